Context: an optimization exercise on an open-source flow, tuned for small area and a short achievable clock period. The choices shown serve that exercise and are no tape-out recipe. Where RTL was checked, it was by simulation tests only, not by an equivalence proof against the original. Runs are listed by start time; runs that overlapped did not see each other's results, and the first one shown may already differ from the original design. The series may have gaps, and a smaller design here may also do less where the tests do not look. No functional check of the RTL was part of runs 2 to 7, 10 and 11. Power is estimated from default activity; no workload was simulated.

--- design/flow/design.v ---
`timescale 1ns / 1ps
module MUX_2x1 #(parameter W = 32) (
    input [W-1:0] in1,
    input [W-1:0] w1,
    input s,
    output [W-1:0] out
    );
	 assign out=s?w1:in1;
endmodule
`timescale 1ns / 1ps
module PC(
	 input clk,
	 input rst,
    input [7:0] in,
    output reg [7:0] out
    );
	always @(posedge clk)       
		begin
		if(rst)
			out<=0;
		else
			out<=in;          
		end
endmodule
`timescale 1ns / 1ps
module PC_incrementor(
    input [7:0] in,
    output [7:0] out
    );
	assign out=in+8'b00000001;   
endmodule
`timescale 1ns / 1ps
module IF_ID(
		input rst,
		input clock,
		input [31:0] In,
		input [7:0] NPCI,
		output reg [31:0] Out,
		output reg [7:0] NPCO
    );
	always @(posedge clock)      
			begin
			if(rst)
				begin
					NPCO<=0;
					Out<=0;
				end
			else
				begin
					NPCO<=NPCI;
					Out<=In;
				end				
			end
endmodule
`timescale 1ns / 1ps
module InstrFetch(
	input clock,
	input rst,
	input select,
	input [7:0] EN,
	output [7:0] imem_addr,
	input [31:0] imem_data,
	output [31:0] instruction,
	output [7:0] NPC
    );
	wire [7:0] npc,pc,npc_mux;
	MUX_2x1 #(8) M(npc,EN,select,npc_mux);
	PC P1(clock,rst,npc_mux,pc); 
	assign imem_addr = pc;           
	IF_ID if_id(rst,clock,imem_data,npc,instruction,NPC);
	PC_incrementor I(pc,npc);
endmodule
`timescale 1ns / 1ps
module InstDecode( 
    input [31:0] inst,
    output reg [2:0] opcode,
    output reg [4:0] rsA,
    output reg [4:0] rtA,
    output reg [4:0] shamt,
    output reg [3:0] func,
    output reg [21:0] immt,
    output reg [24:0] lbl,
   output reg MemWrite
    );
always @(*)
  begin
  opcode=inst[31:29];     
  if(opcode==3'b100)      
    begin
    rsA<=inst[28:24];
    rtA<=5'b0;
    shamt<=5'b0;
    func<=4'b0;
    immt<=22'b0;
    lbl<=25'b0;
    end
  else if(opcode==3'b011)  
    begin
    rsA<=5'b0;
    rtA<=5'b0;
    shamt<=5'b0;
    func<=inst[3:0];
    immt<=22'b0;
    lbl<=inst[28:4];
    end
  else if(opcode==3'b010) 
    begin
    rsA<=inst[28:24];
    rtA<=inst[23:19];
    shamt<=5'b0;
    func<={3'b0,inst[0]};
    immt<={5'b0,inst[18:1]};
    lbl<=25'b0;
    end
  else if(opcode==3'b001)     
    begin
    rsA<=inst[28:24];
    rtA<=5'b0;
    shamt<=5'b0;
    func<={2'b0,inst[1:0]};
    immt<=inst[23:2];
    lbl<=25'b0;
    end
  else if(opcode==3'b000)  
    begin
    rsA<=inst[28:24];
    rtA<=inst[23:19];
    shamt<=inst[18:14];
    func<=inst[13:10];
    immt<=22'b0;
    lbl<=25'b0;
    end
  else              
    begin
    rsA<=5'b0;
    rtA<=5'b0;
    shamt<=5'b0;
    func<=4'b0;
    immt<=22'b0;
    lbl<=25'b0;
    end
  end
always @(*)            
  begin
    if(opcode==3'd2 & func==4'd1)
      begin
      MemWrite<=1;
      end
    else
      MemWrite<=0;
  end
endmodule
`timescale 1ns / 1ps
module regBank(
  input rst,
  input clock,
  input RgW,       
  input [4:0] wrA,     
  input [31:0] wrD,       
  input [4:0] rdA,       
  output reg [31:0] rdDA,
  input [4:0] rdB,
  output reg [31:0] rdDB,
  output [31:0] rout
  );
  reg [31:0] r[31:0];
  assign rout=r[7];
  always @(*) 
    begin
      if(rdB<32)begin
          rdDB=r[rdB];           
        end 
      else begin
          rdDB=32'h0;        
        end
      if(rdA<32) begin
          rdDA=r[rdA];           
        end
      else begin
          rdDA=32'h0;
        end
    end
  always @(posedge clock)             
    begin
    if (RgW) begin
        r[wrA]=wrD;
        end
    end
endmodule
`timescale 1ns / 1ps
module writeAddress(
    input [2:0] opcode,
    input [3:0] fcode,
    input [4:0] rsA,
    input [4:0] rtA,
    input [31:0] ALUOut,
    input [31:0] ra,
    input [31:0] MemOut,
    output reg [4:0] wrA,
    output reg RegWrite,
    output reg [31:0] wrD
    );
always @(*)
  begin
    if(opcode==3'd3)     		 
		begin	
      if(fcode==4'd9)         
        begin
        RegWrite<=1;
        wrA<=5'b11111;
        wrD<=ra;
        end
      else
        begin               
          RegWrite<=0;
          wrA<=0;
          wrD<=0;
        end
      end
	 else if (opcode==3'd2)
		begin
        if(fcode==4'd0)
          begin
          RegWrite<=1;
          wrA<=rtA;
          wrD<=MemOut;       
          end
        else 
          begin
            RegWrite<=0;     
            wrA<=0;
            wrD<=0;
          end
      end
    else if(opcode==3'b000)   
      begin
		wrD<=ALUOut;      
      wrA<=rsA;
		RegWrite<=1;
      end
    else if(opcode==3'b001)     
      begin
		wrD<=ALUOut;      
      wrA<=rsA;
      RegWrite<=1;	
		end
    else 
    begin
      RegWrite<=0;         
      wrA<=0;
      wrD<=0;
    end
  end
endmodule
`timescale 1ns / 1ps
module assignInputs(
		input [31:0] rs,
		input [31:0] rt,
		input [4:0] shamt,
		input [21:0] immt,
		input [2:0] opcode,
		input [3:0] fcode,
		output reg [31:0] inp1,
		output reg [31:0] inp2
    );
always @(*)
	begin
		if(opcode==3'b1) 
			begin				
				inp1<=rs;
				if(immt[21]!=1'b1)
					inp2<={10'b0,immt};
				else inp2<={10'b1111111111,immt};
			end
		else if(opcode==3'd0)     
			begin      
				if(fcode==4'd0)		 
					begin
					inp1<=rs;
					inp2<=rt;
					end
				else if(fcode==4'd1)
					begin
					inp1<=rs;
					inp2<=rt;
					end
				else if(fcode==4'd2)
					begin
					inp2<=rt;
					inp1<=rs;
					end
				else if(fcode==4'd3)
					begin
					inp2<=rt;
					inp1<=rs;
					end
				else if(fcode==4'd4)
					begin
					inp2<=rt;
					inp1<=rs;
					end
				else if(fcode==4'd5)
					begin
					inp1<=rs;
					inp2<=rt;
					end
				else if(fcode==4'd6)
					begin
					inp2<=rt;
					inp1<=rs;
					end
				else if(fcode==4'd7)
					begin
					inp1<=rs;
					inp2<=rt;
					end
				else if(fcode==4'd8)
					begin
					inp1<=rs;
					inp2<=rt;
					end
				else if(fcode==4'd9)
					begin
					inp2<=rt;
					inp1<=rs;
					end
				else if(fcode==4'd10)
					begin
					inp1<=rs;
					inp2<=rt;
					end
				else if(fcode==4'd11)
					begin
					inp2<=rt;
					inp1<=rs;
					end		
				else    
					begin
					inp1<=rs;
					inp2<={27'b0,shamt};
					end
			end
		else                  
			begin
				inp1<=0;
				inp2<=0;
			end
	end
endmodule
`timescale 1ns / 1ps
module hybrid_adder(
    input [31:0] a,
    input [31:0] b,
    output [31:0] sum,
    output cout
    );
	 wire cin = 0;  
	 wire [7:0] c;			 
	 four_bit_CLA_adder Adder1(a[3:0], b[3:0], cin, sum[3:0], c[0]); 
	 four_bit_CLA_adder Adder2(a[7:4], b[7:4], c[0], sum[7:4], c[1]); 
	 four_bit_CLA_adder Adder3(a[11:8], b[11:8], c[1], sum[11:8], c[2]);
	 four_bit_CLA_adder Adder4(a[15:12], b[15:12], c[2], sum[15:12], c[3]);
	 four_bit_CLA_adder Adder5(a[19:16], b[19:16], c[3], sum[19:16], c[4]);
	 four_bit_CLA_adder Adder6(a[23:20], b[23:20], c[4], sum[23:20], c[5]);
	 four_bit_CLA_adder Adder7(a[27:24], b[27:24], c[5], sum[27:24], c[6]);
	 four_bit_CLA_adder Adder8(a[31:28], b[31:28], c[6], sum[31:28], cout);
endmodule
module four_bit_CLA_adder(input [3:0]a, input [3:0]b, input cin, output [3:0]sum, output cout);
	 wire [3:0]G,P,C; 	 
	 assign G = a&b; 		 
	 assign P = a^b;		 
	 assign C[0] = cin; 	 
	 assign C[1]=G[0] + (P[0]&C[0]);
	 assign C[2]=G[1] + (P[1]&G[0]) + (P[1]&P[0]&cin);
	 assign C[3]=G[2] + (P[2]&G[1]) + (P[2]&P[1]&G[0]) +  (P[2]&P[1]&P[0]&cin);
	 assign cout=G[3]+ (P[3]&G[2]) + (P[3]&P[2]&G[1]) +  (P[3]&P[2]&P[1]&G[0]) + (P[3]&P[2]&P[1]&P[0]&cin);	 
	 assign sum = P^C;
endmodule
`timescale 1ns / 1ps
module twos_complement(
    input [31:0] inp1,
    output [31:0] out
    );
	 wire c;
	 wire [31:0] one = 32'b00000000000000000000000000000001;
	 hybrid_adder HA1(~inp1,one,out,c);
endmodule
`timescale 1ns / 1ps
module twos_complement_64(
    input [63:0] inp1,
    output [63:0] out
    );
	 wire c;
	 wire [63:0] one = 64'b1;
	 assign out = ~inp1 + one;
endmodule
`timescale 1ns / 1ps
module Barrel_Shifter(
   input [31:0] in,
	input [4:0] shamt,
	input dir,
	output [31:0] out
	);
	 wire [31:0] w1;
	 wire [31:0] w2;
	 wire [31:0] w3;
	 wire [31:0] w4;
	 wire [31:0] w5;
	 wire [31:0] out1;
	 wire [31:0] out2;
	 wire [31:0] out3;
	 wire [31:0] out4;
	 assign w1=dir?{in[15:0],16'b0}:{16'b0,in[31:16]};
	 MUX_2x1 M1(in,w1,shamt[4],out1);
	 assign w2=dir?{out1[23:0],8'b0}:{8'b0,out1[31:8]};
	 MUX_2x1 M2(out1,w2,shamt[3],out2);
	 assign w3=dir?{out2[27:0],4'b0}:{4'b0,out2[31:4]};
	 MUX_2x1 M3(out2,w3,shamt[2],out3);
	 assign w4=dir?{out3[29:0],2'b0}:{2'b0,out3[31:2]};
	 MUX_2x1 M4(out3,w4,shamt[1],out4);
	 assign w5=dir?{out4[30:0],1'b0}:{1'b0,out4[31:1]};
	 MUX_2x1 M5(out4,w5,shamt[0],out);
endmodule
`timescale 1ns / 1ps
module Arithmetic_Barrel_Right_Shifter(
   input [31:0] in,
	input [4:0] shamt,
	output [31:0] out
	);
	 wire [31:0] w1;
	 wire [31:0] w2;
	 wire [31:0] w3;
	 wire [31:0] w4;
	 wire [31:0] w5;
	 wire [31:0] out1;
	 wire [31:0] out2;
	 wire [31:0] out3;
	 wire [31:0] out4;
	 assign w1=in[31]?{16'b1111111111111111,in[31:16]}:{16'b0,in[31:16]};
	 MUX_2x1 M1(in,w1,shamt[4],out1);
	 assign w2=out1[31]?{8'b11111111,out1[31:8]}:{8'b0,out1[31:8]};
	 MUX_2x1 M2(out1,w2,shamt[3],out2);
	 assign w3=out2[31]?{4'b1111,out2[31:4]}:{4'b0,out2[31:4]};
	 MUX_2x1 M3(out2,w3,shamt[2],out3);
	 assign w4=out3[31]?{2'b11,out3[31:2]}:{2'b0,out3[31:2]};
	 MUX_2x1 M4(out3,w4,shamt[1],out4);
	 assign w5=out4[31]?{1'b1,out4[31:1]}:{1'b0,out4[31:1]};
	 MUX_2x1 M5(out4,w5,shamt[0],out);
endmodule
`timescale 1ns / 1ps
module Combinational_32x32_Multiplier(
   input [31:0] inp1,
	input [31:0] inp2,
	output [63:0] result
		 );
	parameter size = 32;      
	wire [(2*size*size)-1:0] p;         
	genvar i;        
	assign p[(2*size)-1 : 0] = inp1[0] ? inp2 : 0;   
	generate          
	for (i = 1; i < size; i = i+1)      
		begin        
			assign p[(size*(4+(2*(i-1))))-1 : (size*2)*i] = (inp1[i]? inp2<<i :0)+ p[(size*(4+(2*(i-2))))-1:(size*2)*(i-1)];      
		end
	endgenerate
	assign result=p[(2*size*size)-1:(2*size)*(size-1)];      
endmodule
`timescale 1ns / 1ps
module ALU(
    input [31:0] inp1,
    input [31:0] inp2,
   input [2:0] opcode,
    input [3:0] fcode,
    output reg [31:0] out,
   output reg [31:0] ext_out,
   output reg cFlag,
   output reg zFlag,
   output reg sFlag,
   output reg oFlag
    );
reg c31, c32;
reg [31:0] mag1, mag2;
wire w_c31;
wire [31:0] in1;
wire [31:0] in2;
wire [31:0] w_sum_out;
wire [31:0] sr,sl,as;   
wire [63:0] p, p_comp, p_unsigned;  
wire [31:0] inp1_comp, inp2_comp;
twos_complement C1 (inp1,inp1_comp);
twos_complement C2 (inp2,inp2_comp);
assign in1 = mag1;
assign in2 = mag2;
hybrid_adder HA(inp1,inp2,w_sum_out,w_c31);
Barrel_Shifter BSR(inp1,inp2[4:0],1'b0,sr);
Barrel_Shifter BSL(inp1,inp2[4:0],1'b1,sl);
Arithmetic_Barrel_Right_Shifter ABRS(inp1, inp2[4:0], as);
Combinational_32x32_Multiplier Mult_32x32(in1, in2, p);
Combinational_32x32_Multiplier Mult_32x32_unsigned(inp1, inp2, p_unsigned);
twos_complement_64 C3(p, p_comp);
always @(*)
  begin
    mag1 = (inp1[31]) ? inp1_comp : inp1;
    mag2 = (inp2[31]) ? inp2_comp : inp2;
    out = 0;             
    ext_out = 0;
    cFlag = 1'b0;
    zFlag = 1'b0;
    sFlag = 1'b0;
    oFlag = 1'b0;
    case(opcode)  
       3'b001:
        begin
          case(fcode)             
            4'b0000:  begin        
              out = w_sum_out;
              cFlag=w_c31;
              ext_out = 0;
              oFlag=cFlag^out[31]^inp1[31]^inp2[31];
              zFlag=(out==0)?1'b1:1'b0;
              sFlag=out[31];
            end
            4'b0001:  begin
              out=inp2_comp;       
              oFlag=1'b0;
              cFlag=1'b0;
              zFlag=(out==0)?1'b1:1'b0;
              sFlag=out[31];
            end
          endcase
        end
      3'b000: begin              
          case(fcode)
            4'b1010: begin  
              {ext_out, out} = p_unsigned;
              oFlag=1'b0;
              cFlag=1'b0;
              zFlag=({ext_out,out}==0)?1'b1:1'b0;
              sFlag=0;
            end
            4'b1011: begin  
              zFlag=(p==0)?1'b1:1'b0;
              sFlag=(zFlag==1)?1'b0:(inp1[31]^inp2[31]);
              {ext_out, out}=(sFlag)? p_comp : p;
              oFlag=1'b0;
              cFlag=1'b0;
            end
            4'b1001:  begin  
              out=as;
              ext_out = 0;
              oFlag=1'b0;
              cFlag=1'b0;
              zFlag=(out==0)?1'b1:1'b0;
              sFlag=out[31];
            end
            4'b1000:  begin  
              out=as;
              ext_out = 0;
              oFlag=1'b0;
              cFlag=1'b0;
              zFlag=(out==0)?1'b1:1'b0;
              sFlag=out[31];
            end
            4'b0111:  begin  
              out=sr;
              ext_out = 0;
              oFlag=1'b0;
              cFlag=1'b0;
              zFlag=(out==0)?1'b1:1'b0;
              sFlag=out[31];
            end
            4'b0101:  begin  
              out=sr;
              ext_out = 0;
              oFlag=1'b0;
              cFlag=1'b0;
              zFlag=(out==0)?1'b1:1'b0;
              sFlag=out[31];
            end
            4'b0110:  begin  
              out=sl;
              ext_out = 0;
              oFlag=1'b0;
              cFlag=1'b0;
              zFlag=(out==0)?1'b1:1'b0;
              sFlag=out[31];
            end  
            4'b0100:  begin  
              out=sl;
              ext_out = 0;
              oFlag=1'b0;
              cFlag=1'b0;
              zFlag=(out==0)?1'b1:1'b0;
              sFlag=out[31];
            end
            4'b0011:  begin  
              out = w_sum_out;
              cFlag=w_c31;
              ext_out = 0;
              oFlag=cFlag^out[31]^inp1[31]^inp2[31];
              zFlag=(out==0)?1'b1:1'b0;
              sFlag=out[31];
            end
            4'b0010:  begin  
              out=inp2_comp;
              ext_out = 0;
              oFlag=1'b0;
              cFlag=1'b0;
              zFlag=(out==0)?1'b1:1'b0;
              sFlag=out[31];
            end
            4'b0001:  begin  
              out=inp1&inp2;
              ext_out = 0;
              oFlag=1'b0;
              cFlag=1'b0;
              zFlag=(out==0)?1'b1:1'b0;
              sFlag=out[31];
            end
            4'b0000: begin    
              out=inp1^inp2;
              ext_out = 0;
              oFlag=1'b0;
              cFlag=1'b0;
              zFlag=(out==0)?1'b1:1'b0;
              sFlag=out[31];
            end
          endcase
        end
      default:  
        begin               
          out=0;
        end
    endcase
  end
endmodule
`timescale 1ns / 1ps
module branch(
    input [2:0] opcode,
    input [3:0] fcode,
   input [24:0] lbl,
    input cFlag,
    input zFlag,
    input oFlag,
    input sFlag,
   input [7:0] PC,
    output reg [7:0] eN,
   output reg PCSrc,
   output reg [31:0] ra
    );
always @(*)
  begin
  ra<=0;     
      if(opcode==3'b011)      
        begin
        PCSrc<=1;
        eN<=lbl[7:0];
        end
      else if(opcode==3'b100)
        begin
        if(fcode==4'b0)
          begin        
            eN<=lbl[7:0];
            PCSrc<=1;
          end
        else if(fcode==4'b0001)
          begin        
            if(zFlag==1) 
              begin
                eN<=lbl[7:0];
                PCSrc<=1;
              end
            else 
              begin
                PCSrc<=0;
                eN<=0;
              end
          end
        else if(fcode==4'd2)
          begin    
            if(zFlag==0) 
              begin
                eN<=lbl[7:0];
                PCSrc<=1;
              end
            else 
              begin
                PCSrc<=0;
                eN<=0;
              end
          end
        else if(fcode==4'd3)
          begin    
            if(cFlag==1) 
              begin
                eN<=lbl[7:0];
                PCSrc<=1;
              end
            else 
              begin
                PCSrc<=0;
                eN<=0;
              end
          end
        else if(fcode==4'd4)
          begin    
            if(cFlag==0) 
              begin
                eN<=lbl[7:0];
                PCSrc<=1;
              end
            else 
              begin
                PCSrc<=0;
                eN<=0;
              end
          end
        else if(fcode==4'd5)
          begin    
            if(sFlag==1) 
              begin
                eN<=lbl[7:0];
                PCSrc<=1;
              end
            else 
              begin
                PCSrc<=0;
                eN<=0;
              end
          end
        else if(fcode==4'd6)
          begin  
            if(sFlag==0) 
              begin
                eN<=lbl[7:0];
                PCSrc<=1;
              end
            else 
              begin
                PCSrc<=0;
                eN<=0;
              end
          end
        else if(fcode==4'd7)
          begin  
            if(oFlag==1) 
              begin
                eN<=lbl[7:0];
                PCSrc<=1;
              end
            else 
              begin
                PCSrc<=0;
                eN<=0;
              end
          end
        else if(fcode==4'd8)
          begin  
            if(oFlag==0) 
              begin
                eN<=lbl[7:0];
                PCSrc<=1;
              end
            else 
              begin
                PCSrc<=0;
                eN<=0;
              end
          end
        else if(fcode==4'd9)
          begin    
            eN<=lbl[7:0];
            PCSrc<=1;
            ra<=PC;    
          end
        else if(fcode==4'd10)
            begin  
            eN<=ra[7:0];
            PCSrc<=1;
          end
        else    
          begin  
            PCSrc<=0;
            eN<=0;
          end
      end
      else
        begin
          eN<=0;
          PCSrc<=0;
        end
    end
endmodule
`timescale 1ns / 1ps
module KGP_RISC(
        input clock,
        input rst,
        output [7:0] imem_addr,
        input [31:0] imem_data,
        output [7:0] dmem_addr,
        output [31:0] dmem_wdata,
        output dmem_we,
        input [31:0] dmem_rdata,
        output [15:0] r
    );
wire [31:0] rout;
assign r = rout[15:0];
wire PCSrcIn,PCSrc;         
wire [7:0] eNI,eN;   
wire [7:0] npc,pc,npc_mux;   
wire [2:0] opcode;
wire [4:0] rsA,rtA,shamt,wrAddr;
wire [7:0] if_id_NPC;
wire [31:0] if_id_instr; 
wire [3:0] fcode;
wire [21:0] immt;
wire [24:0] lbl;
wire RegWrite;
wire [31:0] rsData,rtData,wrData;
wire [31:0] dout,ra;
wire MemWrite;
wire cFlag,oFlag,zFlag,sFlag;
wire [31:0] ALUOut,ALUExtOut,inp1,inp2;
wire [31:0] MemOut;
wire [31:0] MemAddrFull;
wire [7:0] MemAddr;
wire [31:0] rout2;
InstrFetch IF(clock,rst,PCSrc,eN,imem_addr,imem_data,if_id_instr,if_id_NPC);
InstDecode I_D(
     .inst(if_id_instr),
     .opcode(opcode),
     .rsA(rsA),
     .rtA(rtA),
     .shamt(shamt),
     .func(fcode),
     .immt(immt),
     .lbl(lbl),
     .MemWrite(MemWrite)
     );
writeAddress wa (
    .opcode(opcode), 
    .fcode(fcode), 
    .rsA(rsA),
     .rtA(rtA),
    .ALUOut(ALUOut), 
    .ra(ra), 
     .MemOut(MemOut),
    .wrA(wrAddr), 
    .RegWrite(RegWrite), 
    .wrD(wrData)
    );
assign rout = rout2;
regBank RB(
     .rst(rst),
    .clock(clock), 
    .RgW(RegWrite), 
    .wrA(wrAddr), 
    .wrD(wrData), 
    .rdA(rsA), 
    .rdDA(rsData), 
    .rdB(rtA), 
    .rdDB(rtData),
     .rout(rout2)
    );
assign MemAddrFull=rsData+immt;   
assign MemAddr=MemAddrFull[7:0];
assignInputs a_i (
    .rs(rsData), 
    .rt(rtData), 
    .shamt(shamt), 
    .immt(immt), 
    .opcode(opcode), 
    .fcode(fcode), 
    .inp1(inp1), 
    .inp2(inp2)
    ); 
ALU alu(
    .inp1(inp1), 
    .inp2(inp2), 
    .opcode(opcode), 
    .fcode(fcode), 
    .out(ALUOut),
     .ext_out(ALUExtOut),
    .cFlag(cFlag), 
    .zFlag(zFlag), 
    .sFlag(sFlag), 
    .oFlag(oFlag)
    );
branch b (
    .opcode(opcode), 
    .fcode(fcode), 
    .lbl(lbl), 
    .cFlag(cFlag), 
    .zFlag(zFlag), 
    .oFlag(oFlag), 
    .sFlag(sFlag), 
    .PC(if_id_NPC), 
    .eN(eN), 
    .PCSrc(PCSrc), 
    .ra(ra)
    );
assign dmem_addr = MemAddr;
assign dmem_wdata = rtData;
assign dmem_we = MemWrite;
assign MemOut = dmem_rdata;
endmodule
--- design/flow/run.sh ---
#!/bin/bash
# synth_recipe.tcl (not shown) runs the flow's synth.tcl, then flattens the netlist and writes it again
# the make line also repeats each setting of config.mk as NAME=value (left out here)
make -C /OpenROAD-flow-scripts/flow DESIGN_CONFIG=/design/flow/config.mk WORK_HOME=/design/flow/orfs CLKGATE_MAP_FILE= SYNTH_SCRIPT=/design/flow/synth_recipe.tcl finish
--- design/flow/config.mk ---
export PLATFORM = sky130hd
export DESIGN_NAME = KGP_RISC
export DESIGN_NICKNAME = KGP_RISC
export VERILOG_FILES = /design/flow/design.v
export SDC_FILE = /design/flow/constraint.sdc
export NUM_CORES = 4
export LEC_CHECK = 0
export CAP_MARGIN = 20
export CORE_MARGIN = 2
export CORE_UTILIZATION = 40
export SLEW_MARGIN = 20
--- design/flow/constraint.sdc ---
create_clock -name core_clock -period 22.0 [get_ports {clock}]
set_input_delay 4.4000 -clock core_clock [delete_from_list [all_inputs] [get_ports {clock}]]
set_output_delay 4.4000 -clock core_clock [all_outputs]
set_load 0.01 [all_outputs]
==> results.py, run 1 <==
metrics = {
    "floorplan": {
        "start_util_pct": 40.10,
        "die_width_um": 524.3,
        "row_count": 191,
        "core_sq_mm": 0.2700,
        "die_area_sq_mm": 0.2749,
        "ioPinCount": 131,
        "die_h_um": 524.3,
    },
    "clock_network": {
        "cts_root_buf": "clkbuf_16",
        "cts_sinks": 1064,
        "path_clk_slew_ps": 70,
        "clockBufferDepth": 3,
        "cts_inserted_buffers": 101,
        "worst_skew_pair.late_latency_ps": 760,
        "h-tree-depth": 3,
        "cts_tree": "done",
    },
    "timing": {
        "finalSetupViolations": 0,
        "hold_viol": 0,
        "clock.fmax_ghz": 0.04763,
        "holdWs_ps": 609.4,
        "drv_slew": 0,
        "min_period_over_period_pct": 95.44,
        "tightest_slew_ps": 1388,
        "relSlewSlack_pct": 7.471,
        "period_needed_ps": 21000,
        "skew_ps": 66.30,
        "finalWorstSetupSlack_ps": 1004,
    },
    "layout": {
        "final_cells": 14850,
        "multiInputGateArea_sq_mm": 0.06918,
        "fillers": 25800,
        "drive_gt1_share_pct": 9.354,
        "seqCellArea_sq_mm": 0.03156,
        "final_util_pct": 44.17,
        "area_delta_synth_final_pct": 10.13,
        "final_cell_mix": "nand2_1 (1706), inv_1 (1346), fa_1 (1319)",
        "finalNetCount": 12950,
        "final_common_cell": "nand2_1",
    },
    "logic_synthesis": {
        "ys.flop_type": "edfxtp_1",
        "synth_area_leaders": "edfxtp_1 (28%), fa_1 (24%), nand2_1 (5.9%)",
        "avgSynthCellArea_sq_um": 9.516,
        "async_flop_share_pct": 0,
        "synth-adder-area-share_pct": 28.82,
        "synth_top_family_by_area": "adder cells",
        "synth_edf_count": 1024,
        "syn_area_sq_mm": 0.1083,
        "ys_ff_latch": 1064,
        "yosysSeqAreaShare_pct": 29.13,
        "synth.distinct_cells": 112,
        "yosysTopAreaCellShare_pct": 28.39,
        "synth_compound_area_share_pct": 12.29,
        "synth_warnings": 8,
        "synth-simple-area-share_pct": 15.64,
        "postSynthCellCount": 11380,
        "muxShareOfSynthArea_pct": 4.049,
        "synth_nets": 13150,
        "yosys.area_share.xor_xnor_pct": 1.882,
        "netlist.top_cell.by_area": "edfxtp_1",
    },
    "critical_path": {
        "crit_arrival_ps": 21420,
        "path_max_fanout": 68,
        "cp_slowest_stage_delay_ps": 650,
        "critPathKind": "flip-flop to flip-flop",
        "required_ps": 22420,
        "cp_slowest_cell": "buf_6",
        "startpoint_type": "flip-flop",
        "cp-end-kind": "flip-flop",
    },
    "grt": {
        "overflow": 0,
        "grt_pass1_wl_um": 686800,
        "antenna_found_initial": 27,
        "grt_pass1_vias": 93600,
        "grt_util_all_layers_pct": 34.84,
        "grt_max_degree": 194,
    },
    "flow_run": {
        "drv_cap": 0,
    },
    "place": {
        "hpwlAfterDp_um": 343200,
        "gp_congestion": 1.058,
        "dpl.cell_count": 14630,
        "dp_slack_ps": 607.9,
        "port_buffers": 130,
    },
    "route": {
        "detail-route-antenna-nets": 0,
        "routed_wl_um": 484400,
        "drtIter0Drc": 11560,
        "first_pass_iters": 7,
        "wl_per_cell_um": 32.63,
        "drc": 0,
        "vias": 92850,
        "viasPerCell": 6.253,
    },
    "min_path": {
        "hp-class": "flip-flop to flip-flop",
    },
    "run_status": {
        "outcome": "no timing/DRC/antenna violations",
    },
}
path summary, 6_finish.rpt:
path / depth (start not counted) / end / startpoint / slack, ps
setup / recovery: 77 / RB.r[11][21] / IF.if_id.Out[31] / 1000
hold / removal: 3 / IF.P1.out[0] / IF.P1.out[0] / 610
hold reg to reg: 3 / IF.P1.out[0] / IF.P1.out[0] / 610
setup reg to reg: 77 / RB.r[11][21] / IF.if_id.Out[31] / 1000
synthesized netlist by cell type, types with 111 or more instances:
library cell and count:
a211oi_1 269, nand3_1 289, xnor2_1 149, mux4_2 111
a21oi_1 408, clkbuf_1 553, buf_2 171, ha_1 384
a311oi_1 146, o21ai_0 261, mux2i_1 169, buf_1 145
nor3_1 247, and2_1 179, fa_1 1319, nand2_1 1716
a221oi_1 259, inv_1 1349, edfxtp_1 1024, nor2_1 1122
layout make-up:
class / count / share of cell area (%)
tap: 3570 / 3.745
sequential: 1064 / 26.46
clock inverter: 67 / 0.7081
clock buffer: 121 / 2.217
multi-input combinational: 8057 / 58.00
inverter: 1357 / 4.276
timing repair buffer: 602 / 4.576
antenna: 11 / 0.02308
critical path, delay by kind of cell (launching register included):
family | cells | cell delay (ps)
adder cells (fa/ha/maj) | 15 | 6580
AO/OA/AOI/OAI | 28 | 5680
AND/OR/NAND/NOR | 17 | 3670
buffers and inverters | 14 | 3260
multiplexers | 1 | 590
flip-flops | 1 | 440
XOR/XNOR | 2 | 310
what timing repair did:
action	CTS	global route
gates resized for setup	0	43
hold buffers	0	0
setup endpoints to repair	0	960
setup buffers	0	16
per-layer routing:
| metal | vias up | wire, um | track usage [%] |
|---|---|---|---|
| met2 | 6148 | 213800 | 53.75 |
| met5 | - | 115 | 0 |
| li1 | 38110 | - | - |
| met3 | 1359 | 51740 | 7.517 |
| met1 | 47220 | 182200 | 44.60 |
| met4 | 16 | 36540 | 21.86 |
metrics by stage:
step           TNS (ps)  instance area, sq um
6_report              0                119300
5_1_grt          -350.5                119300
4_1_cts               0                118800
3_5_place_dp          0                115300
3_3_place_gp          0                115200
2_1_floorplan         0                108300
flip-flops by register name, summed over array words and instances, names as in the netlist:
| name | flops |
|---|---|
| IF.P1.out | 8 |
| IF.if_id.Out | 32 |
| RB.r | 1024 |
cells by family after synthesis:
logic type               Yosys count
XOR/XNOR                         231
multiplexers                     297
flip-flops                      1064
AO/OA/AOI/OAI                   1902
adder cells (fa/ha/maj)         1703
buffers and inverters           2264
AND/OR/NAND/NOR                 3920
Power of run 1 is left out: the tool's default activity adds up to more than one toggle a clock period on the data nets, which glitch-free logic cannot reach.
==> run 2, diff against run 1 <==
==> design/flow/design.v (replaced) <==
`timescale 1ns / 1ps
module KGP_RISC(
        input clock,
        input rst,
        output [7:0] imem_addr,
        input [31:0] imem_data,
        output [7:0] dmem_addr,
        output [31:0] dmem_wdata,
        output dmem_we,
        input [31:0] dmem_rdata,
        output [15:0] r
    );
reg [7:0]  pc;
reg [31:0] rf [0:31];
reg [31:0] opa, opb;         
reg [22:0] e_imm;            
reg        e_xor, e_and, e_add, e_neg, e_shl, e_shr, e_sra, e_mul, e_ld;
reg        e_useimm, e_st, e_we, e_jmp, e_jlbl;
reg [4:0]  e_wa;
wire [31:0] nx = rst ? 32'd0 : imem_data;      
wire [2:0]  n_op = nx[31:29];
wire [4:0]  n_rs = nx[28:24];
wire [4:0]  n_rt = nx[23:19];
wire [3:0]  n_f  = nx[13:10];
wire [1:0]  n_fi = nx[1:0];
wire n_r = n_op == 3'd0;
wire n_i = n_op == 3'd1;
wire n_m = n_op == 3'd2;
wire n_j = n_op == 3'd3;
wire n_z = n_op == 3'd4;
wire [31:0] imm = {{10{e_imm[22]}}, e_imm[22:1]};
wire [31:0] y   = e_useimm ? imm : opb;
wire [31:0] sum = (e_neg ? 32'd0 : opa) + (e_neg ? ~y : y) + {31'd0, e_neg};
wire [4:0]  shamt = opb[4:0];
wire [31:0] opa_rev;
genvar gi;
generate for (gi = 0; gi < 32; gi = gi + 1) begin : g_rev
    assign opa_rev[gi] = opa[31-gi];
end endgenerate
wire [31:0] sh_in = e_shl ? opa_rev : opa;
wire        sh_fill = e_sra & opa[31];
wire [32:0] sh_full = $signed({sh_fill, sh_in}) >>> shamt;
wire [31:0] sh_r = sh_full[31:0];
wire [31:0] sh_rev;
generate for (gi = 0; gi < 32; gi = gi + 1) begin : g_rev2
    assign sh_rev[gi] = sh_r[31-gi];
end endgenerate
wire [31:0] shv = e_shl ? sh_rev : sh_r;
wire [31:0] prod = opa * opb;
wire [31:0] res = ({32{e_xor}} & (opa ^ opb))
                | ({32{e_and}} & (opa & opb))
                | ({32{e_add | e_neg}} & sum)
                | ({32{e_shl | e_shr | e_sra}} & shv)
                | ({32{e_mul}} & prod)
                | ({32{e_ld}} & dmem_rdata);
wire fwd_a = e_we && e_wa == n_rs;
wire fwd_b = e_we && e_wa == n_rt;
wire [31:0] rd_a = fwd_a ? res : rf[n_rs];
wire [31:0] rd_b = fwd_b ? res : rf[n_rt];
always @(posedge clock) begin
    if (e_we) rf[e_wa] <= res;
    opa <= rd_a;
    opb <= rd_b;
end
always @(posedge clock) begin
    e_imm    <= nx[23:1];
    e_xor    <= n_r && n_f == 4'd0;
    e_and    <= n_r && n_f == 4'd1;
    e_neg    <= (n_r && n_f == 4'd2) || (n_i && n_fi == 2'd1);
    e_add    <= (n_r && n_f == 4'd3) || (n_i && n_fi == 2'd0);
    e_shl    <= n_r && (n_f == 4'd4 || n_f == 4'd6);
    e_shr    <= n_r && (n_f == 4'd5 || n_f == 4'd7);
    e_sra    <= n_r && (n_f == 4'd8 || n_f == 4'd9);
    e_mul    <= n_r && (n_f == 4'd10 || n_f == 4'd11);
    e_ld     <= n_m && !nx[0];
    e_st     <= n_m && nx[0];
    e_useimm <= n_i;
    e_we     <= n_r || n_i || (n_m && !nx[0]) || (n_j && nx[3:0] == 4'd9);
    e_wa     <= n_m ? n_rt : (n_j ? 5'd31 : n_rs);
    e_jmp    <= n_j || n_z;
    e_jlbl   <= n_j;
end
always @(posedge clock) begin
    if (rst)
        pc <= 8'd0;
    else if (e_jmp)
        pc <= e_jlbl ? e_imm[10:3] : 8'd0;
    else
        pc <= pc + 8'd1;
end
assign imem_addr  = pc;
assign dmem_addr  = opa[7:0] + {e_imm[7:0]};
assign dmem_wdata = opb;
assign dmem_we    = e_st;
assign r          = rf[7][15:0];
endmodule
==> results.py, run 2 <==
metrics = {
    "clock_network": {
        "cts_hold_buf": 0,
        "cts_root_buf": "clkbuf_16",
        "worst_skew_pair.late_latency_ps": 740,
        "path_clk_slew_ps": 60,
        "post_cts_buffers": 0,
        "clockBufferDepth": 3,
        "cts_resized": 0,
        "cts_tree": "done",
        "cts_inserted_buffers": 106,
        "h-tree-depth": 3,
        "cts_sinks": 1079,
    },
    "critical_path": {
        "cp-end-kind": "flip-flop",
        "cpMostUsedCell": "fa_1",
        "required_ps": 22390,
        "startpoint_type": "flip-flop",
        "cp_slowest_stage_delay_ps": 860,
        "reg2reg_from": "e_imm[18]",
        "reg2reg_to": "rf[9][30]",
        "cp_slowest_cell": "dfxtp_4",
        "rrSetupSlack_ps": 9660,
        "r2r_cells": 34,
        "crit_arrival_ps": 12730,
        "setup.worst_path.end": "rf[9][30]",
        "critPathKind": "flip-flop to flip-flop",
        "path_max_fanout": 82,
        "crit_start": "e_imm[18]",
    },
    "logic_synthesis": {
        "synth_warnings": 1,
        "avgSynthCellArea_sq_um": 13.21,
        "synth_top_family_by_area": "multiplexers",
        "yosysSeqAreaShare_pct": 44.58,
        "yosysTopAreaCellShare_pct": 43.04,
        "muxShareOfSynthArea_pct": 18.74,
        "synth-adder-area-share_pct": 14.87,
        "synth_common_cells": "edfxtp_1 (1024), inv_1 (510), mux2i_1 (459)",
        "ys.flop_type": "edfxtp_1",
        "synth_compound_area_share_pct": 6.845,
        "postSynthCellCount": 5408,
        "async_flop_share_pct": 0,
        "synth_edf_count": 1024,
        "ys_ff_latch": 1079,
        "synth_nets": 6077,
        "syn_area_sq_mm": 0.07145,
        "synth.distinct_cells": 98,
        "netlist.top_cell.by_area": "edfxtp_1",
        "synth-simple-area-share_pct": 7.243,
        "yosys.area_share.xor_xnor_pct": 1.917,
        "synth_area_leaders": "edfxtp_1 (43%), mux4_2 (12%), fa_1 (11%)",
        "post-synth-top-count-cell": "edfxtp_1",
    },
    "route": {
        "drtIter0Drc": 7307,
        "wl_per_cell_um": 34.43,
        "viasPerCell": 6.376,
        "vias": 50380,
        "drc": 0,
        "routed_wl_um": 272100,
        "first_pass_iters": 9,
        "detail-route-antenna-nets": 0,
    },
    "place": {
        "post_dp_cell_area_sq_mm": 0.07541,
        "hpwlAfterDp_um": 174900,
        "port_buffers": 130,
        "dp_slack_ps": 9796,
        "gp_congestion": 1.026,
    },
    "flow_run": {
        "drv_cap": 0,
    },
    "grt": {
        "grt_max_degree": 98,
        "grt_pass1_vias": 50770,
        "antenna_found_initial": 5,
        "grt_util_all_layers_pct": 29.64,
        "grt_pass1_wl_um": 381000,
        "overflow": 0,
    },
    "timing": {
        "hold_viol": 0,
        "rsz0062_at_grt": "no",
        "tightest_slew_ps": 1305,
        "skew_ps": 39.36,
        "period_needed_ps": 12340,
        "clock.fmax_ghz": 0.08102,
        "min_period_over_period_pct": 56.11,
        "drv_slew": 0,
        "finalWorstSetupSlack_ps": 9657,
        "fin_tns_setup_ps": 0,
        "relSlewSlack_pct": 12.99,
        "finalSetupViolations": 0,
    },
    "layout": {
        "largest_register_ffs": 1024,
        "fillers": 15990,
        "seqCellArea_sq_mm": 0.03188,
        "finalNetCount": 6127,
        "final_cell_mix": "edfxtp_1 (1024), inv_1 (510), mux2i_1 (458)",
        "area_delta_synth_final_pct": 10.39,
        "final_common_cell": "edfxtp_1",
        "drive_gt1_share_pct": 15.57,
        "final_area_sq_mm": 0.07888,
        "multiInputGateArea_sq_mm": 0.03585,
    },
    "floorplan": {
        "row_count": 155,
        "start_util_pct": 40.13,
        "die_width_um": 426.6,
        "ioPinCount": 131,
        "die_area_sq_mm": 0.1820,
        "core_sq_mm": 0.1780,
        "die_h_um": 426.6,
    },
    "min_path": {
        "hp-class": "flip-flop to flip-flop",
    },
    "run_status": {
        "outcome": "no timing/DRC/antenna violations",
    },
}
run 2: area by class of cell:
cell class | count | share of cell area [%]
clock buffer | 127 | 3.482
timing repair buffer | 316 | 3.491
multi-input combinational | 3424 | 45.46
sequential | 1079 | 40.42
inverter | 531 | 2.543
antenna | 6 | 0.01904
clock inverter | 64 | 0.8503
tap | 2355 | 3.736
run 2: kinds of logic (layout without fill, tap and decap cells):
logic type / Yosys count / count (layout)
AND/OR/NAND/NOR: 1132 / 1132
flip-flops: 1079 / 1079
buffers and inverters: 905 / 1038
multiplexers: 860 / 860
AO/OA/AOI/OAI: 679 / 679
adder cells (fa/ha/maj): 603 / 603
XOR/XNOR: 150 / 150
other: 0 / 6
run 2: critical path, delay by kind of cell (launching register included):
kind                       cells  cell delay (ps)
AOI/OAI and AO/OA             11             2850
xor gates and xnor gates       1              320
adders and majority gates      9             4360
buffers and inverters          8             2320
DFF                            1              860
muxes                          2              770
and+or+nand+nor                3              280
run 2: stage by stage:
step / hold slack [ps] / instances / utilization (%)
after global placement: 474.8 / 7703 / 42.34
after floorplan: 448.8 / 5408 / -
after global routing: 570.7 / 7896 / 44.30
after detailed placement: 485.5 / 7704 / 42.36
after CTS: 503.1 / 7895 / 44.27
final: 505.7 / 7902 / 44.30
run 2: how the worst min path moves through the flow:
stage / startpoint / end / cells after the start
2_1_floorplan: e_imm[10] / pc[7] / 2
3_3_place_gp: e_jlbl / pc[6] / 2
3_5_place_dp: e_jlbl / pc[6] / 2
4_1_cts: e_jlbl / pc[6] / 2
5_1_grt: e_jlbl / pc[6] / 2
6_report: e_jlbl / pc[6] / 2
run 2: layer usage:
| metal | share of wire (%) | routed length (um) | track usage [%] |
|---|---|---|---|
| met3 | 11 | 29050 | 5.979 |
| met4 | 6.1 | 16680 | 15.90 |
| met1 | 37 | 101300 | 38.58 |
| met2 | 46 | 125000 | 46.73 |
| met5 | 0.0044 | 12 | 0 |
Power of run 2 is left out for the same reason.
==> run 3, diff against run 2 <==
--- a/design/flow/design.v
+++ b/design/flow/design.v
@@ -1,3 +1,809 @@
+module mul32lo(input [31:0] a, input [31:0] b, output [31:0] p);
+wire neg0 = b[1];
+wire one0 = b[0] ^ 1'b0;
+wire two0 = (b[1] & ~b[0] & ~1'b0) | (~b[1] & b[0] & 1'b0);
+wire [31:0] pp0;
+assign pp0[0] = ((one0 & a[0]) | (two0 & 1'b0)) ^ neg0;
+assign pp0[1] = ((one0 & a[1]) | (two0 & a[0])) ^ neg0;
+assign pp0[2] = ((one0 & a[2]) | (two0 & a[1])) ^ neg0;
+assign pp0[3] = ((one0 & a[3]) | (two0 & a[2])) ^ neg0;
+assign pp0[4] = ((one0 & a[4]) | (two0 & a[3])) ^ neg0;
+assign pp0[5] = ((one0 & a[5]) | (two0 & a[4])) ^ neg0;
+assign pp0[6] = ((one0 & a[6]) | (two0 & a[5])) ^ neg0;
+assign pp0[7] = ((one0 & a[7]) | (two0 & a[6])) ^ neg0;
+assign pp0[8] = ((one0 & a[8]) | (two0 & a[7])) ^ neg0;
+assign pp0[9] = ((one0 & a[9]) | (two0 & a[8])) ^ neg0;
+assign pp0[10] = ((one0 & a[10]) | (two0 & a[9])) ^ neg0;
+assign pp0[11] = ((one0 & a[11]) | (two0 & a[10])) ^ neg0;
+assign pp0[12] = ((one0 & a[12]) | (two0 & a[11])) ^ neg0;
+assign pp0[13] = ((one0 & a[13]) | (two0 & a[12])) ^ neg0;
+assign pp0[14] = ((one0 & a[14]) | (two0 & a[13])) ^ neg0;
+assign pp0[15] = ((one0 & a[15]) | (two0 & a[14])) ^ neg0;
+assign pp0[16] = ((one0 & a[16]) | (two0 & a[15])) ^ neg0;
+assign pp0[17] = ((one0 & a[17]) | (two0 & a[16])) ^ neg0;
+assign pp0[18] = ((one0 & a[18]) | (two0 & a[17])) ^ neg0;
+assign pp0[19] = ((one0 & a[19]) | (two0 & a[18])) ^ neg0;
+assign pp0[20] = ((one0 & a[20]) | (two0 & a[19])) ^ neg0;
+assign pp0[21] = ((one0 & a[21]) | (two0 & a[20])) ^ neg0;
+assign pp0[22] = ((one0 & a[22]) | (two0 & a[21])) ^ neg0;
+assign pp0[23] = ((one0 & a[23]) | (two0 & a[22])) ^ neg0;
+assign pp0[24] = ((one0 & a[24]) | (two0 & a[23])) ^ neg0;
+assign pp0[25] = ((one0 & a[25]) | (two0 & a[24])) ^ neg0;
+assign pp0[26] = ((one0 & a[26]) | (two0 & a[25])) ^ neg0;
+assign pp0[27] = ((one0 & a[27]) | (two0 & a[26])) ^ neg0;
+assign pp0[28] = ((one0 & a[28]) | (two0 & a[27])) ^ neg0;
+assign pp0[29] = ((one0 & a[29]) | (two0 & a[28])) ^ neg0;
+assign pp0[30] = ((one0 & a[30]) | (two0 & a[29])) ^ neg0;
+assign pp0[31] = ((one0 & a[31]) | (two0 & a[30])) ^ neg0;
+wire neg1 = b[3];
+wire one1 = b[2] ^ b[1];
+wire two1 = (b[3] & ~b[2] & ~b[1]) | (~b[3] & b[2] & b[1]);
+wire [29:0] pp1;
+assign pp1[0] = ((one1 & a[0]) | (two1 & 1'b0)) ^ neg1;
+assign pp1[1] = ((one1 & a[1]) | (two1 & a[0])) ^ neg1;
+assign pp1[2] = ((one1 & a[2]) | (two1 & a[1])) ^ neg1;
+assign pp1[3] = ((one1 & a[3]) | (two1 & a[2])) ^ neg1;
+assign pp1[4] = ((one1 & a[4]) | (two1 & a[3])) ^ neg1;
+assign pp1[5] = ((one1 & a[5]) | (two1 & a[4])) ^ neg1;
+assign pp1[6] = ((one1 & a[6]) | (two1 & a[5])) ^ neg1;
+assign pp1[7] = ((one1 & a[7]) | (two1 & a[6])) ^ neg1;
+assign pp1[8] = ((one1 & a[8]) | (two1 & a[7])) ^ neg1;
+assign pp1[9] = ((one1 & a[9]) | (two1 & a[8])) ^ neg1;
+assign pp1[10] = ((one1 & a[10]) | (two1 & a[9])) ^ neg1;
+assign pp1[11] = ((one1 & a[11]) | (two1 & a[10])) ^ neg1;
+assign pp1[12] = ((one1 & a[12]) | (two1 & a[11])) ^ neg1;
+assign pp1[13] = ((one1 & a[13]) | (two1 & a[12])) ^ neg1;
+assign pp1[14] = ((one1 & a[14]) | (two1 & a[13])) ^ neg1;
+assign pp1[15] = ((one1 & a[15]) | (two1 & a[14])) ^ neg1;
+assign pp1[16] = ((one1 & a[16]) | (two1 & a[15])) ^ neg1;
+assign pp1[17] = ((one1 & a[17]) | (two1 & a[16])) ^ neg1;
+assign pp1[18] = ((one1 & a[18]) | (two1 & a[17])) ^ neg1;
+assign pp1[19] = ((one1 & a[19]) | (two1 & a[18])) ^ neg1;
+assign pp1[20] = ((one1 & a[20]) | (two1 & a[19])) ^ neg1;
+assign pp1[21] = ((one1 & a[21]) | (two1 & a[20])) ^ neg1;
+assign pp1[22] = ((one1 & a[22]) | (two1 & a[21])) ^ neg1;
+assign pp1[23] = ((one1 & a[23]) | (two1 & a[22])) ^ neg1;
+assign pp1[24] = ((one1 & a[24]) | (two1 & a[23])) ^ neg1;
+assign pp1[25] = ((one1 & a[25]) | (two1 & a[24])) ^ neg1;
+assign pp1[26] = ((one1 & a[26]) | (two1 & a[25])) ^ neg1;
+assign pp1[27] = ((one1 & a[27]) | (two1 & a[26])) ^ neg1;
+assign pp1[28] = ((one1 & a[28]) | (two1 & a[27])) ^ neg1;
+assign pp1[29] = ((one1 & a[29]) | (two1 & a[28])) ^ neg1;
+wire neg2 = b[5];
+wire one2 = b[4] ^ b[3];
+wire two2 = (b[5] & ~b[4] & ~b[3]) | (~b[5] & b[4] & b[3]);
+wire [27:0] pp2;
+assign pp2[0] = ((one2 & a[0]) | (two2 & 1'b0)) ^ neg2;
+assign pp2[1] = ((one2 & a[1]) | (two2 & a[0])) ^ neg2;
+assign pp2[2] = ((one2 & a[2]) | (two2 & a[1])) ^ neg2;
+assign pp2[3] = ((one2 & a[3]) | (two2 & a[2])) ^ neg2;
+assign pp2[4] = ((one2 & a[4]) | (two2 & a[3])) ^ neg2;
+assign pp2[5] = ((one2 & a[5]) | (two2 & a[4])) ^ neg2;
+assign pp2[6] = ((one2 & a[6]) | (two2 & a[5])) ^ neg2;
+assign pp2[7] = ((one2 & a[7]) | (two2 & a[6])) ^ neg2;
+assign pp2[8] = ((one2 & a[8]) | (two2 & a[7])) ^ neg2;
+assign pp2[9] = ((one2 & a[9]) | (two2 & a[8])) ^ neg2;
+assign pp2[10] = ((one2 & a[10]) | (two2 & a[9])) ^ neg2;
+assign pp2[11] = ((one2 & a[11]) | (two2 & a[10])) ^ neg2;
+assign pp2[12] = ((one2 & a[12]) | (two2 & a[11])) ^ neg2;
+assign pp2[13] = ((one2 & a[13]) | (two2 & a[12])) ^ neg2;
+assign pp2[14] = ((one2 & a[14]) | (two2 & a[13])) ^ neg2;
+assign pp2[15] = ((one2 & a[15]) | (two2 & a[14])) ^ neg2;
+assign pp2[16] = ((one2 & a[16]) | (two2 & a[15])) ^ neg2;
+assign pp2[17] = ((one2 & a[17]) | (two2 & a[16])) ^ neg2;
+assign pp2[18] = ((one2 & a[18]) | (two2 & a[17])) ^ neg2;
+assign pp2[19] = ((one2 & a[19]) | (two2 & a[18])) ^ neg2;
+assign pp2[20] = ((one2 & a[20]) | (two2 & a[19])) ^ neg2;
+assign pp2[21] = ((one2 & a[21]) | (two2 & a[20])) ^ neg2;
+assign pp2[22] = ((one2 & a[22]) | (two2 & a[21])) ^ neg2;
+assign pp2[23] = ((one2 & a[23]) | (two2 & a[22])) ^ neg2;
+assign pp2[24] = ((one2 & a[24]) | (two2 & a[23])) ^ neg2;
+assign pp2[25] = ((one2 & a[25]) | (two2 & a[24])) ^ neg2;
+assign pp2[26] = ((one2 & a[26]) | (two2 & a[25])) ^ neg2;
+assign pp2[27] = ((one2 & a[27]) | (two2 & a[26])) ^ neg2;
+wire neg3 = b[7];
+wire one3 = b[6] ^ b[5];
+wire two3 = (b[7] & ~b[6] & ~b[5]) | (~b[7] & b[6] & b[5]);
+wire [25:0] pp3;
+assign pp3[0] = ((one3 & a[0]) | (two3 & 1'b0)) ^ neg3;
+assign pp3[1] = ((one3 & a[1]) | (two3 & a[0])) ^ neg3;
+assign pp3[2] = ((one3 & a[2]) | (two3 & a[1])) ^ neg3;
+assign pp3[3] = ((one3 & a[3]) | (two3 & a[2])) ^ neg3;
+assign pp3[4] = ((one3 & a[4]) | (two3 & a[3])) ^ neg3;
+assign pp3[5] = ((one3 & a[5]) | (two3 & a[4])) ^ neg3;
+assign pp3[6] = ((one3 & a[6]) | (two3 & a[5])) ^ neg3;
+assign pp3[7] = ((one3 & a[7]) | (two3 & a[6])) ^ neg3;
+assign pp3[8] = ((one3 & a[8]) | (two3 & a[7])) ^ neg3;
+assign pp3[9] = ((one3 & a[9]) | (two3 & a[8])) ^ neg3;
+assign pp3[10] = ((one3 & a[10]) | (two3 & a[9])) ^ neg3;
+assign pp3[11] = ((one3 & a[11]) | (two3 & a[10])) ^ neg3;
+assign pp3[12] = ((one3 & a[12]) | (two3 & a[11])) ^ neg3;
+assign pp3[13] = ((one3 & a[13]) | (two3 & a[12])) ^ neg3;
+assign pp3[14] = ((one3 & a[14]) | (two3 & a[13])) ^ neg3;
+assign pp3[15] = ((one3 & a[15]) | (two3 & a[14])) ^ neg3;
+assign pp3[16] = ((one3 & a[16]) | (two3 & a[15])) ^ neg3;
+assign pp3[17] = ((one3 & a[17]) | (two3 & a[16])) ^ neg3;
+assign pp3[18] = ((one3 & a[18]) | (two3 & a[17])) ^ neg3;
+assign pp3[19] = ((one3 & a[19]) | (two3 & a[18])) ^ neg3;
+assign pp3[20] = ((one3 & a[20]) | (two3 & a[19])) ^ neg3;
+assign pp3[21] = ((one3 & a[21]) | (two3 & a[20])) ^ neg3;
+assign pp3[22] = ((one3 & a[22]) | (two3 & a[21])) ^ neg3;
+assign pp3[23] = ((one3 & a[23]) | (two3 & a[22])) ^ neg3;
+assign pp3[24] = ((one3 & a[24]) | (two3 & a[23])) ^ neg3;
+assign pp3[25] = ((one3 & a[25]) | (two3 & a[24])) ^ neg3;
+wire neg4 = b[9];
+wire one4 = b[8] ^ b[7];
+wire two4 = (b[9] & ~b[8] & ~b[7]) | (~b[9] & b[8] & b[7]);
+wire [23:0] pp4;
+assign pp4[0] = ((one4 & a[0]) | (two4 & 1'b0)) ^ neg4;
+assign pp4[1] = ((one4 & a[1]) | (two4 & a[0])) ^ neg4;
+assign pp4[2] = ((one4 & a[2]) | (two4 & a[1])) ^ neg4;
+assign pp4[3] = ((one4 & a[3]) | (two4 & a[2])) ^ neg4;
+assign pp4[4] = ((one4 & a[4]) | (two4 & a[3])) ^ neg4;
+assign pp4[5] = ((one4 & a[5]) | (two4 & a[4])) ^ neg4;
+assign pp4[6] = ((one4 & a[6]) | (two4 & a[5])) ^ neg4;
+assign pp4[7] = ((one4 & a[7]) | (two4 & a[6])) ^ neg4;
+assign pp4[8] = ((one4 & a[8]) | (two4 & a[7])) ^ neg4;
+assign pp4[9] = ((one4 & a[9]) | (two4 & a[8])) ^ neg4;
+assign pp4[10] = ((one4 & a[10]) | (two4 & a[9])) ^ neg4;
+assign pp4[11] = ((one4 & a[11]) | (two4 & a[10])) ^ neg4;
+assign pp4[12] = ((one4 & a[12]) | (two4 & a[11])) ^ neg4;
+assign pp4[13] = ((one4 & a[13]) | (two4 & a[12])) ^ neg4;
+assign pp4[14] = ((one4 & a[14]) | (two4 & a[13])) ^ neg4;
+assign pp4[15] = ((one4 & a[15]) | (two4 & a[14])) ^ neg4;
+assign pp4[16] = ((one4 & a[16]) | (two4 & a[15])) ^ neg4;
+assign pp4[17] = ((one4 & a[17]) | (two4 & a[16])) ^ neg4;
+assign pp4[18] = ((one4 & a[18]) | (two4 & a[17])) ^ neg4;
+assign pp4[19] = ((one4 & a[19]) | (two4 & a[18])) ^ neg4;
+assign pp4[20] = ((one4 & a[20]) | (two4 & a[19])) ^ neg4;
+assign pp4[21] = ((one4 & a[21]) | (two4 & a[20])) ^ neg4;
+assign pp4[22] = ((one4 & a[22]) | (two4 & a[21])) ^ neg4;
+assign pp4[23] = ((one4 & a[23]) | (two4 & a[22])) ^ neg4;
+wire neg5 = b[11];
+wire one5 = b[10] ^ b[9];
+wire two5 = (b[11] & ~b[10] & ~b[9]) | (~b[11] & b[10] & b[9]);
+wire [21:0] pp5;
+assign pp5[0] = ((one5 & a[0]) | (two5 & 1'b0)) ^ neg5;
+assign pp5[1] = ((one5 & a[1]) | (two5 & a[0])) ^ neg5;
+assign pp5[2] = ((one5 & a[2]) | (two5 & a[1])) ^ neg5;
+assign pp5[3] = ((one5 & a[3]) | (two5 & a[2])) ^ neg5;
+assign pp5[4] = ((one5 & a[4]) | (two5 & a[3])) ^ neg5;
+assign pp5[5] = ((one5 & a[5]) | (two5 & a[4])) ^ neg5;
+assign pp5[6] = ((one5 & a[6]) | (two5 & a[5])) ^ neg5;
+assign pp5[7] = ((one5 & a[7]) | (two5 & a[6])) ^ neg5;
+assign pp5[8] = ((one5 & a[8]) | (two5 & a[7])) ^ neg5;
+assign pp5[9] = ((one5 & a[9]) | (two5 & a[8])) ^ neg5;
+assign pp5[10] = ((one5 & a[10]) | (two5 & a[9])) ^ neg5;
+assign pp5[11] = ((one5 & a[11]) | (two5 & a[10])) ^ neg5;
+assign pp5[12] = ((one5 & a[12]) | (two5 & a[11])) ^ neg5;
+assign pp5[13] = ((one5 & a[13]) | (two5 & a[12])) ^ neg5;
+assign pp5[14] = ((one5 & a[14]) | (two5 & a[13])) ^ neg5;
+assign pp5[15] = ((one5 & a[15]) | (two5 & a[14])) ^ neg5;
+assign pp5[16] = ((one5 & a[16]) | (two5 & a[15])) ^ neg5;
+assign pp5[17] = ((one5 & a[17]) | (two5 & a[16])) ^ neg5;
+assign pp5[18] = ((one5 & a[18]) | (two5 & a[17])) ^ neg5;
+assign pp5[19] = ((one5 & a[19]) | (two5 & a[18])) ^ neg5;
+assign pp5[20] = ((one5 & a[20]) | (two5 & a[19])) ^ neg5;
+assign pp5[21] = ((one5 & a[21]) | (two5 & a[20])) ^ neg5;
+wire neg6 = b[13];
+wire one6 = b[12] ^ b[11];
+wire two6 = (b[13] & ~b[12] & ~b[11]) | (~b[13] & b[12] & b[11]);
+wire [19:0] pp6;
+assign pp6[0] = ((one6 & a[0]) | (two6 & 1'b0)) ^ neg6;
+assign pp6[1] = ((one6 & a[1]) | (two6 & a[0])) ^ neg6;
+assign pp6[2] = ((one6 & a[2]) | (two6 & a[1])) ^ neg6;
+assign pp6[3] = ((one6 & a[3]) | (two6 & a[2])) ^ neg6;
+assign pp6[4] = ((one6 & a[4]) | (two6 & a[3])) ^ neg6;
+assign pp6[5] = ((one6 & a[5]) | (two6 & a[4])) ^ neg6;
+assign pp6[6] = ((one6 & a[6]) | (two6 & a[5])) ^ neg6;
+assign pp6[7] = ((one6 & a[7]) | (two6 & a[6])) ^ neg6;
+assign pp6[8] = ((one6 & a[8]) | (two6 & a[7])) ^ neg6;
+assign pp6[9] = ((one6 & a[9]) | (two6 & a[8])) ^ neg6;
+assign pp6[10] = ((one6 & a[10]) | (two6 & a[9])) ^ neg6;
+assign pp6[11] = ((one6 & a[11]) | (two6 & a[10])) ^ neg6;
+assign pp6[12] = ((one6 & a[12]) | (two6 & a[11])) ^ neg6;
+assign pp6[13] = ((one6 & a[13]) | (two6 & a[12])) ^ neg6;
+assign pp6[14] = ((one6 & a[14]) | (two6 & a[13])) ^ neg6;
+assign pp6[15] = ((one6 & a[15]) | (two6 & a[14])) ^ neg6;
+assign pp6[16] = ((one6 & a[16]) | (two6 & a[15])) ^ neg6;
+assign pp6[17] = ((one6 & a[17]) | (two6 & a[16])) ^ neg6;
+assign pp6[18] = ((one6 & a[18]) | (two6 & a[17])) ^ neg6;
+assign pp6[19] = ((one6 & a[19]) | (two6 & a[18])) ^ neg6;
+wire neg7 = b[15];
+wire one7 = b[14] ^ b[13];
+wire two7 = (b[15] & ~b[14] & ~b[13]) | (~b[15] & b[14] & b[13]);
+wire [17:0] pp7;
+assign pp7[0] = ((one7 & a[0]) | (two7 & 1'b0)) ^ neg7;
+assign pp7[1] = ((one7 & a[1]) | (two7 & a[0])) ^ neg7;
+assign pp7[2] = ((one7 & a[2]) | (two7 & a[1])) ^ neg7;
+assign pp7[3] = ((one7 & a[3]) | (two7 & a[2])) ^ neg7;
+assign pp7[4] = ((one7 & a[4]) | (two7 & a[3])) ^ neg7;
+assign pp7[5] = ((one7 & a[5]) | (two7 & a[4])) ^ neg7;
+assign pp7[6] = ((one7 & a[6]) | (two7 & a[5])) ^ neg7;
+assign pp7[7] = ((one7 & a[7]) | (two7 & a[6])) ^ neg7;
+assign pp7[8] = ((one7 & a[8]) | (two7 & a[7])) ^ neg7;
+assign pp7[9] = ((one7 & a[9]) | (two7 & a[8])) ^ neg7;
+assign pp7[10] = ((one7 & a[10]) | (two7 & a[9])) ^ neg7;
+assign pp7[11] = ((one7 & a[11]) | (two7 & a[10])) ^ neg7;
+assign pp7[12] = ((one7 & a[12]) | (two7 & a[11])) ^ neg7;
+assign pp7[13] = ((one7 & a[13]) | (two7 & a[12])) ^ neg7;
+assign pp7[14] = ((one7 & a[14]) | (two7 & a[13])) ^ neg7;
+assign pp7[15] = ((one7 & a[15]) | (two7 & a[14])) ^ neg7;
+assign pp7[16] = ((one7 & a[16]) | (two7 & a[15])) ^ neg7;
+assign pp7[17] = ((one7 & a[17]) | (two7 & a[16])) ^ neg7;
+wire neg8 = b[17];
+wire one8 = b[16] ^ b[15];
+wire two8 = (b[17] & ~b[16] & ~b[15]) | (~b[17] & b[16] & b[15]);
+wire [15:0] pp8;
+assign pp8[0] = ((one8 & a[0]) | (two8 & 1'b0)) ^ neg8;
+assign pp8[1] = ((one8 & a[1]) | (two8 & a[0])) ^ neg8;
+assign pp8[2] = ((one8 & a[2]) | (two8 & a[1])) ^ neg8;
+assign pp8[3] = ((one8 & a[3]) | (two8 & a[2])) ^ neg8;
+assign pp8[4] = ((one8 & a[4]) | (two8 & a[3])) ^ neg8;
+assign pp8[5] = ((one8 & a[5]) | (two8 & a[4])) ^ neg8;
+assign pp8[6] = ((one8 & a[6]) | (two8 & a[5])) ^ neg8;
+assign pp8[7] = ((one8 & a[7]) | (two8 & a[6])) ^ neg8;
+assign pp8[8] = ((one8 & a[8]) | (two8 & a[7])) ^ neg8;
+assign pp8[9] = ((one8 & a[9]) | (two8 & a[8])) ^ neg8;
+assign pp8[10] = ((one8 & a[10]) | (two8 & a[9])) ^ neg8;
+assign pp8[11] = ((one8 & a[11]) | (two8 & a[10])) ^ neg8;
+assign pp8[12] = ((one8 & a[12]) | (two8 & a[11])) ^ neg8;
+assign pp8[13] = ((one8 & a[13]) | (two8 & a[12])) ^ neg8;
+assign pp8[14] = ((one8 & a[14]) | (two8 & a[13])) ^ neg8;
+assign pp8[15] = ((one8 & a[15]) | (two8 & a[14])) ^ neg8;
+wire neg9 = b[19];
+wire one9 = b[18] ^ b[17];
+wire two9 = (b[19] & ~b[18] & ~b[17]) | (~b[19] & b[18] & b[17]);
+wire [13:0] pp9;
+assign pp9[0] = ((one9 & a[0]) | (two9 & 1'b0)) ^ neg9;
+assign pp9[1] = ((one9 & a[1]) | (two9 & a[0])) ^ neg9;
+assign pp9[2] = ((one9 & a[2]) | (two9 & a[1])) ^ neg9;
+assign pp9[3] = ((one9 & a[3]) | (two9 & a[2])) ^ neg9;
+assign pp9[4] = ((one9 & a[4]) | (two9 & a[3])) ^ neg9;
+assign pp9[5] = ((one9 & a[5]) | (two9 & a[4])) ^ neg9;
+assign pp9[6] = ((one9 & a[6]) | (two9 & a[5])) ^ neg9;
+assign pp9[7] = ((one9 & a[7]) | (two9 & a[6])) ^ neg9;
+assign pp9[8] = ((one9 & a[8]) | (two9 & a[7])) ^ neg9;
+assign pp9[9] = ((one9 & a[9]) | (two9 & a[8])) ^ neg9;
+assign pp9[10] = ((one9 & a[10]) | (two9 & a[9])) ^ neg9;
+assign pp9[11] = ((one9 & a[11]) | (two9 & a[10])) ^ neg9;
+assign pp9[12] = ((one9 & a[12]) | (two9 & a[11])) ^ neg9;
+assign pp9[13] = ((one9 & a[13]) | (two9 & a[12])) ^ neg9;
+wire neg10 = b[21];
+wire one10 = b[20] ^ b[19];
+wire two10 = (b[21] & ~b[20] & ~b[19]) | (~b[21] & b[20] & b[19]);
+wire [11:0] pp10;
+assign pp10[0] = ((one10 & a[0]) | (two10 & 1'b0)) ^ neg10;
+assign pp10[1] = ((one10 & a[1]) | (two10 & a[0])) ^ neg10;
+assign pp10[2] = ((one10 & a[2]) | (two10 & a[1])) ^ neg10;
+assign pp10[3] = ((one10 & a[3]) | (two10 & a[2])) ^ neg10;
+assign pp10[4] = ((one10 & a[4]) | (two10 & a[3])) ^ neg10;
+assign pp10[5] = ((one10 & a[5]) | (two10 & a[4])) ^ neg10;
+assign pp10[6] = ((one10 & a[6]) | (two10 & a[5])) ^ neg10;
+assign pp10[7] = ((one10 & a[7]) | (two10 & a[6])) ^ neg10;
+assign pp10[8] = ((one10 & a[8]) | (two10 & a[7])) ^ neg10;
+assign pp10[9] = ((one10 & a[9]) | (two10 & a[8])) ^ neg10;
+assign pp10[10] = ((one10 & a[10]) | (two10 & a[9])) ^ neg10;
+assign pp10[11] = ((one10 & a[11]) | (two10 & a[10])) ^ neg10;
+wire neg11 = b[23];
+wire one11 = b[22] ^ b[21];
+wire two11 = (b[23] & ~b[22] & ~b[21]) | (~b[23] & b[22] & b[21]);
+wire [9:0] pp11;
+assign pp11[0] = ((one11 & a[0]) | (two11 & 1'b0)) ^ neg11;
+assign pp11[1] = ((one11 & a[1]) | (two11 & a[0])) ^ neg11;
+assign pp11[2] = ((one11 & a[2]) | (two11 & a[1])) ^ neg11;
+assign pp11[3] = ((one11 & a[3]) | (two11 & a[2])) ^ neg11;
+assign pp11[4] = ((one11 & a[4]) | (two11 & a[3])) ^ neg11;
+assign pp11[5] = ((one11 & a[5]) | (two11 & a[4])) ^ neg11;
+assign pp11[6] = ((one11 & a[6]) | (two11 & a[5])) ^ neg11;
+assign pp11[7] = ((one11 & a[7]) | (two11 & a[6])) ^ neg11;
+assign pp11[8] = ((one11 & a[8]) | (two11 & a[7])) ^ neg11;
+assign pp11[9] = ((one11 & a[9]) | (two11 & a[8])) ^ neg11;
+wire neg12 = b[25];
+wire one12 = b[24] ^ b[23];
+wire two12 = (b[25] & ~b[24] & ~b[23]) | (~b[25] & b[24] & b[23]);
+wire [7:0] pp12;
+assign pp12[0] = ((one12 & a[0]) | (two12 & 1'b0)) ^ neg12;
+assign pp12[1] = ((one12 & a[1]) | (two12 & a[0])) ^ neg12;
+assign pp12[2] = ((one12 & a[2]) | (two12 & a[1])) ^ neg12;
+assign pp12[3] = ((one12 & a[3]) | (two12 & a[2])) ^ neg12;
+assign pp12[4] = ((one12 & a[4]) | (two12 & a[3])) ^ neg12;
+assign pp12[5] = ((one12 & a[5]) | (two12 & a[4])) ^ neg12;
+assign pp12[6] = ((one12 & a[6]) | (two12 & a[5])) ^ neg12;
+assign pp12[7] = ((one12 & a[7]) | (two12 & a[6])) ^ neg12;
+wire neg13 = b[27];
+wire one13 = b[26] ^ b[25];
+wire two13 = (b[27] & ~b[26] & ~b[25]) | (~b[27] & b[26] & b[25]);
+wire [5:0] pp13;
+assign pp13[0] = ((one13 & a[0]) | (two13 & 1'b0)) ^ neg13;
+assign pp13[1] = ((one13 & a[1]) | (two13 & a[0])) ^ neg13;
+assign pp13[2] = ((one13 & a[2]) | (two13 & a[1])) ^ neg13;
+assign pp13[3] = ((one13 & a[3]) | (two13 & a[2])) ^ neg13;
+assign pp13[4] = ((one13 & a[4]) | (two13 & a[3])) ^ neg13;
+assign pp13[5] = ((one13 & a[5]) | (two13 & a[4])) ^ neg13;
+wire neg14 = b[29];
+wire one14 = b[28] ^ b[27];
+wire two14 = (b[29] & ~b[28] & ~b[27]) | (~b[29] & b[28] & b[27]);
+wire [3:0] pp14;
+assign pp14[0] = ((one14 & a[0]) | (two14 & 1'b0)) ^ neg14;
+assign pp14[1] = ((one14 & a[1]) | (two14 & a[0])) ^ neg14;
+assign pp14[2] = ((one14 & a[2]) | (two14 & a[1])) ^ neg14;
+assign pp14[3] = ((one14 & a[3]) | (two14 & a[2])) ^ neg14;
+wire neg15 = b[31];
+wire one15 = b[30] ^ b[29];
+wire two15 = (b[31] & ~b[30] & ~b[29]) | (~b[31] & b[30] & b[29]);
+wire [1:0] pp15;
+assign pp15[0] = ((one15 & a[0]) | (two15 & 1'b0)) ^ neg15;
+assign pp15[1] = ((one15 & a[1]) | (two15 & a[0])) ^ neg15;
+wire s1 = pp0[24] ^ pp1[22];
+wire c2 = pp0[24] & pp1[22];
+wire s3 = pp0[25] ^ pp1[23];
+wire c4 = pp0[25] & pp1[23];
+wire s5 = pp0[26] ^ pp1[24] ^ pp2[22];
+wire c6 = (pp0[26] & pp1[24]) | (pp0[26] & pp2[22]) | (pp1[24] & pp2[22]);
+wire s7 = pp3[20] ^ pp4[18];
+wire c8 = pp3[20] & pp4[18];
+wire s9 = pp0[27] ^ pp1[25] ^ pp2[23];
+wire c10 = (pp0[27] & pp1[25]) | (pp0[27] & pp2[23]) | (pp1[25] & pp2[23]);
+wire s11 = pp3[21] ^ pp4[19];
+wire c12 = pp3[21] & pp4[19];
+wire s13 = pp0[28] ^ pp1[26] ^ pp2[24];
+wire c14 = (pp0[28] & pp1[26]) | (pp0[28] & pp2[24]) | (pp1[26] & pp2[24]);
+wire s15 = pp3[22] ^ pp4[20] ^ pp5[18];
+wire c16 = (pp3[22] & pp4[20]) | (pp3[22] & pp5[18]) | (pp4[20] & pp5[18]);
+wire s17 = pp6[16] ^ pp7[14];
+wire c18 = pp6[16] & pp7[14];
+wire s19 = pp0[29] ^ pp1[27] ^ pp2[25];
+wire c20 = (pp0[29] & pp1[27]) | (pp0[29] & pp2[25]) | (pp1[27] & pp2[25]);
+wire s21 = pp3[23] ^ pp4[21] ^ pp5[19];
+wire c22 = (pp3[23] & pp4[21]) | (pp3[23] & pp5[19]) | (pp4[21] & pp5[19]);
+wire s23 = pp6[17] ^ pp7[15];
+wire c24 = pp6[17] & pp7[15];
+wire s25 = pp0[30] ^ pp1[28] ^ pp2[26];
+wire c26 = (pp0[30] & pp1[28]) | (pp0[30] & pp2[26]) | (pp1[28] & pp2[26]);
+wire s27 = pp3[24] ^ pp4[22] ^ pp5[20];
+wire c28 = (pp3[24] & pp4[22]) | (pp3[24] & pp5[20]) | (pp4[22] & pp5[20]);
+wire s29 = pp6[18] ^ pp7[16] ^ pp8[14];
+wire c30 = (pp6[18] & pp7[16]) | (pp6[18] & pp8[14]) | (pp7[16] & pp8[14]);
+wire s31 = pp9[12] ^ pp10[10];
+wire c32 = pp9[12] & pp10[10];
+wire s33 = pp0[31] ^ pp1[29] ^ pp2[27];
+wire s35 = pp3[25] ^ pp4[23] ^ pp5[21];
+wire s37 = pp6[19] ^ pp7[17] ^ pp8[15];
+wire s39 = pp9[13] ^ pp10[11];
+wire s41 = pp0[16] ^ pp1[14];
+wire c42 = pp0[16] & pp1[14];
+wire s43 = pp0[17] ^ pp1[15];
+wire c44 = pp0[17] & pp1[15];
+wire s45 = pp0[18] ^ pp1[16] ^ pp2[14];
+wire c46 = (pp0[18] & pp1[16]) | (pp0[18] & pp2[14]) | (pp1[16] & pp2[14]);
+wire s47 = pp3[12] ^ pp4[10];
+wire c48 = pp3[12] & pp4[10];
+wire s49 = pp0[19] ^ pp1[17] ^ pp2[15];
+wire c50 = (pp0[19] & pp1[17]) | (pp0[19] & pp2[15]) | (pp1[17] & pp2[15]);
+wire s51 = pp3[13] ^ pp4[11];
+wire c52 = pp3[13] & pp4[11];
+wire s53 = pp0[20] ^ pp1[18] ^ pp2[16];
+wire c54 = (pp0[20] & pp1[18]) | (pp0[20] & pp2[16]) | (pp1[18] & pp2[16]);
+wire s55 = pp3[14] ^ pp4[12] ^ pp5[10];
+wire c56 = (pp3[14] & pp4[12]) | (pp3[14] & pp5[10]) | (pp4[12] & pp5[10]);
+wire s57 = pp6[8] ^ pp7[6];
+wire c58 = pp6[8] & pp7[6];
+wire s59 = pp0[21] ^ pp1[19] ^ pp2[17];
+wire c60 = (pp0[21] & pp1[19]) | (pp0[21] & pp2[17]) | (pp1[19] & pp2[17]);
+wire s61 = pp3[15] ^ pp4[13] ^ pp5[11];
+wire c62 = (pp3[15] & pp4[13]) | (pp3[15] & pp5[11]) | (pp4[13] & pp5[11]);
+wire s63 = pp6[9] ^ pp7[7];
+wire c64 = pp6[9] & pp7[7];
+wire s65 = pp0[22] ^ pp1[20] ^ pp2[18];
+wire c66 = (pp0[22] & pp1[20]) | (pp0[22] & pp2[18]) | (pp1[20] & pp2[18]);
+wire s67 = pp3[16] ^ pp4[14] ^ pp5[12];
+wire c68 = (pp3[16] & pp4[14]) | (pp3[16] & pp5[12]) | (pp4[14] & pp5[12]);
+wire s69 = pp6[10] ^ pp7[8] ^ pp8[6];
+wire c70 = (pp6[10] & pp7[8]) | (pp6[10] & pp8[6]) | (pp7[8] & pp8[6]);
+wire s71 = pp9[4] ^ pp10[2];
+wire c72 = pp9[4] & pp10[2];
+wire s73 = pp0[23] ^ pp1[21] ^ pp2[19];
+wire c74 = (pp0[23] & pp1[21]) | (pp0[23] & pp2[19]) | (pp1[21] & pp2[19]);
+wire s75 = pp3[17] ^ pp4[15] ^ pp5[13];
+wire c76 = (pp3[17] & pp4[15]) | (pp3[17] & pp5[13]) | (pp4[15] & pp5[13]);
+wire s77 = pp6[11] ^ pp7[9] ^ pp8[7];
+wire c78 = (pp6[11] & pp7[9]) | (pp6[11] & pp8[7]) | (pp7[9] & pp8[7]);
+wire s79 = pp9[5] ^ pp10[3];
+wire c80 = pp9[5] & pp10[3];
+wire s81 = s1 ^ pp2[20] ^ pp3[18];
+wire c82 = (s1 & pp2[20]) | (s1 & pp3[18]) | (pp2[20] & pp3[18]);
+wire s83 = pp4[16] ^ pp5[14] ^ pp6[12];
+wire c84 = (pp4[16] & pp5[14]) | (pp4[16] & pp6[12]) | (pp5[14] & pp6[12]);
+wire s85 = pp7[10] ^ pp8[8] ^ pp9[6];
+wire c86 = (pp7[10] & pp8[8]) | (pp7[10] & pp9[6]) | (pp8[8] & pp9[6]);
+wire s87 = pp10[4] ^ pp11[2] ^ pp12[0];
+wire c88 = (pp10[4] & pp11[2]) | (pp10[4] & pp12[0]) | (pp11[2] & pp12[0]);
+wire s89 = s3 ^ pp2[21] ^ pp3[19];
+wire c90 = (s3 & pp2[21]) | (s3 & pp3[19]) | (pp2[21] & pp3[19]);
+wire s91 = pp4[17] ^ pp5[15] ^ pp6[13];
+wire c92 = (pp4[17] & pp5[15]) | (pp4[17] & pp6[13]) | (pp5[15] & pp6[13]);
+wire s93 = pp7[11] ^ pp8[9] ^ pp9[7];
+wire c94 = (pp7[11] & pp8[9]) | (pp7[11] & pp9[7]) | (pp8[9] & pp9[7]);
+wire s95 = pp10[5] ^ pp11[3] ^ pp12[1];
+wire c96 = (pp10[5] & pp11[3]) | (pp10[5] & pp12[1]) | (pp11[3] & pp12[1]);
+wire s97 = s5 ^ s7 ^ pp5[16];
+wire c98 = (s5 & s7) | (s5 & pp5[16]) | (s7 & pp5[16]);
+wire s99 = pp6[14] ^ pp7[12] ^ pp8[10];
+wire c100 = (pp6[14] & pp7[12]) | (pp6[14] & pp8[10]) | (pp7[12] & pp8[10]);
+wire s101 = pp9[8] ^ pp10[6] ^ pp11[4];
+wire c102 = (pp9[8] & pp10[6]) | (pp9[8] & pp11[4]) | (pp10[6] & pp11[4]);
+wire s103 = pp12[2] ^ pp13[0] ^ neg13;
+wire c104 = (pp12[2] & pp13[0]) | (pp12[2] & neg13) | (pp13[0] & neg13);
+wire s105 = s9 ^ s11 ^ pp5[17];
+wire c106 = (s9 & s11) | (s9 & pp5[17]) | (s11 & pp5[17]);
+wire s107 = pp6[15] ^ pp7[13] ^ pp8[11];
+wire c108 = (pp6[15] & pp7[13]) | (pp6[15] & pp8[11]) | (pp7[13] & pp8[11]);
+wire s109 = pp9[9] ^ pp10[7] ^ pp11[5];
+wire c110 = (pp9[9] & pp10[7]) | (pp9[9] & pp11[5]) | (pp10[7] & pp11[5]);
+wire s111 = pp12[3] ^ pp13[1] ^ c6;
+wire c112 = (pp12[3] & pp13[1]) | (pp12[3] & c6) | (pp13[1] & c6);
+wire s113 = s13 ^ s15 ^ s17;
+wire c114 = (s13 & s15) | (s13 & s17) | (s15 & s17);
+wire s115 = pp8[12] ^ pp9[10] ^ pp10[8];
+wire c116 = (pp8[12] & pp9[10]) | (pp8[12] & pp10[8]) | (pp9[10] & pp10[8]);
+wire s117 = pp11[6] ^ pp12[4] ^ pp13[2];
+wire c118 = (pp11[6] & pp12[4]) | (pp11[6] & pp13[2]) | (pp12[4] & pp13[2]);
+wire s119 = pp14[0] ^ neg14 ^ c10;
+wire c120 = (pp14[0] & neg14) | (pp14[0] & c10) | (neg14 & c10);
+wire s121 = s19 ^ s21 ^ s23;
+wire c122 = (s19 & s21) | (s19 & s23) | (s21 & s23);
+wire s123 = pp8[13] ^ pp9[11] ^ pp10[9];
+wire c124 = (pp8[13] & pp9[11]) | (pp8[13] & pp10[9]) | (pp9[11] & pp10[9]);
+wire s125 = pp11[7] ^ pp12[5] ^ pp13[3];
+wire c126 = (pp11[7] & pp12[5]) | (pp11[7] & pp13[3]) | (pp12[5] & pp13[3]);
+wire s127 = pp14[1] ^ c14 ^ c16;
+wire c128 = (pp14[1] & c14) | (pp14[1] & c16) | (c14 & c16);
+wire s129 = s25 ^ s27 ^ s29;
+wire c130 = (s25 & s27) | (s25 & s29) | (s27 & s29);
+wire s131 = s31 ^ pp11[8] ^ pp12[6];
+wire c132 = (s31 & pp11[8]) | (s31 & pp12[6]) | (pp11[8] & pp12[6]);
+wire s133 = pp13[4] ^ pp14[2] ^ pp15[0];
+wire c134 = (pp13[4] & pp14[2]) | (pp13[4] & pp15[0]) | (pp14[2] & pp15[0]);
+wire s135 = neg15 ^ c20 ^ c22;
+wire c136 = (neg15 & c20) | (neg15 & c22) | (c20 & c22);
+wire s137 = s33 ^ s35 ^ s37;
+wire s139 = s39 ^ pp11[9] ^ pp12[7];
+wire s141 = pp13[5] ^ pp14[3] ^ pp15[1];
+wire s143 = c26 ^ c28 ^ c30;
+wire s145 = pp0[10] ^ pp1[8];
+wire c146 = pp0[10] & pp1[8];
+wire s147 = pp0[11] ^ pp1[9];
+wire c148 = pp0[11] & pp1[9];
+wire s149 = pp0[12] ^ pp1[10] ^ pp2[8];
+wire c150 = (pp0[12] & pp1[10]) | (pp0[12] & pp2[8]) | (pp1[10] & pp2[8]);
+wire s151 = pp3[6] ^ pp4[4];
+wire c152 = pp3[6] & pp4[4];
+wire s153 = pp0[13] ^ pp1[11] ^ pp2[9];
+wire c154 = (pp0[13] & pp1[11]) | (pp0[13] & pp2[9]) | (pp1[11] & pp2[9]);
+wire s155 = pp3[7] ^ pp4[5];
+wire c156 = pp3[7] & pp4[5];
+wire s157 = pp0[14] ^ pp1[12] ^ pp2[10];
+wire c158 = (pp0[14] & pp1[12]) | (pp0[14] & pp2[10]) | (pp1[12] & pp2[10]);
+wire s159 = pp3[8] ^ pp4[6] ^ pp5[4];
+wire c160 = (pp3[8] & pp4[6]) | (pp3[8] & pp5[4]) | (pp4[6] & pp5[4]);
+wire s161 = pp6[2] ^ pp7[0];
+wire c162 = pp6[2] & pp7[0];
+wire s163 = pp0[15] ^ pp1[13] ^ pp2[11];
+wire c164 = (pp0[15] & pp1[13]) | (pp0[15] & pp2[11]) | (pp1[13] & pp2[11]);
+wire s165 = pp3[9] ^ pp4[7] ^ pp5[5];
+wire c166 = (pp3[9] & pp4[7]) | (pp3[9] & pp5[5]) | (pp4[7] & pp5[5]);
+wire s167 = pp6[3] ^ pp7[1];
+wire c168 = pp6[3] & pp7[1];
+wire s169 = s41 ^ pp2[12] ^ pp3[10];
+wire c170 = (s41 & pp2[12]) | (s41 & pp3[10]) | (pp2[12] & pp3[10]);
+wire s171 = pp4[8] ^ pp5[6] ^ pp6[4];
+wire c172 = (pp4[8] & pp5[6]) | (pp4[8] & pp6[4]) | (pp5[6] & pp6[4]);
+wire s173 = pp7[2] ^ pp8[0] ^ neg8;
+wire c174 = (pp7[2] & pp8[0]) | (pp7[2] & neg8) | (pp8[0] & neg8);
+wire s175 = s43 ^ pp2[13] ^ pp3[11];
+wire c176 = (s43 & pp2[13]) | (s43 & pp3[11]) | (pp2[13] & pp3[11]);
+wire s177 = pp4[9] ^ pp5[7] ^ pp6[5];
+wire c178 = (pp4[9] & pp5[7]) | (pp4[9] & pp6[5]) | (pp5[7] & pp6[5]);
+wire s179 = pp7[3] ^ pp8[1] ^ c42;
+wire c180 = (pp7[3] & pp8[1]) | (pp7[3] & c42) | (pp8[1] & c42);
+wire s181 = s45 ^ s47 ^ pp5[8];
+wire c182 = (s45 & s47) | (s45 & pp5[8]) | (s47 & pp5[8]);
+wire s183 = pp6[6] ^ pp7[4] ^ pp8[2];
+wire c184 = (pp6[6] & pp7[4]) | (pp6[6] & pp8[2]) | (pp7[4] & pp8[2]);
+wire s185 = pp9[0] ^ neg9 ^ c44;
+wire c186 = (pp9[0] & neg9) | (pp9[0] & c44) | (neg9 & c44);
+wire s187 = s49 ^ s51 ^ pp5[9];
+wire c188 = (s49 & s51) | (s49 & pp5[9]) | (s51 & pp5[9]);
+wire s189 = pp6[7] ^ pp7[5] ^ pp8[3];
+wire c190 = (pp6[7] & pp7[5]) | (pp6[7] & pp8[3]) | (pp7[5] & pp8[3]);
+wire s191 = pp9[1] ^ c46 ^ c48;
+wire c192 = (pp9[1] & c46) | (pp9[1] & c48) | (c46 & c48);
+wire s193 = s53 ^ s55 ^ s57;
+wire c194 = (s53 & s55) | (s53 & s57) | (s55 & s57);
+wire s195 = pp8[4] ^ pp9[2] ^ pp10[0];
+wire c196 = (pp8[4] & pp9[2]) | (pp8[4] & pp10[0]) | (pp9[2] & pp10[0]);
+wire s197 = neg10 ^ c50 ^ c52;
+wire c198 = (neg10 & c50) | (neg10 & c52) | (c50 & c52);
+wire s199 = s59 ^ s61 ^ s63;
+wire c200 = (s59 & s61) | (s59 & s63) | (s61 & s63);
+wire s201 = pp8[5] ^ pp9[3] ^ pp10[1];
+wire c202 = (pp8[5] & pp9[3]) | (pp8[5] & pp10[1]) | (pp9[3] & pp10[1]);
+wire s203 = c54 ^ c56 ^ c58;
+wire c204 = (c54 & c56) | (c54 & c58) | (c56 & c58);
+wire s205 = s65 ^ s67 ^ s69;
+wire c206 = (s65 & s67) | (s65 & s69) | (s67 & s69);
+wire s207 = s71 ^ pp11[0] ^ neg11;
+wire c208 = (s71 & pp11[0]) | (s71 & neg11) | (pp11[0] & neg11);
+wire s209 = c60 ^ c62 ^ c64;
+wire c210 = (c60 & c62) | (c60 & c64) | (c62 & c64);
+wire s211 = s73 ^ s75 ^ s77;
+wire c212 = (s73 & s75) | (s73 & s77) | (s75 & s77);
+wire s213 = s79 ^ pp11[1] ^ c66;
+wire c214 = (s79 & pp11[1]) | (s79 & c66) | (pp11[1] & c66);
+wire s215 = c68 ^ c70 ^ c72;
+wire c216 = (c68 & c70) | (c68 & c72) | (c70 & c72);
+wire s217 = s81 ^ s83 ^ s85;
+wire c218 = (s81 & s83) | (s81 & s85) | (s83 & s85);
+wire s219 = s87 ^ neg12 ^ c74;
+wire c220 = (s87 & neg12) | (s87 & c74) | (neg12 & c74);
+wire s221 = c76 ^ c78 ^ c80;
+wire c222 = (c76 & c78) | (c76 & c80) | (c78 & c80);
+wire s223 = s89 ^ s91 ^ s93;
+wire c224 = (s89 & s91) | (s89 & s93) | (s91 & s93);
+wire s225 = s95 ^ c2 ^ c82;
+wire c226 = (s95 & c2) | (s95 & c82) | (c2 & c82);
+wire s227 = c84 ^ c86 ^ c88;
+wire c228 = (c84 & c86) | (c84 & c88) | (c86 & c88);
+wire s229 = s97 ^ s99 ^ s101;
+wire c230 = (s97 & s99) | (s97 & s101) | (s99 & s101);
+wire s231 = s103 ^ c4 ^ c90;
+wire c232 = (s103 & c4) | (s103 & c90) | (c4 & c90);
+wire s233 = c92 ^ c94 ^ c96;
+wire c234 = (c92 & c94) | (c92 & c96) | (c94 & c96);
+wire s235 = s105 ^ s107 ^ s109;
+wire c236 = (s105 & s107) | (s105 & s109) | (s107 & s109);
+wire s237 = s111 ^ c8 ^ c98;
+wire c238 = (s111 & c8) | (s111 & c98) | (c8 & c98);
+wire s239 = c100 ^ c102 ^ c104;
+wire c240 = (c100 & c102) | (c100 & c104) | (c102 & c104);
+wire s241 = s113 ^ s115 ^ s117;
+wire c242 = (s113 & s115) | (s113 & s117) | (s115 & s117);
+wire s243 = s119 ^ c12 ^ c106;
+wire c244 = (s119 & c12) | (s119 & c106) | (c12 & c106);
+wire s245 = c108 ^ c110 ^ c112;
+wire c246 = (c108 & c110) | (c108 & c112) | (c110 & c112);
+wire s247 = s121 ^ s123 ^ s125;
+wire c248 = (s121 & s123) | (s121 & s125) | (s123 & s125);
+wire s249 = s127 ^ c18 ^ c114;
+wire c250 = (s127 & c18) | (s127 & c114) | (c18 & c114);
+wire s251 = c116 ^ c118 ^ c120;
+wire c252 = (c116 & c118) | (c116 & c120) | (c118 & c120);
+wire s253 = s129 ^ s131 ^ s133;
+wire c254 = (s129 & s131) | (s129 & s133) | (s131 & s133);
+wire s255 = s135 ^ c24 ^ c122;
+wire c256 = (s135 & c24) | (s135 & c122) | (c24 & c122);
+wire s257 = c124 ^ c126 ^ c128;
+wire c258 = (c124 & c126) | (c124 & c128) | (c126 & c128);
+wire s259 = s137 ^ s139 ^ s141;
+wire s261 = s143 ^ c32 ^ c130;
+wire s263 = c132 ^ c134 ^ c136;
+wire s265 = pp0[6] ^ pp1[4];
+wire c266 = pp0[6] & pp1[4];
+wire s267 = pp0[7] ^ pp1[5];
+wire c268 = pp0[7] & pp1[5];
+wire s269 = pp0[8] ^ pp1[6] ^ pp2[4];
+wire c270 = (pp0[8] & pp1[6]) | (pp0[8] & pp2[4]) | (pp1[6] & pp2[4]);
+wire s271 = pp3[2] ^ pp4[0];
+wire c272 = pp3[2] & pp4[0];
+wire s273 = pp0[9] ^ pp1[7] ^ pp2[5];
+wire c274 = (pp0[9] & pp1[7]) | (pp0[9] & pp2[5]) | (pp1[7] & pp2[5]);
+wire s275 = pp3[3] ^ pp4[1];
+wire c276 = pp3[3] & pp4[1];
+wire s277 = s145 ^ pp2[6] ^ pp3[4];
+wire c278 = (s145 & pp2[6]) | (s145 & pp3[4]) | (pp2[6] & pp3[4]);
+wire s279 = pp4[2] ^ pp5[0] ^ neg5;
+wire c280 = (pp4[2] & pp5[0]) | (pp4[2] & neg5) | (pp5[0] & neg5);
+wire s281 = s147 ^ pp2[7] ^ pp3[5];
+wire c282 = (s147 & pp2[7]) | (s147 & pp3[5]) | (pp2[7] & pp3[5]);
+wire s283 = pp4[3] ^ pp5[1] ^ c146;
+wire c284 = (pp4[3] & pp5[1]) | (pp4[3] & c146) | (pp5[1] & c146);
+wire s285 = s149 ^ s151 ^ pp5[2];
+wire c286 = (s149 & s151) | (s149 & pp5[2]) | (s151 & pp5[2]);
+wire s287 = pp6[0] ^ neg6 ^ c148;
+wire c288 = (pp6[0] & neg6) | (pp6[0] & c148) | (neg6 & c148);
+wire s289 = s153 ^ s155 ^ pp5[3];
+wire c290 = (s153 & s155) | (s153 & pp5[3]) | (s155 & pp5[3]);
+wire s291 = pp6[1] ^ c150 ^ c152;
+wire c292 = (pp6[1] & c150) | (pp6[1] & c152) | (c150 & c152);
+wire s293 = s157 ^ s159 ^ s161;
+wire c294 = (s157 & s159) | (s157 & s161) | (s159 & s161);
+wire s295 = neg7 ^ c154 ^ c156;
+wire c296 = (neg7 & c154) | (neg7 & c156) | (c154 & c156);
+wire s297 = s163 ^ s165 ^ s167;
+wire c298 = (s163 & s165) | (s163 & s167) | (s165 & s167);
+wire s299 = c158 ^ c160 ^ c162;
+wire c300 = (c158 & c160) | (c158 & c162) | (c160 & c162);
+wire s301 = s169 ^ s171 ^ s173;
+wire c302 = (s169 & s171) | (s169 & s173) | (s171 & s173);
+wire s303 = c164 ^ c166 ^ c168;
+wire c304 = (c164 & c166) | (c164 & c168) | (c166 & c168);
+wire s305 = s175 ^ s177 ^ s179;
+wire c306 = (s175 & s177) | (s175 & s179) | (s177 & s179);
+wire s307 = c170 ^ c172 ^ c174;
+wire c308 = (c170 & c172) | (c170 & c174) | (c172 & c174);
+wire s309 = s181 ^ s183 ^ s185;
+wire c310 = (s181 & s183) | (s181 & s185) | (s183 & s185);
+wire s311 = c176 ^ c178 ^ c180;
+wire c312 = (c176 & c178) | (c176 & c180) | (c178 & c180);
+wire s313 = s187 ^ s189 ^ s191;
+wire c314 = (s187 & s189) | (s187 & s191) | (s189 & s191);
+wire s315 = c182 ^ c184 ^ c186;
+wire c316 = (c182 & c184) | (c182 & c186) | (c184 & c186);
+wire s317 = s193 ^ s195 ^ s197;
+wire c318 = (s193 & s195) | (s193 & s197) | (s195 & s197);
+wire s319 = c188 ^ c190 ^ c192;
+wire c320 = (c188 & c190) | (c188 & c192) | (c190 & c192);
+wire s321 = s199 ^ s201 ^ s203;
+wire c322 = (s199 & s201) | (s199 & s203) | (s201 & s203);
+wire s323 = c194 ^ c196 ^ c198;
+wire c324 = (c194 & c196) | (c194 & c198) | (c196 & c198);
+wire s325 = s205 ^ s207 ^ s209;
+wire c326 = (s205 & s207) | (s205 & s209) | (s207 & s209);
+wire s327 = c200 ^ c202 ^ c204;
+wire c328 = (c200 & c202) | (c200 & c204) | (c202 & c204);
+wire s329 = s211 ^ s213 ^ s215;
+wire c330 = (s211 & s213) | (s211 & s215) | (s213 & s215);
+wire s331 = c206 ^ c208 ^ c210;
+wire c332 = (c206 & c208) | (c206 & c210) | (c208 & c210);
+wire s333 = s217 ^ s219 ^ s221;
+wire c334 = (s217 & s219) | (s217 & s221) | (s219 & s221);
+wire s335 = c212 ^ c214 ^ c216;
+wire c336 = (c212 & c214) | (c212 & c216) | (c214 & c216);
+wire s337 = s223 ^ s225 ^ s227;
+wire c338 = (s223 & s225) | (s223 & s227) | (s225 & s227);
+wire s339 = c218 ^ c220 ^ c222;
+wire c340 = (c218 & c220) | (c218 & c222) | (c220 & c222);
+wire s341 = s229 ^ s231 ^ s233;
+wire c342 = (s229 & s231) | (s229 & s233) | (s231 & s233);
+wire s343 = c224 ^ c226 ^ c228;
+wire c344 = (c224 & c226) | (c224 & c228) | (c226 & c228);
+wire s345 = s235 ^ s237 ^ s239;
+wire c346 = (s235 & s237) | (s235 & s239) | (s237 & s239);
+wire s347 = c230 ^ c232 ^ c234;
+wire c348 = (c230 & c232) | (c230 & c234) | (c232 & c234);
+wire s349 = s241 ^ s243 ^ s245;
+wire c350 = (s241 & s243) | (s241 & s245) | (s243 & s245);
+wire s351 = c236 ^ c238 ^ c240;
+wire c352 = (c236 & c238) | (c236 & c240) | (c238 & c240);
+wire s353 = s247 ^ s249 ^ s251;
+wire c354 = (s247 & s249) | (s247 & s251) | (s249 & s251);
+wire s355 = c242 ^ c244 ^ c246;
+wire c356 = (c242 & c244) | (c242 & c246) | (c244 & c246);
+wire s357 = s253 ^ s255 ^ s257;
+wire c358 = (s253 & s255) | (s253 & s257) | (s255 & s257);
+wire s359 = c248 ^ c250 ^ c252;
+wire c360 = (c248 & c250) | (c248 & c252) | (c250 & c252);
+wire s361 = s259 ^ s261 ^ s263;
+wire s363 = c254 ^ c256 ^ c258;
+wire s365 = pp0[4] ^ pp1[2];
+wire c366 = pp0[4] & pp1[2];
+wire s367 = pp0[5] ^ pp1[3];
+wire c368 = pp0[5] & pp1[3];
+wire s369 = s265 ^ pp2[2] ^ pp3[0];
+wire c370 = (s265 & pp2[2]) | (s265 & pp3[0]) | (pp2[2] & pp3[0]);
+wire s371 = s267 ^ pp2[3] ^ pp3[1];
+wire c372 = (s267 & pp2[3]) | (s267 & pp3[1]) | (pp2[3] & pp3[1]);
+wire s373 = s269 ^ s271 ^ neg4;
+wire c374 = (s269 & s271) | (s269 & neg4) | (s271 & neg4);
+wire s375 = s273 ^ s275 ^ c270;
+wire c376 = (s273 & s275) | (s273 & c270) | (s275 & c270);
+wire s377 = s277 ^ s279 ^ c274;
+wire c378 = (s277 & s279) | (s277 & c274) | (s279 & c274);
+wire s379 = s281 ^ s283 ^ c278;
+wire c380 = (s281 & s283) | (s281 & c278) | (s283 & c278);
+wire s381 = s285 ^ s287 ^ c282;
+wire c382 = (s285 & s287) | (s285 & c282) | (s287 & c282);
+wire s383 = s289 ^ s291 ^ c286;
+wire c384 = (s289 & s291) | (s289 & c286) | (s291 & c286);
+wire s385 = s293 ^ s295 ^ c290;
+wire c386 = (s293 & s295) | (s293 & c290) | (s295 & c290);
+wire s387 = s297 ^ s299 ^ c294;
+wire c388 = (s297 & s299) | (s297 & c294) | (s299 & c294);
+wire s389 = s301 ^ s303 ^ c298;
+wire c390 = (s301 & s303) | (s301 & c298) | (s303 & c298);
+wire s391 = s305 ^ s307 ^ c302;
+wire c392 = (s305 & s307) | (s305 & c302) | (s307 & c302);
+wire s393 = s309 ^ s311 ^ c306;
+wire c394 = (s309 & s311) | (s309 & c306) | (s311 & c306);
+wire s395 = s313 ^ s315 ^ c310;
+wire c396 = (s313 & s315) | (s313 & c310) | (s315 & c310);
+wire s397 = s317 ^ s319 ^ c314;
+wire c398 = (s317 & s319) | (s317 & c314) | (s319 & c314);
+wire s399 = s321 ^ s323 ^ c318;
+wire c400 = (s321 & s323) | (s321 & c318) | (s323 & c318);
+wire s401 = s325 ^ s327 ^ c322;
+wire c402 = (s325 & s327) | (s325 & c322) | (s327 & c322);
+wire s403 = s329 ^ s331 ^ c326;
+wire c404 = (s329 & s331) | (s329 & c326) | (s331 & c326);
+wire s405 = s333 ^ s335 ^ c330;
+wire c406 = (s333 & s335) | (s333 & c330) | (s335 & c330);
+wire s407 = s337 ^ s339 ^ c334;
+wire c408 = (s337 & s339) | (s337 & c334) | (s339 & c334);
+wire s409 = s341 ^ s343 ^ c338;
+wire c410 = (s341 & s343) | (s341 & c338) | (s343 & c338);
+wire s411 = s345 ^ s347 ^ c342;
+wire c412 = (s345 & s347) | (s345 & c342) | (s347 & c342);
+wire s413 = s349 ^ s351 ^ c346;
+wire c414 = (s349 & s351) | (s349 & c346) | (s351 & c346);
+wire s415 = s353 ^ s355 ^ c350;
+wire c416 = (s353 & s355) | (s353 & c350) | (s355 & c350);
+wire s417 = s357 ^ s359 ^ c354;
+wire c418 = (s357 & s359) | (s357 & c354) | (s359 & c354);
+wire s419 = s361 ^ s363 ^ c358;
+wire s421 = pp0[2] ^ pp1[0];
+wire c422 = pp0[2] & pp1[0];
+wire s423 = pp0[3] ^ pp1[1];
+wire c424 = pp0[3] & pp1[1];
+wire s425 = s365 ^ pp2[0] ^ neg2;
+wire c426 = (s365 & pp2[0]) | (s365 & neg2) | (pp2[0] & neg2);
+wire s427 = s367 ^ pp2[1] ^ c366;
+wire c428 = (s367 & pp2[1]) | (s367 & c366) | (pp2[1] & c366);
+wire s429 = s369 ^ neg3 ^ c368;
+wire c430 = (s369 & neg3) | (s369 & c368) | (neg3 & c368);
+wire s431 = s371 ^ c266 ^ c370;
+wire c432 = (s371 & c266) | (s371 & c370) | (c266 & c370);
+wire s433 = s373 ^ c268 ^ c372;
+wire c434 = (s373 & c268) | (s373 & c372) | (c268 & c372);
+wire s435 = s375 ^ c272 ^ c374;
+wire c436 = (s375 & c272) | (s375 & c374) | (c272 & c374);
+wire s437 = s377 ^ c276 ^ c376;
+wire c438 = (s377 & c276) | (s377 & c376) | (c276 & c376);
+wire s439 = s379 ^ c280 ^ c378;
+wire c440 = (s379 & c280) | (s379 & c378) | (c280 & c378);
+wire s441 = s381 ^ c284 ^ c380;
+wire c442 = (s381 & c284) | (s381 & c380) | (c284 & c380);
+wire s443 = s383 ^ c288 ^ c382;
+wire c444 = (s383 & c288) | (s383 & c382) | (c288 & c382);
+wire s445 = s385 ^ c292 ^ c384;
+wire c446 = (s385 & c292) | (s385 & c384) | (c292 & c384);
+wire s447 = s387 ^ c296 ^ c386;
+wire c448 = (s387 & c296) | (s387 & c386) | (c296 & c386);
+wire s449 = s389 ^ c300 ^ c388;
+wire c450 = (s389 & c300) | (s389 & c388) | (c300 & c388);
+wire s451 = s391 ^ c304 ^ c390;
+wire c452 = (s391 & c304) | (s391 & c390) | (c304 & c390);
+wire s453 = s393 ^ c308 ^ c392;
+wire c454 = (s393 & c308) | (s393 & c392) | (c308 & c392);
+wire s455 = s395 ^ c312 ^ c394;
+wire c456 = (s395 & c312) | (s395 & c394) | (c312 & c394);
+wire s457 = s397 ^ c316 ^ c396;
+wire c458 = (s397 & c316) | (s397 & c396) | (c316 & c396);
+wire s459 = s399 ^ c320 ^ c398;
+wire c460 = (s399 & c320) | (s399 & c398) | (c320 & c398);
+wire s461 = s401 ^ c324 ^ c400;
+wire c462 = (s401 & c324) | (s401 & c400) | (c324 & c400);
+wire s463 = s403 ^ c328 ^ c402;
+wire c464 = (s403 & c328) | (s403 & c402) | (c328 & c402);
+wire s465 = s405 ^ c332 ^ c404;
+wire c466 = (s405 & c332) | (s405 & c404) | (c332 & c404);
+wire s467 = s407 ^ c336 ^ c406;
+wire c468 = (s407 & c336) | (s407 & c406) | (c336 & c406);
+wire s469 = s409 ^ c340 ^ c408;
+wire c470 = (s409 & c340) | (s409 & c408) | (c340 & c408);
+wire s471 = s411 ^ c344 ^ c410;
+wire c472 = (s411 & c344) | (s411 & c410) | (c344 & c410);
+wire s473 = s413 ^ c348 ^ c412;
+wire c474 = (s413 & c348) | (s413 & c412) | (c348 & c412);
+wire s475 = s415 ^ c352 ^ c414;
+wire c476 = (s415 & c352) | (s415 & c414) | (c352 & c414);
+wire s477 = s417 ^ c356 ^ c416;
+wire c478 = (s417 & c356) | (s417 & c416) | (c356 & c416);
+wire s479 = s419 ^ c360 ^ c418;
+wire [31:0] ra = {s479, s477, s475, s473, s471, s469, s467, s465, s463, s461, s459, s457, s455, s453, s451, s449, s447, s445, s443, s441, s439, s437, s435, s433, s431, s429, s427, s425, s423, s421, pp0[1], pp0[0]};
+wire [31:0] rb = {c478, c476, c474, c472, c470, c468, c466, c464, c462, c460, c458, c456, c454, c452, c450, c448, c446, c444, c442, c440, c438, c436, c434, c432, c430, c428, c426, c424, c422, neg1, 1'b0, neg0};
+assign p = ra + rb;
+endmodule
 `timescale 1ns / 1ps
 module KGP_RISC(
         input clock,
@@ -11,7 +817,7 @@
         output [15:0] r
     );
 reg [7:0]  pc;
-reg [31:0] rf [0:31];
+reg [1023:0] rf;            
 reg [31:0] opa, opb;         
 reg [22:0] e_imm;            
 reg        e_xor, e_and, e_add, e_neg, e_shl, e_shr, e_sra, e_mul, e_ld;
@@ -46,7 +852,8 @@
     assign sh_rev[gi] = sh_r[31-gi];
 end endgenerate
 wire [31:0] shv = e_shl ? sh_rev : sh_r;
-wire [31:0] prod = opa * opb;
+wire [31:0] prod;
+mul32lo u_mul(.a(opa), .b(opb), .p(prod));
 wire [31:0] res = ({32{e_xor}} & (opa ^ opb))
                 | ({32{e_and}} & (opa & opb))
                 | ({32{e_add | e_neg}} & sum)
@@ -55,10 +862,24 @@
                 | ({32{e_ld}} & dmem_rdata);
 wire fwd_a = e_we && e_wa == n_rs;
 wire fwd_b = e_we && e_wa == n_rt;
-wire [31:0] rd_a = fwd_a ? res : rf[n_rs];
-wire [31:0] rd_b = fwd_b ? res : rf[n_rt];
+wire [31:0] dec_a = 32'd1 << n_rs;
+wire [31:0] dec_b = 32'd1 << n_rt;
+reg  [31:0] rf_a, rf_b;
+integer j;
+always @(*) begin
+    rf_a = 32'd0;
+    rf_b = 32'd0;
+    for (j = 0; j < 32; j = j + 1) begin
+        rf_a = rf_a | ({32{dec_a[j]}} & rf[32*j +: 32]);
+        rf_b = rf_b | ({32{dec_b[j]}} & rf[32*j +: 32]);
+    end
+end
+wire [31:0] rd_a = fwd_a ? res : rf_a;
+wire [31:0] rd_b = fwd_b ? res : rf_b;
+integer k;
 always @(posedge clock) begin
-    if (e_we) rf[e_wa] <= res;
+    for (k = 0; k < 32; k = k + 1)
+        if (e_we && e_wa == k) rf[32*k +: 32] <= res;
     opa <= rd_a;
     opb <= rd_b;
 end
@@ -92,5 +913,5 @@
 assign dmem_addr  = opa[7:0] + {e_imm[7:0]};
 assign dmem_wdata = opb;
 assign dmem_we    = e_st;
-assign r          = rf[7][15:0];
+assign r          = rf[32*7 +: 16];
 endmodule
--- a/design/flow/config.mk
+++ b/design/flow/config.mk
@@ -5,6 +5,7 @@
 export SDC_FILE = /design/flow/constraint.sdc
 export NUM_CORES = 4
 export LEC_CHECK = 0
+export ABC_AREA = 1
 export CAP_MARGIN = 20
 export CORE_MARGIN = 2
 export CORE_UTILIZATION = 40
==> results.py, run 3 <==
metrics = {
    "grt": {
        "grt_pass1_vias": 56080,
        "antenna_found_initial": 26,
        "overflow": 0,
        "grt_pass1_wl_um": 434000,
        "grt_max_degree": 98,
        "grt_util_all_layers_pct": 35.62,
    },
    "timing": {
        "finalWorstSetupSlack_ps": 13210,
        "min_period_over_period_pct": 39.97,
        "holdWs_ps": 477.7,
        "clock.fmax_ghz": 0.1137,
        "relSlewSlack_pct": 12.49,
        "period_needed_ps": 8793,
        "fin_tns_setup_ps": 0,
        "skew_ps": 33.28,
        "drv_slew": 0,
        "tightest_slew_ps": 1305,
        "finalSetupViolations": 0,
        "rsz0062_at_grt": "no",
        "hold_viol": 0,
    },
    "layout": {
        "area_delta_synth_final_pct": 12.49,
        "largest_register_ffs": 1024,
        "final_cell_mix": "nand2_1 (1437), edfxtp_1 (1024), inv_1 (833)",
        "final_common_cell": "nand2_1",
        "drive_gt1_share_pct": 8.787,
        "finalNetCount": 7605,
        "final_cells": 9531,
    },
    "route": {
        "wl_per_cell_um": 33.23,
        "viasPerCell": 6.332,
        "first_pass_iters": 7,
        "drc": 0,
        "drtIter0Drc": 10560,
        "routed_wl_um": 316700,
        "vias": 60350,
        "detail-route-antenna-nets": 0,
    },
    "clock_network": {
        "cts_hold_buf": 0,
        "path_clk_slew_ps": 60,
        "cts_resized": 0,
        "cts_inserted_buffers": 115,
        "h-tree-depth": 3,
        "post_cts_buffers": 0,
        "cts_tree": "done",
        "clockBufferDepth": 3,
        "cts_sinks": 1138,
        "worst_skew_pair.late_latency_ps": 770,
        "cts_root_buf": "clkbuf_16",
    },
    "logic_synthesis": {
        "synth_area_leaders": "edfxtp_1 (46%), nand2_1 (8.0%), fa_1 (5.6%)",
        "synth_common_cells": "nand2_1 (1437), edfxtp_1 (1024), inv_1 (834)",
        "synth.distinct_cells": 66,
        "netlist.top_cell.by_area": "edfxtp_1",
        "async_flop_share_pct": 0,
        "synth_nets": 7497,
        "yosysSeqAreaShare_pct": 48.95,
        "ys.flop_type": "edfxtp_1",
        "postSynthCellCount": 7111,
        "ys_ff_latch": 1138,
        "synth_edf_count": 1024,
        "avgSynthCellArea_sq_um": 9.490,
        "synth_warnings": 1,
        "post-synth-top-count-cell": "nand2_1",
        "syn_area_sq_mm": 0.06749,
        "yosysTopAreaCellShare_pct": 45.56,
    },
    "critical_path": {
        "path_max_fanout": 34,
        "cp-end-kind": "flip-flop",
        "crit_arrival_ps": 8970,
        "rrSetupSlack_ps": 13210,
        "critPathKind": "flip-flop to flip-flop",
        "startpoint_type": "flip-flop",
        "required_ps": 22180,
        "r2r_cells": 26,
        "reg2reg_from": "opb[5]",
        "reg2reg_to": "rf[447]",
    },
    "floorplan": {
        "start_util_pct": 40.31,
        "die_area_sq_mm": 0.1720,
        "die_width_um": 414.8,
        "row_count": 150,
        "core_sq_mm": 0.1674,
        "die_h_um": 414.8,
        "ioPinCount": 131,
    },
    "run_status": {
        "outcome": "no timing/DRC/antenna violations",
    },
    "place": {
        "dpl.cell_count": 9304,
        "dp_slack_ps": 13200,
        "gp_congestion": 1.065,
        "hpwlAfterDp_um": 217900,
        "port_buffers": 130,
    },
    "min_path": {
        "min-delay-start": "e_imm[8]",
        "hold_depth": 2,
        "min_to": "pc[5]",
        "hp-class": "flip-flop to flip-flop",
    },
    "flow_run": {
        "drv_cap": 0,
    },
}
## run 3: critical path: stages (launching register included)
cell and delay [ps]:
dfxtp_1 300, buf_4 270, inv_4 440, nand2_1 320, and2_1 320, inv_1 480
buf_4 330, o22ai_1 120, xor2_1 200, fa_1 520, inv_1 70, fa_1 510
inv_1 50, fa_1 470, fa_1 500, inv_1 50, fa_1 500, fa_1 450
ha_1 420, a21oi_1 200, o21bai_1 90, a221oi_1 260, nand2_1 200, inv_1 90
nand3_1 80, nand3_1 150, nand3_2 750
## run 3: kinds of logic (layout without fill, tap and decap cells)
group / Yosys count / in the layout / share of synthesized area (%)
buffers and inverters: 1286 / 1493 / 7.726
flip-flops: 1138 / 1138 / 48.95
other: 0 / 9 / 0
AND/OR/NAND/NOR: 2416 / 2416 / 15.40
XOR/XNOR: 310 / 310 / 4.023
adder cells (fa/ha/maj): 320 / 320 / 8.046
multiplexers: 27 / 27 / 0.4005
AO/OA/AOI/OAI: 1614 / 1614 / 15.46
## run 3: worst max path at each step
stage | startpoint | end | cells after the start
5_1_grt | opb[3] | rf[479] | 23
6_report | opb[5] | rf[447] | 26
4_1_cts | opb[3] | rf[447] | 23
2_1_floorplan | opb[3] | rf[1022] | 22
3_3_place_gp | imem_data[23] | opb[11] | 13
3_5_place_dp | imem_data[23] | opb[29] | 14
## run 3: per-stage QoR
stage,utilization [%],instance area (sq um)
6_report,45.35,75920
5_1_grt,45.34,75900
4_1_cts,45.31,75850
3_5_place_dp,43.03,72040
3_3_place_gp,42.93,71860
2_1_floorplan,-,67490
## run 3: area by class of cell
type / instances / area [sq um]
Antenna cell: 9 / 22.52
Clock buffer: 157 / 3211
Fill cell: 15930 / 91490
Inverter: 911 / 3435
Clock inverter: 59 / 594.3
Sequential cell: 1138 / 33040
Timing Repair Buffer: 366 / 3083
Tap cell: 2204 / 2758
Multi-Input combinational cell: 4687 / 29780
## run 3: metal layers
metal  part of all wire [%]  track usage, %  up-vias  wire [um]
li1                       -               -    25310          -
met1                     36           44.88    29330     115100
met2                     43           52.93     4613     134700
met3                     12           8.750     1081      38200
met4                    9.0           26.83       14      28510
met5                  0.030               0        -         95
Power of run 3 is left out for the same reason.
==> run 4, diff against run 3 <==
==> design/flow/flow/run.sh (new file) <==
#!/bin/bash
# Standard ORFS layout (standard.sh), with repair_timing asked to
# leave a setup margin so that it keeps improving paths well below the
# (loose) clock period. The SDC and the clock period are unchanged.
set -euo pipefail
export SETUP_SLACK_MARGIN=14
bash standard.sh synth > synth.log 2>&1
bash standard.sh finish > layout.log 2>&1
==> design/flow/standard.sh (new file) <==
#!/bin/bash
# synth_recipe.tcl (not shown) runs the flow's synth.tcl, then flattens the netlist and writes it again
# the make line also repeats each setting of config.mk as NAME=value (left out here)
make -C /OpenROAD-flow-scripts/flow DESIGN_CONFIG=/design/flow/config.mk WORK_HOME=/design/flow/orfs CLKGATE_MAP_FILE= SYNTH_SCRIPT=/design/flow/synth_recipe.tcl "${@:-finish}"
removed: design/flow/run.sh
==> results.py, run 4 <==
metrics = {
    "layout": {
        "final_util_pct": 45.49,
        "drive_gt1_share_pct": 9.184,
        "final_cell_mix": "nand2_1 (1433), edfxtp_1 (1024), inv_1 (828)",
        "finalNetCount": 7615,
        "area_delta_synth_final_pct": 12.84,
        "final_common_cell": "nand2_1",
        "largest_register_ffs": 1024,
        "fillers": 15940,
    },
    "floorplan": {
        "row_count": 150,
        "die_h_um": 414.8,
        "start_util_pct": 40.31,
        "ioPinCount": 131,
        "core_sq_mm": 0.1674,
        "die_width_um": 414.8,
        "die_area_sq_mm": 0.1720,
    },
    "place": {
        "hpwlAfterDp_um": 217900,
        "dp_slack_ps": 13200,
        "port_buffers": 130,
        "gp_congestion": 1.065,
    },
    "clock_network": {
        "path_clk_slew_ps": 60,
        "cts_sinks": 1138,
        "cts_tree": "done",
        "cts_inserted_buffers": 115,
        "cts_root_buf": "clkbuf_16",
        "h-tree-depth": 3,
        "worst_skew_pair.late_latency_ps": 770,
        "clockBufferDepth": 3,
    },
    "timing": {
        "tightest_slew_ps": 1315,
        "period_needed_ps": 7947,
        "clock.fmax_ghz": 0.1258,
        "relSlewSlack_pct": 12.17,
        "drv_slew": 0,
        "finalSetupViolations": 0,
        "rsz0062_at_grt": "no",
        "fin_tns_setup_ps": 0,
        "skew_ps": 40.11,
        "hold_viol": 0,
        "min_period_over_period_pct": 36.12,
        "finalWorstSetupSlack_ps": 14050,
    },
    "logic_synthesis": {
        "synth_edf_count": 1024,
        "ys.flop_type": "edfxtp_1",
        "synth_area_leaders": "edfxtp_1 (46%), nand2_1 (8.0%), fa_1 (5.6%)",
        "synth_warnings": 1,
        "yosysSeqAreaShare_pct": 48.95,
        "synth_nets": 7497,
        "netlist.top_cell.by_area": "edfxtp_1",
        "synth.distinct_cells": 66,
        "avgSynthCellArea_sq_um": 9.490,
        "yosysTopAreaCellShare_pct": 45.56,
        "postSynthCellCount": 7111,
        "post-synth-top-count-cell": "nand2_1",
        "async_flop_share_pct": 0,
        "ys_ff_latch": 1138,
        "synth_common_cells": "nand2_1 (1437), edfxtp_1 (1024), inv_1 (834)",
        "syn_area_sq_mm": 0.06749,
    },
    "grt": {
        "grt_pass1_wl_um": 435400,
        "grt_util_all_layers_pct": 35.75,
        "grt_max_degree": 98,
        "overflow": 0,
        "grt_pass1_vias": 56180,
        "antenna_found_initial": 25,
    },
    "route": {
        "vias": 60490,
        "drc": 0,
        "detail-route-antenna-nets": 0,
        "viasPerCell": 6.342,
        "wl_per_cell_um": 33.39,
        "routed_wl_um": 318400,
        "first_pass_iters": 7,
        "drtIter0Drc": 10590,
    },
    "critical_path": {
        "startpoint_type": "primary input",
        "path_max_fanout": 18,
        "critPathKind": "primary input to flip-flop",
        "required_ps": 22620,
        "cp-end-kind": "flip-flop",
        "crit_arrival_ps": 8560,
    },
    "run_status": {
        "outcome": "no timing/DRC/antenna violations",
    },
    "flow_run": {
        "drv_cap": 0,
    },
    "min_path": {
        "hp-class": "flip-flop to flip-flop",
    },
}
run 4: changes by cell type in the layout (fill, tap and decap cells not counted), sizes merged:
cell / change
clkinvlp: +7
diode: -3
o21ai: +1
clkbuf: +1
clkinv: -1
nand3: +1
buf: +6
inv: -5
run 4: routing by layer:
layer	track usage [%]	vias up	share of wire, %
met5	0	-	0.042
met3	8.802	1086	12
met1	45.08	29400	36
met4	27.24	20	9.2
met2	52.92	4648	42
li1	-	25340	-
run 4: cell families (layout without fill, tap and decap cells):
family,after synthesis,after routing,share of synthesized area (%)
and+or+nand+nor,2416,2417,15.40
adders and majority gates,320,320,8.046
buffers and inverters,1286,1501,7.726
xor gates and xnor gates,310,310,4.023
DFF,1138,1138,48.95
other,0,6,0
muxes,27,27,0.4005
AOI/OAI and AO/OA,1614,1615,15.46
run 4: worst paths after layout:
path	startpoint	end	slack, ps	cells after the start
max reg2reg	opb[7]	rf[414]	14080	26
min	e_imm[8]	pc[5]	480	2
min reg2reg	e_imm[8]	pc[5]	480	2
max	imem_data[28]	opa[2]	14050	12
run 4: timing repair:
item,CTS,global route
gates cloned,2,1
setup buffers,3,3
hold buffers,0,0
pin swaps,1,0
gates resized for setup,18,20
endpoints found under the setup margin,273,244
run 4: per-stage QoR:
| step | hold slack [ps] | area, sq um | cells |
|---|---|---|---|
| final | 477.2 | 76150 | 9538 |
| after global routing | 510.1 | 76140 | 9533 |
| after CTS | 476.0 | 75940 | 9525 |
| after detailed placement | 470.5 | 72040 | 9304 |
| after global placement | 467.8 | 71860 | 9293 |
| after floorplan | 445.4 | 67490 | 7111 |
run 4: area by class of cell:
| type | instances | area (sq um) | share of cell area [%] |
|---|---|---|---|
| multi-input combinational | 4689 | 29850 | 39.20 |
| antenna | 6 | 15.01 | 0.01972 |
| clock inverter | 59 | 594.3 | 0.7804 |
| clock buffer | 157 | 3211 | 4.216 |
| tap | 2204 | 2758 | 3.621 |
| timing repair inverter | 1 | 5.005 | 0.006572 |
| timing repair buffer | 373 | 3216 | 4.223 |
| inverter | 911 | 3463 | 4.548 |
| sequential | 1138 | 33040 | 43.39 |
run 4: worst max-delay path: stages:
cell	delay [ps]
clkdlybuf4s50_1	1010
inv_4	230
nor2_8	290
inv_4	130
nand3_2	400
inv_2	380
nand2_1	160
nand4_1	100
a2111oi_0	730
nand3_1	410
nand2_1	170
nand2_1	90
Power of run 4 is left out for the same reason.
==> run 5, diff against run 4 <==
--- a/design/flow/design.v
+++ b/design/flow/design.v
@@ -1,3 +1,156 @@
+module add32bk(input [31:0] a, input [31:0] b, input cin, output [31:0] s);
+wire [31:0] p = a ^ b;
+wire [31:0] g = a & b;
+wire gc0 = g[0] | (p[0] & cin);
+wire G1 = g[1] | (p[1] & gc0);
+wire P1 = p[1] & p[0];
+wire G2 = g[3] | (p[3] & g[2]);
+wire P2 = p[3] & p[2];
+wire G3 = g[5] | (p[5] & g[4]);
+wire P3 = p[5] & p[4];
+wire G4 = g[7] | (p[7] & g[6]);
+wire P4 = p[7] & p[6];
+wire G5 = g[9] | (p[9] & g[8]);
+wire P5 = p[9] & p[8];
+wire G6 = g[11] | (p[11] & g[10]);
+wire P6 = p[11] & p[10];
+wire G7 = g[13] | (p[13] & g[12]);
+wire P7 = p[13] & p[12];
+wire G8 = g[15] | (p[15] & g[14]);
+wire P8 = p[15] & p[14];
+wire G9 = g[17] | (p[17] & g[16]);
+wire P9 = p[17] & p[16];
+wire G10 = g[19] | (p[19] & g[18]);
+wire P10 = p[19] & p[18];
+wire G11 = g[21] | (p[21] & g[20]);
+wire P11 = p[21] & p[20];
+wire G12 = g[23] | (p[23] & g[22]);
+wire P12 = p[23] & p[22];
+wire G13 = g[25] | (p[25] & g[24]);
+wire P13 = p[25] & p[24];
+wire G14 = g[27] | (p[27] & g[26]);
+wire P14 = p[27] & p[26];
+wire G15 = g[29] | (p[29] & g[28]);
+wire P15 = p[29] & p[28];
+wire G16 = g[31] | (p[31] & g[30]);
+wire P16 = p[31] & p[30];
+wire G17 = G2 | (P2 & G1);
+wire P17 = P2 & P1;
+wire G18 = G4 | (P4 & G3);
+wire P18 = P4 & P3;
+wire G19 = G6 | (P6 & G5);
+wire P19 = P6 & P5;
+wire G20 = G8 | (P8 & G7);
+wire P20 = P8 & P7;
+wire G21 = G10 | (P10 & G9);
+wire P21 = P10 & P9;
+wire G22 = G12 | (P12 & G11);
+wire P22 = P12 & P11;
+wire G23 = G14 | (P14 & G13);
+wire P23 = P14 & P13;
+wire G24 = G16 | (P16 & G15);
+wire P24 = P16 & P15;
+wire G25 = G18 | (P18 & G17);
+wire P25 = P18 & P17;
+wire G26 = G20 | (P20 & G19);
+wire P26 = P20 & P19;
+wire G27 = G22 | (P22 & G21);
+wire P27 = P22 & P21;
+wire G28 = G24 | (P24 & G23);
+wire P28 = P24 & P23;
+wire G29 = G26 | (P26 & G25);
+wire P29 = P26 & P25;
+wire G30 = G28 | (P28 & G27);
+wire P30 = P28 & P27;
+wire G31 = G30 | (P30 & G29);
+wire P31 = P30 & P29;
+wire G32 = G27 | (P27 & G29);
+wire P32 = P27 & P29;
+wire G33 = G19 | (P19 & G25);
+wire P33 = P19 & P25;
+wire G34 = G21 | (P21 & G29);
+wire P34 = P21 & P29;
+wire G35 = G23 | (P23 & G32);
+wire P35 = P23 & P32;
+wire G36 = G3 | (P3 & G17);
+wire P36 = P3 & P17;
+wire G37 = G5 | (P5 & G25);
+wire P37 = P5 & P25;
+wire G38 = G7 | (P7 & G33);
+wire P38 = P7 & P33;
+wire G39 = G9 | (P9 & G29);
+wire P39 = P9 & P29;
+wire G40 = G11 | (P11 & G34);
+wire P40 = P11 & P34;
+wire G41 = G13 | (P13 & G32);
+wire P41 = P13 & P32;
+wire G42 = G15 | (P15 & G35);
+wire P42 = P15 & P35;
+wire G43 = g[2] | (p[2] & G1);
+wire P43 = p[2] & P1;
+wire G44 = g[4] | (p[4] & G17);
+wire P44 = p[4] & P17;
+wire G45 = g[6] | (p[6] & G36);
+wire P45 = p[6] & P36;
+wire G46 = g[8] | (p[8] & G25);
+wire P46 = p[8] & P25;
+wire G47 = g[10] | (p[10] & G37);
+wire P47 = p[10] & P37;
+wire G48 = g[12] | (p[12] & G33);
+wire P48 = p[12] & P33;
+wire G49 = g[14] | (p[14] & G38);
+wire P49 = p[14] & P38;
+wire G50 = g[16] | (p[16] & G29);
+wire P50 = p[16] & P29;
+wire G51 = g[18] | (p[18] & G39);
+wire P51 = p[18] & P39;
+wire G52 = g[20] | (p[20] & G34);
+wire P52 = p[20] & P34;
+wire G53 = g[22] | (p[22] & G40);
+wire P53 = p[22] & P40;
+wire G54 = g[24] | (p[24] & G32);
+wire P54 = p[24] & P32;
+wire G55 = g[26] | (p[26] & G41);
+wire P55 = p[26] & P41;
+wire G56 = g[28] | (p[28] & G35);
+wire P56 = p[28] & P35;
+wire G57 = g[30] | (p[30] & G42);
+wire P57 = p[30] & P42;
+wire [31:0] c;
+assign c[0] = cin;
+assign c[1] = gc0;
+assign c[2] = G1;
+assign c[3] = G43;
+assign c[4] = G17;
+assign c[5] = G44;
+assign c[6] = G36;
+assign c[7] = G45;
+assign c[8] = G25;
+assign c[9] = G46;
+assign c[10] = G37;
+assign c[11] = G47;
+assign c[12] = G33;
+assign c[13] = G48;
+assign c[14] = G38;
+assign c[15] = G49;
+assign c[16] = G29;
+assign c[17] = G50;
+assign c[18] = G39;
+assign c[19] = G51;
+assign c[20] = G34;
+assign c[21] = G52;
+assign c[22] = G40;
+assign c[23] = G53;
+assign c[24] = G32;
+assign c[25] = G54;
+assign c[26] = G41;
+assign c[27] = G55;
+assign c[28] = G35;
+assign c[29] = G56;
+assign c[30] = G42;
+assign c[31] = G57;
+assign s = p ^ c;
+endmodule
 module mul32lo(input [31:0] a, input [31:0] b, output [31:0] p);
 wire neg0 = b[1];
 wire one0 = b[0] ^ 1'b0;
@@ -836,7 +989,8 @@
 wire n_z = n_op == 3'd4;
 wire [31:0] imm = {{10{e_imm[22]}}, e_imm[22:1]};
 wire [31:0] y   = e_useimm ? imm : opb;
-wire [31:0] sum = (e_neg ? 32'd0 : opa) + (e_neg ? ~y : y) + {31'd0, e_neg};
+wire [31:0] sum;
+add32bk u_add(.a(e_neg ? 32'd0 : opa), .b(e_neg ? ~y : y), .cin(e_neg), .s(sum));
 wire [4:0]  shamt = opb[4:0];
 wire [31:0] opa_rev;
 genvar gi;
==> design/flow/run.sh (new file) <==
#!/bin/bash
# synth_recipe.tcl (not shown) runs the flow's synth.tcl, then flattens the netlist and writes it again
# the make line also repeats each setting of config.mk as NAME=value (left out here)
make -C /OpenROAD-flow-scripts/flow DESIGN_CONFIG=/design/flow/config.mk WORK_HOME=/design/flow/orfs CLKGATE_MAP_FILE= SYNTH_SCRIPT=/design/flow/synth_recipe.tcl finish
--- a/design/flow/config.mk
+++ b/design/flow/config.mk
@@ -8,5 +8,6 @@
 export ABC_AREA = 1
 export CAP_MARGIN = 20
 export CORE_MARGIN = 2
-export CORE_UTILIZATION = 40
+export CORE_UTILIZATION = 50
+export CTS_BUF_LIST = sky130_fd_sc_hd__clkbuf_8
 export SLEW_MARGIN = 20
removed: design/flow/flow/run.sh
removed: design/flow/standard.sh
==> results.py, run 5 <==
metrics = {
    "run_status": {
        "outcome": "no timing/DRC/antenna violations",
    },
    "logic_synthesis": {
        "ys_ff_latch": 1138,
        "synth_common_cells": "nand2_1 (1346), edfxtp_1 (1024), inv_1 (794)",
        "yosys.area_share.xor_xnor_pct": 4.221,
        "synth_area_leaders": "edfxtp_1 (46%), nand2_1 (7.6%), fa_1 (6.2%)",
        "synth-simple-area-share_pct": 13.99,
        "muxShareOfSynthArea_pct": 0.5444,
        "synth_edf_count": 1024,
        "synth_nets": 7232,
        "post-synth-top-count-cell": "nand2_1",
        "syn_area_sq_mm": 0.06619,
        "synth_compound_area_share_pct": 15.35,
        "yosysSeqAreaShare_pct": 49.91,
        "yosysTopAreaCellShare_pct": 46.46,
        "avgSynthCellArea_sq_um": 9.686,
        "netlist.top_cell.by_area": "edfxtp_1",
        "synth_top_family_by_area": "compound AO/OA/AOI/OAI gates",
        "synth-adder-area-share_pct": 8.620,
        "postSynthCellCount": 6833,
        "async_flop_share_pct": 0,
        "synth_warnings": 1,
        "synth.distinct_cells": 59,
        "ys.flop_type": "edfxtp_1",
    },
    "floorplan": {
        "ioPinCount": 131,
        "start_util_pct": 50.35,
        "row_count": 133,
        "die_width_um": 367.8,
        "core_sq_mm": 0.1315,
        "die_area_sq_mm": 0.1353,
        "die_h_um": 367.8,
    },
    "critical_path": {
        "startpoint_type": "flip-flop",
        "path_max_fanout": 34,
        "cp-end-kind": "flip-flop",
        "required_ps": 22270,
        "critPathKind": "flip-flop to flip-flop",
        "crit_arrival_ps": 9330,
    },
    "timing": {
        "relSlewSlack_pct": 5.803,
        "finalSetupViolations": 0,
        "hold_viol": 0,
        "skew_ps": 99.55,
        "fin_tns_setup_ps": 0,
        "clock.fmax_ghz": 0.1104,
        "min_period_over_period_pct": 41.19,
        "rsz0062_at_grt": "no",
        "drv_slew": 0,
        "period_needed_ps": 9062,
        "tightest_slew_ps": 1413,
    },
    "grt": {
        "overflow": 0,
        "grt_max_degree": 99,
        "grt_pass1_wl_um": 435000,
        "grt_util_all_layers_pct": 46.31,
        "antenna_found_initial": 34,
        "grt_pass1_vias": 55030,
    },
    "place": {
        "port_buffers": 130,
        "hpwlAfterDp_um": 219500,
        "gp_congestion": 1.058,
    },
    "clock_network": {
        "cts_resized": 0,
        "worst_skew_pair.late_latency_ps": 980,
        "cts_tree": "done",
        "post_cts_buffers": 0,
        "cts_hold_buf": 0,
        "clockBufferDepth": 3,
        "h-tree-depth": 4,
        "cts_sinks": 1138,
        "path_clk_slew_ps": 60,
        "cts_root_buf": "clkbuf_8",
        "cts_inserted_buffers": 185,
    },
    "route": {
        "wl_per_cell_um": 35.72,
        "first_pass_iters": 7,
        "drtIter0Drc": 10150,
        "viasPerCell": 6.633,
        "detail-route-antenna-nets": 0,
        "vias": 59330,
        "routed_wl_um": 319500,
        "drc": 0,
    },
    "min_path": {
        "hp-class": "flip-flop to flip-flop",
    },
    "layout": {
        "finalNetCount": 7418,
        "largest_register_ffs": 1024,
        "final_cell_mix": "nand2_1 (1346), edfxtp_1 (1024), inv_1 (857)",
        "drive_gt1_share_pct": 9.947,
        "final_common_cell": "nand2_1",
        "area_delta_synth_final_pct": 12.33,
    },
    "flow_run": {
        "drv_cap": 0,
    },
}
run 5: changes by cell type after synthesis, moves of 18 or more:
cell / before / now
inv_1: 834 / 794
nand2_1: 1437 / 1346
o21ai_1: 40 / 12
a21oi_1: 283 / 244
o2111ai_1: 66 / 47
nand3_2: 26 / 8
buf_2: 138 / 89
a22o_1: 80 / 57
a221oi_1: 112 / 154
nand3_1: 375 / 330
clkbuf_1: 152 / 217
run 5: through the flow:
| step | setup slack, ps | instances | util, % | hold slack, ps | instance area (sq um) |
|---|---|---|---|---|---|
| 5_1_grt | 12930 | 8937 | 56.54 | 539.5 | 74330 |
| 4_1_cts | 13360 | 8930 | 56.47 | 516.8 | 74230 |
| 3_5_place_dp | 12810 | 8584 | 53.69 | 509.3 | 70580 |
| 2_1_floorplan | 15130 | 6833 | - | 443.9 | 66190 |
| 3_3_place_gp | 11650 | 8573 | 53.54 | 495.0 | 70380 |
| 6_report | 12940 | 8944 | 56.55 | 519.7 | 74350 |
run 5: final timing paths:
kind / startpoint / to / slack [ps] / cells after the start
setup reg to reg: opb[1] / rf[601] / 12940 / 24
hold / removal: e_imm[3] / pc[0] / 520 / 2
setup / recovery: opb[1] / rf[601] / 12940 / 24
hold reg to reg: e_imm[3] / pc[0] / 520 / 2
run 5: logic make-up (layout without fill, tap and decap cells):
family | count (synthesis) | after routing
AOI/OAI and AO/OA | 1558 | 1558
xor gates and xnor gates | 319 | 319
adders and majority gates | 333 | 333
buffers and inverters | 1250 | 1595
DFF | 1138 | 1138
muxes | 36 | 36
other | 0 | 11
and+or+nand+nor | 2199 | 2199
run 5: final cells by class:
type,instances,area [sq um]
Clock buffer,203,2794
Antenna cell,11,27.53
Fill cell,11630,57120
Tap cell,1755,2196
Sequential cell,1138,33040
Inverter,874,3281
Multi-Input combinational cell,4445,28970
Timing Repair Buffer,375,3187
Clock inverter,143,855.8
run 5: worst max-delay path, stage by stage (launching register included):
cell     delay, ps
dfxtp_2        920
inv_1          470
nand2_1        310
nand2_1        110
nand2_1         90
buf_4          380
o22ai_1        140
xor2_1         190
ha_1           340
fa_1           480
inv_1           60
fa_1           460
fa_1           500
inv_1           50
fa_1           490
fa_1           440
ha_1           380
a21oi_1        250
inv_1           70
a21oi_1        270
o21ai_0        140
a21oi_1        120
o21ai_0        200
o21ai_0        470
nand3_2        950
run 5: routing by layer:
layer | vias to the layer above | track usage [%] | wire (um)
li1 | 24580 | - | -
met1 | 29010 | 61.15 | 116900
met4 | 36 | 27.20 | 22400
met2 | 4833 | 63.82 | 128900
met5 | - | 1.211 | 471
met3 | 873 | 18.60 | 50820
Power of run 5 is left out for the same reason.
==> run 6, diff against run 5 <==
==> design/flow/flow/run.sh (new file) <==
#!/bin/bash
# Standard ORFS layout (standard.sh), with repair_timing asked to
# leave a setup margin so that it keeps improving paths well below the
# (loose) clock period. The SDC and the clock period are unchanged.
set -euo pipefail
export SETUP_SLACK_MARGIN=15.5
bash standard.sh synth > synth.log 2>&1
bash standard.sh finish > layout.log 2>&1
==> design/flow/standard.sh (new file) <==
#!/bin/bash
# synth_recipe.tcl (not shown) runs the flow's synth.tcl, then flattens the netlist and writes it again
# the make line also repeats each setting of config.mk as NAME=value (left out here)
make -C /OpenROAD-flow-scripts/flow DESIGN_CONFIG=/design/flow/config.mk WORK_HOME=/design/flow/orfs CLKGATE_MAP_FILE= SYNTH_SCRIPT=/design/flow/synth_recipe.tcl "${@:-finish}"
--- a/design/flow/config.mk
+++ b/design/flow/config.mk
@@ -8,6 +8,5 @@
 export ABC_AREA = 1
 export CAP_MARGIN = 20
 export CORE_MARGIN = 2
-export CORE_UTILIZATION = 50
-export CTS_BUF_LIST = sky130_fd_sc_hd__clkbuf_8
+export CORE_UTILIZATION = 40
 export SLEW_MARGIN = 20
removed: design/flow/run.sh
==> results.py, run 6 <==
metrics = {
    "run_status": {
        "outcome": "no timing/DRC/antenna violations",
    },
    "timing": {
        "drv_slew": 0,
        "period_needed_ps": 6980,
        "tightest_slew_ps": 1361,
        "hold_viol": 0,
        "relSlewSlack_pct": 9.278,
        "finalSetupViolations": 0,
        "fin_tns_setup_ps": 0,
        "holdWs_ps": 548.6,
        "min_period_over_period_pct": 31.73,
        "clock.fmax_ghz": 0.1433,
        "skew_ps": 106.3,
        "rsz0062_at_grt": "yes",
    },
    "critical_path": {
        "cp-end-kind": "primary output",
        "crit_start": "opa[1]",
        "reg2reg_from": "opb[0]",
        "cp_slowest_cell": "dfxtp_4",
        "required_ps": 17600,
        "crit_chain": "buf_6, ha_4, a21oi_2, nand2_2, a21oi_2, inv_1, a21oi_2, nor2_1, nor2_1, nor2_1, nor2_1, xor2_1, buf_2",
        "cpMostUsedCell": "nor2_1",
        "critPathKind": "flip-flop to primary output",
        "crit_arrival_ps": 2580,
        "path_max_fanout": 3,
        "startpoint_type": "flip-flop",
        "cp_slowest_stage_delay_ps": 400,
    },
    "route": {
        "first_pass_iters": 8,
        "detail-route-antenna-nets": 0,
        "drc": 0,
        "routed_wl_um": 337200,
        "drtIter0Drc": 12000,
        "viasPerCell": 6.462,
        "vias": 61880,
        "wl_per_cell_um": 35.21,
    },
    "grt": {
        "grt_util_all_layers_pct": 37.80,
        "grt_pass1_wl_um": 447000,
        "overflow": 0,
        "grt_pass1_vias": 56440,
        "antenna_found_initial": 36,
        "grt_max_degree": 59,
    },
    "floorplan": {
        "core_sq_mm": 0.1646,
        "die_h_um": 410.8,
        "row_count": 149,
        "die_area_sq_mm": 0.1687,
        "start_util_pct": 40.21,
        "ioPinCount": 131,
        "die_width_um": 410.8,
    },
    "logic_synthesis": {
        "synth.distinct_cells": 59,
        "synth_warnings": 1,
        "yosysSeqAreaShare_pct": 49.91,
        "synth_area_leaders": "edfxtp_1 (46%), nand2_1 (7.6%), fa_1 (6.2%)",
        "synth_common_cells": "nand2_1 (1346), edfxtp_1 (1024), inv_1 (794)",
        "post-synth-top-count-cell": "nand2_1",
        "yosysTopAreaCellShare_pct": 46.46,
        "synth_nets": 7232,
        "ys.flop_type": "edfxtp_1",
        "ys_ff_latch": 1138,
        "postSynthCellCount": 6833,
        "synth_edf_count": 1024,
        "netlist.top_cell.by_area": "edfxtp_1",
        "avgSynthCellArea_sq_um": 9.686,
        "async_flop_share_pct": 0,
        "syn_area_sq_mm": 0.06619,
    },
    "min_path": {
        "min-delay-start": "e_imm[10]",
        "hp-class": "flip-flop to flip-flop",
    },
    "layout": {
        "largest_register_ffs": 1024,
        "final_common_cell": "nand2_1",
        "fillers": 14660,
        "area_delta_synth_final_pct": 24.55,
        "drive_gt1_share_pct": 19.36,
        "final_cell_mix": "nand2_1 (1273), edfxtp_1 (1024), inv_1 (741)",
        "finalNetCount": 7672,
    },
    "clock_network": {
        "cts_sinks": 1138,
        "cts_root_buf": "clkbuf_16",
        "cts_tree": "done",
        "worst_skew_pair.late_latency_ps": 820,
        "path_clk_slew_ps": 90,
        "cts_inserted_buffers": 118,
        "h-tree-depth": 3,
        "clockBufferDepth": 3,
    },
    "flow_run": {
        "drv_cap": 0,
    },
    "place": {
        "port_buffers": 130,
        "gp_congestion": 1.057,
        "hpwlAfterDp_um": 209100,
    },
}
-- run 6: worst paths after layout --
path / endpoint / slack, ps / depth (start not counted)
setup reg to reg: rf[539] / 15240 / 25
hold reg to reg: pc[7] / 550 / 2
setup / recovery: dmem_addr[7] / 15020 / 13
hold / removal: pc[7] / 550 / 2
-- run 6: final cells by class --
| class | count | area, sq um | share of cell area, % |
|---|---|---|---|
| Tap cell | 2189 | 2739 | 3.322 |
| Antenna cell | 12 | 30.03 | 0.03643 |
| Timing Repair inverter | 7 | 51.30 | 0.06223 |
| Clock inverter | 66 | 649.4 | 0.7877 |
| Sequential cell | 1138 | 33120 | 40.18 |
| Multi-Input combinational cell | 4460 | 31750 | 38.52 |
| Inverter | 874 | 3716 | 4.508 |
| Timing Repair Buffer | 674 | 7214 | 8.751 |
| Clock buffer | 157 | 3159 | 3.832 |
-- run 6: logic make-up (layout without fill, tap and decap cells) --
logic type,Yosys count,in the layout,synth area share [%]
simple gates,2199,2214,13.99
fa+ha+maj,333,333,8.620
other cells,0,12,0
compound gates,1558,1558,15.35
buf+inv,1250,1778,7.365
mux,36,36,0.5445
xor+xnor,319,319,4.221
flops,1138,1138,49.91
-- run 6: what timing repair did --
item / CTS / global route
gates cloned: 34 / 27
resized for setup: 675 / 380
pin swaps: 84 / 152
setup endpoints to repair: 769 / 617
hold buffers: 0 / 0
setup buffers: 182 / 110
-- run 6: routing by layer --
metal	vias up	track usage [%]	share of wire, %
met1	30110	48.38	35
met5	-	0	0.044
met3	1219	14.93	17
met2	5410	52.42	40
li1	25130	-	-
met4	22	25.32	8.4
-- run 6: metrics by stage --
stage          setup slack, ps  instance area (sq um)  util [%]  instances
4_1_cts                  14960                  79290     48.16       9427
3_5_place_dp             13290                  70760     42.98       8988
3_3_place_gp             11890                  70660     42.93       8984
5_1_grt                  14870                  82410     50.06       9567
6_report                 15020                  82440     50.08       9577
2_1_floorplan            15520                  66250         -       6833
-- run 6: worst max-delay path, delay by kind of cell, from the launching register on --
family	cells	cell delay (ps)
fa+ha+maj	1	150
buf+inv	3	350
simple gates	5	370
flops	1	400
xor+xnor	1	150
compound gates	3	420
Power of run 6 is left out for the same reason.
==> run 7, diff against run 6 <==
==> design/flow/flow/run.sh (replaced) <==
#!/bin/bash
# Standard ORFS layout (standard.sh) with three changes to how the
# layout is made; the SDC, the clock period and the synthesis are unchanged:
# - repair_timing is asked to leave a setup margin, so that it keeps
#   improving paths well below the (loose) clock period;
# - every port still gets a buffer, but a plain buf_2 rather than the delay
#   cell buffer_ports picks by default;
# - clock tree: larger sink clusters and no dummy loads.
set -euo pipefail
export SETUP_SLACK_MARGIN=15.5
export BUFFER_PORTS_ARGS="-buffer_cell sky130_fd_sc_hd__buf_2"
export CTS_ARGS="-sink_clustering_enable -repair_clock_nets -dont_use_dummy_load -sink_clustering_size 24 -sink_clustering_max_diameter 80"
bash standard.sh synth > synth.log 2>&1
bash standard.sh finish > layout.log 2>&1
==> results.py, run 7 <==
metrics = {
    "logic_synthesis": {
        "async_flop_share_pct": 0,
        "synth_area_leaders": "edfxtp_1 (46%), nand2_1 (7.6%), fa_1 (6.2%)",
        "avgSynthCellArea_sq_um": 9.686,
        "post-synth-top-count-cell": "nand2_1",
        "ys_ff_latch": 1138,
        "postSynthCellCount": 6833,
        "yosysTopAreaCellShare_pct": 46.46,
        "synth_common_cells": "nand2_1 (1346), edfxtp_1 (1024), inv_1 (794)",
        "synth.distinct_cells": 59,
        "yosysSeqAreaShare_pct": 49.91,
        "ys.flop_type": "edfxtp_1",
        "synth_warnings": 1,
        "netlist.top_cell.by_area": "edfxtp_1",
        "syn_area_sq_mm": 0.06619,
        "synth_nets": 7232,
        "synth_edf_count": 1024,
    },
    "floorplan": {
        "die_h_um": 410.8,
        "die_width_um": 410.8,
        "row_count": 149,
        "start_util_pct": 40.21,
        "ioPinCount": 131,
        "core_sq_mm": 0.1646,
        "die_area_sq_mm": 0.1687,
    },
    "layout": {
        "area_delta_synth_final_pct": 20.06,
        "final_common_cell": "nand2_1",
        "multiInputGateArea_sq_mm": 0.03156,
        "fillers": 14980,
        "seqCellArea_sq_mm": 0.03310,
        "drive_gt1_share_pct": 18.87,
        "largest_register_ffs": 1024,
        "finalNetCount": 7588,
        "final_cell_mix": "nand2_1 (1276), edfxtp_1 (1024), inv_1 (739)",
    },
    "clock_network": {
        "cts_root_buf": "clkbuf_16",
        "cts_hold_buf": 0,
        "clockBufferDepth": 3,
        "h-tree-depth": 3,
        "worst_skew_pair.late_latency_ps": 750,
        "path_clk_slew_ps": 100,
        "cts_inserted_buffers": 72,
        "cts_sinks": 1138,
        "cts_tree": "done",
    },
    "timing": {
        "relSlewSlack_pct": 16.87,
        "skew_ps": 145.0,
        "tightest_slew_ps": 1241,
        "period_needed_ps": 7146,
        "clock.fmax_ghz": 0.1399,
        "finalSetupViolations": 0,
        "drv_slew": 0,
        "fin_tns_setup_ps": 0,
        "rsz0062_at_grt": "yes",
        "hold_viol": 0,
        "min_period_over_period_pct": 32.48,
    },
    "critical_path": {
        "critical_path.top_delay_family": "simple AND/OR/NAND/NOR gates",
        "path_max_fanout": 7,
        "cp_slowest_cell": "dfxtp_4",
        "cp_slowest_stage_delay_ps": 390,
        "cp_num_buf_inv": 3,
        "crit_chain": "buf_12, ha_4, nand3_2, nand2_2, a21oi_2, inv_1, a21oi_2, nor2_1, nor2_1, nor2_1, nor2_1, xor2_1, buf_2",
        "crit_arrival_ps": 2750,
        "critPathKind": "flip-flop to primary output",
        "required_ps": 17600,
        "rrSetupSlack_ps": 15110,
        "cp-end-kind": "primary output",
        "cpMostUsedCell": "nor2_1",
        "startpoint_type": "flip-flop",
    },
    "min_path": {
        "hp-class": "flip-flop to flip-flop",
    },
    "route": {
        "drc": 0,
        "detail-route-antenna-nets": 0,
        "wl_per_cell_um": 36.44,
        "vias": 61530,
        "drtIter0Drc": 10970,
        "first_pass_iters": 10,
        "viasPerCell": 6.552,
        "routed_wl_um": 342200,
    },
    "grt": {
        "grt_util_all_layers_pct": 38.16,
        "antenna_found_initial": 30,
        "overflow": 0,
        "grt_max_degree": 65,
        "grt_pass1_wl_um": 448800,
        "grt_pass1_vias": 55660,
    },
    "place": {
        "port_buffers": 130,
        "hpwlAfterDp_um": 217100,
        "gp_congestion": 1.021,
    },
    "flow_run": {
        "drv_cap": 0,
    },
    "run_status": {
        "outcome": "no timing/DRC/antenna violations",
    },
}
run 7: what timing repair did:
action                                  CTS  global route
buffers inserted                        163            86
endpoints found under the setup margin  800           616
gates resized for setup                 610           354
pin swaps                                89           124
cloned                                   30            26
run 7: worst paths after layout:
kind,startpoint,endpoint,cells after the start
worst max-delay path,opa[1],dmem_addr[7],13
worst min-delay path,e_jlbl,pc[6],2
worst max register to register,opa[26],rf[91],23
worst min register to register,e_jlbl,pc[6],2
run 7: kinds of logic (layout without fill, tap and decap cells):
logic type      Yosys count  after routing  share of synthesized area, %
compound gates         1558           1558                         15.35
xor+xnor                319            319                         4.221
fa+ha+maj               333            333                         8.620
buf+inv                1250           1594                         7.365
flops                  1138           1138                         49.91
mux                      36             36                        0.5445
other cells               0             14                             0
simple gates           2199           2209                         13.99
run 7: area by class of cell:
cell class,count,area share (%)
flip-flops and latches,1138,41.65
repair inverters,4,0.04094
well taps,2189,3.447
multi-input cells,4455,39.72
repair buffers,644,8.211
inverters,874,4.618
diodes,14,0.04409
clock buffers,72,2.267
run 7: layer usage:
metal | GRT usage, % | vias up | part of all wire (%)
met1 | 49.79 | 30080 | 35
met5 | 0.5088 | - | 0.13
met2 | 52.44 | 5397 | 39
met3 | 14.94 | 1175 | 17
met4 | 24.30 | 36 | 8.3
li1 | - | 24840 | -
run 7: per-stage QoR:
| stage | cell area [sq um] | worst slack (ps) | util (%) | std cells | hold slack [ps] |
|---|---|---|---|---|---|
| 4_1_cts | 76780 | 14890 | 46.64 | 9262 | 531.7 |
| 3_3_place_gp | 70100 | 10990 | 42.58 | 8985 | 517.0 |
| 2_1_floorplan | 66250 | 15520 | - | 6833 | 443.9 |
| 5_1_grt | 79430 | 14800 | 48.25 | 9378 | 551.3 |
| 3_5_place_dp | 70320 | 12640 | 42.72 | 8997 | 525.4 |
| 6_report | 79470 | 14850 | 48.27 | 9390 | 529.9 |
run 7: tightest hold or removal path: stages (launching register included):
cell and delay [ps]:
dfxtp_1 330, a21oi_1 140, a211oi_1 50
Power of run 7 is left out for the same reason.
==> run 8, diff against run 7 <==
--- a/design/flow/design.v
+++ b/design/flow/design.v
@@ -999,8 +999,8 @@
 end endgenerate
 wire [31:0] sh_in = e_shl ? opa_rev : opa;
 wire        sh_fill = e_sra & opa[31];
-wire [32:0] sh_full = $signed({sh_fill, sh_in}) >>> shamt;
-wire [31:0] sh_r = sh_full[31:0];
+wire [31:0] sh_mask = 32'hffffffff >> shamt;       
+wire [31:0] sh_r = (sh_in >> shamt) | ({32{sh_fill}} & ~sh_mask);
 wire [31:0] sh_rev;
 generate for (gi = 0; gi < 32; gi = gi + 1) begin : g_rev2
     assign sh_rev[gi] = sh_r[31-gi];
==> results.py, run 8 <==
metrics = {
    "grt": {
        "grt_max_degree": 71,
        "overflow": 0,
        "grt_util_met1_pct": 44.92,
        "grt_pass1_vias": 57170,
        "antenna_found_initial": 29,
        "busiest_layer": "met2",
        "grt_pass1_wl_um": 467700,
        "grt_util_met2_pct": 57.83,
        "grt_util_all_layers_pct": 39.76,
        "grt_use_met3_pct": 15.87,
    },
    "floorplan": {
        "row_count": 150,
        "die_h_um": 413.5,
        "die_area_sq_mm": 0.1710,
        "start_util_pct": 40.21,
        "core_sq_mm": 0.1668,
        "ioPinCount": 131,
        "die_width_um": 413.5,
    },
    "route": {
        "viasPerCell": 6.509,
        "first_pass_iters": 10,
        "routed_wl_um": 354400,
        "wl_per_cell_um": 36.25,
        "vias": 63640,
        "drc": 0,
        "drtIter0Drc": 10660,
        "detail-route-antenna-nets": 0,
    },
    "logic_synthesis": {
        "postSynthCellCount": 7074,
        "synth-simple-area-share_pct": 15.45,
        "netlist.top_cell.by_area": "edfxtp_1",
        "syn_area_sq_mm": 0.06709,
        "synth_nets": 7477,
        "synth_common_cells": "nand2_1 (1488), edfxtp_1 (1024), inv_1 (866)",
        "synth-adder-area-share_pct": 8.579,
        "synth_top_family_by_area": "simple AND/OR/NAND/NOR gates",
        "synth_edf_count": 1024,
        "yosys.area_share.xor_xnor_pct": 3.721,
        "avgSynthCellArea_sq_um": 9.484,
        "ys.flop_type": "edfxtp_1",
        "yosysTopAreaCellShare_pct": 45.83,
        "synth.distinct_cells": 64,
        "synth_area_leaders": "edfxtp_1 (46%), nand2_1 (8.3%), fa_1 (6.1%)",
        "post-synth-top-count-cell": "nand2_1",
        "ys_ff_latch": 1138,
        "synth_compound_area_share_pct": 15.09,
        "muxShareOfSynthArea_pct": 0.08952,
        "yosysSeqAreaShare_pct": 49.23,
        "async_flop_share_pct": 0,
        "synth_warnings": 1,
    },
    "min_path": {
        "hp-class": "flip-flop to flip-flop",
        "min-delay-start": "e_imm[9]",
        "hold_depth": 2,
    },
    "timing": {
        "rsz0062_at_grt": "yes",
        "holdWs_ps": 533.0,
        "skew_ps": 107.9,
        "drv_slew": 6,
        "finalWorstSetupSlack_ps": 14800,
        "tightest_slew_ps": 1716,
        "finalSetupViolations": 0,
        "fin_tns_setup_ps": 0,
        "min_period_over_period_pct": 32.71,
        "period_needed_ps": 7197,
        "hold_viol": 0,
        "clock.fmax_ghz": 0.1390,
        "relSlewSlack_pct": -14.96,
    },
    "critical_path": {
        "crit_start": "opa[2]",
        "reg2reg_from": "opb[2]",
        "required_ps": 17600,
        "startpoint_type": "flip-flop",
        "cp-end-kind": "primary output",
        "critPathKind": "flip-flop to primary output",
        "path_max_fanout": 3,
        "r2r_cells": 26,
        "crit_arrival_ps": 2800,
    },
    "layout": {
        "final_common_cell": "nand2_1",
        "final_cells": 9777,
        "drive_gt1_share_pct": 20.83,
        "largest_register_ffs": 1024,
        "final_cell_mix": "nand2_1 (1423), edfxtp_1 (1024), inv_1 (808)",
        "area_delta_synth_final_pct": 22.74,
        "finalNetCount": 7947,
    },
    "clock_network": {
        "worst_skew_pair.late_latency_ps": 740,
        "path_clk_slew_ps": 80,
        "h-tree-depth": 3,
        "cts_sinks": 1138,
        "clockBufferDepth": 3,
        "cts_tree": "done",
        "cts_inserted_buffers": 69,
        "cts_root_buf": "clkbuf_16",
    },
    "place": {
        "port_buffers": 130,
        "gp_congestion": 1.061,
        "dpl.cell_count": 9264,
        "hpwlAfterDp_um": 222700,
        "dp_slack_ps": 13060,
    },
    "run_status": {
        "outcome": "failed layout checks",
        "so_faults": "capacitance limit, slew limit",
    },
    "flow_run": {
        "drv_cap": 2,
    },
}
run 8: cell count changes after synthesis, sizes merged, moves of 30 or more:
cell,delta
a221oi,-42
buf,+63
clkbuf,-66
inv,+68
mux2i,-30
nand2,+142
nand3,+33
nor2,+40
o21ai,+43
xor2,-32
run 8: critical path, stage by stage, from the launching register on:
cell     delay [ps]
dfxtp_4         380
buf_12          150
ha_4            230
a21oi_2         130
nand2_2          80
a21oi_2         170
inv_1            70
a21oi_2         160
buf_4           130
buf_6            90
buf_6            80
buf_6            80
xor2_2          150
buf_2           160
run 8: routing by layer:
metal / routed length [um] / part of all wire, % / up-vias
met1: 114000 / 32 / 30850
met3: 51420 / 15 / 1493
met2: 147800 / 42 / 5464
met4: 40660 / 11 / 20
met5: 534 / 0.15 / -
li1: - / - / 25820
run 8: what timing repair did:
action / 4_1_cts / 5_1_grt
cloned: 49 / 18
endpoints found under the hold margin: 0 / 0
setup buffers: 234 / 107
pin swaps: 126 / 157
hold buffers: 0 / 0
setup endpoints to repair: 775 / 678
gates resized for setup: 752 / 399
run 8: cells by family (layout without fill, tap and decap cells):
group           Yosys count  count (layout)
compound gates         1560            1560
other cells               0              31
xor+xnor                285             285
fa+ha+maj               337             337
mux                       6               6
buf+inv                1306            1757
flops                  1138            1138
simple gates           2442            2459
run 8: cell type report:
class,count,area [sq um]
Fill cell,15050,84500
Sequential cell,1138,33090
Multi-Input combinational cell,4647,33020
Timing Repair Buffer,744,7597
Inverter,933,3969
Tap cell,2204,2758
Clock buffer,69,1727
Timing Repair inverter,11,105.1
Antenna cell,31,77.57
run 8: worst paths after layout:
path	endpoint	slack (ps)
worst max-delay path	dmem_addr[5]	14800
worst min-delay path	pc[6]	530
worst max register to register	rf[765]	15210
worst min register to register	pc[6]	530
run 8: stage by stage:
stage,util (%),instance area [sq um]
after CTS,47.42,79120
after global routing,49.31,82270
after detailed placement,42.56,71010
after global placement,42.46,70850
final,49.36,82350
after floorplan,-,67180
Power of run 8 is left out for the same reason.
==> run 9, diff against run 8 <==
--- a/design/flow/design.v
+++ b/design/flow/design.v
@@ -973,10 +973,13 @@
 reg [1023:0] rf;            
 reg [31:0] opa, opb;         
 reg [22:0] e_imm;            
+reg [3:0]  e_alo;            
+reg        e_ac4;            
+reg [3:0]  e_ahi, e_ohi;     
 reg        e_xor, e_and, e_add, e_neg, e_shl, e_shr, e_sra, e_mul, e_ld;
 reg        e_useimm, e_st, e_we, e_jmp, e_jlbl;
 reg [4:0]  e_wa;
-wire [31:0] nx = rst ? 32'd0 : imem_data;      
+wire [31:0] nx = imem_data;                    
 wire [2:0]  n_op = nx[31:29];
 wire [4:0]  n_rs = nx[28:24];
 wire [4:0]  n_rt = nx[23:19];
@@ -1030,29 +1033,34 @@
 end
 wire [31:0] rd_a = fwd_a ? res : rf_a;
 wire [31:0] rd_b = fwd_b ? res : rf_b;
+wire [4:0] alo_n = rd_a[3:0] + nx[4:1];
 integer k;
 always @(posedge clock) begin
     for (k = 0; k < 32; k = k + 1)
         if (e_we && e_wa == k) rf[32*k +: 32] <= res;
     opa <= rd_a;
     opb <= rd_b;
+    e_alo <= alo_n[3:0];
+    e_ac4 <= alo_n[4];
+    e_ahi <= rd_a[7:4];
+    e_ohi <= nx[8:5];
 end
 always @(posedge clock) begin
     e_imm    <= nx[23:1];
-    e_xor    <= n_r && n_f == 4'd0;
-    e_and    <= n_r && n_f == 4'd1;
-    e_neg    <= (n_r && n_f == 4'd2) || (n_i && n_fi == 2'd1);
-    e_add    <= (n_r && n_f == 4'd3) || (n_i && n_fi == 2'd0);
-    e_shl    <= n_r && (n_f == 4'd4 || n_f == 4'd6);
-    e_shr    <= n_r && (n_f == 4'd5 || n_f == 4'd7);
-    e_sra    <= n_r && (n_f == 4'd8 || n_f == 4'd9);
-    e_mul    <= n_r && (n_f == 4'd10 || n_f == 4'd11);
-    e_ld     <= n_m && !nx[0];
-    e_st     <= n_m && nx[0];
+    e_xor    <= !rst && n_r && n_f == 4'd0;
+    e_and    <= !rst && n_r && n_f == 4'd1;
+    e_neg    <= !rst && ((n_r && n_f == 4'd2) || (n_i && n_fi == 2'd1));
+    e_add    <= !rst && ((n_r && n_f == 4'd3) || (n_i && n_fi == 2'd0));
+    e_shl    <= !rst && n_r && (n_f == 4'd4 || n_f == 4'd6);
+    e_shr    <= !rst && n_r && (n_f == 4'd5 || n_f == 4'd7);
+    e_sra    <= !rst && n_r && (n_f == 4'd8 || n_f == 4'd9);
+    e_mul    <= !rst && n_r && (n_f == 4'd10 || n_f == 4'd11);
+    e_ld     <= !rst && n_m && !nx[0];
+    e_st     <= !rst && n_m && nx[0];
     e_useimm <= n_i;
-    e_we     <= n_r || n_i || (n_m && !nx[0]) || (n_j && nx[3:0] == 4'd9);
-    e_wa     <= n_m ? n_rt : (n_j ? 5'd31 : n_rs);
-    e_jmp    <= n_j || n_z;
+    e_we     <= rst || n_r || n_i || (n_m && !nx[0]) || (n_j && nx[3:0] == 4'd9);
+    e_wa     <= rst ? 5'd0 : n_m ? n_rt : (n_j ? 5'd31 : n_rs);
+    e_jmp    <= !rst && (n_j || n_z);
     e_jlbl   <= n_j;
 end
 always @(posedge clock) begin
@@ -1064,7 +1072,7 @@
         pc <= pc + 8'd1;
 end
 assign imem_addr  = pc;
-assign dmem_addr  = opa[7:0] + {e_imm[7:0]};
+assign dmem_addr  = {e_ahi + e_ohi + {3'd0, e_ac4}, e_alo};
 assign dmem_wdata = opb;
 assign dmem_we    = e_st;
 assign r          = rf[32*7 +: 16];
--- a/design/flow/flow/run.sh
+++ b/design/flow/flow/run.sh
@@ -7,7 +7,7 @@
 #   cell buffer_ports picks by default;
 # - clock tree: larger sink clusters and no dummy loads.
 set -euo pipefail
-export SETUP_SLACK_MARGIN=15.5
+export SETUP_SLACK_MARGIN=16
 export BUFFER_PORTS_ARGS="-buffer_cell sky130_fd_sc_hd__buf_2"
 export CTS_ARGS="-sink_clustering_enable -repair_clock_nets -dont_use_dummy_load -sink_clustering_size 24 -sink_clustering_max_diameter 80"
 bash standard.sh synth > synth.log 2>&1
--- a/design/flow/config.mk
+++ b/design/flow/config.mk
@@ -10,3 +10,4 @@
 export CORE_MARGIN = 2
 export CORE_UTILIZATION = 40
 export SLEW_MARGIN = 20
+export TNS_END_PERCENT = 5
==> results.py, run 9 <==
metrics = {
    "floorplan": {
        "die_area_sq_mm": 0.1689,
        "row_count": 149,
        "ioPinCount": 131,
        "start_util_pct": 40.23,
        "core_sq_mm": 0.1646,
        "die_width_um": 410.9,
        "die_h_um": 410.9,
    },
    "clock_network": {
        "worst_skew_pair.late_latency_ps": 740,
        "clockBufferDepth": 3,
        "cts_inserted_buffers": 67,
        "h-tree-depth": 3,
        "path_clk_slew_ps": 100,
        "cts_hold_buf": 0,
        "cts_root_buf": "clkbuf_16",
        "cts_tree": "done",
        "cts_sinks": 1142,
    },
    "critical_path": {
        "cp-end-kind": "flip-flop",
        "cp_slowest_cell": "a2111oi_4",
        "crit_chain": "buf_6, inv_6, nand3_1, buf_6, o21ai_0, a2111oi_4, nand4_1, nand2_1, inv_1, ha_4, a21oi_1, nand2_1, xor2_1",
        "cp_num_buf_inv": 4,
        "setup.worst_path.end": "e_alo[3]",
        "rrSetupSlack_ps": 15280,
        "required_ps": 22620,
        "crit_start": "imem_data[28]",
        "path_max_fanout": 21,
        "cp_num_cells": 13,
        "r2r_cells": 21,
        "cp_slowest_stage_delay_ps": 700,
        "crit_arrival_ps": 7510,
        "critPathKind": "primary input to flip-flop",
        "reg2reg_to": "rf[62]",
        "reg2reg_from": "opa[26]",
        "critical_path.top_delay_family": "compound AO/OA/AOI/OAI gates",
        "startpoint_type": "primary input",
    },
    "timing": {
        "rsz0062_at_grt": "yes",
        "relSlewSlack_pct": 5.799,
        "tightest_slew_ps": 1405,
        "clock.fmax_ghz": 0.1452,
        "finalSetupViolations": 0,
        "drv_slew": 0,
        "fin_tns_setup_ps": 0,
        "holdWs_ps": 478.6,
        "hold_viol": 0,
        "skew_ps": 108.2,
        "period_needed_ps": 6887,
        "min_period_over_period_pct": 31.30,
    },
    "logic_synthesis": {
        "synth_common_cells": "nand2_1 (1358), edfxtp_1 (1024), inv_1 (740)",
        "post-synth-top-count-cell": "nand2_1",
        "netlist.top_cell.by_area": "edfxtp_1",
        "avgSynthCellArea_sq_um": 9.792,
        "async_flop_share_pct": 0,
        "synth.distinct_cells": 69,
        "ys.flop_type": "edfxtp_1",
        "yosysSeqAreaShare_pct": 49.99,
        "synth_nets": 7168,
        "synth_warnings": 1,
        "synth_edf_count": 1024,
        "yosysTopAreaCellShare_pct": 46.43,
        "ys_ff_latch": 1142,
        "postSynthCellCount": 6764,
        "syn_area_sq_mm": 0.06623,
        "synth_area_leaders": "edfxtp_1 (46%), nand2_1 (7.7%), fa_1 (6.3%)",
    },
    "layout": {
        "seqCellArea_sq_mm": 0.03318,
        "final_cell_mix": "nand2_1 (1318), edfxtp_1 (1024), inv_1 (695)",
        "drive_gt1_share_pct": 16.91,
        "area_delta_synth_final_pct": 16.86,
        "largest_register_ffs": 1024,
        "finalNetCount": 7439,
        "multiInputGateArea_sq_mm": 0.03091,
        "final_util_pct": 47.02,
        "final_common_cell": "nand2_1",
        "fillers": 15180,
        "final_cells": 9246,
    },
    "route": {
        "drc": 0,
        "wl_per_cell_um": 36.11,
        "viasPerCell": 6.542,
        "routed_wl_um": 333900,
        "detail-route-antenna-nets": 0,
        "drtIter0Drc": 10400,
        "vias": 60490,
        "first_pass_iters": 6,
    },
    "grt": {
        "overflow": 0,
        "grt_pass1_wl_um": 447300,
        "grt_max_degree": 97,
        "grt_util_all_layers_pct": 38.08,
        "antenna_found_initial": 30,
        "grt_pass1_vias": 56180,
    },
    "place": {
        "port_buffers": 130,
        "hpwlAfterDp_um": 210500,
        "gp_congestion": 1.038,
        "dpl.cell_count": 8922,
    },
    "min_path": {
        "hp-class": "flip-flop to flip-flop",
    },
    "flow_run": {
        "drv_cap": 0,
    },
    "run_status": {
        "outcome": "no timing/DRC/antenna violations",
    },
}
==> run 9: metal layers <==
layer	wire length [um]	track usage [%]	share of wire [%]
met3	49200	13.32	15
met5	335	0.1979	0.10
met2	136800	54.61	41
met4	33730	31.23	10
met1	113900	46.05	34
==> run 9: what timing repair did <==
item,in CTS,in global routing
endpoints found under the setup margin,827,724
buffers inserted,130,62
cloned,23,16
resized for setup,368,293
pin swaps,48,80
==> run 9: kinds of logic (layout without fill, tap and decap cells) <==
family          count (synthesis)  in the layout  share of synthesized area, %
compound gates               1572           1572                         15.85
xor+xnor                      280            280                         3.703
fa+ha+maj                     338            338                         8.731
buf+inv                      1186           1443                         7.143
flops                        1142           1142                         49.99
mux                            10             10                        0.1511
other cells                     0             24                             0
simple gates                 2236           2248                         14.43
==> run 9: worst min-delay path by stage <==
stage,startpoint,endpoint,slack (ps),cells after the start
finish,e_imm[3],pc[0],480,2
global route,e_imm[3],pc[0],520,2
CTS,e_imm[3],pc[0],480,2
detailed placement,e_imm[3],pc[0],470,2
global placement,e_imm[3],pc[0],470,2
floorplan,e_imm[3],pc[0],440,2
==> run 9: worst reg2reg max path, stage by stage, from the launching register on <==
cell,delay (ps)
dfxtp_1,650
inv_1,420
o22ai_1,310
xor2_1,120
fa_1,510
inv_1,60
fa_2,530
inv_2,40
fa_1,470
fa_1,510
inv_2,40
fa_1,440
fa_1,610
ha_4,240
a21oi_1,170
o21ai_0,130
a21oi_2,160
o311ai_4,160
o21ai_4,200
buf_12,130
nand3_4,240
clkbuf_16,340
==> run 9: layout make-up <==
| type | count | share of cell area [%] |
|---|---|---|
| clock buffers | 67 | 2.166 |
| repair inverters | 6 | 0.06466 |
| inverters | 814 | 4.387 |
| flip-flops and latches | 1142 | 42.87 |
| multi-input cells | 4448 | 39.94 |
| well taps | 2189 | 3.539 |
| repair buffers | 556 | 6.953 |
| diodes | 24 | 0.07759 |
==> run 9: per-stage QoR <==
stage,setup slack (ps),instance area (sq um)
finish,15110,77400
global route,15200,77340
CTS,15290,75280
detailed placement,12970,70330
global placement,12890,70230
floorplan,15570,66720
Power of run 9 is left out for the same reason.
==> run 10, diff against run 9 <==
--- a/design/flow/design.v
+++ b/design/flow/design.v
@@ -972,11 +972,12 @@
 reg [7:0]  pc;
 reg [1023:0] rf;            
 reg [31:0] opa, opb;         
+reg [31:0] mpa, mpb;         
 reg [22:0] e_imm;            
 reg [3:0]  e_alo;            
 reg        e_ac4;            
-reg [3:0]  e_ahi, e_ohi;     
-reg        e_xor, e_and, e_add, e_neg, e_shl, e_shr, e_sra, e_mul, e_ld;
+reg [3:0]  e_ahi0, e_ahi1;   
+reg        e_xor, e_and, e_add, e_neg, e_shl, e_shr, e_sra, e_ld;
 reg        e_useimm, e_st, e_we, e_jmp, e_jlbl;
 reg [4:0]  e_wa;
 wire [31:0] nx = imem_data;                    
@@ -990,6 +991,7 @@
 wire n_m = n_op == 3'd2;
 wire n_j = n_op == 3'd3;
 wire n_z = n_op == 3'd4;
+wire n_mul = !rst && n_r && (n_f == 4'd10 || n_f == 4'd11);
 wire [31:0] imm = {{10{e_imm[22]}}, e_imm[22:1]};
 wire [31:0] y   = e_useimm ? imm : opb;
 wire [31:0] sum;
@@ -1009,13 +1011,13 @@
     assign sh_rev[gi] = sh_r[31-gi];
 end endgenerate
 wire [31:0] shv = e_shl ? sh_rev : sh_r;
-wire [31:0] prod;
-mul32lo u_mul(.a(opa), .b(opb), .p(prod));
+wire [31:0] prod;             
+mul32lo u_mul(.a(mpa), .b(mpb), .p(prod));
 wire [31:0] res = ({32{e_xor}} & (opa ^ opb))
                 | ({32{e_and}} & (opa & opb))
                 | ({32{e_add | e_neg}} & sum)
                 | ({32{e_shl | e_shr | e_sra}} & shv)
-                | ({32{e_mul}} & prod)
+                | prod
                 | ({32{e_ld}} & dmem_rdata);
 wire fwd_a = e_we && e_wa == n_rs;
 wire fwd_b = e_we && e_wa == n_rt;
@@ -1033,17 +1035,23 @@
 end
 wire [31:0] rd_a = fwd_a ? res : rf_a;
 wire [31:0] rd_b = fwd_b ? res : rf_b;
-wire [4:0] alo_n = rd_a[3:0] + nx[4:1];
+wire [4:0] alo_n  = rd_a[3:0] + nx[4:1];
+wire [3:0] ahi0_n = rd_a[7:4] + nx[8:5];
+wire [3:0] ohi_p1 = {nx[8] ^ (nx[7] & nx[6] & nx[5]), nx[7] ^ (nx[6] & nx[5]),
+                     nx[6] ^ nx[5], ~nx[5]};    
+wire [3:0] ahi1_n = rd_a[7:4] + ohi_p1;
 integer k;
 always @(posedge clock) begin
     for (k = 0; k < 32; k = k + 1)
         if (e_we && e_wa == k) rf[32*k +: 32] <= res;
     opa <= rd_a;
     opb <= rd_b;
+    mpa <= rd_a & {32{n_mul}};
+    mpb <= rd_b & {32{n_mul}};
     e_alo <= alo_n[3:0];
     e_ac4 <= alo_n[4];
-    e_ahi <= rd_a[7:4];
-    e_ohi <= nx[8:5];
+    e_ahi0 <= ahi0_n;
+    e_ahi1 <= ahi1_n;
 end
 always @(posedge clock) begin
     e_imm    <= nx[23:1];
@@ -1054,7 +1062,6 @@
     e_shl    <= !rst && n_r && (n_f == 4'd4 || n_f == 4'd6);
     e_shr    <= !rst && n_r && (n_f == 4'd5 || n_f == 4'd7);
     e_sra    <= !rst && n_r && (n_f == 4'd8 || n_f == 4'd9);
-    e_mul    <= !rst && n_r && (n_f == 4'd10 || n_f == 4'd11);
     e_ld     <= !rst && n_m && !nx[0];
     e_st     <= !rst && n_m && nx[0];
     e_useimm <= n_i;
@@ -1072,7 +1079,7 @@
         pc <= pc + 8'd1;
 end
 assign imem_addr  = pc;
-assign dmem_addr  = {e_ahi + e_ohi + {3'd0, e_ac4}, e_alo};
+assign dmem_addr  = {e_ac4 ? e_ahi1 : e_ahi0, e_alo};
 assign dmem_wdata = opb;
 assign dmem_we    = e_st;
 assign r          = rf[32*7 +: 16];
==> design/flow/flow/run.sh (replaced) <==
#!/bin/bash
# Standard ORFS layout (standard.sh) with these changes to how the
# layout is made; the SDC, the clock period and the synthesis are unchanged:
# - repair_timing is asked to leave a setup margin, so that it keeps
#   improving paths well below the (loose) clock period;
# - every port still gets a buffer, but a plain buf_2 rather than the delay
#   cell buffer_ports picks by default;
# - clock tree: larger sink clusters and no dummy loads;
# - no gate cloning in repair_timing (clones late in the flow can overload
#   the net that drives them, after the last repair_design).
set -euo pipefail
export SETUP_SLACK_MARGIN=16
export BUFFER_PORTS_ARGS="-buffer_cell sky130_fd_sc_hd__buf_2"
export SKIP_GATE_CLONING=1
export CTS_ARGS="-sink_clustering_enable -repair_clock_nets -dont_use_dummy_load -sink_clustering_size 24 -sink_clustering_max_diameter 80"
bash standard.sh synth > synth.log 2>&1
bash standard.sh finish > layout.log 2>&1
==> results.py, run 10 <==
metrics = {
    "logic_synthesis": {
        "synth_area_leaders": "edfxtp_1 (45%), nand2_1 (8.2%), fa_1 (6.0%)",
        "synth_warnings": 1,
        "synth.distinct_cells": 69,
        "synth_nets": 7442,
        "synth_common_cells": "nand2_1 (1496), edfxtp_1 (1024), inv_1 (769)",
        "yosysSeqAreaShare_pct": 50.37,
        "avgSynthCellArea_sq_um": 9.744,
        "ys.flop_type": "edfxtp_1",
        "netlist.top_cell.by_area": "edfxtp_1",
        "yosysTopAreaCellShare_pct": 44.85,
        "ys_ff_latch": 1213,
        "async_flop_share_pct": 0,
        "synth_edf_count": 1024,
        "post-synth-top-count-cell": "nand2_1",
        "syn_area_sq_mm": 0.06856,
        "postSynthCellCount": 7036,
    },
    "clock_network": {
        "cts_inserted_buffers": 59,
        "cts_hold_buf": 0,
        "path_clk_slew_ps": 90,
        "clockBufferDepth": 3,
        "h-tree-depth": 2,
        "worst_skew_pair.late_latency_ps": 750,
        "cts_sinks": 1213,
        "cts_tree": "done",
        "cts_root_buf": "clkbuf_16",
    },
    "floorplan": {
        "start_util_pct": 40.36,
        "core_sq_mm": 0.1698,
        "row_count": 151,
        "die_width_um": 418.0,
        "die_area_sq_mm": 0.1747,
        "ioPinCount": 131,
        "die_h_um": 418.0,
    },
    "grt": {
        "overflow": 0,
        "grt_util_all_layers_pct": 36.10,
        "grt_pass1_wl_um": 443500,
        "grt_pass1_vias": 56130,
        "antenna_found_initial": 25,
        "grt_max_degree": 95,
    },
    "route": {
        "vias": 62130,
        "wl_per_cell_um": 34.17,
        "first_pass_iters": 9,
        "dr_wl_met3_um": 46830,
        "detail-route-antenna-nets": 0,
        "viasPerCell": 6.423,
        "drc": 0,
        "wl_met2_um": 139200,
        "highest_layer": "met5",
        "wirelength_met1_um": 118300,
        "drtIter0Drc": 11000,
        "routed_wl_um": 330600,
    },
    "place": {
        "gp_congestion": 1.026,
        "post_dp_cell_area_sq_mm": 0.07268,
        "hpwlAfterDp_um": 222300,
        "port_buffers": 130,
    },
    "timing": {
        "rsz0062_at_grt": "yes",
        "drv_slew": 0,
        "hold_viol": 0,
        "clock.fmax_ghz": 0.1458,
        "skew_ps": 62.93,
        "min_period_over_period_pct": 31.18,
        "period_needed_ps": 6860,
        "fin_tns_setup_ps": 0,
        "finalSetupViolations": 0,
        "relSlewSlack_pct": 11.58,
        "tightest_slew_ps": 1326,
    },
    "critical_path": {
        "cp-end-kind": "flip-flop",
        "critPathKind": "primary input to flip-flop",
        "crit_arrival_ps": 7510,
        "startpoint_type": "primary input",
        "required_ps": 22650,
        "path_max_fanout": 22,
        "r2r_cells": 28,
    },
    "layout": {
        "final_area_sq_mm": 0.08168,
        "final_cell_mix": "nand2_1 (1439), edfxtp_1 (1024), inv_1 (716)",
        "final_common_cell": "nand2_1",
        "largest_register_ffs": 1024,
        "area_delta_synth_final_pct": 19.14,
        "drive_gt1_share_pct": 18.65,
        "finalNetCount": 7846,
        "fillers": 15540,
    },
    "power_and_ir_drop": {
        "irDropWorstVdd_uv": 63.85,
        "total_power_w": 0.004809,
        "p_per_area_mw_per_mm2": 58.87,
        "p_leak_nw": 31.65,
    },
    "min_path": {
        "hold_depth": 2,
        "hp-class": "flip-flop to flip-flop",
    },
    "run_status": {
        "outcome": "no timing/DRC/antenna violations",
    },
    "flow_run": {
        "drv_cap": 0,
    },
}
-- run 10: final cells by class --
cell class / instances / area, sq um / share of cell area, %
sequential: 1213 / 34570 / 42.32
multi-input combinational: 4612 / 32400 / 39.67
timing repair buffer: 709 / 6768 / 8.286
inverter: 845 / 3651 / 4.470
tap: 2218 / 2775 / 3.398
clock buffer: 59 / 1476 / 1.808
antenna: 17 / 42.54 / 0.05208
-- run 10: where the power goes --
| group | switching (W) | internal, W |
|---|---|---|
| Combinational | 0.000662 | 0.000282 |
| Clock | 0.000733 | 0.000477 |
| Sequential | 0.0000835 | 0.00257 |
-- run 10: kinds of logic after synthesis --
group                    Yosys count  synth area share (%)
XOR/XNOR                         323                 4.126
AND/OR/NAND/NOR                 2434                 15.16
buffers and inverters           1211                 7.054
flip-flops                      1213                 50.37
multiplexers                      13                0.1971
AO/OA/AOI/OAI                   1502                 14.63
adder cells (fa/ha/maj)          340                 8.472
-- run 10: per-layer routing --
metal	global-route usage, %	vias to the layer above
met5	0	-
met4	22.16	16
met3	11.46	961
met2	53.38	5095
met1	45.95	30430
li1	-	25630
-- run 10: what timing repair did --
item | in CTS | in global routing
gates resized for setup | 547 | 366
setup buffers | 221 | 154
pin swaps | 105 | 118
endpoints found under the setup margin | 893 | 827
-- run 10: per-stage QoR --
step | cells | utilization (%) | hold WS [ps] | setup slack (ps)
finish | 9673 | 48.09 | 490.7 | 15140
detailed placement | 9221 | 42.79 | 480.0 | 13220
CTS | 9501 | 46.33 | 494.9 | 15460
floorplan | 7036 | - | 441.1 | 15310
global route | 9658 | 48.07 | 517.9 | 15280
global placement | 9214 | 42.69 | 476.2 | 12930
-- run 10: worst paths after layout --
path / end / startpoint / slack [ps]
worst max-delay path: e_ahi0[3] / imem_data[28] / 15140
worst min register to register: pc[7] / e_imm[10] / 490
worst min-delay path: pc[7] / e_imm[10] / 490
worst max register to register: rf[287] / mpb[9] / 15480
-- run 10: critical path, cell delays in order --
cell and delay [ps]:
buf_16 140, clkinv_16 80, clkbuf_16 190, nand2_8 180
inv_2 60, buf_6 200, nand2_1 90, o21ai_0 70
a21oi_1 480, nand3b_1 470, nor3_2 330, nand4_1 320
nand2_1 270, nand2_1 80, nand2_1 70, inv_1 40
==> run 11, diff against run 10 <==
--- a/design/flow/design.v
+++ b/design/flow/design.v
@@ -973,12 +973,13 @@
 reg [1023:0] rf;            
 reg [31:0] opa, opb;         
 reg [31:0] mpa, mpb;         
+reg [31:0] ada, adb;         
 reg [22:0] e_imm;            
 reg [3:0]  e_alo;            
 reg        e_ac4;            
 reg [3:0]  e_ahi0, e_ahi1;   
-reg        e_xor, e_and, e_add, e_neg, e_shl, e_shr, e_sra, e_ld;
-reg        e_useimm, e_st, e_we, e_jmp, e_jlbl;
+reg        e_xor, e_and, e_neg, e_shl, e_shr, e_sra, e_ld;
+reg        e_st, e_we, e_jmp, e_jlbl;
 reg [4:0]  e_wa;
 wire [31:0] nx = imem_data;                    
 wire [2:0]  n_op = nx[31:29];
@@ -992,10 +993,11 @@
 wire n_j = n_op == 3'd3;
 wire n_z = n_op == 3'd4;
 wire n_mul = !rst && n_r && (n_f == 4'd10 || n_f == 4'd11);
-wire [31:0] imm = {{10{e_imm[22]}}, e_imm[22:1]};
-wire [31:0] y   = e_useimm ? imm : opb;
-wire [31:0] sum;
-add32bk u_add(.a(e_neg ? 32'd0 : opa), .b(e_neg ? ~y : y), .cin(e_neg), .s(sum));
+wire n_add = !rst && ((n_r && n_f == 4'd3) || (n_i && n_fi == 2'd0));    
+wire n_neg = !rst && ((n_r && n_f == 4'd2) || (n_i && n_fi == 2'd1));    
+wire [31:0] n_imm = {{10{nx[23]}}, nx[23:2]};
+wire [31:0] sum;              
+add32bk u_add(.a(ada), .b(adb), .cin(e_neg), .s(sum));
 wire [4:0]  shamt = opb[4:0];
 wire [31:0] opa_rev;
 genvar gi;
@@ -1015,7 +1017,7 @@
 mul32lo u_mul(.a(mpa), .b(mpb), .p(prod));
 wire [31:0] res = ({32{e_xor}} & (opa ^ opb))
                 | ({32{e_and}} & (opa & opb))
-                | ({32{e_add | e_neg}} & sum)
+                | sum
                 | ({32{e_shl | e_shr | e_sra}} & shv)
                 | prod
                 | ({32{e_ld}} & dmem_rdata);
@@ -1048,6 +1050,9 @@
     opb <= rd_b;
     mpa <= rd_a & {32{n_mul}};
     mpb <= rd_b & {32{n_mul}};
+    ada <= rd_a & {32{n_add}};
+    adb <= n_i ? (n_imm & {32{n_add}}) | (~n_imm & {32{n_neg}})
+               : (rd_b & {32{n_add}}) | (~rd_b & {32{n_neg}});
     e_alo <= alo_n[3:0];
     e_ac4 <= alo_n[4];
     e_ahi0 <= ahi0_n;
@@ -1057,14 +1062,12 @@
     e_imm    <= nx[23:1];
     e_xor    <= !rst && n_r && n_f == 4'd0;
     e_and    <= !rst && n_r && n_f == 4'd1;
-    e_neg    <= !rst && ((n_r && n_f == 4'd2) || (n_i && n_fi == 2'd1));
-    e_add    <= !rst && ((n_r && n_f == 4'd3) || (n_i && n_fi == 2'd0));
+    e_neg    <= n_neg;
     e_shl    <= !rst && n_r && (n_f == 4'd4 || n_f == 4'd6);
     e_shr    <= !rst && n_r && (n_f == 4'd5 || n_f == 4'd7);
     e_sra    <= !rst && n_r && (n_f == 4'd8 || n_f == 4'd9);
     e_ld     <= !rst && n_m && !nx[0];
     e_st     <= !rst && n_m && nx[0];
-    e_useimm <= n_i;
     e_we     <= rst || n_r || n_i || (n_m && !nx[0]) || (n_j && nx[3:0] == 4'd9);
     e_wa     <= rst ? 5'd0 : n_m ? n_rt : (n_j ? 5'd31 : n_rs);
     e_jmp    <= !rst && (n_j || n_z);
==> results.py, run 11 <==
metrics = {
    "critical_path": {
        "path_max_fanout": 13,
        "r2r_cells": 26,
        "cp-end-kind": "flip-flop",
        "startpoint_type": "primary input",
        "critPathKind": "primary input to flip-flop",
        "rrSetupSlack_ps": 15280,
        "reg2reg_from": "mpb[3]",
        "required_ps": 22540,
        "reg2reg_to": "rf[413]",
        "crit_arrival_ps": 7480,
    },
    "logic_synthesis": {
        "ys.flop_type": "edfxtp_1",
        "avgSynthCellArea_sq_um": 9.865,
        "synth_compound_area_share_pct": 14.41,
        "synth-simple-area-share_pct": 15.12,
        "syn_area_sq_mm": 0.06974,
        "synth_warnings": 1,
        "ys_ff_latch": 1261,
        "postSynthCellCount": 7069,
        "async_flop_share_pct": 0,
        "yosysSeqAreaShare_pct": 50.90,
        "netlist.top_cell.by_area": "edfxtp_1",
        "synth_nets": 7475,
        "synth_area_leaders": "edfxtp_1 (44%), nand2_1 (7.6%), dfxtp_1 (6.8%)",
        "synth-adder-area-share_pct": 8.339,
        "synth.distinct_cells": 70,
        "post-synth-top-count-cell": "nand2_1",
        "synth_edf_count": 1024,
        "muxShareOfSynthArea_pct": 0.3283,
        "synth_top_family_by_area": "simple AND/OR/NAND/NOR gates",
        "yosysTopAreaCellShare_pct": 44.09,
        "synth_common_cells": "nand2_1 (1421), edfxtp_1 (1024), inv_1 (751)",
        "yosys.area_share.xor_xnor_pct": 3.868,
    },
    "power_and_ir_drop": {
        "irDropWorstVdd_uv": 60.92,
        "p_per_area_mw_per_mm2": 65.37,
        "p_clk_share_pct": 25.8,
        "seqPwrFrac_pct": 52.3,
        "switchingPower_w": 0.001729,
        "p_leak_nw": 32.15,
        "p_int_w": 0.003703,
        "comb_power_share_pct": 21.9,
        "total_power_w": 0.005433,
        "swShare_pct": 31.83,
    },
    "timing": {
        "min_period_over_period_pct": 31.53,
        "drv_slew": 0,
        "relSlewSlack_pct": 16.03,
        "hold_viol": 0,
        "rsz0062_at_grt": "yes",
        "clock.fmax_ghz": 0.1442,
        "finalWorstSetupSlack_ps": 15060,
        "fin_tns_setup_ps": 0,
        "period_needed_ps": 6936,
        "tightest_slew_ps": 1248,
        "finalSetupViolations": 0,
        "skew_ps": 125.6,
    },
    "route": {
        "viasPerCell": 6.395,
        "routed_wl_um": 336900,
        "first_pass_iters": 9,
        "drc": 0,
        "drtIter0Drc": 10850,
        "detail-route-antenna-nets": 0,
        "vias": 62400,
        "wl_per_cell_um": 34.52,
    },
    "layout": {
        "area_delta_synth_final_pct": 19.18,
        "finalNetCount": 7834,
        "final_cells": 9758,
        "largest_register_ffs": 1024,
        "final_common_cell": "nand2_1",
        "final_cell_mix": "nand2_1 (1367), edfxtp_1 (1024), inv_1 (700)",
        "drive_gt1_share_pct": 19.18,
        "final_util_pct": 47.87,
    },
    "grt": {
        "grt_pass1_wl_um": 455500,
        "grt_pass1_vias": 56790,
        "antenna_found_initial": 35,
        "grt_max_degree": 79,
        "grt_util_all_layers_pct": 36.40,
        "overflow": 0,
    },
    "floorplan": {
        "row_count": 153,
        "ioPinCount": 131,
        "die_area_sq_mm": 0.1777,
        "core_sq_mm": 0.1736,
        "start_util_pct": 40.16,
        "die_width_um": 421.5,
        "die_h_um": 421.5,
    },
    "clock_network": {
        "cts_root_buf": "clkbuf_16",
        "clockBufferDepth": 3,
        "cts_sinks": 1261,
        "path_clk_slew_ps": 100,
        "h-tree-depth": 3,
        "cts_hold_buf": 0,
        "cts_inserted_buffers": 76,
        "cts_tree": "done",
        "worst_skew_pair.late_latency_ps": 770,
    },
    "min_path": {
        "min_to": "pc[1]",
        "min-delay-start": "e_imm[4]",
        "hold_depth": 2,
        "hp-class": "flip-flop to flip-flop",
    },
    "place": {
        "dpl.cell_count": 9345,
        "dp_slack_ps": 13350,
        "port_buffers": 130,
        "gp_congestion": 1.054,
        "hpwlAfterDp_um": 225500,
    },
    "run_status": {
        "outcome": "no timing/DRC/antenna violations",
    },
    "flow_run": {
        "drv_cap": 0,
    },
}
==> run 11: cell types whose count changed after synthesis, sizes merged, moves of 21 or more <==
cell    change
nand2      -70
xor2       -21
a221oi     +33
nand3      +55
dfxtp      +48
buf        +24
o21ai      +31
nor2       +30
o22ai      -22
==> run 11: logic make-up after synthesis <==
group	after synthesis
adders and majority gates	340
buffers and inverters	1203
muxes	22
AOI/OAI and AO/OA	1493
DFF	1261
xor gates and xnor gates	308
and+or+nand+nor	2442
==> run 11: per-layer routing <==
layer | GRT usage (%) | vias up | wire length [um] | share of wire, %
li1 | - | 25740 | - | -
met1 | 46.54 | 30560 | 119100 | 35
met2 | 51.43 | 5067 | 136300 | 40
met3 | 12.68 | 1012 | 51230 | 15
met4 | 25.23 | 24 | 30120 | 8.9
met5 | 0 | - | 186 | 0.055
==> run 11: worst max-delay path by stage <==
stage,depth (start not counted),start,end
final,16,imem_data[25],mpa[30]
after CTS,18,imem_data[25],e_alo[3]
after floorplan,15,imem_data[25],e_ahi0[2]
after global routing,27,mpb[3],rf[349]
after global placement,12,imem_data[27],opa[18]
after detailed placement,25,mpb[3],mpa[21]
==> run 11: per-stage QoR <==
step           hold slack (ps)  instance area [sq um]
6_report                 441.4                  83110
5_1_grt                  466.7                  83100
4_1_cts                  445.0                  81380
3_5_place_dp             434.8                  73810
3_3_place_gp             429.3                  73620
2_1_floorplan            426.3                  70240
==> run 11: power groups by stage <==
stage | Sequential, W | Combinational, W | Clock, W
after floorplan | 0.00286 | 0.000452 | 0
after global placement | 0.00289 | 0.000928 | 0
after detailed placement | 0.00289 | 0.000939 | 0
after CTS | 0.00283 | 0.00108 | 0.00140
after global routing | 0.00284 | 0.00121 | 0.00147
final | 0.00284 | 0.00119 | 0.00140
==> run 11: area by class of cell <==
class / count / area [sq um]
fill: 15790 / 90520
timing repair buffer: 659 / 6201
inverter: 825 / 3551
multi-input combinational: 4605 / 33020
tap: 2325 / 2909
clock buffer: 76 / 1902
sequential: 1261 / 35510
antenna: 7 / 17.52
==> run 11: critical path, stage by stage <==
cell	delay, ps
buf_12	110
clkinvlp_4	160
nor3_4	90
nand2_2	140
buf_12	120
nor2_4	30
buf_12	150
clkinvlp_4	100
o22ai_1	70
a21oi_1	130
nand4_1	790
nor4_1	540
buf_4	240
nand2_2	110
nand2_2	130
a21oi_1	110
==> run 11: repair_timing <==
| item | in CTS | in global routing |
|---|---|---|
| gates resized for setup | 729 | 227 |
| cloned | 0 | 0 |
| setup buffers | 258 | 72 |
| endpoints found under the setup margin | 914 | 836 |
| pin swaps | 143 | 99 |
==> run 12, diff against run 11 <==
==> design/flow/design.v: back to that of run 9 <==
==> design/flow/flow/run.sh (replaced) <==
#!/bin/bash
# Standard ORFS layout (standard.sh) with these changes to how the
# layout is made; the SDC, the clock period and the synthesis are unchanged:
# - repair_timing is asked to leave a setup margin, so that it keeps
#   improving paths well below the (loose) clock period;
# - every port still gets a buffer, but a plain buf_2 rather than the delay
#   cell buffer_ports picks by default;
# - clock tree: larger sink clusters and no dummy loads.
set -euo pipefail
export SETUP_SLACK_MARGIN=15.2
export BUFFER_PORTS_ARGS="-buffer_cell sky130_fd_sc_hd__buf_2"
export CTS_ARGS="-sink_clustering_enable -repair_clock_nets -dont_use_dummy_load -sink_clustering_size 24 -sink_clustering_max_diameter 80"
bash standard.sh synth > synth.log 2>&1
bash standard.sh finish > layout.log 2>&1
==> results.py, run 12 <==
metrics = {
    "run_status": {
        "outcome": "failed layout checks",
        "so_faults": "capacitance limit, slew limit",
    },
    "route": {
        "drc": 0,
        "detail-route-antenna-nets": 0,
        "viasPerCell": 6.487,
        "first_pass_iters": 7,
        "routed_wl_um": 324900,
        "drtIter0Drc": 10280,
        "vias": 59550,
        "wl_per_cell_um": 35.39,
    },
    "floorplan": {
        "start_util_pct": 40.23,
        "die_area_sq_mm": 0.1689,
        "die_width_um": 410.9,
        "die_h_um": 410.9,
        "ioPinCount": 131,
        "row_count": 149,
        "core_sq_mm": 0.1646,
    },
    "grt": {
        "grt_util_all_layers_pct": 36.67,
        "overflow": 0,
        "grt_max_degree": 59,
        "grt_pass1_wl_um": 432300,
        "grt_use_met3_pct": 12.73,
        "grt_util_met1_pct": 46.30,
        "busiest_layer": "met2",
        "grt_pass1_vias": 53740,
        "antenna_found_initial": 28,
        "grt_util_met2_pct": 52.70,
    },
    "place": {
        "gp_congestion": 1.066,
        "hpwlAfterDp_um": 214900,
        "port_buffers": 130,
    },
    "clock_network": {
        "path_clk_slew_ps": 100,
        "cts_sinks": 1142,
        "h-tree-depth": 3,
        "cts_hold_buf": 0,
        "cts_root_buf": "clkbuf_16",
        "clockBufferDepth": 3,
        "cts_inserted_buffers": 74,
        "cts_tree": "done",
        "worst_skew_pair.late_latency_ps": 750,
    },
    "flow_run": {
        "drv_cap": 1,
    },
    "logic_synthesis": {
        "ys_ff_latch": 1142,
        "synth_warnings": 1,
        "synth_common_cells": "nand2_1 (1358), edfxtp_1 (1024), inv_1 (740)",
        "synth.distinct_cells": 69,
        "yosysSeqAreaShare_pct": 49.99,
        "avgSynthCellArea_sq_um": 9.792,
        "synth_area_leaders": "edfxtp_1 (46%), nand2_1 (7.7%), fa_1 (6.3%)",
        "postSynthCellCount": 6764,
        "post-synth-top-count-cell": "nand2_1",
        "synth_nets": 7168,
        "async_flop_share_pct": 0,
        "synth_edf_count": 1024,
        "syn_area_sq_mm": 0.06623,
        "yosysTopAreaCellShare_pct": 46.43,
        "netlist.top_cell.by_area": "edfxtp_1",
        "ys.flop_type": "edfxtp_1",
    },
    "timing": {
        "min_period_over_period_pct": 33.13,
        "tightest_slew_ps": 1991,
        "relSlewSlack_pct": -33.56,
        "finalSetupViolations": 0,
        "clock.fmax_ghz": 0.1372,
        "holdWs_ps": 528.6,
        "period_needed_ps": 7288,
        "drv_slew": 3,
        "skew_ps": 137.1,
        "hold_viol": 0,
        "rsz0062_at_grt": "yes",
        "fin_tns_setup_ps": 0,
    },
    "layout": {
        "area_delta_synth_final_pct": 14.17,
        "largest_register_ffs": 1024,
        "drive_gt1_share_pct": 14.49,
        "final_cell_mix": "nand2_1 (1340), edfxtp_1 (1024), inv_1 (713)",
        "final_common_cell": "nand2_1",
        "finalNetCount": 7385,
        "fillers": 15450,
    },
    "critical_path": {
        "path_max_fanout": 15,
        "critPathKind": "primary input to flip-flop",
        "required_ps": 22540,
        "cp-end-kind": "flip-flop",
        "crit_arrival_ps": 7830,
        "startpoint_type": "primary input",
    },
    "min_path": {
        "hp-class": "flip-flop to flip-flop",
    },
}
==> run 12: area by class of cell <==
cell class	instances	area [sq um]	share of cell area [%]
flip-flops and latches	1142	33160	43.85
multi-input cells	4444	30130	39.84
repair buffers	499	4369	5.778
inverters	814	3296	4.358
well taps	2189	2739	3.622
clock buffers	74	1852	2.449
repair inverters	6	42.54	0.05626
diodes	13	32.53	0.04302
==> run 12: repair_timing <==
item | CTS | global route
setup endpoints to repair | 645 | 577
cloned | 12 | 18
pin swaps | 22 | 54
setup buffers | 34 | 101
gates resized for setup | 163 | 264
==> run 12: kinds of logic (layout without fill, tap and decap cells) <==
logic type      after synthesis  count (layout)  share of synthesized area (%)
mux                          10              10                         0.1511
buf+inv                    1186            1393                          7.143
xor+xnor                    280             280                          3.703
other cells                   0              13                              0
flops                      1142            1142                          49.99
compound gates             1572            1572                          15.85
simple gates               2236            2244                          14.43
fa+ha+maj                   338             338                          8.731
==> run 12: layer usage <==
| metal | vias to the layer above | wire, um | share of wire (%) |
|---|---|---|---|
| met2 | 4829 | 134200 | 41 |
| met3 | 1015 | 48050 | 15 |
| met4 | 32 | 27820 | 8.6 |
| met1 | 29180 | 114600 | 35 |
| li1 | 24500 | - | - |
| met5 | - | 226 | 0.070 |
==> run 12: through the flow <==
stage	instances	utilization, %	setup WS, ps	cell area [sq um]
after global routing	9168	45.92	14920	75590
after global placement	8922	42.54	12430	70040
after floorplan	6764	-	15200	66270
after CTS	9046	44.49	14930	73240
final	9181	45.94	14710	75620
after detailed placement	8926	42.59	13050	70110
==> run 12: critical path, cell delays in order <==
cell and delay (ps):
clkbuf_4 230, inv_2 270, nor2_1 90, inv_1 190, nor2_2 100, buf_4 260, inv_1 420, o22ai_1 150
a211oi_2 540, nand4_1 400, nor3_1 600, o21ai_1 140
==> run 12: final timing paths <==
check	from	endpoint	slack, ps	depth (start not counted)
worst max register to register	opa[0]	rf[467]	14850	18
worst max-delay path	imem_data[22]	opb[12]	14710	12
worst min-delay path	e_imm[10]	pc[7]	530	2
worst min register to register	e_imm[10]	pc[7]	530	2
Power of run 12 is left out: the tool's default activity adds up to more than one toggle a clock period on the data nets, which glitch-free logic cannot reach.
==> run 13, diff against run 12 <==
--- a/design/flow/design.v
+++ b/design/flow/design.v
@@ -973,9 +973,10 @@
 reg [1023:0] rf;            
 reg [31:0] opa, opb;         
 reg [22:0] e_imm;            
-reg [3:0]  e_alo;            
-reg        e_ac4;            
-reg [3:0]  e_ahi, e_ohi;     
+reg [7:0]  e_as0;
+reg [7:2]  e_as1;
+reg [2:0]  e_ac0;
+reg [2:1]  e_ac1;
 reg        e_xor, e_and, e_add, e_neg, e_shl, e_shr, e_sra, e_mul, e_ld;
 reg        e_useimm, e_st, e_we, e_jmp, e_jlbl;
 reg [4:0]  e_wa;
@@ -1033,17 +1034,28 @@
 end
 wire [31:0] rd_a = fwd_a ? res : rf_a;
 wire [31:0] rd_b = fwd_b ? res : rf_b;
-wire [4:0] alo_n = rd_a[3:0] + nx[4:1];
+wire [7:0] ap = rd_a[7:0] ^ nx[8:1];
+wire [7:0] ag = rd_a[7:0] & nx[8:1];
+wire [7:0] as0_n, as1_n;
+wire [3:0] ac0_n, ac1_n;
+generate for (gi = 0; gi < 4; gi = gi + 1) begin : g_agrp
+    assign as0_n[2*gi]   = ap[2*gi];
+    assign as0_n[2*gi+1] = ap[2*gi+1] ^ ag[2*gi];
+    assign ac0_n[gi]     = ag[2*gi+1] | (ap[2*gi+1] & ag[2*gi]);
+    assign as1_n[2*gi]   = ~ap[2*gi];
+    assign as1_n[2*gi+1] = ap[2*gi+1] ^ (ag[2*gi] | ap[2*gi]);
+    assign ac1_n[gi]     = ag[2*gi+1] | (ap[2*gi+1] & (ag[2*gi] | ap[2*gi]));
+end endgenerate
 integer k;
 always @(posedge clock) begin
     for (k = 0; k < 32; k = k + 1)
         if (e_we && e_wa == k) rf[32*k +: 32] <= res;
     opa <= rd_a;
     opb <= rd_b;
-    e_alo <= alo_n[3:0];
-    e_ac4 <= alo_n[4];
-    e_ahi <= rd_a[7:4];
-    e_ohi <= nx[8:5];
+    e_as0 <= as0_n;
+    e_as1 <= as1_n[7:2];
+    e_ac0 <= ac0_n[2:0];
+    e_ac1 <= ac1_n[2:1];
 end
 always @(posedge clock) begin
     e_imm    <= nx[23:1];
@@ -1072,7 +1084,11 @@
         pc <= pc + 8'd1;
 end
 assign imem_addr  = pc;
-assign dmem_addr  = {e_ahi + e_ohi + {3'd0, e_ac4}, e_alo};
+wire ak2 = e_ac0[0];                           
+wire ak4 = ak2 ? e_ac1[1] : e_ac0[1];          
+wire ak6 = ak4 ? e_ac1[2] : e_ac0[2];          
+assign dmem_addr  = {ak6 ? e_as1[7:6] : e_as0[7:6], ak4 ? e_as1[5:4] : e_as0[5:4],
+                     ak2 ? e_as1[3:2] : e_as0[3:2], e_as0[1:0]};
 assign dmem_wdata = opb;
 assign dmem_we    = e_st;
 assign r          = rf[32*7 +: 16];
--- a/design/flow/flow/run.sh
+++ b/design/flow/flow/run.sh
@@ -7,7 +7,7 @@
 #   cell buffer_ports picks by default;
 # - clock tree: larger sink clusters and no dummy loads.
 set -euo pipefail
-export SETUP_SLACK_MARGIN=15.2
+export SETUP_SLACK_MARGIN=16
 export BUFFER_PORTS_ARGS="-buffer_cell sky130_fd_sc_hd__buf_2"
 export CTS_ARGS="-sink_clustering_enable -repair_clock_nets -dont_use_dummy_load -sink_clustering_size 24 -sink_clustering_max_diameter 80"
 bash standard.sh synth > synth.log 2>&1
==> results.py, run 13 <==
metrics = {
    "run_status": {
        "outcome": "failed layout checks",
        "so_faults": "capacitance limit, slew limit",
    },
    "timing": {
        "skew_ps": 106.1,
        "rsz0062_at_grt": "yes",
        "hold_viol": 0,
        "clock.fmax_ghz": 0.1423,
        "relSlewSlack_pct": -10.02,
        "min_period_over_period_pct": 31.95,
        "tightest_slew_ps": 1643,
        "period_needed_ps": 7029,
        "fin_tns_setup_ps": 0,
        "drv_slew": 5,
        "finalSetupViolations": 0,
    },
    "layout": {
        "area_delta_synth_final_pct": 15.84,
        "final_common_cell": "nand2_1",
        "final_cell_mix": "nand2_1 (1321), edfxtp_1 (1024), inv_1 (727)",
        "largest_register_ffs": 1024,
        "finalNetCount": 7501,
        "final_util_pct": 46.68,
        "drive_gt1_share_pct": 15.18,
        "final_cells": 9287,
    },
    "clock_network": {
        "cts_sinks": 1156,
        "clockBufferDepth": 3,
        "cts_inserted_buffers": 72,
        "path_clk_slew_ps": 90,
        "cts_tree": "done",
        "cts_root_buf": "clkbuf_16",
        "h-tree-depth": 3,
        "worst_skew_pair.late_latency_ps": 770,
        "cts_hold_buf": 0,
    },
    "route": {
        "first_pass_iters": 6,
        "vias": 61080,
        "viasPerCell": 6.577,
        "drc": 0,
        "detail-route-antenna-nets": 0,
        "wl_per_cell_um": 35.73,
        "drtIter0Drc": 11410,
        "routed_wl_um": 331800,
    },
    "logic_synthesis": {
        "synth_edf_count": 1024,
        "async_flop_share_pct": 0,
        "yosysSeqAreaShare_pct": 50.16,
        "ys.flop_type": "edfxtp_1",
        "avgSynthCellArea_sq_um": 9.766,
        "post-synth-top-count-cell": "nand2_1",
        "yosysTopAreaCellShare_pct": 46.19,
        "synth.distinct_cells": 65,
        "postSynthCellCount": 6816,
        "synth_area_leaders": "edfxtp_1 (46%), nand2_1 (7.6%), fa_1 (6.3%)",
        "syn_area_sq_mm": 0.06657,
        "synth_common_cells": "nand2_1 (1354), edfxtp_1 (1024), inv_1 (775)",
        "synth_nets": 7222,
        "netlist.top_cell.by_area": "edfxtp_1",
        "ys_ff_latch": 1156,
        "synth_warnings": 1,
    },
    "floorplan": {
        "ioPinCount": 131,
        "die_area_sq_mm": 0.1697,
        "row_count": 149,
        "die_h_um": 411.9,
        "core_sq_mm": 0.1652,
        "start_util_pct": 40.30,
        "die_width_um": 411.9,
    },
    "critical_path": {
        "required_ps": 22610,
        "startpoint_type": "primary input",
        "path_max_fanout": 25,
        "cp-end-kind": "flip-flop",
        "crit_arrival_ps": 7640,
        "critPathKind": "primary input to flip-flop",
    },
    "place": {
        "gp_congestion": 1.021,
        "port_buffers": 130,
        "dpl.cell_count": 8982,
        "hpwlAfterDp_um": 214500,
    },
    "min_path": {
        "hp-class": "flip-flop to flip-flop",
    },
    "grt": {
        "grt_pass1_wl_um": 447200,
        "grt_pass1_vias": 56280,
        "antenna_found_initial": 28,
        "overflow": 0,
        "grt_util_all_layers_pct": 37.82,
        "grt_max_degree": 63,
    },
    "flow_run": {
        "drv_cap": 1,
    },
}
[run 13: area by class of cell]
class                   instances  area (sq um)
diodes                          5         12.51
repair inverters                3         33.78
flip-flops and latches       1156         33440
fillers                     15310         88070
multi-input cells            4466         30450
inverters                     834          3477
well taps                    2189          2739
clock buffers                  72          1802
repair buffers                562          5155
[run 13: critical path: stages]
cell and delay (ps):
buf_2 160, inv_4 160, nor2_1 70, nand2_1 70, nor2_2 70, nand2_1 80
buf_4 260, clkinv_2 100, buf_6 230, a221oi_1 310, nand3_1 500, nor4_1 850
nand3_1 170, o21a_1 160
[run 13: path summary, 6_finish.rpt]
| path | start | endpoint | slack [ps] | cells after the start |
|---|---|---|---|---|
| min | e_imm[4] | pc[1] | 550 | 2 |
| min reg2reg | e_imm[4] | pc[1] | 550 | 2 |
| max reg2reg | opb[15] | rf[255] | 15080 | 21 |
| max | imem_data[24] | opa[17] | 14970 | 14 |
[run 13: through the flow]
stage / hold WS (ps) / setup WS (ps) / cell area, sq um
2_1_floorplan: 443.6 / 15570 / 67020
6_report: 548.1 / 14970 / 77110
3_3_place_gp: 534.7 / 12810 / 70580
3_5_place_dp: 527.4 / 13360 / 70600
4_1_cts: 541.6 / 15150 / 75110
5_1_grt: 559.4 / 15040 / 77100
[run 13: cells by family after synthesis]
kind of cell               Yosys count  synth area share (%)
muxes                               11                0.1786
and+or+nand+nor                   2251                 14.30
xor gates and xnor gates           277                 3.645
adders and majority gates          340                 8.748
DFF                               1156                 50.16
buffers and inverters             1209                 7.178
AOI/OAI and AO/OA                 1572                 15.79
[run 13: per-layer routing]
| metal | vias up | global-route usage (%) | wire (um) |
|---|---|---|---|
| met4 | 18 | 24.43 | 26780 |
| li1 | 24820 | - | - |
| met3 | 1307 | 14.61 | 50990 |
| met2 | 5308 | 55.28 | 139100 |
| met5 | - | 0 | 139 |
| met1 | 29620 | 46.56 | 114800 |
[run 13: what timing repair did]
action                                  4_1_cts  5_1_grt
pin swaps                                    25       41
gates resized for setup                     318      214
endpoints found under the hold margin         0        0
endpoints found under the setup margin      846      804
buffers inserted                            104       82
gates cloned                                 25       12
Power of run 13 is left out for the same reason.
==> run 14, diff against run 13 <==
--- a/design/flow/flow/run.sh
+++ b/design/flow/flow/run.sh
@@ -5,10 +5,13 @@
 #   improving paths well below the (loose) clock period;
 # - every port still gets a buffer, but a plain buf_2 rather than the delay
 #   cell buffer_ports picks by default;
-# - clock tree: larger sink clusters and no dummy loads.
+# - clock tree: larger sink clusters and no dummy loads;
+# - no gate cloning in repair_timing (clones late in the flow can overload
+#   the net that drives them, after the last repair_design).
 set -euo pipefail
 export SETUP_SLACK_MARGIN=16
 export BUFFER_PORTS_ARGS="-buffer_cell sky130_fd_sc_hd__buf_2"
+export SKIP_GATE_CLONING=1
 export CTS_ARGS="-sink_clustering_enable -repair_clock_nets -dont_use_dummy_load -sink_clustering_size 24 -sink_clustering_max_diameter 80"
 bash standard.sh synth > synth.log 2>&1
 bash standard.sh finish > layout.log 2>&1
==> results.py, run 14 <==
metrics = {
    "grt": {
        "overflow": 0,
        "grt_pass1_vias": 56340,
        "grt_util_all_layers_pct": 37.49,
        "grt_max_degree": 63,
        "grt_pass1_wl_um": 444200,
        "antenna_found_initial": 20,
    },
    "place": {
        "gp_congestion": 1.021,
        "dp_slack_ps": 13360,
        "hpwlAfterDp_um": 214500,
        "port_buffers": 130,
    },
    "timing": {
        "period_needed_ps": 6865,
        "relSlewSlack_pct": 16.83,
        "hold_viol": 0,
        "rsz0062_at_grt": "yes",
        "min_period_over_period_pct": 31.20,
        "finalSetupViolations": 0,
        "fin_tns_setup_ps": 0,
        "finalWorstSetupSlack_ps": 15140,
        "tightest_slew_ps": 1234,
        "clock.fmax_ghz": 0.1457,
        "holdWs_ps": 548.0,
        "drv_slew": 0,
        "skew_ps": 110.2,
    },
    "logic_synthesis": {
        "ys_ff_latch": 1156,
        "post-synth-top-count-cell": "nand2_1",
        "synth_area_leaders": "edfxtp_1 (46%), nand2_1 (7.6%), fa_1 (6.3%)",
        "postSynthCellCount": 6816,
        "yosysTopAreaCellShare_pct": 46.19,
        "avgSynthCellArea_sq_um": 9.766,
        "synth_common_cells": "nand2_1 (1354), edfxtp_1 (1024), inv_1 (775)",
        "async_flop_share_pct": 0,
        "synth_nets": 7222,
        "ys.flop_type": "edfxtp_1",
        "yosysSeqAreaShare_pct": 50.16,
        "syn_area_sq_mm": 0.06657,
        "synth_warnings": 1,
        "synth.distinct_cells": 65,
        "netlist.top_cell.by_area": "edfxtp_1",
        "synth_edf_count": 1024,
    },
    "route": {
        "viasPerCell": 6.544,
        "drc": 0,
        "drtIter0Drc": 10730,
        "vias": 60470,
        "detail-route-antenna-nets": 0,
        "first_pass_iters": 9,
        "routed_wl_um": 328300,
        "wl_per_cell_um": 35.53,
    },
    "clock_network": {
        "cts_root_buf": "clkbuf_16",
        "worst_skew_pair.late_latency_ps": 760,
        "path_clk_slew_ps": 100,
        "cts_tree": "done",
        "cts_sinks": 1156,
        "h-tree-depth": 3,
        "cts_hold_buf": 0,
        "clockBufferDepth": 3,
        "cts_inserted_buffers": 72,
    },
    "critical_path": {
        "crit_chain": "buf_6, inv_2, nand3_1, nor2_1, nand2_2, inv_2, nand2_1, nand3_1, a2111oi_1, nand4_1, nand2_1, nand2_1",
        "critPathKind": "primary input to flip-flop",
        "cp_slowest_cell": "a2111oi_1",
        "startpoint_type": "primary input",
        "cp-end-kind": "flip-flop",
        "cp_slowest_stage_delay_ps": 700,
        "cpMostUsedCell": "nand2_1",
        "critical_path.top_delay_family": "simple AND/OR/NAND/NOR gates",
        "crit_arrival_ps": 7460,
        "cp_num_buf_inv": 3,
        "required_ps": 22600,
        "path_max_fanout": 23,
    },
    "floorplan": {
        "die_h_um": 411.9,
        "row_count": 149,
        "core_sq_mm": 0.1652,
        "die_width_um": 411.9,
        "die_area_sq_mm": 0.1697,
        "start_util_pct": 40.30,
        "ioPinCount": 131,
    },
    "layout": {
        "drive_gt1_share_pct": 14.37,
        "largest_register_ffs": 1024,
        "seqCellArea_sq_mm": 0.03344,
        "multiInputGateArea_sq_mm": 0.03016,
        "area_delta_synth_final_pct": 14.72,
        "final_cell_mix": "nand2_1 (1325), edfxtp_1 (1024), inv_1 (728)",
        "fillers": 15410,
        "finalNetCount": 7451,
        "final_common_cell": "nand2_1",
    },
    "flow_run": {
        "drv_cap": 0,
    },
    "min_path": {
        "hp-class": "flip-flop to flip-flop",
    },
    "run_status": {
        "outcome": "no timing/DRC/antenna violations",
    },
}
[run 14: cell counts after synthesis]
No cell type changed its count.
[run 14: cell type report]
class                   count  share of cell area (%)
multi-input cells        4451                   39.50
inverters                 834                   4.519
flip-flops and latches   1156                   43.79
diodes                      9                 0.02949
well taps                2189                   3.587
repair buffers            530                   6.221
clock buffers              72                   2.359
[run 14: logic make-up after synthesis]
logic type               after synthesis  synth area share (%)
AND/OR/NAND/NOR                     2251                 14.30
AO/OA/AOI/OAI                       1572                 15.79
buffers and inverters               1209                 7.178
flip-flops                          1156                 50.16
adder cells (fa/ha/maj)              340                 8.748
XOR/XNOR                             277                 3.645
multiplexers                          11                0.1786
[run 14: path summary, 6_finish.rpt]
path | startpoint | endpoint | slack (ps) | depth (start not counted)
max | imem_data[19] | opb[2] | 15140 | 12
min | e_imm[8] | pc[5] | 550 | 4
min reg2reg | e_imm[8] | pc[5] | 550 | 4
max reg2reg | opa[26] | rf[286] | 15190 | 24
[run 14: routing by layer]
layer | global-route usage, % | share of wire (%) | vias to the layer above
li1 | - | - | 24690
met4 | 24.72 | 8.2 | 18
met3 | 13.10 | 15 | 1230
met5 | 0 | 0.14 | -
met1 | 46.43 | 35 | 29360
met2 | 55.28 | 42 | 5172
[run 14: worst register-to-register path: cells and delay by family, from the launching register on]
family	cells	cell delay (ps)
adders and majority gates	7	3360
buffers and inverters	7	990
DFF	1	750
AOI/OAI and AO/OA	4	680
and+or+nand+nor	5	600
xor gates and xnor gates	1	120
[run 14: through the flow]
step / util [%] / cells / cell area, sq um
floorplan: - / 6816 / 67020
global placement: 42.73 / 8981 / 70580
detailed placement: 42.74 / 8982 / 70600
CTS: 45.67 / 9197 / 75440
global route: 46.22 / 9232 / 76340
finish: 46.23 / 9241 / 76360
[run 14: repair_timing]
action	CTS	global route
gates cloned	0	0
pin swaps	52	27
buffers inserted	143	34
endpoints found under the setup margin	846	709
gates resized for setup	404	124
Power of run 14 is left out for the same reason.
==> run 15, diff against run 14 <==
--- a/design/flow/flow/run.sh
+++ b/design/flow/flow/run.sh
@@ -9,9 +9,9 @@
 # - no gate cloning in repair_timing (clones late in the flow can overload
 #   the net that drives them, after the last repair_design).
 set -euo pipefail
-export SETUP_SLACK_MARGIN=16
+export SETUP_SLACK_MARGIN=15.4
 export BUFFER_PORTS_ARGS="-buffer_cell sky130_fd_sc_hd__buf_2"
 export SKIP_GATE_CLONING=1
-export CTS_ARGS="-sink_clustering_enable -repair_clock_nets -dont_use_dummy_load -sink_clustering_size 24 -sink_clustering_max_diameter 80"
+export CTS_ARGS="-sink_clustering_enable -repair_clock_nets -dont_use_dummy_load -sink_clustering_size 30 -sink_clustering_max_diameter 100"
 bash standard.sh synth > synth.log 2>&1
 bash standard.sh finish > layout.log 2>&1
==> results.py, run 15 <==
metrics = {
    "run_status": {
        "outcome": "no timing/DRC/antenna violations",
    },
    "logic_synthesis": {
        "ys.flop_type": "edfxtp_1",
        "yosysSeqAreaShare_pct": 50.16,
        "post-synth-top-count-cell": "nand2_1",
        "synth_nets": 7222,
        "synth.distinct_cells": 65,
        "synth_edf_count": 1024,
        "synth_area_leaders": "edfxtp_1 (46%), nand2_1 (7.6%), fa_1 (6.3%)",
        "avgSynthCellArea_sq_um": 9.766,
        "syn_area_sq_mm": 0.06657,
        "postSynthCellCount": 6816,
        "synth_warnings": 1,
        "synth_common_cells": "nand2_1 (1354), edfxtp_1 (1024), inv_1 (775)",
        "ys_ff_latch": 1156,
        "yosysTopAreaCellShare_pct": 46.19,
        "async_flop_share_pct": 0,
        "netlist.top_cell.by_area": "edfxtp_1",
    },
    "floorplan": {
        "core_sq_mm": 0.1652,
        "start_util_pct": 40.30,
        "die_width_um": 411.9,
        "die_h_um": 411.9,
        "ioPinCount": 131,
        "die_area_sq_mm": 0.1697,
        "row_count": 149,
    },
    "critical_path": {
        "crit_start": "imem_data[21]",
        "startpoint_type": "primary input",
        "crit_arrival_ps": 7550,
        "cp-end-kind": "flip-flop",
        "reg2reg_from": "opb[3]",
        "critPathKind": "primary input to flip-flop",
        "required_ps": 22590,
        "path_max_fanout": 14,
    },
    "route": {
        "viasPerCell": 6.468,
        "drtIter0Drc": 9500,
        "drc": 0,
        "first_pass_iters": 7,
        "vias": 59450,
        "routed_wl_um": 318300,
        "wl_per_cell_um": 34.64,
        "detail-route-antenna-nets": 0,
    },
    "clock_network": {
        "cts_tree": "done",
        "worst_skew_pair.late_latency_ps": 770,
        "cts_root_buf": "clkbuf_16",
        "cts_inserted_buffers": 50,
        "h-tree-depth": 2,
        "path_clk_slew_ps": 120,
        "cts_sinks": 1156,
        "cts_hold_buf": 0,
        "clockBufferDepth": 3,
    },
    "timing": {
        "skew_ps": 154.8,
        "drv_slew": 0,
        "min_period_over_period_pct": 31.64,
        "tightest_slew_ps": 1190,
        "period_needed_ps": 6962,
        "hold_viol": 0,
        "clock.fmax_ghz": 0.1436,
        "rsz0062_at_grt": "yes",
        "fin_tns_setup_ps": 0,
        "finalSetupViolations": 0,
        "relSlewSlack_pct": 20.19,
    },
    "grt": {
        "antenna_found_initial": 20,
        "grt_max_degree": 57,
        "grt_use_met3_pct": 11.23,
        "grt_util_all_layers_pct": 36.23,
        "overflow": 0,
        "busiest_layer": "met2",
        "grt_util_met2_pct": 55.72,
        "grt_util_met1_pct": 44.45,
        "grt_pass1_vias": 55600,
        "grt_pass1_wl_um": 431900,
    },
    "place": {
        "post_dp_cell_area_sq_mm": 0.07047,
        "port_buffers": 130,
        "gp_congestion": 1.015,
        "hpwlAfterDp_um": 212100,
    },
    "layout": {
        "final_common_cell": "nand2_1",
        "final_cell_mix": "nand2_1 (1332), edfxtp_1 (1024), inv_1 (736)",
        "drive_gt1_share_pct": 12.74,
        "area_delta_synth_final_pct": 12.21,
        "largest_register_ffs": 1024,
        "finalNetCount": 7402,
        "final_area_sq_mm": 0.07470,
    },
    "min_path": {
        "min-delay-start": "e_imm[4]",
        "hp-class": "flip-flop to flip-flop",
    },
    "flow_run": {
        "drv_cap": 0,
    },
}
run 15: final cells by class:
class	instances	area, sq um
antenna	7	17.52
clock buffer	50	1251
fill	15640	90480
inverter	834	3410
multi-input combinational	4451	29650
sequential	1156	33450
tap	2189	2739
timing repair buffer	503	4183
run 15: worst max-delay path, stage by stage:
cell      delay, ps
buf_2           230
inv_1           260
nor3_1          100
nand2_1         110
nor2_1           50
buf_4           290
clkinv_2        240
buf_6           280
o22ai_1         100
a221oi_1        300
nand3_1         150
nor2_2          250
nand4_1         470
o21a_1          280
run 15: cells by family (layout without fill, tap and decap cells):
kind of cell / Yosys count / after routing / synth area share, %
and+or+nand+nor: 2251 / 2251 / 14.30
AOI/OAI and AO/OA: 1572 / 1572 / 15.79
adders and majority gates: 340 / 340 / 8.748
other: 0 / 7 / 0
muxes: 11 / 11 / 0.1786
buffers and inverters: 1209 / 1387 / 7.178
xor gates and xnor gates: 277 / 277 / 3.645
DFF: 1156 / 1156 / 50.16
run 15: worst paths after layout:
kind	end	slack [ps]	cells after the start
worst min register to register	pc[1]	550	2
worst min-delay path	pc[1]	550	2
worst max register to register	opb[21]	15360	26
worst max-delay path	opb[5]	15040	14
run 15: layer usage:
metal | routed length [um] | vias to the layer above
li1 | - | 24580
met1 | 110500 | 28840
met2 | 137800 | 4826
met3 | 44400 | 1181
met4 | 25490 | 20
met5 | 130 | -
run 15: metrics by stage:
stage	std cells	util [%]	setup slack [ps]	hold WS [ps]
final	9190	45.22	15040	548.6
after global routing	9183	45.21	15130	609.9
after CTS	9129	44.54	15290	585.8
after detailed placement	8989	42.66	13280	566.0
after global placement	8989	42.66	13120	548.6
after floorplan	6816	-	15310	443.6
run 15: timing repair:
action                                  CTS  global route
gates resized for setup                 246           169
endpoints found under the setup margin  654           516
pin swaps                                25            31
buffers inserted                         90            53
Power of run 15 is left out for the same reason.
==> run 16, diff against run 15 <==
--- a/design/flow/flow/run.sh
+++ b/design/flow/flow/run.sh
@@ -12,6 +12,6 @@
 export SETUP_SLACK_MARGIN=15.4
 export BUFFER_PORTS_ARGS="-buffer_cell sky130_fd_sc_hd__buf_2"
 export SKIP_GATE_CLONING=1
-export CTS_ARGS="-sink_clustering_enable -repair_clock_nets -dont_use_dummy_load -sink_clustering_size 30 -sink_clustering_max_diameter 100"
+export CTS_ARGS="-sink_clustering_enable -repair_clock_nets -dont_use_dummy_load -sink_clustering_size 24 -sink_clustering_max_diameter 80"
 bash standard.sh synth > synth.log 2>&1
 bash standard.sh finish > layout.log 2>&1
==> results.py, run 16 <==
metrics = {
    "run_status": {
        "outcome": "no timing/DRC/antenna violations",
    },
    "critical_path": {
        "crit_arrival_ps": 7500,
        "setup.worst_path.end": "opa[22]",
        "path_max_fanout": 12,
        "rrSetupSlack_ps": 15350,
        "cp-end-kind": "flip-flop",
        "r2r_cells": 28,
        "required_ps": 22540,
        "reg2reg_from": "opb[3]",
        "critPathKind": "primary input to flip-flop",
        "startpoint_type": "primary input",
        "reg2reg_to": "rf[127]",
        "crit_start": "imem_data[26]",
    },
    "route": {
        "routed_wl_um": 320300,
        "drtIter0Drc": 9729,
        "detail-route-antenna-nets": 0,
        "vias": 59720,
        "viasPerCell": 6.471,
        "wl_per_cell_um": 34.70,
        "drc": 0,
        "first_pass_iters": 9,
    },
    "timing": {
        "clock.fmax_ghz": 0.1436,
        "min_period_over_period_pct": 31.66,
        "skew_ps": 128.1,
        "hold_viol": 0,
        "period_needed_ps": 6965,
        "finalSetupViolations": 0,
        "rsz0062_at_grt": "yes",
        "relSlewSlack_pct": 20.02,
        "fin_tns_setup_ps": 0,
        "drv_slew": 0,
        "tightest_slew_ps": 1192,
        "holdWs_ps": 558.7,
    },
    "logic_synthesis": {
        "netlist.top_cell.by_area": "edfxtp_1",
        "post-synth-top-count-cell": "nand2_1",
        "ys.flop_type": "edfxtp_1",
        "async_flop_share_pct": 0,
        "synth_edf_count": 1024,
        "synth_warnings": 1,
        "synth_nets": 7222,
        "syn_area_sq_mm": 0.06657,
        "ys_ff_latch": 1156,
        "yosysSeqAreaShare_pct": 50.16,
        "yosysTopAreaCellShare_pct": 46.19,
        "synth_common_cells": "nand2_1 (1354), edfxtp_1 (1024), inv_1 (775)",
        "synth_area_leaders": "edfxtp_1 (46%), nand2_1 (7.6%), fa_1 (6.3%)",
        "synth.distinct_cells": 65,
        "avgSynthCellArea_sq_um": 9.766,
        "postSynthCellCount": 6816,
    },
    "clock_network": {
        "clockBufferDepth": 3,
        "worst_skew_pair.late_latency_ps": 760,
        "cts_hold_buf": 0,
        "cts_root_buf": "clkbuf_16",
        "path_clk_slew_ps": 90,
        "h-tree-depth": 3,
        "cts_inserted_buffers": 75,
        "cts_tree": "done",
        "cts_sinks": 1156,
    },
    "place": {
        "hpwlAfterDp_um": 212100,
        "gp_congestion": 1.015,
        "port_buffers": 130,
    },
    "floorplan": {
        "row_count": 149,
        "die_h_um": 411.9,
        "ioPinCount": 131,
        "core_sq_mm": 0.1652,
        "die_area_sq_mm": 0.1697,
        "die_width_um": 411.9,
        "start_util_pct": 40.30,
    },
    "layout": {
        "final_common_cell": "nand2_1",
        "fillers": 15570,
        "final_cell_mix": "nand2_1 (1331), edfxtp_1 (1024), inv_1 (734)",
        "finalNetCount": 7445,
        "drive_gt1_share_pct": 13.34,
        "area_delta_synth_final_pct": 13.69,
        "final_util_pct": 45.82,
        "largest_register_ffs": 1024,
    },
    "min_path": {
        "hp-class": "flip-flop to flip-flop",
    },
    "grt": {
        "grt_pass1_vias": 55700,
        "grt_util_all_layers_pct": 36.35,
        "grt_pass1_wl_um": 432500,
        "grt_max_degree": 57,
        "overflow": 0,
        "antenna_found_initial": 17,
    },
    "flow_run": {
        "drv_cap": 0,
    },
}
run 16: cell counts after synthesis:
No cell type changed its count.
run 16: how the worst min path moves through the flow:
stage	cells past startpoint	start	endpoint
2_1_floorplan	2	e_imm[4]	pc[1]
3_5_place_dp	2	rf[379]	opb[27]
3_3_place_gp	2	rf[379]	opb[27]
5_1_grt	2	e_imm[4]	pc[1]
6_report	2	e_imm[4]	pc[1]
4_1_cts	2	e_imm[4]	pc[1]
run 16: worst max-delay path: stages:
cell and delay (ps):
buf_4 180, clkinvlp_4 170, nor3_4 90, nand3_1 90
buf_6 260, inv_1 160, buf_12 180, buf_12 140
a221oi_1 250, nand3_1 410, nor4_1 820, a31oi_1 300
run 16: repair_timing:
action,CTS,global route
endpoints found under the setup margin,639,517
buffers inserted,80,81
gates resized for setup,253,211
pin swaps,27,19
run 16: logic make-up (layout without fill, tap and decap cells):
kind of cell | Yosys count | count (layout) | share of synthesized area (%)
buffers and inverters | 1209 | 1430 | 7.178
xor gates and xnor gates | 277 | 277 | 3.645
DFF | 1156 | 1156 | 50.16
other | 0 | 4 | 0
and+or+nand+nor | 2251 | 2251 | 14.30
adders and majority gates | 340 | 340 | 8.748
AOI/OAI and AO/OA | 1572 | 1572 | 15.79
muxes | 11 | 11 | 0.1786
run 16: metal layers:
metal	up-vias	track usage, %	routed length (um)	share of wire (%)
met5	-	0.05653	160	0.050
met2	4791	55.50	138500	43
met3	1205	11.61	44460	14
met4	24	22.71	25630	8.0
li1	24670	-	-	-
met1	29030	44.59	111600	35
run 16: area by class of cell:
type / instances / area [sq um] / share of cell area [%]
antenna: 4 / 10.01 / 0.01323
clock buffer: 75 / 1877 / 2.480
tap: 2189 / 2739 / 3.619
inverter: 834 / 3417 / 4.515
sequential: 1156 / 33440 / 44.19
multi-input combinational: 4451 / 29700 / 39.24
timing repair buffer: 521 / 4497 / 5.942
run 16: metrics by stage:
| stage | setup slack [ps] | area, sq um | instances |
|---|---|---|---|
| 2_1_floorplan | 15310 | 66640 | 6816 |
| 3_5_place_dp | 13280 | 70470 | 8989 |
| 5_1_grt | 15170 | 75670 | 9226 |
| 4_1_cts | 15290 | 74130 | 9144 |
| 6_report | 15030 | 75680 | 9230 |
| 3_3_place_gp | 13120 | 70470 | 8989 |
Power of run 16 is left out for the same reason.

static timing again, ports no longer ideal:
In the flow no input, the clock included, has a driving cell. The finished layouts below were timed again as built, in two steps. Step 1: set_driving_cell puts a clkbuf_16 on clock and a buf_2 on each other input, an assumption about the parent block. Step 2 moves the port delays by t, midway between the first and last clock arrival at a register: inputs arrive t later, outputs are due t later. That takes back most of the time a late clock gives input paths. Slacks: ideal ports / drivers / drivers and shift; pairs: ideal ports / drivers.
run | t (ns) | setup slack, ns | worst register clock-pin slew, ns | worst slew at a driven data input, ns | pins driven straight from the clock port
run 1 | 0.799 | 1.004 / 1.004 / 1.004 | 0.07 / 0.07 | 0.11 | 1
run 2 | 0.806 | 9.657 / 9.657 / 9.657 | 0.07 / 0.07 | 0.05 | 1
run 3 | 0.835 | 13.207 / 13.207 / 12.528 | 0.07 / 0.07 | 0.16 | 1
run 4 | 0.828 | 14.054 / 14.015 / 13.222 | 0.07 / 0.07 | 0.15 | 1
run 5 | 1.014 | 12.938 / 12.938 / 12.106 | 0.07 / 0.07 | 0.12 | 1
run 6 | 0.844 | 15.020 / 14.946 / 14.565 | 0.09 / 0.09 | 0.15 | 1
run 7 | 0.754 | 14.854 / 14.776 / 14.436 | 0.10 / 0.10 | 0.35 | 1
run 8 | 0.769 | 14.803 / 14.717 / 14.496 | 0.11 / 0.11 | 0.17 | 1
run 9 | 0.761 | 15.113 / 15.126 / 14.365 | 0.10 / 0.10 | 0.10 | 1
run 10 | 0.795 | 15.140 / 15.132 / 14.337 | 0.11 / 0.11 | 0.25 | 1
run 11 | 0.783 | 15.064 / 15.026 / 14.243 | 0.10 / 0.10 | 0.22 | 1
run 12 | 0.769 | 14.712 / 14.768 / 13.999 | 0.10 / 0.10 | 0.08 | 1
run 13 | 0.793 | 14.971 / 14.911 / 14.117 | 0.10 / 0.10 | 0.31 | 1
run 14 | 0.785 | 15.135 / 15.089 / 14.304 | 0.10 / 0.10 | 0.17 | 1
run 15 | 0.785 | 15.038 / 15.075 / 14.290 | 0.12 / 0.12 | 0.12 | 1
run 16 | 0.778 | 15.035 / 15.094 / 14.316 | 0.10 / 0.10 | 0.11 | 1
The setup slack of run 13, which loses most, moves by -0.060 ns with the drivers and by -0.854 ns with both steps.
